Background: an optimization exercise with open tools, aiming at small area. Do not read the settings as production practice. Function was checked by simulation only, so behaviour that the tests miss may differ from the original. The runs stand in the order in which they began. Some may have run side by side, so a run need not build on the results above it, and the first need not be the original design. Not every run is shown, and edits may drop behaviour that the tests do not exercise.

<file path="design.v">
module clock_divider_1s #(parameter integer CLK_HZ = 50000000)(
    input wire clk, 
    input wire rst_n,
    output reg clk_1s 
);
reg [25:0] cnt;   
always @(posedge clk or negedge rst_n) begin
    if(!rst_n) begin
        cnt <= 26'd0;
        clk_1s <= 1'b0;
    end
    else begin
        clk_1s <= 1'b0;          
        if(cnt != CLK_HZ - 1)   
            cnt <= cnt + 1'b1;
        else begin
            cnt <= 26'd0;
            clk_1s <= 1'b1;   
        end
    end
end
endmodule
module btn_onepulse #(
    parameter integer CLK_HZ = 50_000_000,
    parameter integer DEBOUNCE_MS = 20
)(
    input  wire clk,
    input  wire rst_n,
    input  wire btn_n,   
    output reg  pulse    
);
    localparam integer N = (CLK_HZ/1000)*DEBOUNCE_MS;
    reg [1:0] sync;
    always @(posedge clk or negedge rst_n) begin
        if (!rst_n) begin
            sync <= 2'b00;
        end else begin
            sync <= {sync[0], ~btn_n};
        end
    end
    reg [31:0] cnt;
    reg db, db_d;
    always @(posedge clk or negedge rst_n) begin
        if (!rst_n) begin
            cnt   <= 32'd0;
            db    <= 1'b0;
            db_d  <= 1'b0;
            pulse <= 1'b0;
        end else begin
            if (sync[1] == db) begin
                cnt <= 32'd0;
            end else begin
                if (cnt >= N[31:0]) begin
                    db  <= sync[1];
                    cnt <= 32'd0;
                end else begin
                    cnt <= cnt + 32'd1;
                end
            end
            db_d <= db;
            if (db == 1'b1) begin
                if (db_d == 1'b0) pulse <= 1'b1;
                else              pulse <= 1'b0;
            end else begin
                pulse <= 1'b0;
            end
        end
    end
endmodule
module adjust_select(
    input  wire clk,
    input  wire rst_n,
    input  wire sw_mode,      
    input  wire sel_pulse,    
    input  wire up_pulse,     
    input  wire down_pulse,   
    output reg [1:0] idx,      
    output reg en_sec,  
    output reg en_min,
    output reg en_hour,
    output reg en_day,
    output reg en_mon,
    output reg en_year,
    output reg adj_sec_up,  output reg adj_sec_down,
    output reg adj_min_up,  output reg adj_min_down,
    output reg adj_hour_up, output reg adj_hour_down,
    output reg adj_day_up,  output reg adj_day_down,
    output reg adj_mon_up,  output reg adj_mon_down,
    output reg adj_year_up, output reg adj_year_down
);
    reg sw_mode_d;
    always @(posedge clk or negedge rst_n) begin
        if (!rst_n) begin
            sw_mode_d <= 1'b0;
            idx       <= 2'd0;     
        end else begin
            if (sw_mode != sw_mode_d) begin
                sw_mode_d <= sw_mode;
                idx       <= 2'd0;   
            end else begin
                sw_mode_d <= sw_mode_d;
                if (sel_pulse == 1'b1) begin
                    if (idx == 2'd2) begin
                        idx <= 2'd0;
                    end else begin
                        idx <= idx + 2'd1;
                    end
                end else begin
                    idx <= idx;  
                end
            end
        end
    end
    always @(posedge clk or negedge rst_n) begin
        if (!rst_n) begin
            en_sec  <= 1'b0; en_min  <= 1'b0; en_hour <= 1'b0;
            en_day  <= 1'b0; en_mon  <= 1'b0; en_year <= 1'b0;
        end else begin
            en_sec  <= 1'b0; en_min  <= 1'b0; en_hour <= 1'b0;
            en_day  <= 1'b0; en_mon  <= 1'b0; en_year <= 1'b0;
            if (!(up_pulse || down_pulse)) begin
            end else if (sw_mode == 1'b0) begin
                if (idx == 2'd0) begin
                    en_hour <= 1'b1;
                end else if (idx == 2'd1) begin
                    en_min  <= 1'b1;
                end else begin
                    en_sec  <= 1'b1;
                end
            end else begin
                if (idx == 2'd0) begin
                    en_day  <= 1'b1;
                end else if (idx == 2'd1) begin
                    en_mon  <= 1'b1;
                end else begin
                    en_year <= 1'b1;
                end
            end
        end
    end
    always @(posedge clk or negedge rst_n) begin
        if (!rst_n) begin
            adj_sec_up  <= 1'b0; adj_sec_down  <= 1'b0;
            adj_min_up  <= 1'b0; adj_min_down  <= 1'b0;
            adj_hour_up <= 1'b0; adj_hour_down <= 1'b0;
            adj_day_up  <= 1'b0; adj_day_down  <= 1'b0;
            adj_mon_up  <= 1'b0; adj_mon_down  <= 1'b0;
            adj_year_up <= 1'b0; adj_year_down <= 1'b0;
        end else begin
            adj_sec_up  <= 1'b0; adj_sec_down  <= 1'b0;
            adj_min_up  <= 1'b0; adj_min_down  <= 1'b0;
            adj_hour_up <= 1'b0; adj_hour_down <= 1'b0;
            adj_day_up  <= 1'b0; adj_day_down  <= 1'b0;
            adj_mon_up  <= 1'b0; adj_mon_down  <= 1'b0;
            adj_year_up <= 1'b0; adj_year_down <= 1'b0;
            if (sw_mode == 1'b0) begin
                if (idx == 2'd0) begin
                    if (up_pulse == 1'b1) begin
                        adj_hour_up <= 1'b1;
                    end else begin
                        if (down_pulse == 1'b1) begin
                            adj_hour_down <= 1'b1;
                        end else begin
                            adj_hour_up   <= 1'b0;
                            adj_hour_down <= 1'b0;
                        end
                    end
                end else if (idx == 2'd1) begin
                    if (up_pulse == 1'b1) begin
                        adj_min_up <= 1'b1;
                    end else begin
                        if (down_pulse == 1'b1) begin
                            adj_min_down <= 1'b1;
                        end else begin
                            adj_min_up   <= 1'b0;
                            adj_min_down <= 1'b0;
                        end
                    end
                end else begin
                    if (up_pulse == 1'b1) begin
                        adj_sec_up <= 1'b1;
                    end else begin
                        if (down_pulse == 1'b1) begin
                            adj_sec_down <= 1'b1;
                        end else begin
                            adj_sec_up   <= 1'b0;
                            adj_sec_down <= 1'b0;
                        end
                    end
                end
            end else begin
                if (idx == 2'd0) begin
                    if (up_pulse == 1'b1) begin
                        adj_day_up <= 1'b1;
                    end else begin
                        if (down_pulse == 1'b1) begin
                            adj_day_down <= 1'b1;
                        end else begin
                            adj_day_up   <= 1'b0;
                            adj_day_down <= 1'b0;
                        end
                    end
                end else if (idx == 2'd1) begin
                    if (up_pulse == 1'b1) begin
                        adj_mon_up <= 1'b1;
                    end else begin
                        if (down_pulse == 1'b1) begin
                            adj_mon_down <= 1'b1;
                        end else begin
                            adj_mon_up   <= 1'b0;
                            adj_mon_down <= 1'b0;
                        end
                    end
                end else begin
                    if (up_pulse == 1'b1) begin
                        adj_year_up <= 1'b1;
                    end else begin
                        if (down_pulse == 1'b1) begin
                            adj_year_down <= 1'b1;
                        end else begin
                            adj_year_up   <= 1'b0;
                            adj_year_down <= 1'b0;
                        end
                    end
                end
            end
        end
    end
endmodule
module count_adjust_sec(
    input wire clk, 
    input wire rst_n,
    input wire t_1s,  
    input wire adj_en,
    input wire adj_up,
    input wire adj_down,
    output reg [5:0] sec,  
    output reg carry_sec  
);
always @(posedge clk or negedge rst_n) begin
    if(!rst_n) begin
        sec <= 6'd0;
        carry_sec <= 1'b0;
    end else begin
        carry_sec <= 1'b0;
        if(adj_en) begin
            if(adj_up && !adj_down) begin
                if(sec == 6'd59)
                    sec <= 6'd0;
                else 
                    sec <= sec + 6'd1;
            end else if(adj_down && !adj_up) begin
                if(sec == 6'd0)
                    sec <= 6'd59;
                else
                    sec <= sec - 6'd1;
            end else 
                sec <= sec;
        end else begin
            if(t_1s) begin
                if(sec == 6'd59) begin
                    sec <= 6'd0;  
                    carry_sec <= 1'b1;
                end else 
                    sec <= sec + 6'd1;
            end else
                sec <= sec;
        end
    end
end
endmodule 
module count_adjust_min(
    input wire clk, 
    input wire rst_n,
    input wire carry_sec,
    input wire adj_en,
    input wire adj_up,
    input wire adj_down,
    output reg [5:0] min,  
    output reg carry_min  
);
always @(posedge clk or negedge rst_n) begin
    if(!rst_n) begin
        carry_min <= 1'b0;
        min <= 6'd0;
    end else begin
        carry_min <= 1'b0;
        if(adj_en) begin
            if(adj_up && !adj_down) begin
                if(min == 6'd59)
                    min <= 6'd0;
                else 
                    min <= min + 6'd1;
            end else if(adj_down && !adj_up) begin
                if(min == 6'd0)
                    min <= 6'd59;
                else 
                    min <= min - 6'd1;
            end else
                min <= min;
        end else begin
            if(carry_sec) begin
                if(min == 6'd59) begin
                    min <= 6'd0;  
                    carry_min <= 1'b1;
                end else
                    min <= min + 6'd1;
            end else
                min <= min;
        end
    end
end
endmodule
module count_adjust_hour(
    input wire clk, 
    input wire rst_n,
    input wire carry_min,
    input wire adj_en,
    input wire adj_up,
    input wire adj_down,
    output reg [4:0] hour,  
    output reg carry_hour  
);
always @(posedge clk or negedge rst_n) begin
    if(!rst_n) begin
        carry_hour <= 1'b0;
        hour <= 5'd0;
    end else begin
        carry_hour <= 1'b0;
        if(adj_en) begin
            if(adj_up && !adj_down) begin
                if(hour == 5'd23)
                    hour <= 5'd0;
                else 
                    hour <= hour + 5'd1;
            end else if(adj_down && !adj_up) begin
                if(hour == 5'd0)
                    hour <= 5'd23;
                else
                    hour <= hour - 5'd1;
            end else
                hour <= hour;
        end else begin
            if(carry_min) begin
                if(hour == 5'd23) begin
                    hour <= 5'd0;  
                    carry_hour <= 1'b1;
                end else
                    hour <= hour + 5'd1;
            end else
                hour <= hour;
        end
    end
end
endmodule
module count_adjust_day(
    input wire clk,
    input wire rst_n,
    input wire carry_hour,
    input wire adj_en,
    input wire adj_up,
    input wire adj_down,
    input wire [3:0] mon,  
    input wire [13:0] year, 
    output reg [4:0] day,  
    output reg carry_day  
);
reg [4:0] max_day;
reg is_leap_year; 
always @(year) begin 
    if((year % 14'd400) == 14'd0) is_leap_year = 1'b1;
    else if ((year % 14'd100) == 14'd0) is_leap_year = 1'b0;
    else if ((year % 14'd4) == 14'd0) is_leap_year = 1'b1;
    else is_leap_year = 1'b0;
end
always @(mon or is_leap_year) begin
    case(mon)
        4'd1, 4'd3, 4'd5, 4'd7, 4'd8, 4'd10, 4'd12: max_day = 5'd31;
        4'd4, 4'd6, 4'd9, 4'd11                   : max_day = 5'd30;
        4'd2                                      : max_day = (is_leap_year ? 5'd29 : 5'd28);
        default                                   : max_day = 5'd31;
    endcase
end
always @(posedge clk or negedge rst_n) begin
    if(!rst_n) begin
        carry_day <= 1'b0;
        day <= 5'd1;
    end else begin
        carry_day <= 1'b0;
        if (day < 5'd1 || day > max_day) begin
            day <= 5'd1;
        end else begin
            if(adj_en) begin
                if(adj_up && !adj_down) begin
                    if(day == max_day) 
                        day <= 5'd1;
                    else 
                        day <= day + 5'd1;
                end else if(adj_down && !adj_up) begin
                    if(day == 5'd1)
                        day <= max_day;
                    else
                        day <= day - 5'd1;
                end else 
                    day <= day;
            end else begin
                if(carry_hour) begin
                    if(day == max_day) begin
                        day <= 5'd1;
                        carry_day <= 1'b1;
                    end else
                        day <= day + 5'd1;
                end else 
                    day <= day;
            end
        end
    end
end
endmodule
module count_adjust_month(
    input  wire clk,
    input  wire rst_n,
    input  wire carry_day,
    input  wire adj_en,    
    input  wire adj_up,    
    input  wire adj_down,    
    output reg        carry_mon,
    output reg [3:0]  mon
);
always @(posedge clk or negedge rst_n) begin
    if (!rst_n) begin
        carry_mon <= 1'b0;
        mon       <= 4'd1;
    end else begin
        carry_mon <= 1'b0;
        if (mon < 4'd1 || mon > 4'd12) begin
            mon <= 4'd1;
        end else begin
            if (adj_en) begin
                if (adj_up && !adj_down) begin
                    if (mon == 4'd12) begin
                        mon <= 4'd1;
                    end else begin
                        mon <= mon + 4'd1;
                    end
                end else begin
                    if (adj_down && !adj_up) begin
                        if (mon == 4'd1) begin
                            mon <= 4'd12;
                        end else begin
                            mon <= mon - 4'd1;
                        end
                    end else begin
                        mon <= mon;
                    end
                end
            end else begin
                if (carry_day) begin
                    if (mon == 4'd12) begin
                        mon <= 4'd1;
                        carry_mon <= 1'b1;
                    end else begin
                        mon <= mon + 4'd1;
                    end
                end else begin
                    mon <= mon;
                end
            end
        end
    end
end
endmodule
module count_adjust_year(
    input wire clk,
    input wire rst_n,
    input wire carry_mon,
    input wire adj_en,    
    input wire adj_up,   
    input wire adj_down,
    output reg [13:0] year
);
always @(posedge clk or negedge rst_n) begin
    if(!rst_n)
        year <= 14'd2000;
    else begin
        if(adj_en) begin
            if(adj_up && !adj_down)
                year <= year + 14'd1;
            else if(adj_down && !adj_up)
                year <= year - 14'd1;
            else
                year <= year;
        end else begin
            if(carry_mon)
                year <= year + 14'd1;
            else
                year <= year;
        end
    end
end
endmodule
module clock_blink #(parameter integer CLK_HZ = 50000000)(
    input wire clk, rst_n,
    input wire en,
    input wire event_clk1s,  
    output reg blink 
);
always @(posedge clk or negedge rst_n) begin
    if(!rst_n) 
        blink <= 1'b0;
    else if(en && event_clk1s) 
        blink <= ~blink;  
    else 
        blink <= blink;
end
endmodule
module bcd_0_99(
    input wire [6:0] digit,
    output reg [3:0] digit0,  
    output reg [3:0] digit1  
);
    always @(digit) begin
        if (digit > 7'd99) begin       
           digit1 = 4'd9; 
           digit0 = 4'd9;
        end
        else if(digit >= 7'd90) begin
            digit1 = 4'd9;
            digit0 = digit - 7'd90;
        end
        else if(digit >= 7'd80) begin
            digit1 = 4'd8;
            digit0 = digit - 7'd80;
        end
        else if(digit >= 7'd70) begin
            digit1 = 4'd7;
            digit0 = digit - 7'd70;
        end
        else if(digit >= 7'd60) begin
            digit1 = 4'd6;
            digit0 = digit - 7'd60;
        end
        else if(digit >= 7'd50) begin
            digit1 = 4'd5;
            digit0 = digit - 7'd50;
        end
        else if(digit >= 7'd40) begin
            digit1 = 4'd4;
            digit0 = digit - 7'd40;
        end
        else if(digit >= 7'd30) begin
            digit1 = 4'd3;
            digit0 = digit - 7'd30;
        end
        else if(digit >= 7'd20) begin
            digit1 = 4'd2;
            digit0 = digit - 7'd20;
        end
        else if(digit >= 7'd10) begin
            digit1 = 4'd1;
            digit0 = digit - 7'd10;
        end
        else begin
            digit1 = 4'd0;
            digit0 = digit;
        end
    end
endmodule
module bcd_to_7seg(
    input wire [3:0] hex_digit,
    output reg [6:0] seg_data
);
    always @(hex_digit) begin
        case (hex_digit)
            4'b0000: seg_data = 7'b1000000;  
            4'b0001: seg_data = 7'b1111001;  
            4'b0010: seg_data = 7'b0100100;  
            4'b0011: seg_data = 7'b0110000;  
            4'b0100: seg_data = 7'b0011001;  
            4'b0101: seg_data = 7'b0010010;  
            4'b0110: seg_data = 7'b0000010;  
            4'b0111: seg_data = 7'b1111000;  
            4'b1000: seg_data = 7'b0000000;  
            4'b1001: seg_data = 7'b0010000;  
            default: seg_data = 7'b1111111;  
        endcase
    end
endmodule
module top_level(
    input  wire clk,
    input  wire [3:0]  button,       
    input  wire [17:0] SW,        
    output wire [6:0]  HEX0, HEX1, HEX2, HEX3, HEX4, HEX5, HEX6, HEX7
);
    wire rst_n = button[3];           
    wire clk_1s;
    clock_divider_1s #(.CLK_HZ(32768)) u_div (
        .clk(clk), .rst_n(rst_n), .clk_1s(clk_1s)
    );
    wire sel_pulse, up_pulse, down_pulse;
    btn_onepulse #(.CLK_HZ(32768)) u_sel  (.clk(clk), .rst_n(rst_n), .btn_n(button[2]), .pulse(sel_pulse));
    btn_onepulse #(.CLK_HZ(32768)) u_up   (.clk(clk), .rst_n(rst_n), .btn_n(button[1]), .pulse(up_pulse));
    btn_onepulse #(.CLK_HZ(32768)) u_down (.clk(clk), .rst_n(rst_n), .btn_n(button[0]), .pulse(down_pulse));
    wire sw_mode = SW[0];   
    wire [1:0] idx;
    wire adjust_active;
    wire en_sec,en_min,en_hour,en_day,en_mon,en_year;
    wire adj_sec_up,adj_sec_down,adj_min_up,adj_min_down,adj_hour_up,adj_hour_down;
    wire adj_day_up,adj_day_down,adj_mon_up,adj_mon_down,adj_year_up,adj_year_down;
    adjust_select u_adj (
        .clk(clk), .rst_n(rst_n),
        .sw_mode(sw_mode),
        .sel_pulse(sel_pulse), .up_pulse(up_pulse), .down_pulse(down_pulse),
        .idx(idx),
        .en_sec(en_sec), .en_min(en_min), .en_hour(en_hour),
        .en_day(en_day), .en_mon(en_mon), .en_year(en_year),
        .adj_sec_up(adj_sec_up),   .adj_sec_down(adj_sec_down),
        .adj_min_up(adj_min_up),   .adj_min_down(adj_min_down),
        .adj_hour_up(adj_hour_up), .adj_hour_down(adj_hour_down),
        .adj_day_up(adj_day_up),   .adj_day_down(adj_day_down),
        .adj_mon_up(adj_mon_up),   .adj_mon_down(adj_mon_down),
        .adj_year_up(adj_year_up), .adj_year_down(adj_year_down)
    );
    wire [5:0] sec, min;
    wire [4:0] hour, day;
    wire [3:0] mon;
    wire [13:0] year;
    wire carry_sec, carry_min, carry_hour, carry_day, carry_mon;
    count_adjust_sec u_sec (
        .clk(clk), .rst_n(rst_n),
        .t_1s(clk_1s),
        .adj_en(en_sec), .adj_up(adj_sec_up), .adj_down(adj_sec_down),
        .sec(sec), .carry_sec(carry_sec)
    );
    count_adjust_min u_min (
        .clk(clk), .rst_n(rst_n),
        .carry_sec(carry_sec),
        .adj_en(en_min), .adj_up(adj_min_up), .adj_down(adj_min_down),
        .min(min), .carry_min(carry_min)
    );
    count_adjust_hour u_hour (
        .clk(clk), .rst_n(rst_n),
        .carry_min(carry_min),
        .adj_en(en_hour), .adj_up(adj_hour_up), .adj_down(adj_hour_down),
        .hour(hour), .carry_hour(carry_hour)
    );
    count_adjust_day u_day (
        .clk(clk), .rst_n(rst_n),
        .carry_hour(carry_hour),
        .adj_en(en_day), .adj_up(adj_day_up), .adj_down(adj_day_down),
        .mon(mon), .year(year),
        .day(day), .carry_day(carry_day)
    );
    count_adjust_month u_mon (
        .clk(clk), .rst_n(rst_n),
        .carry_day(carry_day),
        .adj_en(en_mon), .adj_up(adj_mon_up), .adj_down(adj_mon_down),
        .carry_mon(carry_mon), .mon(mon)
    );
    count_adjust_year u_year (
        .clk(clk), .rst_n(rst_n),
        .carry_mon(carry_mon),
        .adj_en(en_year), .adj_up(adj_year_up), .adj_down(adj_year_down),
        .year(year)
    );
    wire blink;
    clock_blink u_blink (.clk(clk), .rst_n(rst_n), .en(1'b1), .event_clk1s(clk_1s), .blink(blink));
    wire [3:0] s0,s1,m0,m1,h0,h1;
    wire [3:0] d0,d1,mo0,mo1;
    bcd_0_99 u_bcd_sec  (.digit(sec),              .digit0(s0),  .digit1(s1));         
    bcd_0_99 u_bcd_min  (.digit(min),              .digit0(m0),  .digit1(m1));         
    bcd_0_99 u_bcd_hour (.digit({2'b00,hour}),     .digit0(h0),  .digit1(h1));         
    bcd_0_99 u_bcd_day  (.digit({2'b00,day}),      .digit0(d0),  .digit1(d1));         
    bcd_0_99 u_bcd_mon  (.digit({3'b000,mon}),     .digit0(mo0), .digit1(mo1));        
    reg [6:0] y_lo, y_hi;
    always @(year) begin
        y_lo = year % 14'd100;
        y_hi = year / 14'd100;
    end
    wire [3:0] y0,y1,y2,y3;
    bcd_0_99 u_bcd_ylo (.digit(y_lo), .digit0(y0), .digit1(y1));  
    bcd_0_99 u_bcd_yhi (.digit(y_hi), .digit0(y2), .digit1(y3));  
    wire [3:0] dHEX7 = (sw_mode) ? y3  : 4'd15;  
    wire [3:0] dHEX6 = (sw_mode) ? y2  : 4'd15;
    wire [3:0] dHEX5 = (sw_mode) ? y1  : h1;
    wire [3:0] dHEX4 = (sw_mode) ? y0  : h0;
    wire [3:0] dHEX3 = (sw_mode) ? mo1 : m1;
    wire [3:0] dHEX2 = (sw_mode) ? mo0 : m0;
    wire [3:0] dHEX1 = (sw_mode) ? d1  : s1;
    wire [3:0] dHEX0 = (sw_mode) ? d0  : s0;
    reg [7:0] en_mask;
    always @(posedge clk or negedge rst_n) begin
        if (!rst_n) begin
            en_mask <= 8'hFF;
        end else begin
            en_mask <= 8'hFF;
            if (blink == 1'b0) begin
                if (sw_mode == 1'b0) begin
                    if (idx == 2'd0)      en_mask[5:4] <= 2'b00;   
                    else if (idx == 2'd1) en_mask[3:2] <= 2'b00;   
                    else                  en_mask[1:0] <= 2'b00;   
                    en_mask[7:6] <= 2'b00;  
                end else begin
                    if (idx == 2'd0)      en_mask[1:0] <= 2'b00;    
                    else if (idx == 2'd1) en_mask[3:2] <= 2'b00;    
                    else                  en_mask[7:4] <= 4'b0000;  
                end
            end
        end
    end
    wire [6:0] seg7,seg6,seg5,seg4,seg3,seg2,seg1,seg0;
    wire [6:0] seg7r,seg6r,seg5r,seg4r,seg3r,seg2r,seg1r,seg0r;
    bcd_to_7seg u7 (.hex_digit(dHEX7), .seg_data(seg7r));
    bcd_to_7seg u6 (.hex_digit(dHEX6), .seg_data(seg6r));
    bcd_to_7seg u5 (.hex_digit(dHEX5), .seg_data(seg5r));
    bcd_to_7seg u4 (.hex_digit(dHEX4), .seg_data(seg4r));
    bcd_to_7seg u3 (.hex_digit(dHEX3), .seg_data(seg3r));
    bcd_to_7seg u2 (.hex_digit(dHEX2), .seg_data(seg2r));
    bcd_to_7seg u1 (.hex_digit(dHEX1), .seg_data(seg1r));
    bcd_to_7seg u0 (.hex_digit(dHEX0), .seg_data(seg0r));
    wire [6:0] blank = 7'b1111111;
    assign HEX7 = en_mask[7] ? seg7r : blank;
    assign HEX6 = en_mask[6] ? seg6r : blank;
    assign HEX5 = en_mask[5] ? seg5r : blank;
    assign HEX4 = en_mask[4] ? seg4r : blank;
    assign HEX3 = en_mask[3] ? seg3r : blank;
    assign HEX2 = en_mask[2] ? seg2r : blank;
    assign HEX1 = en_mask[1] ? seg1r : blank;
    assign HEX0 = en_mask[0] ? seg0r : blank;
endmodule
</file>
<file path="run.sh">
#!/bin/bash
# synth_recipe.tcl (not shown) runs the flow's synth.tcl, then flattens the netlist and writes it again
# the make line also repeats each setting of config.mk as NAME=value (left out here)
make -C /OpenROAD-flow-scripts/flow DESIGN_CONFIG=/design/flow/config.mk WORK_HOME=/design/flow/orfs CLKGATE_MAP_FILE= SYNTH_SCRIPT=/design/flow/synth_recipe.tcl finish
</file>
<file path="config.mk">
export PLATFORM = sky130hd
export DESIGN_NAME = top_level
export DESIGN_NICKNAME = top_level
export VERILOG_FILES = /design/flow/design.v
export SDC_FILE = /design/flow/constraint.sdc
export NUM_CORES = 8
export LEC_CHECK = 0
export CAP_MARGIN = 20
export CORE_MARGIN = 2
export CORE_UTILIZATION = 40
export SLEW_MARGIN = 20
</file>
<file path="constraint.sdc">
create_clock -name core_clock -period 15.0 [get_ports {clk}]
set_input_delay 3.0000 -clock core_clock [delete_from_list [all_inputs] [get_ports {clk}]]
set_output_delay 3.0000 -clock core_clock [all_outputs]
set_load 0.01 [all_outputs]
</file>
==> impl_metrics.tcl, run 1 <==
set metrics [dict create \
    drive_above_1_share 0.07018 \
    synthXorXnorAreaFrac 0.05452 \
    synth_top_cell_area_share 0.3240 \
    cts_tree "built" \
    clk_pin_slew_ps 60 \
    drv_cap 0 \
    cpMostUsedCell "a21oi_1" \
    syn_inst 1787 \
    max_freq_mhz 72.04 \
    drt_iter0_markers 951 \
    synthSimpleGateAreaFrac 0.2187 \
    setup_ws_ps 1118 \
    critPathKind "flip-flop to primary output" \
    rr_startpoint "u_year.year[13]" \
    synth_area_leaders "dfrtp_1 32%, ha_1 8.9%, nand2_1 4.6%" \
    design.core.area_sq_um 37580 \
    grt_pass1_vias 12380 \
    dpl_worst_slack_ps 1852 \
    fin_cells 2392 \
    arrival_ps 10880 \
    setup_viol 0 \
    cts_resized 0 \
    cts_hold_buffers 0 \
    synth_compound_area_frac 0.2248 \
    tns_ps 0 \
    startpoint_type "flip-flop" \
    start_util 0.4049 \
    worst_slew_pin_slew_ps 954.2 \
    syn_area_sq_um 15220 \
    place_inst 2350 \
    status "no timing/DRC/antenna violations" \
    cts.sinks 209 \
    synth.avg_cell_area_sq_um 8.515 \
    grt_first_pass_wirelength_mm 60.59 \
    hold_depth 0 \
    synth.area.mux_share 0.02154 \
    ys_ff_latch 209 \
    synth_warnings 15 \
    synth_top_family_by_area "compound AO/OA/AOI/OAI gates" \
    firstDrtPassIters 6 \
    cts_setup_buffers 0 \
    io_buffers 61 \
    cts-root-buf "clkbuf_16" \
    syn2layout_area_growth_pct 12.79 \
    clk_latency_ps 510 \
    final_hold_viol_count 0 \
    drc 0 \
    die_area_sq_um 39610 \
    via_count 13070 \
    h-tree-depth 1 \
    fp.dieW_um 199.0 \
    slowest_stage "dfrtp_1" \
    worstRegToRegCells 27 \
    ys_types 113 \
    io_pins 79 \
    antenna_found_initial 0 \
    avgRoutedWirePerCell_um 14.84 \
    cts_buffer_depth 3 \
    track_usage 0.1818 \
    synth_edf_count 0 \
    critPathMaxFanout 27 \
    critPathLaunch "u_year.year[13]" \
    antenna_cells 0 \
    cts_inserted_buffers 23 \
    rsz0062_at_grt "false" \
    placementRows 71 \
    async_flop_share 1.000 \
    grt_max_degree 79 \
    final_max_slew_viol_count 0 \
    hold_start "u_up.sync[0]" \
    post-route-min-period_ps 13880 \
    fin_crit_sh 0.9255 \
    critPathRequiredTime_ps 12000 \
    synth-main-ff-cell "dfrtp_1" \
    endpoint_kind "primary output" \
    holdWs_ps 349.1 \
    synth_fa_ha_area_frac 0.08955 \
    detail_route.vias_per_cell 5.463 \
    synth_largest_area_cell "dfrtp_1" \
    final_nets 1995 \
    drtAntennaViolNets 0 \
    critical-path-max-stage-delay_ps 860 \
    dp_hpwl_mm 25.63 \
    dieHeight_um 199.0 \
    place_congestion 0.8629 \
    grt_overflow 0 \
    routed_wl_mm 35.49 \
    fin_skew_ps 15.18 \
    slew_headroom 0.3584 \
    ys_seq_area_frac 0.3447 \
    hold_class "flip-flop to flip-flop" \
]
-- metrics by stage --
stage          utilization  instance area (sq um)
6_report            0.4567                  17160
3_3_place_gp        0.4357                  16370
5_1_grt             0.4567                  17160
4_1_cts             0.4567                  17160
3_5_place_dp        0.4357                  16370
2_1_floorplan            -                  15460
-- cells by family (layout without fill, tap and decap cells) --
family | after synthesis | count (layout)
other cells | 1 | 66
mux | 31 | 31
compound gates | 487 | 487
fa+ha+maj | 109 | 109
xor+xnor | 93 | 93
buf+inv | 167 | 196
flops | 209 | 209
simple gates | 690 | 690
-- sequential cells by signal, indices dropped and copies added (netlist names), 2 cells and up --
signal	cells
u_sec.sec	6
u_up.sync	2
u_day.day	5
u_div.cnt	26
u_adj.idx	2
en_mask	4
u_min.min	6
u_down.sync	2
u_year.year	14
u_mon.mon	4
u_hour.hour	5
u_sel.cnt	32
u_sel.sync	2
u_up.cnt	32
u_down.cnt	32
-- cell usage in the layout (no fill, tap or decap), types with 9 or more instances in the layout --
cell	instances
nand4_1	28
ha_1	108
inv_1	83
nor2_1	177
clkbuf_16	23
clkdlybuf4s50_1	59
a31oi_1	34
and3_1	26
nand2b_1	25
mux2_2	9
a211oi_1	9
xor2_1	26
conb_1	66
nor3_1	49
nand3_1	84
o22ai_1	11
o211ai_1	18
nor2b_1	12
dfrtp_1	197
dfstp_2	12
o21ai_0	111
and2_1	21
mux2i_1	20
nand2_1	187
a21oi_1	99
xnor2_1	65
nor4_1	27
o21a_1	10
a21o_1	20
or3_1	11
o31ai_1	20
o21ai_1	16
-- routing by layer --
metal  up-vias  wire, um  GRT usage  part of all wire
met1      6189     16870     0.2561              0.48
met4         0       671    0.04422             0.019
met5         -         0          0                 0
met3        42      1512    0.02492             0.043
met2       309     16440     0.2944              0.46
li1       6527         -          -                 -
-- area by class of cell --
type	instances	area, sq um
clock inverters	8	113.9
clock buffers	34	676.9
inverters	90	337.8
repair buffers	64	631.9
flip-flops and latches	209	5245
multi-input cells	1476	9517
well taps	511	639.4
fillers	3637	20420
-- critical path, delay by kind of cell, from the launching register on --
kind	cells	cell delay (ps)
xor+xnor	2	400
buf+inv	4	1260
simple gates	5	1090
compound gates	18	6150
flops	1	860
fa+ha+maj	2	590
-- worst paths after layout --
check / endpoint / slack [ps]
worst max-delay path: HEX5[3] / 1120
worst min-delay path: u_up.sync[1] / 350
worst max register to register: u_day.day[0] / 5800
worst min register to register: u_up.sync[1] / 350
max in group asynchronous: u_up.cnt[16] / 11150
min in group asynchronous: u_down.cnt[31] / 2470
-- cell usage after synthesis (all sizes together) (28+ instances only) --
cell / instances
nand4: 28
nor2: 178
dfrtp: 197
inv: 89
buf: 32
ha: 108
o21ai: 131
nand2: 190
nand3: 86
nor3: 55
clkbuf: 45
a21oi: 104
xnor2: 66
a31oi: 38
Power of run 1 is not shown: the default activity estimate is doubtful for this run.
==> run 2, diff against run 1 <==
==> design.v (replaced) <==
module clock_divider_1s(
    input  wire clk,
    input  wire rst_n,
    output wire tick,       
    output wire first,      
    output wire tick_d1,    
    output wire [4:0] ph    
);
    reg [14:0] s;
    reg f;
    wire z13 = ~|s[13:1];
    wire fb = s[14] ^ s[13] ^ (z13 & ~s[0]);
    always @(posedge clk or negedge rst_n) begin
        if (!rst_n) begin
            s <= 15'd0;
            f <= 1'b0;
        end else begin
            s <= {s[13:0], fb};
            if (s[14] & z13 & ~s[0]) f <= 1'b1;
        end
    end
    wire zhi = ~s[14] & z13;
    assign tick    = f & zhi & ~s[0];
    assign first   = ~f & zhi & ~s[0];
    assign tick_d1 = f & zhi & s[0];
    assign ph = s[4:0];
endmodule
module btn_onepulse(
    input  wire clk,
    input  wire rst_n,
    input  wire btn_n,   
    output reg  pulse    
);
    reg [1:0] sync;
    reg [9:0] cnt;
    reg db, db_d;
    wire full = cnt[9] & cnt[6] & cnt[5] & cnt[4] & cnt[3] & cnt[2] & cnt[0];
    wire fb = ~(cnt[9] ^ cnt[2]);
    always @(posedge clk or negedge rst_n) begin
        if (!rst_n) begin
            sync  <= 2'b00;
            cnt   <= 10'd0;
            db    <= 1'b0;
            db_d  <= 1'b0;
            pulse <= 1'b0;
        end else begin
            sync <= {sync[0], ~btn_n};
            if (sync[1] == db || full)
                cnt <= 10'd0;
            else
                cnt <= {cnt[8:0], fb};
            if (sync[1] != db && full)
                db <= sync[1];
            db_d  <= db;
            pulse <= db & ~db_d;
        end
    end
endmodule
module top_level(
    input  wire clk,
    input  wire [3:0]  button,
    input  wire [17:0] SW,
    output wire [6:0]  HEX0, HEX1, HEX2, HEX3, HEX4, HEX5, HEX6, HEX7
);
    wire rst_n = button[3];
    wire sw_mode = SW[0];
    wire tick, first, tick_d1;
    wire [4:0] ph;
    clock_divider_1s u_div (.clk(clk), .rst_n(rst_n), .tick(tick), .first(first),
                            .tick_d1(tick_d1), .ph(ph));
    wire sel_pulse, up_pulse, down_pulse;
    btn_onepulse u_sel  (.clk(clk), .rst_n(rst_n), .btn_n(button[2]), .pulse(sel_pulse));
    btn_onepulse u_up   (.clk(clk), .rst_n(rst_n), .btn_n(button[1]), .pulse(up_pulse));
    btn_onepulse u_down (.clk(clk), .rst_n(rst_n), .btn_n(button[0]), .pulse(down_pulse));
    reg sw_mode_d;
    reg [1:0] idx, i_r;
    reg up_r, dn_r;
    always @(posedge clk or negedge rst_n) begin
        if (!rst_n) begin
            sw_mode_d <= 1'b0;
            idx <= 2'd0;
            i_r <= 2'd0;
            up_r <= 1'b0;
            dn_r <= 1'b0;
        end else begin
            sw_mode_d <= sw_mode;
            i_r <= idx;
            up_r <= up_pulse;
            dn_r <= down_pulse & ~up_pulse;
            if (sw_mode != sw_mode_d)
                idx <= 2'd0;
            else if (sel_pulse)
                idx <= idx[1] ? 2'd0 : idx + 2'd1;
        end
    end
    wire adj = up_r | dn_r;
    wire f0 = ~i_r[1] & ~i_r[0];
    wire f1 = ~i_r[1] &  i_r[0];
    wire f2 =  i_r[1];
    wire en_hour = adj & ~sw_mode_d & f0;
    wire en_min  = adj & ~sw_mode_d & f1;
    wire en_sec  = adj & ~sw_mode_d & f2;
    wire en_day  = adj &  sw_mode_d & f0;
    wire en_mon  = adj &  sw_mode_d & f1;
    wire en_year = adj &  sw_mode_d & f2;
    reg [2:0] s1; reg [3:0] s0;      
    reg [2:0] m1; reg [3:0] m0;      
    reg [1:0] h1; reg [3:0] h0;      
    reg [1:0] d1; reg [3:0] d0;      
    reg       o1; reg [3:0] o0;      
    reg [3:0] l1, l0;                
    reg [7:0] yh;                    
    reg c;                           
    wire carry_sec  = c & ph[0];
    wire carry_min  = c & ph[1];
    wire carry_hour = c & ph[2];
    wire carry_day  = c & ph[3];
    wire carry_mon  = c & ph[4];
    wire s59 = (s1 == 3'd5) & (s0 == 4'd9);
    wire s00 = (s1 == 3'd0) & (s0 == 4'd0);
    wire mi59 = (m1 == 3'd5) & (m0 == 4'd9);
    wire mi00 = (m1 == 3'd0) & (m0 == 4'd0);
    wire h23 = (h1 == 2'd2) & (h0 == 4'd3);
    wire h00 = (h1 == 2'd0) & (h0 == 4'd0);
    wire o12 = o1 & (o0 == 4'd2);
    wire o01 = ~o1 & (o0 == 4'd1);
    wire l_div4 = l1[0] ? (l0 == 4'd2 || l0 == 4'd6) : (l0 == 4'd0 || l0 == 4'd4 || l0 == 4'd8);
    wire yl0 = (l1 == 4'd0) & (l0 == 4'd0);
    wire leap = yl0 ? (yh[1:0] == 2'd0) : l_div4;
    wire [3:0] mon = o1 ? (o0 + 4'd10) : o0;
    wire m30 = (mon == 4'd4) | (mon == 4'd6) | (mon == 4'd9) | (mon == 4'd11);
    wire feb = (mon == 4'd2);
    wire [1:0] maxd1 = feb ? 2'd2 : 2'd3;
    wire [3:0] maxd0 = feb ? (leap ? 4'd9 : 4'd8) : (m30 ? 4'd0 : 4'd1);
    wire dmax = (d1 == maxd1) & (d0 == maxd0);
    wire d01 = (d1 == 2'd0) & (d0 == 4'd1);
    wire dbig = ({d1, d0} > {maxd1, maxd0});
    always @(posedge clk or negedge rst_n) begin
        if (!rst_n) begin
            s1 <= 3'd0; s0 <= 4'd0;
            m1 <= 3'd0; m0 <= 4'd0;
            h1 <= 2'd0; h0 <= 4'd0;
            d1 <= 2'd0; d0 <= 4'd1;
            o1 <= 1'b0; o0 <= 4'd1;
            l1 <= 4'd0; l0 <= 4'd0;
            yh <= 8'd20;
            c <= 1'b0;
        end else begin
            c <= (tick & ~en_sec & s59)
               | (carry_sec & ~en_min & mi59)
               | (carry_min & ~en_hour & h23)
               | (carry_hour & ~en_day & dmax)
               | (carry_day & ~en_mon & o12);
            if ((en_sec & up_r) | (~en_sec & tick)) begin
                if (s0 == 4'd9) begin
                    s0 <= 4'd0;
                    s1 <= (s1 == 3'd5) ? 3'd0 : s1 + 3'd1;
                end else s0 <= s0 + 4'd1;
            end else if (en_sec & dn_r) begin
                if (s0 == 4'd0) begin
                    s0 <= 4'd9;
                    s1 <= (s1 == 3'd0) ? 3'd5 : s1 - 3'd1;
                end else s0 <= s0 - 4'd1;
            end
            if ((en_min & up_r) | (~en_min & carry_sec)) begin
                if (m0 == 4'd9) begin
                    m0 <= 4'd0;
                    m1 <= (m1 == 3'd5) ? 3'd0 : m1 + 3'd1;
                end else m0 <= m0 + 4'd1;
            end else if (en_min & dn_r) begin
                if (m0 == 4'd0) begin
                    m0 <= 4'd9;
                    m1 <= (m1 == 3'd0) ? 3'd5 : m1 - 3'd1;
                end else m0 <= m0 - 4'd1;
            end
            if ((en_hour & up_r) | (~en_hour & carry_min)) begin
                if (h23) begin
                    h1 <= 2'd0; h0 <= 4'd0;
                end else if (h0 == 4'd9) begin
                    h0 <= 4'd0; h1 <= h1 + 2'd1;
                end else h0 <= h0 + 4'd1;
            end else if (en_hour & dn_r) begin
                if (h00) begin
                    h1 <= 2'd2; h0 <= 4'd3;
                end else if (h0 == 4'd0) begin
                    h0 <= 4'd9; h1 <= h1 - 2'd1;
                end else h0 <= h0 - 4'd1;
            end
            if (dbig) begin
                d1 <= 2'd0; d0 <= 4'd1;
            end else if ((en_day & up_r) | (~en_day & carry_hour)) begin
                if (dmax) begin
                    d1 <= 2'd0; d0 <= 4'd1;
                end else if (d0 == 4'd9) begin
                    d0 <= 4'd0; d1 <= d1 + 2'd1;
                end else d0 <= d0 + 4'd1;
            end else if (en_day & dn_r) begin
                if (d01) begin
                    d1 <= maxd1; d0 <= maxd0;
                end else if (d0 == 4'd0) begin
                    d0 <= 4'd9; d1 <= d1 - 2'd1;
                end else d0 <= d0 - 4'd1;
            end
            if ((en_mon & up_r) | (~en_mon & carry_day)) begin
                if (o12) begin
                    o1 <= 1'b0; o0 <= 4'd1;
                end else if (o0 == 4'd9) begin
                    o1 <= 1'b1; o0 <= 4'd0;
                end else o0 <= o0 + 4'd1;
            end else if (en_mon & dn_r) begin
                if (o01) begin
                    o1 <= 1'b1; o0 <= 4'd2;
                end else if (o0 == 4'd0) begin
                    o1 <= 1'b0; o0 <= 4'd9;
                end else o0 <= o0 - 4'd1;
            end
            if ((en_year & up_r) | (~en_year & carry_mon)) begin
                if (yh == 8'd163 && l1 == 4'd8 && l0 == 4'd3) begin
                    yh <= 8'd0; l1 <= 4'd0; l0 <= 4'd0;
                end else if (l0 == 4'd9) begin
                    l0 <= 4'd0;
                    if (l1 == 4'd9) begin
                        l1 <= 4'd0; yh <= yh + 8'd1;
                    end else l1 <= l1 + 4'd1;
                end else l0 <= l0 + 4'd1;
            end else if (en_year & dn_r) begin
                if (yh == 8'd0 && yl0) begin
                    yh <= 8'd163; l1 <= 4'd8; l0 <= 4'd3;
                end else if (l0 == 4'd0) begin
                    l0 <= 4'd9;
                    if (l1 == 4'd0) begin
                        l1 <= 4'd9; yh <= yh - 8'd1;
                    end else l1 <= l1 - 4'd1;
                end else l0 <= l0 - 4'd1;
            end
        end
    end
    reg nb;    
    always @(posedge clk or negedge rst_n) begin
        if (!rst_n) nb <= 1'b0;
        else nb <= first | (nb ^ tick_d1);
    end
    wire b = ~nb;
    wire e76 = b | (sw_mode_d & ~f2 ? 1'b1 : 1'b0);
    wire e54 = b | ~((~sw_mode_d & f0) | (sw_mode_d & f2));
    wire e32 = b | ~f1;
    wire e10 = b | ~((~sw_mode_d & f2) | (sw_mode_d & f0));
    wire [6:0] yv = yh[6:0];
    reg [3:0] y3, y2;
    always @(*) begin
        if (yv > 7'd99) begin
            y3 = 4'd9; y2 = 4'd9;
        end else begin
            y3 = yv / 7'd10;
            y2 = yv % 7'd10;
        end
    end
    wire [3:0] dg7 = y3;
    wire [3:0] dg6 = y2;
    wire [3:0] dg5 = sw_mode ? l1 : {2'b00, h1};
    wire [3:0] dg4 = sw_mode ? l0 : h0;
    wire [2:0] dg3 = sw_mode ? {2'b00, o1} : m1;
    wire [3:0] dg2 = sw_mode ? o0 : m0;
    wire [2:0] dg1 = sw_mode ? {1'b0, d1} : s1;
    wire [3:0] dg0 = sw_mode ? d0 : s0;
    function [6:0] seg;
        input [3:0] v;
        case (v)
            4'd0: seg = 7'b1000000;
            4'd1: seg = 7'b1111001;
            4'd2: seg = 7'b0100100;
            4'd3: seg = 7'b0110000;
            4'd4: seg = 7'b0011001;
            4'd5: seg = 7'b0010010;
            4'd6: seg = 7'b0000010;
            4'd7: seg = 7'b1111000;
            4'd8: seg = 7'b0000000;
            4'd9: seg = 7'b0010000;
            default: seg = 7'b1111111;
        endcase
    endfunction
    wire [6:0] blank = 7'b1111111;
    assign HEX7 = (sw_mode & e76) ? seg(dg7) : blank;
    assign HEX6 = (sw_mode & e76) ? seg(dg6) : blank;
    assign HEX5 = e54 ? seg(dg5) : blank;
    assign HEX4 = e54 ? seg(dg4) : blank;
    assign HEX3 = e32 ? seg({1'b0, dg3}) : blank;
    assign HEX2 = e32 ? seg(dg2) : blank;
    assign HEX1 = e10 ? seg({1'b0, dg1}) : blank;
    assign HEX0 = e10 ? seg(dg0) : blank;
endmodule
--- a/config.mk
+++ b/config.mk
@@ -6,4 +6,5 @@
 export NUM_CORES = 8
 export LEC_CHECK = 0
+export ABC_AREA = 1
 export CAP_MARGIN = 20
 export CORE_MARGIN = 2
==> run 2 against run 1 <==
Compared with the run above: still clean; cell area is 43% lower; utilization is 2.6 points higher; sequential share of layout area is 0.65 points lower; cell count is 37% lower; via count is 44% lower.
==> impl_metrics.tcl, run 2 <==
set metrics [dict create \
    status "no timing/DRC/antenna violations" \
    cts_tree "built" \
    cts_buffer_depth 2 \
    io_pins 79 \
    gr-usage-met2 0.2634 \
    io_buffers 61 \
    final_common_cell "nand2_1" \
    via_count 7330 \
    cts_setup_buffers 0 \
    ys_ff_latch 117 \
    antenna_found_initial 0 \
    grt_pass1_vias 6718 \
    layout_common_cells "224 x nand2_1, 192 x inv_1, 149 x nor2_1, 113 x dfrtp_1, 102 x o21ai_0" \
    fin_skew_ps 12.12 \
    critPathMaxFanout 42 \
    fin_cells 1500 \
    largest_register_ffs 15 \
    final_nets 1305 \
    critPathKind "input pin to primary output" \
    avgRoutedWirePerCell_um 11.74 \
    grt_first_pass_wirelength_mm 30.64 \
    fp.dieW_um 148.0 \
    dieHeight_um 148.0 \
    async_flop_share 1.000 \
    synth_area_leaders "dfrtp_1 34%, nand2_1 10%, ha_1 9.8%" \
    drtAntennaViolNets 0 \
    synth_warnings 3 \
    final_max_slew_viol_count 0 \
    routed_wl_mm 17.61 \
    ys_seq_area_frac 0.3535 \
    dp_hpwl_mm 13.19 \
    cts_inserted_buffers 17 \
    final_hold_viol_count 0 \
    syn2layout_area_growth_pct 18.21 \
    synth_largest_area_cell "dfrtp_1" \
    grt_overflow 0 \
    drive_above_1_share 0.08049 \
    syn_inst 1143 \
    critical-path-max-stage-delay_ps 650 \
    top_register "u_div.s" \
    cts.sinks 117 \
    worst_slew_pin_slew_ps 816.6 \
    synth-main-ff-cell "dfrtp_1" \
    grt_max_degree 61 \
    post-route-min-period_ps 8672 \
    start_util 0.4087 \
    synth.avg_cell_area_sq_um 7.258 \
    placementRows 52 \
    synth_edf_count 0 \
    cts-root-buf "clkbuf_16" \
    slowest_stage "o21ai_0" \
    setup_viol 0 \
    track_usage 0.1677 \
    arrival_ps 5670 \
    drc 0 \
    antenna_cells 0 \
    max_freq_mhz 115.3 \
    cts_resized 0 \
    detail_route.vias_per_cell 4.887 \
    drv_cap 0 \
    hold_class "flip-flop to flip-flop" \
    holdWs_ps 346.9 \
    place_inst 1468 \
    post-route-util 0.4831 \
    critPathRequiredTime_ps 12000 \
    design.core.area_sq_um 20300 \
    synth_top_cell_area_share 0.3409 \
    startpoint_type "input pin" \
    h-tree-depth 4 \
    met1_usage 0.2367 \
    cpMostUsedCell "clkdlybuf4s50_1" \
    endpoint_kind "primary output" \
    worstPathCellList "clkdlybuf4s50_1 > buf_4 > o21ai_0 > inv_1 > ha_1 > or2_2 > o211ai_1 > nand2_1 > clkdlybuf4s50_1" \
    ys_types 55 \
    clk_latency_ps 410 \
    top_usage_layer "met2" \
    fin_crit_sh 0.5781 \
    place_congestion 0.8850 \
    tns_ps 0 \
    synthTopCellsByCount "224 x nand2_1, 192 x inv_1, 149 x nor2_1" \
    gr-usage-met3 0.03333 \
    rsz0062_at_grt "false" \
    synth.most_common_cell "nand2_1" \
    slew_headroom 0.4556 \
    syn_area_sq_um 8295 \
    die_area_sq_um 21910 \
    drt_iter0_markers 377 \
    firstDrtPassIters 5 \
    clk_pin_slew_ps 60 \
    cts_hold_buffers 0 \
]
==> run 2: logic make-up (layout without fill, tap and decap cells) <==
| kind of cell | count (synthesis) | count (layout) | synth area share |
|---|---|---|---|
| AO/OA/AOI/OAI | 220 | 220 | 0.1554 |
| XOR/XNOR | 22 | 22 | 0.02323 |
| adder cells (fa/ha/maj) | 65 | 65 | 0.09804 |
| buffers and inverters | 215 | 302 | 0.1002 |
| flip-flops | 117 | 117 | 0.3535 |
| multiplexers | 1 | 1 | 0.001357 |
| AND/OR/NAND/NOR | 503 | 503 | 0.2683 |
==> run 2: area by class of cell <==
cell class	instances	area (sq um)
Clock buffer	18	439.2
Clock inverter	14	148.9
Fill cell	2067	10490
Inverter	207	792.0
Multi-Input combinational cell	811	4532
Sequential cell	117	2933
Tap cell	270	337.8
Timing Repair Buffer	63	623.1
==> run 2: worst max-delay path: cells and delay by family <==
| family | cells | cell delay [ps] |
|---|---|---|
| AOI/OAI and AO/OA | 2 | 740 |
| buffers and inverters | 4 | 1310 |
| adders and majority gates | 1 | 230 |
| and+or+nand+nor | 2 | 380 |
==> run 2: routing by layer <==
layer / vias to the layer above / part of all wire
met5: - / 0
met4: 0 / 0.011
met3: 11 / 0.031
met2: 116 / 0.44
met1: 3350 / 0.51
li1: 3853 / -
==> run 2: final timing paths <==
kind,start,to,slack [ps],cells past startpoint
max,SW[0],HEX4[6],6330,9
min,u_down.sync[0],u_down.sync[1],350,0
max reg2reg,o0[1],d1[1],11460,15
min reg2reg,u_down.sync[0],u_down.sync[1],350,0
max in group asynchronous,button[3],yh[3],11080,2
min in group asynchronous,button[3],s1[1],2650,1
==> run 2: stage by stage <==
stage / cell area (sq um) / setup WS, ps
floorplan: 8295 / 7427
global placement: 9218 / 6373
detailed placement: 9218 / 6322
CTS: 9806 / 6322
global route: 9806 / 6125
finish: 9806 / 6328
Power of run 2 is not shown: the default activity estimate is doubtful for this run.
==> run 3, diff against run 2 <==
==> design.v (replaced) <==
module clock_divider_1s(
    input  wire clk,
    input  wire rst_n,
    output wire tick,       
    output wire first,      
    output wire tick_d1,    
    output wire [4:0] ph    
);
    reg [14:0] s;
    reg f;
    wire z13 = ~|s[13:1];
    wire fb = s[14] ^ s[13] ^ (z13 & ~s[0]);
    always @(posedge clk or negedge rst_n) begin
        if (!rst_n) begin
            s <= 15'd0;
            f <= 1'b0;
        end else begin
            s <= {s[13:0], fb};
            if (s[14] & z13 & ~s[0]) f <= 1'b1;
        end
    end
    wire zhi = ~s[14] & z13;
    assign tick    = f & zhi & ~s[0];
    assign first   = ~f & zhi & ~s[0];
    assign tick_d1 = f & zhi & s[0];
    assign ph = s[4:0];
endmodule
module btn_onepulse(
    input  wire clk,
    input  wire rst_n,
    input  wire btn_n,   
    output reg  pulse    
);
    reg [1:0] sync;
    reg [9:0] cnt;
    reg db, db_d;
    wire full = cnt[9] & cnt[6] & cnt[5] & cnt[4] & cnt[3] & cnt[2] & cnt[0];
    wire fb = ~(cnt[9] ^ cnt[2]);
    always @(posedge clk or negedge rst_n) begin
        if (!rst_n) begin
            sync  <= 2'b00;
            cnt   <= 10'd0;
            db    <= 1'b0;
            db_d  <= 1'b0;
            pulse <= 1'b0;
        end else begin
            sync <= {sync[0], ~btn_n};
            if (sync[1] == db || full)
                cnt <= 10'd0;
            else
                cnt <= {cnt[8:0], fb};
            if (sync[1] != db && full)
                db <= sync[1];
            db_d  <= db;
            pulse <= db & ~db_d;
        end
    end
endmodule
module adjust_select(
    input  wire clk, rst_n,
    input  wire sw_mode,
    input  wire sel_pulse, up_pulse, down_pulse,
    input  wire first, tick_d1,
    output wire inc_sec, dec_sec, inc_min, dec_min, inc_hour, dec_hour,
    output wire inc_day, dec_day, inc_mon, dec_mon, inc_year, dec_year,
    output wire en_sec, en_min, en_hour, en_day, en_mon, en_year,
    output wire e76, e54, e32, e10         
);
    reg sw_mode_d, up_r, dn_r, nb;
    reg [1:0] idx, i_r;
    always @(posedge clk or negedge rst_n) begin
        if (!rst_n) begin
            sw_mode_d <= 1'b0;
            idx <= 2'd0;
            i_r <= 2'd0;
            up_r <= 1'b0;
            dn_r <= 1'b0;
            nb <= 1'b0;
        end else begin
            sw_mode_d <= sw_mode;
            i_r <= idx;
            up_r <= up_pulse;
            dn_r <= down_pulse & ~up_pulse;
            nb <= first | (nb ^ tick_d1);
            if (sw_mode != sw_mode_d)
                idx <= 2'd0;
            else if (sel_pulse)
                idx <= idx[1] ? 2'd0 : idx + 2'd1;
        end
    end
    wire f0 = ~i_r[1] & ~i_r[0];
    wire f1 = ~i_r[1] &  i_r[0];
    wire f2 =  i_r[1];
    wire t = ~sw_mode_d, d = sw_mode_d;
    assign inc_hour = up_r & t & f0;  assign dec_hour = dn_r & t & f0;
    assign inc_min  = up_r & t & f1;  assign dec_min  = dn_r & t & f1;
    assign inc_sec  = up_r & t & f2;  assign dec_sec  = dn_r & t & f2;
    assign inc_day  = up_r & d & f0;  assign dec_day  = dn_r & d & f0;
    assign inc_mon  = up_r & d & f1;  assign dec_mon  = dn_r & d & f1;
    assign inc_year = up_r & d & f2;  assign dec_year = dn_r & d & f2;
    wire adj = up_r | dn_r;
    assign en_hour = adj & t & f0;
    assign en_min  = adj & t & f1;
    assign en_sec  = adj & t & f2;
    assign en_day  = adj & d & f0;
    assign en_mon  = adj & d & f1;
    assign en_year = adj & d & f2;
    wire b = ~nb;
    assign e76 = b | (d & ~f2);
    assign e54 = b | ~((t & f0) | (d & f2));
    assign e32 = b | ~f1;
    assign e10 = b | ~((t & f2) | (d & f0));
endmodule
module bcd60(
    input  wire clk, rst_n,
    input  wire inc, dec,           
    output reg [2:0] q1,            
    output reg [3:0] q0,            
    output wire top                 
);
    assign top = (q1 == 3'd5) & (q0 == 4'd9);
    always @(posedge clk or negedge rst_n) begin
        if (!rst_n) begin
            q1 <= 3'd0; q0 <= 4'd0;
        end else if (inc) begin
            if (q0 == 4'd9) begin
                q0 <= 4'd0;
                q1 <= (q1 == 3'd5) ? 3'd0 : q1 + 3'd1;
            end else q0 <= q0 + 4'd1;
        end else if (dec) begin
            if (q0 == 4'd0) begin
                q0 <= 4'd9;
                q1 <= (q1 == 3'd0) ? 3'd5 : q1 - 3'd1;
            end else q0 <= q0 - 4'd1;
        end
    end
endmodule
module hour24(
    input  wire clk, rst_n,
    input  wire inc, dec,
    output reg [1:0] q1,
    output reg [3:0] q0,
    output wire top                 
);
    assign top = (q1 == 2'd2) & (q0 == 4'd3);
    wire bot = (q1 == 2'd0) & (q0 == 4'd0);
    always @(posedge clk or negedge rst_n) begin
        if (!rst_n) begin
            q1 <= 2'd0; q0 <= 4'd0;
        end else if (inc) begin
            if (top) begin
                q1 <= 2'd0; q0 <= 4'd0;
            end else if (q0 == 4'd9) begin
                q0 <= 4'd0; q1 <= q1 + 2'd1;
            end else q0 <= q0 + 4'd1;
        end else if (dec) begin
            if (bot) begin
                q1 <= 2'd2; q0 <= 4'd3;
            end else if (q0 == 4'd0) begin
                q0 <= 4'd9; q1 <= q1 - 2'd1;
            end else q0 <= q0 - 4'd1;
        end
    end
endmodule
module day31(
    input  wire clk, rst_n,
    input  wire inc, dec,
    input  wire m30, feb, leap,     
    output reg [1:0] q1,
    output reg [3:0] q0,
    output wire top                 
);
    wire [1:0] max1 = feb ? 2'd2 : 2'd3;
    wire [3:0] max0 = feb ? {3'b100, leap} : {3'b000, ~m30};
    assign top = (q1 == max1) & (q0 == max0);
    wire bot = (q1 == 2'd0) & (q0 == 4'd1);
    wire big = ({q1, q0} > {max1, max0});
    always @(posedge clk or negedge rst_n) begin
        if (!rst_n) begin
            q1 <= 2'd0; q0 <= 4'd1;
        end else if (big) begin
            q1 <= 2'd0; q0 <= 4'd1;
        end else if (inc) begin
            if (top) begin
                q1 <= 2'd0; q0 <= 4'd1;
            end else if (q0 == 4'd9) begin
                q0 <= 4'd0; q1 <= q1 + 2'd1;
            end else q0 <= q0 + 4'd1;
        end else if (dec) begin
            if (bot) begin
                q1 <= max1; q0 <= max0;
            end else if (q0 == 4'd0) begin
                q0 <= 4'd9; q1 <= q1 - 2'd1;
            end else q0 <= q0 - 4'd1;
        end
    end
endmodule
module month12(
    input  wire clk, rst_n,
    input  wire inc, dec,
    output reg       q1,
    output reg [3:0] q0,
    output wire top                 
);
    assign top = q1 & (q0 == 4'd2);
    wire bot = ~q1 & (q0 == 4'd1);
    always @(posedge clk or negedge rst_n) begin
        if (!rst_n) begin
            q1 <= 1'b0; q0 <= 4'd1;
        end else if (inc) begin
            if (top) begin
                q1 <= 1'b0; q0 <= 4'd1;
            end else if (q0 == 4'd9) begin
                q1 <= 1'b1; q0 <= 4'd0;
            end else q0 <= q0 + 4'd1;
        end else if (dec) begin
            if (bot) begin
                q1 <= 1'b1; q0 <= 4'd2;
            end else if (q0 == 4'd0) begin
                q1 <= 1'b0; q0 <= 4'd9;
            end else q0 <= q0 - 4'd1;
        end
    end
endmodule
module year16k(
    input  wire clk, rst_n,
    input  wire inc, dec,
    output reg [3:0] l1, l0,
    output reg [7:0] yh,
    output wire leap
);
    wire l00 = (l1 == 4'd0) & (l0 == 4'd0);
    wire l99 = (l1 == 4'd9) & (l0 == 4'd9);
    wire l_div4 = l1[0] ? (l0 == 4'd2 || l0 == 4'd6) : (l0 == 4'd0 || l0 == 4'd4 || l0 == 4'd8);
    assign leap = l00 ? (yh[1:0] == 2'd0) : l_div4;
    wire ymax = (yh == 8'd163) & (l1 == 4'd8) & (l0 == 4'd3);
    wire ymin = (yh == 8'd0) & l00;
    always @(posedge clk or negedge rst_n) begin
        if (!rst_n) begin
            l1 <= 4'd0; l0 <= 4'd0; yh <= 8'd20;
        end else if (inc) begin
            if (ymax) begin
                yh <= 8'd0; l1 <= 4'd0; l0 <= 4'd0;
            end else if (l0 == 4'd9) begin
                l0 <= 4'd0;
                if (l1 == 4'd9) begin
                    l1 <= 4'd0; yh <= yh + 8'd1;
                end else l1 <= l1 + 4'd1;
            end else l0 <= l0 + 4'd1;
        end else if (dec) begin
            if (ymin) begin
                yh <= 8'd163; l1 <= 4'd8; l0 <= 4'd3;
            end else if (l0 == 4'd0) begin
                l0 <= 4'd9;
                if (l1 == 4'd0) begin
                    l1 <= 4'd9; yh <= yh - 8'd1;
                end else l1 <= l1 - 4'd1;
            end else l0 <= l0 - 4'd1;
        end
    end
endmodule
module yh_digits(
    input  wire [6:0] v,
    output reg  [3:0] t, o
);
    always @(*) begin
        if (v > 7'd99) begin
            t = 4'd9; o = 4'd9;
        end else begin
            t = v / 7'd10;
            o = v % 7'd10;
        end
    end
endmodule
module seg7(
    input  wire [3:0] v,
    output wire [6:0] s
);
    assign s[0] = (~v[3] & ~v[2] & ~v[1] & v[0]) | (v[2] & ~v[1] & ~v[0]);
    assign s[1] = v[2] & (v[1] ^ v[0]);
    assign s[2] = ~v[2] & v[1] & ~v[0];
    assign s[3] = (v[2] & ~(v[1] ^ v[0])) | (~v[3] & ~v[2] & ~v[1] & v[0]);
    assign s[4] = v[0] | (v[2] & ~v[1]);
    assign s[5] = (v[1] & v[0]) | (~v[2] & v[1]) | (~v[3] & ~v[2] & v[0]);
    assign s[6] = (~v[3] & ~v[2] & ~v[1]) | (v[2] & v[1] & v[0]);
endmodule
module top_level(
    input  wire clk,
    input  wire [3:0]  button,
    input  wire [17:0] SW,
    output wire [6:0]  HEX0, HEX1, HEX2, HEX3, HEX4, HEX5, HEX6, HEX7
);
    wire rst_n = button[3];
    wire sw_mode = SW[0];
    wire tick, first, tick_d1;
    wire [4:0] ph;
    clock_divider_1s u_div (.clk(clk), .rst_n(rst_n), .tick(tick), .first(first),
                            .tick_d1(tick_d1), .ph(ph));
    wire sel_pulse, up_pulse, down_pulse;
    btn_onepulse u_sel  (.clk(clk), .rst_n(rst_n), .btn_n(button[2]), .pulse(sel_pulse));
    btn_onepulse u_up   (.clk(clk), .rst_n(rst_n), .btn_n(button[1]), .pulse(up_pulse));
    btn_onepulse u_down (.clk(clk), .rst_n(rst_n), .btn_n(button[0]), .pulse(down_pulse));
    wire inc_sec, dec_sec, inc_min, dec_min, inc_hour, dec_hour;
    wire inc_day, dec_day, inc_mon, dec_mon, inc_year, dec_year;
    wire en_sec, en_min, en_hour, en_day, en_mon, en_year;
    wire e76, e54, e32, e10;
    adjust_select u_adj (
        .clk(clk), .rst_n(rst_n), .sw_mode(sw_mode),
        .sel_pulse(sel_pulse), .up_pulse(up_pulse), .down_pulse(down_pulse),
        .first(first), .tick_d1(tick_d1),
        .inc_sec(inc_sec), .dec_sec(dec_sec), .inc_min(inc_min), .dec_min(dec_min),
        .inc_hour(inc_hour), .dec_hour(dec_hour), .inc_day(inc_day), .dec_day(dec_day),
        .inc_mon(inc_mon), .dec_mon(dec_mon), .inc_year(inc_year), .dec_year(dec_year),
        .en_sec(en_sec), .en_min(en_min), .en_hour(en_hour),
        .en_day(en_day), .en_mon(en_mon), .en_year(en_year),
        .e76(e76), .e54(e54), .e32(e32), .e10(e10));
    reg c;
    wire carry_sec  = c & ph[0];
    wire carry_min  = c & ph[1];
    wire carry_hour = c & ph[2];
    wire carry_day  = c & ph[3];
    wire carry_mon  = c & ph[4];
    wire [2:0] s1, m1; wire [3:0] s0, m0, h0, d0, o0, l1, l0;
    wire [1:0] h1, d1; wire o1; wire [7:0] yh;
    wire s_top, m_top, h_top, d_top, o_top, leap;
    bcd60 u_sec (.clk(clk), .rst_n(rst_n), .inc(inc_sec | (~en_sec & tick)), .dec(dec_sec),
                 .q1(s1), .q0(s0), .top(s_top));
    bcd60 u_min (.clk(clk), .rst_n(rst_n), .inc(inc_min | (~en_min & carry_sec)), .dec(dec_min),
                 .q1(m1), .q0(m0), .top(m_top));
    hour24 u_hour (.clk(clk), .rst_n(rst_n), .inc(inc_hour | (~en_hour & carry_min)), .dec(dec_hour),
                   .q1(h1), .q0(h0), .top(h_top));
    wire m30 = ~o1 ? (o0 == 4'd4 || o0 == 4'd6 || o0 == 4'd9) : (o0 == 4'd1);
    wire feb = ~o1 & (o0 == 4'd2);
    day31 u_day (.clk(clk), .rst_n(rst_n), .inc(inc_day | (~en_day & carry_hour)), .dec(dec_day),
                 .m30(m30), .feb(feb), .leap(leap), .q1(d1), .q0(d0), .top(d_top));
    month12 u_mon (.clk(clk), .rst_n(rst_n), .inc(inc_mon | (~en_mon & carry_day)), .dec(dec_mon),
                   .q1(o1), .q0(o0), .top(o_top));
    year16k u_year (.clk(clk), .rst_n(rst_n), .inc(inc_year | (~en_year & carry_mon)), .dec(dec_year),
                    .l1(l1), .l0(l0), .yh(yh), .leap(leap));
    always @(posedge clk or negedge rst_n) begin
        if (!rst_n) c <= 1'b0;
        else c <= (tick & ~en_sec & s_top)
                | (carry_sec & ~en_min & m_top)
                | (carry_min & ~en_hour & h_top)
                | (carry_hour & ~en_day & d_top)
                | (carry_day & ~en_mon & o_top);
    end
    wire [3:0] y3, y2;
    yh_digits u_yh (.v(yh[6:0]), .t(y3), .o(y2));
    wire [3:0] dg7 = y3;
    wire [3:0] dg6 = y2;
    wire [3:0] dg5 = sw_mode ? l1 : {2'b00, h1};
    wire [3:0] dg4 = sw_mode ? l0 : h0;
    wire [3:0] dg3 = sw_mode ? {3'b000, o1} : {1'b0, m1};
    wire [3:0] dg2 = sw_mode ? o0 : m0;
    wire [3:0] dg1 = sw_mode ? {2'b00, d1} : {1'b0, s1};
    wire [3:0] dg0 = sw_mode ? d0 : s0;
    wire [6:0] g7, g6, g5, g4, g3, g2, g1, g0;
    seg7 u7 (.v(dg7), .s(g7));
    seg7 u6 (.v(dg6), .s(g6));
    seg7 u5 (.v(dg5), .s(g5));
    seg7 u4 (.v(dg4), .s(g4));
    seg7 u3 (.v(dg3), .s(g3));
    seg7 u2 (.v(dg2), .s(g2));
    seg7 u1 (.v(dg1), .s(g1));
    seg7 u0 (.v(dg0), .s(g0));
    assign HEX7 = g7 | {7{~(sw_mode & e76)}};
    assign HEX6 = g6 | {7{~(sw_mode & e76)}};
    assign HEX5 = g5 | {7{~e54}};
    assign HEX4 = g4 | {7{~e54}};
    assign HEX3 = g3 | {7{~e32}};
    assign HEX2 = g2 | {7{~e32}};
    assign HEX1 = g1 | {7{~e10}};
    assign HEX0 = g0 | {7{~e10}};
endmodule
==> flow/run.sh (new file) <==
#!/bin/bash
# Layout flow: the standard flow (standard.sh) with these changes
#  - synthesis maps the logic with an area-oriented ABC script (flow/area.abc)
#    and without extracting half/full adder cells;
#  - ports are buffered with buf_1 cells;
#  - clock tree built with small clock buffers.
set -euo pipefail
export FLOW_WORK=$PWD
export FLOW_ABC_SCRIPT=$PWD/flow/area.abc
bash standard.sh \
  SYNTH_SCRIPT=$PWD/flow/synth.tcl \
  ADDER_MAP_FILE= \
  "BUFFER_PORTS_ARGS=-buffer_cell sky130_fd_sc_hd__buf_1" \
  finish > flow.log 2>&1
==> flow/area.abc (new file) <==
strash
&get -n
&fraig -x
&put
scorr
dc2
strash
&get -n
&deepsyn -T 60
&dch -f
&nf -R 1000 -p
&put
==> flow/synth.tcl (new file) <==
# The standard flow's synthesis (synth_recipe.tcl, which runs ORFS's synth.tcl) with one
# change: ABC maps the logic with flow/area.abc, an area-oriented script, in
# place of ORFS's abc_area.script.  Registers are mapped before ABC runs and
# are not touched by it.
proc abc {args} {
  set i [lsearch -exact $args -script]
  if {$i >= 0} {
    lset args [expr {$i + 1}] $::env(FLOW_ABC_SCRIPT)
  }
  yosys abc {*}$args
}
source $::env(FLOW_WORK)/synth_recipe.tcl
==> standard.sh (new file) <==
#!/bin/bash
# synth_recipe.tcl (not shown) runs the flow's synth.tcl, then flattens the netlist and writes it again
# the make line also repeats each setting of config.mk as NAME=value (left out here)
make -C /OpenROAD-flow-scripts/flow DESIGN_CONFIG=/design/flow/config.mk WORK_HOME=/design/flow/orfs CLKGATE_MAP_FILE= SYNTH_SCRIPT=/design/flow/synth_recipe.tcl "${@:-finish}"
--- a/config.mk
+++ b/config.mk
@@ -10,3 +10,4 @@
 export CORE_MARGIN = 2
 export CORE_UTILIZATION = 40
+export CTS_BUF_LIST = sky130_fd_sc_hd__clkbuf_4
 export SLEW_MARGIN = 20
removed: run.sh
==> run 3 against run 2 <==
Compared with the run above: clock skew barely moved; critical path depth stayed put; highest routed layer unchanged; first-iteration DRC count is 8.0% higher; maximum frequency rose by 6.2%; synthesized area fell by 27%; cell area fell by 31%; non-clock buffer count did not move.
==> impl_metrics.tcl, run 3 <==
set metrics [dict create \
    status "no timing/DRC/antenna violations" \
    synth.most_common_cell "dfrtp_1" \
    final_max_slew_viol_count 0 \
    synth_largest_area_cell "dfrtp_1" \
    drive_above_1_share 0.04980 \
    dieHeight_um 126.8 \
    syn_area_sq_um 6027 \
    top_layer "met4" \
    arrival_ps 5170 \
    cts_buffer_depth 2 \
    start_util 0.4116 \
    design.core.area_sq_um 14640 \
    hold_class "flip-flop to flip-flop" \
    fin_skew_ps 12.35 \
    critPathMaxFanout 29 \
    grt_overflow 0 \
    placementRows 44 \
    io_pins 79 \
    ys_types 49 \
    cts_inserted_buffers 17 \
    drc 0 \
    worst_slew_pin_slew_ps 989.1 \
    post-route-util 0.4648 \
    place_inst 915 \
    synth_top_cell_area_share 0.4692 \
    tns_ps 0 \
    holdWs_ps 359.0 \
    fin_cells 948 \
    grt_pass1_vias 5014 \
    worstRegToRegCells 16 \
    synth_area_leaders "dfrtp_1 47%, nand2_1 5.7%, nor2_1 4.5%" \
    top_register "u_div.s" \
    ys_seq_area_frac 0.4866 \
    fin_crit_sh 0.5444 \
    synth_edf_count 0 \
    final_nets 773 \
    cts_tree "built" \
    endpoint_kind "primary output" \
    clk_pin_slew_ps 100 \
    cts-root-buf "clkbuf_4" \
    slew_headroom 0.3336 \
    synth.avg_cell_area_sq_um 9.022 \
    avgRoutedWirePerCell_um 13.83 \
    io_buffers 61 \
    cts_hold_buffers 0 \
    firstDrtPassIters 5 \
    setup_viol 0 \
    wl_met1_mm 6.011 \
    syn2layout_area_growth_pct 12.93 \
    synthTopCellsByCount "113 x dfrtp_1, 91 x nand2_1, 72 x nor2_1" \
    async_flop_share 1.000 \
    met2_wirelength_mm 6.315 \
    synth-main-ff-cell "dfrtp_1" \
    drt_iter0_markers 407 \
    via_count 5196 \
    synth_warnings 10 \
    clk_latency_ps 510 \
    antenna_found_initial 1 \
    h-tree-depth 4 \
    syn_inst 668 \
    fp.dieW_um 126.8 \
    cts.sinks 117 \
    final_common_cell "dfrtp_1" \
    max_freq_mhz 122.5 \
    track_usage 0.1758 \
    post-route-min-period_ps 8166 \
    dp_hpwl_mm 9.412 \
    die_area_sq_um 16070 \
    ys_ff_latch 117 \
    critical_path.endpoint "HEX6[2]" \
    critPathLaunch "SW[0]" \
    critPathKind "input pin to primary output" \
    grt_first_pass_wirelength_mm 23.23 \
    layout_common_cells "113 x dfrtp_1, 91 x nand2_1, 72 x nor2_1, 60 x buf_1, 51 x o21ai_0" \
    drtAntennaViolNets 0 \
    hold_start "u_up.sync[0]" \
    rr_startpoint "u_adj.up_r" \
    final_hold_viol_count 0 \
    grt_max_degree 85 \
    critPathRequiredTime_ps 12000 \
    reg2reg_slack_ps 10260 \
    routed_wl_mm 13.11 \
    detail_route.vias_per_cell 5.481 \
    cts_resized 0 \
    wl_met3_um 602 \
    place_congestion 0.9018 \
    largest_register_ffs 15 \
    r2r-end "u_year.yh[4]" \
    drv_cap 0 \
    cts_setup_buffers 0 \
    startpoint_type "input pin" \
    rsz0062_at_grt "false" \
]
-- run 3: changes by cell type after synthesis, moves of 12 or more --
cell / change
ha_1: -65
nand2b_1: +26
nor2_1: -77
nand2_2: -12
o21ai_0: -50
nor2b_1: +40
inv_2: -13
inv_1: -192
xnor2_1: +18
nand3_1: -32
nand2_1: -133
clkinv_1: +23
o211ai_1: -14
-- run 3: critical path, cell delays in order --
cell      delay (ps)
buf_1             70
buf_4            330
clkinv_1         470
a21oi_1          580
nand3_1          180
o21ai_0          110
nand3_1          120
a21boi_0         140
buf_1            160
-- run 3: layout make-up --
| type | count | area [sq um] |
|---|---|---|
| clock inverter | 14 | 160.2 |
| sequential | 117 | 2933 |
| multi-input combinational | 528 | 3008 |
| clock buffer | 18 | 135.1 |
| antenna | 1 | 2.502 |
| timing repair buffer | 63 | 251.5 |
| inverter | 23 | 86.33 |
| tap | 184 | 230.2 |
| fill | 1439 | 7838 |
-- run 3: cell families (layout without fill, tap and decap cells) --
| logic type | count (synthesis) | count (layout) | share of synthesized area |
|---|---|---|---|
| DFF | 117 | 117 | 0.4866 |
| other | 0 | 1 | 0 |
| muxes | 12 | 12 | 0.02138 |
| buffers and inverters | 23 | 118 | 0.01432 |
| AOI/OAI and AO/OA | 171 | 171 | 0.1781 |
| xor gates and xnor gates | 38 | 38 | 0.05522 |
| and+or+nand+nor | 307 | 307 | 0.2443 |
-- run 3: metrics by stage --
stage                     worst slack (ps)  area [sq um]
after floorplan                       7735          6027
after global placement                6900          6505
after detailed placement              6801          6505
after CTS                             6801          6800
after global routing                  6451          6807
final                                 6834          6807
-- run 3: worst min path at each step --
stage,end,slack [ps],cells after the start
5_1_grt,u_up.sync[1],370,0
6_report,u_up.sync[1],360,0
3_5_place_dp,u_up.sync[1],340,0
4_1_cts,u_up.sync[1],360,0
2_1_floorplan,u_down.sync[1],330,0
3_3_place_gp,u_up.sync[1],330,0
-- run 3: routing by layer --
metal / track usage / up-vias
met5: 0 / -
met4: 0.06141 / 0
met3: 0.04386 / 16
met2: 0.2855 / 125
met1: 0.2306 / 2508
li1: - / 2547
Power of run 3 is not shown: the default activity estimate is doubtful for this run.
==> run 4, diff against run 3 <==
--- a/design.v
+++ b/design.v
@@ -32,24 +32,28 @@
     output reg  pulse    
 );
-    reg [1:0] sync;
-    reg [9:0] cnt;
+    localparam [9:0] MASK = 10'b1010101010;
+    reg s0, s1;                  
+    reg [9:0] q;
     reg db, db_d;
+    wire [9:0] cnt = q ^ MASK;
+    wire lvl = ~s1;              
+    wire diff = lvl ^ db;
     wire full = cnt[9] & cnt[6] & cnt[5] & cnt[4] & cnt[3] & cnt[2] & cnt[0];
     wire fb = ~(cnt[9] ^ cnt[2]);
+    wire run = diff & ~full;
     always @(posedge clk or negedge rst_n) begin
         if (!rst_n) begin
-            sync  <= 2'b00;
-            cnt   <= 10'd0;
+            s0    <= 1'b1;
+            s1    <= 1'b1;
+            q     <= MASK;
             db    <= 1'b0;
             db_d  <= 1'b0;
             pulse <= 1'b0;
         end else begin
-            sync <= {sync[0], ~btn_n};
-            if (sync[1] == db || full)
-                cnt <= 10'd0;
-            else
-                cnt <= {cnt[8:0], fb};
-            if (sync[1] != db && full)
-                db <= sync[1];
+            s0 <= btn_n;
+            s1 <= s0;
+            q  <= ({10{run}} & {cnt[8:0], fb}) ^ MASK;
+            if (diff & full)
+                db <= ~db;
             db_d  <= db;
             pulse <= db & ~db_d;
@@ -119,18 +123,18 @@
     output wire top                 
 );
-    assign top = (q1 == 3'd5) & (q0 == 4'd9);
+    wire o9 = q0[3] & q0[0];
+    wire o0 = ~q0[3] & ~q0[2] & ~q0[1] & ~q0[0];
+    assign top = q1[2] & q1[0] & o9;
+    wire [3:0] ti0 = {q0[0] & (q0[3] | q0[2] & q0[1]), q0[0] & q0[1], q0[0] & ~q0[3], 1'b1};
+    wire [3:0] td0 = {~q0[0] & ~q0[1] & ~q0[2], ~q0[0] & ~q0[1] & (q0[2] | q0[3]),
+                      ~q0[0] & (q0[1] | q0[2] | q0[3]), 1'b1};
+    wire [2:0] ti1 = {q1[0] & (q1[1] | q1[2]), q1[0] & ~q1[2], 1'b1};
+    wire [2:0] td1 = {~q1[0] & ~q1[1], ~q1[0] & (q1[1] | q1[2]), 1'b1};
     always @(posedge clk or negedge rst_n) begin
         if (!rst_n) begin
             q1 <= 3'd0; q0 <= 4'd0;
-        end else if (inc) begin
-            if (q0 == 4'd9) begin
-                q0 <= 4'd0;
-                q1 <= (q1 == 3'd5) ? 3'd0 : q1 + 3'd1;
-            end else q0 <= q0 + 4'd1;
-        end else if (dec) begin
-            if (q0 == 4'd0) begin
-                q0 <= 4'd9;
-                q1 <= (q1 == 3'd0) ? 3'd5 : q1 - 3'd1;
-            end else q0 <= q0 - 4'd1;
+        end else begin
+            q0 <= q0 ^ ({4{inc}} & ti0 | {4{dec}} & td0);
+            q1 <= q1 ^ ({3{inc & o9}} & ti1 | {3{dec & o0}} & td1);
         end
     end
@@ -143,21 +147,22 @@
     output wire top                 
 );
-    assign top = (q1 == 2'd2) & (q0 == 4'd3);
-    wire bot = (q1 == 2'd0) & (q0 == 4'd0);
+    wire o9 = q0[3] & q0[0];
+    wire o0 = ~q0[3] & ~q0[2] & ~q0[1] & ~q0[0];
+    assign top = q1[1] & q0[1] & q0[0];           
+    wire bot = ~q1[1] & ~q1[0] & o0;
+    wire [3:0] ti0 = {q0[0] & (q0[3] | q0[2] & q0[1]), q0[0] & q0[1], q0[0] & ~q0[3], 1'b1};
+    wire [3:0] td0 = {~q0[0] & ~q0[1] & ~q0[2], ~q0[0] & ~q0[1] & (q0[2] | q0[3]),
+                      ~q0[0] & (q0[1] | q0[2] | q0[3]), 1'b1};
     always @(posedge clk or negedge rst_n) begin
         if (!rst_n) begin
             q1 <= 2'd0; q0 <= 4'd0;
-        end else if (inc) begin
-            if (top) begin
-                q1 <= 2'd0; q0 <= 4'd0;
-            end else if (q0 == 4'd9) begin
-                q0 <= 4'd0; q1 <= q1 + 2'd1;
-            end else q0 <= q0 + 4'd1;
-        end else if (dec) begin
-            if (bot) begin
-                q1 <= 2'd2; q0 <= 4'd3;
-            end else if (q0 == 4'd0) begin
-                q0 <= 4'd9; q1 <= q1 - 2'd1;
-            end else q0 <= q0 - 4'd1;
+        end else if (inc & top) begin
+            q1 <= 2'd0; q0 <= 4'd0;
+        end else if (dec & bot) begin
+            q1 <= 2'd2; q0 <= 4'd3;
+        end else begin
+            q0 <= q0 ^ ({4{inc}} & ti0 | {4{dec}} & td0);
+            if (inc & o9) q1 <= {q1[0], ~q1[0]};
+            else if (dec & o0) q1 <= {1'b0, q1[1]};
         end
     end
@@ -171,26 +176,29 @@
     output wire top                 
 );
-    wire [1:0] max1 = feb ? 2'd2 : 2'd3;
-    wire [3:0] max0 = feb ? {3'b100, leap} : {3'b000, ~m30};
-    assign top = (q1 == max1) & (q0 == max0);
-    wire bot = (q1 == 2'd0) & (q0 == 4'd1);
-    wire big = ({q1, q0} > {max1, max0});
+    wire d31 = q1[1] & q1[0] & q0[0];
+    wire d30 = q1[1] & q1[0] & ~q0[0];
+    wire d29 = q1[1] & ~q1[0] & q0[3] & q0[0];
+    wire d28 = q1[1] & ~q1[0] & q0[3] & ~q0[0];
+    assign top = feb ? (leap ? d29 : d28) : (m30 ? d30 : d31);
+    wire big = (d31 & (m30 | feb)) | (feb & (d30 | (d29 & ~leap)));
+    wire bot = ~q1[1] & ~q1[0] & ~q0[3] & ~q0[2] & ~q0[1];
+    wire o9 = q0[3] & q0[0];
+    wire o0 = ~q0[3] & ~q0[2] & ~q0[1] & ~q0[0];
+    wire [3:0] ti0 = {q0[0] & (q0[3] | q0[2] & q0[1]), q0[0] & q0[1], q0[0] & ~q0[3], 1'b1};
+    wire [3:0] td0 = {~q0[0] & ~q0[1] & ~q0[2], ~q0[0] & ~q0[1] & (q0[2] | q0[3]),
+                      ~q0[0] & (q0[1] | q0[2] | q0[3]), 1'b1};
+    wire [1:0] ti1 = {q1[0], 1'b1};
+    wire [1:0] td1 = {~q1[0], 1'b1};
     always @(posedge clk or negedge rst_n) begin
         if (!rst_n) begin
             q1 <= 2'd0; q0 <= 4'd1;
-        end else if (big) begin
+        end else if (big | (inc & top)) begin
             q1 <= 2'd0; q0 <= 4'd1;
-        end else if (inc) begin
-            if (top) begin
-                q1 <= 2'd0; q0 <= 4'd1;
-            end else if (q0 == 4'd9) begin
-                q0 <= 4'd0; q1 <= q1 + 2'd1;
-            end else q0 <= q0 + 4'd1;
-        end else if (dec) begin
-            if (bot) begin
-                q1 <= max1; q0 <= max0;
-            end else if (q0 == 4'd0) begin
-                q0 <= 4'd9; q1 <= q1 - 2'd1;
-            end else q0 <= q0 - 4'd1;
+        end else if (dec & bot) begin
+            q1 <= feb ? 2'd2 : 2'd3;
+            q0 <= feb ? {3'b100, leap} : {3'b000, ~m30};
+        end else begin
+            q0 <= q0 ^ ({4{inc}} & ti0 | {4{dec}} & td0);
+            q1 <= q1 ^ ({2{inc & o9}} & ti1 | {2{dec & o0}} & td1);
         end
     end
@@ -203,21 +211,21 @@
     output wire top                 
 );
-    assign top = q1 & (q0 == 4'd2);
-    wire bot = ~q1 & (q0 == 4'd1);
+    assign top = q1 & q0[1];                      
+    wire bot = ~q1 & ~q0[3] & ~q0[2] & ~q0[1];    
+    wire o9 = q0[3] & q0[0];
+    wire o0 = ~q0[3] & ~q0[2] & ~q0[1] & ~q0[0];
+    wire [3:0] ti0 = {q0[0] & (q0[3] | q0[2] & q0[1]), q0[0] & q0[1], q0[0] & ~q0[3], 1'b1};
+    wire [3:0] td0 = {~q0[0] & ~q0[1] & ~q0[2], ~q0[0] & ~q0[1] & (q0[2] | q0[3]),
+                      ~q0[0] & (q0[1] | q0[2] | q0[3]), 1'b1};
     always @(posedge clk or negedge rst_n) begin
         if (!rst_n) begin
             q1 <= 1'b0; q0 <= 4'd1;
-        end else if (inc) begin
-            if (top) begin
-                q1 <= 1'b0; q0 <= 4'd1;
-            end else if (q0 == 4'd9) begin
-                q1 <= 1'b1; q0 <= 4'd0;
-            end else q0 <= q0 + 4'd1;
-        end else if (dec) begin
-            if (bot) begin
-                q1 <= 1'b1; q0 <= 4'd2;
-            end else if (q0 == 4'd0) begin
-                q1 <= 1'b0; q0 <= 4'd9;
-            end else q0 <= q0 - 4'd1;
+        end else if (inc & top) begin
+            q1 <= 1'b0; q0 <= 4'd1;
+        end else if (dec & bot) begin
+            q1 <= 1'b1; q0 <= 4'd2;
+        end else begin
+            q0 <= q0 ^ ({4{inc}} & ti0 | {4{dec}} & td0);
+            if ((inc & o9) | (dec & o0)) q1 <= ~q1;
         end
     end
@@ -227,49 +235,51 @@
     input  wire inc, dec,
     output reg [3:0] l1, l0,
-    output reg [7:0] yh,
-    output wire leap
+    output reg [3:0] e1, e0,
+    output reg [1:0] r,
+    output wire leap,
+    output wire [3:0] y3, y2
 );
-    wire l00 = (l1 == 4'd0) & (l0 == 4'd0);
-    wire l99 = (l1 == 4'd9) & (l0 == 4'd9);
-    wire l_div4 = l1[0] ? (l0 == 4'd2 || l0 == 4'd6) : (l0 == 4'd0 || l0 == 4'd4 || l0 == 4'd8);
-    assign leap = l00 ? (yh[1:0] == 2'd0) : l_div4;
-    wire ymax = (yh == 8'd163) & (l1 == 4'd8) & (l0 == 4'd3);
-    wire ymin = (yh == 8'd0) & l00;
+    wire a9 = l0[3] & l0[0];
+    wire a0 = ~l0[3] & ~l0[2] & ~l0[1] & ~l0[0];
+    wire b9 = l1[3] & l1[0];
+    wire b0 = ~l1[3] & ~l1[2] & ~l1[1] & ~l1[0];
+    wire l00 = a0 & b0, l99 = a9 & b9;
+    wire c9 = e0[3] & e0[0];
+    wire c0 = ~e0[3] & ~e0[2] & ~e0[1] & ~e0[0];
+    wire d0 = ~e1[3] & ~e1[2] & ~e1[1] & ~e1[0];
+    wire e00 = c0 & d0;
+    wire l_div4 = ~l0[0] & (l1[0] ^ ~l0[1]);
+    wire e_div4 = ~e0[0] & (e1[0] ^ ~e0[1]);
+    assign leap = l00 ? e_div4 : l_div4;
+    wire etop = r[1] ? (~e1[3] & e1[1] & e1[0] & ~e0[3] & e0[2] & ~e0[1] & e0[0])
+              : r[0] ? (~e1[3] & e1[1] & ~e1[0] & ~e0[3] & e0[2] & e0[1] & e0[0])
+              : (e1[3] & e1[0] & c9);
+    wire ymax = r[1] & etop & l1[3] & ~l1[0] & ~l0[2] & l0[1] & l0[0];
+    wire ymin = ~r[1] & ~r[0] & e00 & l00;
+    function [3:0] ti(input [3:0] q); ti = {q[0] & (q[3] | q[2] & q[1]), q[0] & q[1], q[0] & ~q[3], 1'b1}; endfunction
+    function [3:0] td(input [3:0] q); td = {~q[0] & ~q[1] & ~q[2], ~q[0] & ~q[1] & (q[2] | q[3]), ~q[0] & (q[1] | q[2] | q[3]), 1'b1}; endfunction
+    wire ei = inc & l99, ed = dec & l00;
     always @(posedge clk or negedge rst_n) begin
         if (!rst_n) begin
-            l1 <= 4'd0; l0 <= 4'd0; yh <= 8'd20;
-        end else if (inc) begin
-            if (ymax) begin
-                yh <= 8'd0; l1 <= 4'd0; l0 <= 4'd0;
-            end else if (l0 == 4'd9) begin
-                l0 <= 4'd0;
-                if (l1 == 4'd9) begin
-                    l1 <= 4'd0; yh <= yh + 8'd1;
-                end else l1 <= l1 + 4'd1;
-            end else l0 <= l0 + 4'd1;
-        end else if (dec) begin
-            if (ymin) begin
-                yh <= 8'd163; l1 <= 4'd8; l0 <= 4'd3;
-            end else if (l0 == 4'd0) begin
-                l0 <= 4'd9;
-                if (l1 == 4'd0) begin
-                    l1 <= 4'd9; yh <= yh - 8'd1;
-                end else l1 <= l1 - 4'd1;
-            end else l0 <= l0 - 4'd1;
-        end
-    end
-endmodule
-module yh_digits(
-    input  wire [6:0] v,
-    output reg  [3:0] t, o
-);
-    always @(*) begin
-        if (v > 7'd99) begin
-            t = 4'd9; o = 4'd9;
+            l1 <= 4'd0; l0 <= 4'd0; e1 <= 4'd2; e0 <= 4'd0; r <= 2'd0;
+        end else if (inc & ymax) begin
+            l1 <= 4'd0; l0 <= 4'd0; e1 <= 4'd0; e0 <= 4'd0; r <= 2'd0;
+        end else if (dec & ymin) begin
+            l1 <= 4'd8; l0 <= 4'd3; e1 <= 4'd3; e0 <= 4'd5; r <= 2'd2;
         end else begin
-            t = v / 7'd10;
-            o = v % 7'd10;
+            l0 <= l0 ^ ({4{inc}} & ti(l0) | {4{dec}} & td(l0));
+            l1 <= l1 ^ ({4{inc & a9}} & ti(l1) | {4{dec & a0}} & td(l1));
+            if (ei & etop) begin
+                e1 <= 4'd0; e0 <= 4'd0; r <= {r[0], ~r[0] & ~r[1]};
+            end else if (ed & e00) begin
+                e1 <= r[1] ? 4'd2 : 4'd9; e0 <= r[1] ? 4'd7 : 4'd9; r <= {1'b0, r[1]};
+            end else begin
+                e0 <= e0 ^ ({4{ei}} & ti(e0) | {4{ed}} & td(e0));
+                e1 <= e1 ^ ({4{ei & c9}} & ti(e1) | {4{ed & c0}} & td(e1));
+            end
         end
     end
+    assign y3 = r[0] ? 4'd9 : e1;
+    assign y2 = r[0] ? 4'd9 : e0;
 endmodule
 module seg7(
@@ -285,4 +295,16 @@
     assign s[6] = (~v[3] & ~v[2] & ~v[1]) | (v[2] & v[1] & v[0]);
 endmodule
+module seg7t(
+    input  wire [2:0] v,
+    output wire [6:0] s
+);
+    assign s[0] = (v[0] & ~v[1] & ~v[2]) | (~v[0] & v[2]);
+    assign s[1] = (v[0] & v[2]);
+    assign s[2] = (~v[0] & v[1]);
+    assign s[3] = (v[0] & ~v[1] & ~v[2]) | (~v[0] & v[2]);
+    assign s[4] = ~((~v[0] & ~v[2]));
+    assign s[5] = (v[0] & ~v[2]) | (v[1]);
+    assign s[6] = (~v[1] & ~v[2]);
+endmodule
 module top_level(
     input  wire clk,
@@ -322,5 +344,6 @@
     wire carry_mon  = c & ph[4];
     wire [2:0] s1, m1; wire [3:0] s0, m0, h0, d0, o0, l1, l0;
-    wire [1:0] h1, d1; wire o1; wire [7:0] yh;
+    wire [1:0] h1, d1; wire o1;
+    wire [3:0] y3, y2;
     wire s_top, m_top, h_top, d_top, o_top, leap;
     bcd60 u_sec (.clk(clk), .rst_n(rst_n), .inc(inc_sec | (~en_sec & tick)), .dec(dec_sec),
@@ -337,5 +360,5 @@
                    .q1(o1), .q0(o0), .top(o_top));
     year16k u_year (.clk(clk), .rst_n(rst_n), .inc(inc_year | (~en_year & carry_mon)), .dec(dec_year),
-                    .l1(l1), .l0(l0), .yh(yh), .leap(leap));
+                    .l1(l1), .l0(l0), .e1(), .e0(), .r(), .leap(leap), .y3(y3), .y2(y2));
     always @(posedge clk or negedge rst_n) begin
         if (!rst_n) c <= 1'b0;
@@ -346,13 +369,11 @@
                 | (carry_day & ~en_mon & o_top);
     end
-    wire [3:0] y3, y2;
-    yh_digits u_yh (.v(yh[6:0]), .t(y3), .o(y2));
     wire [3:0] dg7 = y3;
     wire [3:0] dg6 = y2;
     wire [3:0] dg5 = sw_mode ? l1 : {2'b00, h1};
     wire [3:0] dg4 = sw_mode ? l0 : h0;
-    wire [3:0] dg3 = sw_mode ? {3'b000, o1} : {1'b0, m1};
+    wire [2:0] dg3 = sw_mode ? {2'b00, o1} : m1;
     wire [3:0] dg2 = sw_mode ? o0 : m0;
-    wire [3:0] dg1 = sw_mode ? {2'b00, d1} : {1'b0, s1};
+    wire [2:0] dg1 = sw_mode ? {1'b0, d1} : s1;
     wire [3:0] dg0 = sw_mode ? d0 : s0;
     wire [6:0] g7, g6, g5, g4, g3, g2, g1, g0;
@@ -361,7 +382,7 @@
     seg7 u5 (.v(dg5), .s(g5));
     seg7 u4 (.v(dg4), .s(g4));
-    seg7 u3 (.v(dg3), .s(g3));
+    seg7t u3 (.v(dg3), .s(g3));
     seg7 u2 (.v(dg2), .s(g2));
-    seg7 u1 (.v(dg1), .s(g1));
+    seg7t u1 (.v(dg1), .s(g1));
     seg7 u0 (.v(dg0), .s(g0));
     assign HEX7 = g7 | {7{~(sw_mode & e76)}};
==> flow/run.sh (replaced) <==
#!/bin/bash
# Layout flow: the standard flow (standard.sh) with these changes
#  - synthesis maps the logic with an area-oriented ABC script (flow/area.abc)
#    and without extracting half/full adder cells (ADDER_MAP_FILE empty);
#  - ports are buffered with buf_1 cells;
#  - the clock tree is built from clkbuf_4 cells, without dummy loads.
# Each tool's output goes to the ORFS logs under orfs/logs; the make output
# to flow.log.
set -euo pipefail
export FLOW_WORK=$PWD
export FLOW_ABC_SCRIPT=$PWD/flow/area.abc
bash standard.sh \
  SYNTH_SCRIPT=$PWD/flow/synth.tcl \
  ADDER_MAP_FILE= \
  "BUFFER_PORTS_ARGS=-buffer_cell sky130_fd_sc_hd__buf_1" \
  "CTS_ARGS=-sink_clustering_enable -repair_clock_nets -buf_list sky130_fd_sc_hd__clkbuf_4 -dont_use_dummy_load" \
  finish > flow.log 2>&1
==> flow/area.abc (replaced) <==
strash
&get -n
&fraig -x
&put
scorr
dc2
strash
&get -n
&deepsyn -T 120
&dch -f
&nf -R 1000 -p -F 10 -A 10
&put
--- a/config.mk
+++ b/config.mk
@@ -10,4 +10,3 @@
 export CORE_MARGIN = 2
 export CORE_UTILIZATION = 40
-export CTS_BUF_LIST = sky130_fd_sc_hd__clkbuf_4
 export SLEW_MARGIN = 20
==> run 4 against run 3 <==
Compared with the run above: still clean on timing, DRC and antenna; global-route usage down 0.67 points; first-iteration DRC count down 1.2%; die area down 1.5%; largest cell class is now flip-flops and latches; sequential share of layout area up 3.0 points; cell area down 4.1%; register-to-register slack better by 490 ps; cell count down 3.2%; synthesized cell count down 1.9%; via count down 2.6%; critical path depth down 2.
==> impl_metrics.tcl, run 4 <==
set metrics [dict create \
    ys_seq_area_frac 0.5072 \
    r2r-end "u_year.e0[2]" \
    critPathLaunch "SW[0]" \
    critPathRequiredTime_ps 12000 \
    ys_ff_latch 119 \
    firstDrtPassIters 5 \
    place_congestion 0.8665 \
    drive_above_1_share 0.06267 \
    max_freq_mhz 127.3 \
    drc 0 \
    io_buffers 61 \
    synth.avg_cell_area_sq_um 9.054 \
    syn_inst 655 \
    slew_headroom 0.2870 \
    cts_inserted_buffers 17 \
    fin_crit_sh 0.5237 \
    hold_class "flip-flop to flip-flop" \
    cts_tree "built" \
    final_common_cell "nand2_1" \
    grt_overflow 0 \
    clk_pin_slew_ps 70 \
    die_area_sq_um 15820 \
    clk_latency_ps 520 \
    antenna_found_initial 0 \
    synth.most_common_cell "nand2_1" \
    path_buf_inv 3 \
    startpoint_type "input pin" \
    cts-root-buf "clkbuf_4" \
    cts_resized 0 \
    dieHeight_um 125.8 \
    synth_area_leaders "dfrtp_1 40%, dfstp_2 11%, nand2_1 7.5%" \
    placementRows 44 \
    io_pins 79 \
    dp_hpwl_mm 9.256 \
    post-route-min-period_ps 7856 \
    path_depth 7 \
    synth-main-ff-cell "dfrtp_1" \
    critPathKind "input pin to primary output" \
    routed_wl_mm 12.72 \
    via_count 5062 \
    async_flop_share 1.000 \
    place_inst 901 \
    largest_register_ffs 15 \
    cts_hold_buffers 0 \
    avgRoutedWirePerCell_um 13.86 \
    arrival_ps 4860 \
    worstRegToRegCells 14 \
    cts.sinks 119 \
    worst_slew_pin_slew_ps 1058 \
    ys_types 53 \
    cpMostUsedCell "a21boi_0" \
    syn2layout_area_growth_pct 10.11 \
    design.core.area_sq_um 14530 \
    antenna_cells 0 \
    crit_family "buffers and inverters" \
    layout_common_cells "119 x nand2_1, 95 x dfrtp_1, 80 x nor2_1, 59 x buf_1, 40 x a21oi_1" \
    setup_viol 0 \
    hold_start "u_sel.s0" \
    grt_pass1_vias 4739 \
    tns_ps 0 \
    synth_top_cell_area_share 0.4008 \
    slowest_stage "clkbuf_2" \
    post-route-util 0.4493 \
    detail_route.vias_per_cell 5.514 \
    synth_warnings 9 \
    critical_path.endpoint "HEX7[0]" \
    fp.dieW_um 125.8 \
    syn_area_sq_um 5931 \
    rsz0062_at_grt "false" \
    worstPathCellList "clkbuf_2 > a21boi_0 > buf_4 > o311ai_0 > o21a_1 > a21boi_0 > buf_1" \
    fin_skew_ps 48.65 \
    top_register "u_div.s" \
    drv_cap 0 \
    synth_edf_count 0 \
    grt_max_degree 63 \
    drt_iter0_markers 402 \
    cts_buffer_depth 2 \
    final_hold_viol_count 0 \
    synth_largest_area_cell "dfrtp_1" \
    h-tree-depth 4 \
    status "no timing/DRC/antenna violations" \
    final_nets 759 \
    start_util 0.4081 \
    grt_first_pass_wirelength_mm 22.12 \
    endpoint_kind "primary output" \
    final_max_slew_viol_count 0 \
    track_usage 0.1692 \
    rr_startpoint "u_adj.sw_mode_d" \
    critical-path-max-stage-delay_ps 640 \
    reg2reg_slack_ps 10750 \
    critPathMaxFanout 39 \
    drtAntennaViolNets 0 \
    cts_setup_buffers 0 \
    fin_cells 918 \
    synthTopCellsByCount "119 x nand2_1, 95 x dfrtp_1, 80 x nor2_1" \
]
## run 4: changes by cell type after synthesis, moves of 10 or more
cell      before  now
xor2_1        18    8
o21ai_0       52   38
dfstp_2        4   24
nand2_1       91  119
nand2b_1      26   15
nor2b_1       40   14
dfrtp_1      113   95
## run 4: worst min-delay path by stage
stage                 to  slack, ps  depth (start not counted)
2_1_floorplan  u_down.s1        350                          0
3_3_place_gp   u_down.s1        350                          0
3_5_place_dp    u_sel.s1        350                          0
4_1_cts         u_sel.s1        360                          0
5_1_grt         u_sel.s1        360                          0
6_report        u_sel.s1        360                          0
## run 4: cell families after synthesis
family,Yosys count,share of synthesized area
AND/OR/NAND/NOR,335,0.2675
AO/OA/AOI/OAI,146,0.1544
flip-flops,119,0.5072
XOR/XNOR,25,0.03692
buffers and inverters,18,0.01266
multiplexers,12,0.02131
## run 4: per-layer routing
metal | wire length (um) | vias up | part of all wire | track usage
met1 | 5915 | 2434 | 0.46 | 0.2287
met5 | 0 | - | 0 | 0
li1 | - | 2496 | - | -
met4 | 159 | 0 | 0.012 | 0.05818
met3 | 633 | 12 | 0.050 | 0.04163
met2 | 6013 | 120 | 0.47 | 0.2680
## run 4: final cells by class
class                           instances  area (sq um)
Sequential cell                       119          3008
Fill cell                            1442          8004
Clock buffer                           17         127.6
Multi-Input combinational cell        518          2848
Timing Repair Buffer                   64         256.5
Tap cell                              184         230.2
Inverter                               16         60.06
## run 4: stage by stage
step / area, sq um / hold slack, ps / setup WS (ps)
2_1_floorplan: 5931 / 345.2 / 7526
3_5_place_dp: 6402 / 347.2 / 7149
4_1_cts: 6530 / 358.2 / 7140
5_1_grt: 6530 / 363.5 / 6958
3_3_place_gp: 6402 / 345.7 / 7199
6_report: 6530 / 356.6 / 7144
## run 4: worst reg2reg max path, delay by kind of cell (launching register included)
kind | cells | cell delay [ps]
AND/OR/NAND/NOR | 11 | 2850
flip-flops | 1 | 500
multiplexers | 1 | 450
AO/OA/AOI/OAI | 2 | 370
Power of run 4 is not shown: the default activity estimate is doubtful for this run.
==> run 5, diff against run 4 <==
--- a/design.v
+++ b/design.v
@@ -42,19 +42,19 @@
     wire fb = ~(cnt[9] ^ cnt[2]);
     wire run = diff & ~full;
+    always @(posedge clk) begin
+        db_d <= db;
+        q    <= ({10{run}} & {cnt[8:0], fb}) ^ MASK;
+    end
     always @(posedge clk or negedge rst_n) begin
         if (!rst_n) begin
             s0    <= 1'b1;
             s1    <= 1'b1;
-            q     <= MASK;
             db    <= 1'b0;
-            db_d  <= 1'b0;
             pulse <= 1'b0;
         end else begin
             s0 <= btn_n;
             s1 <= s0;
-            q  <= ({10{run}} & {cnt[8:0], fb}) ^ MASK;
             if (diff & full)
                 db <= ~db;
-            db_d  <= db;
             pulse <= db & ~db_d;
         end
@@ -73,15 +73,15 @@
     reg sw_mode_d, up_r, dn_r, nb;
     reg [1:0] idx, i_r;
+    always @(posedge clk) begin
+        sw_mode_d <= sw_mode;
+        i_r <= idx;
+    end
     always @(posedge clk or negedge rst_n) begin
         if (!rst_n) begin
-            sw_mode_d <= 1'b0;
             idx <= 2'd0;
-            i_r <= 2'd0;
             up_r <= 1'b0;
             dn_r <= 1'b0;
             nb <= 1'b0;
         end else begin
-            sw_mode_d <= sw_mode;
-            i_r <= idx;
             up_r <= up_pulse;
             dn_r <= down_pulse & ~up_pulse;
@@ -236,50 +236,38 @@
     output reg [3:0] l1, l0,
     output reg [3:0] e1, e0,
-    output reg [1:0] r,
+    output reg r,
     output wire leap,
     output wire [3:0] y3, y2
 );
-    wire a9 = l0[3] & l0[0];
-    wire a0 = ~l0[3] & ~l0[2] & ~l0[1] & ~l0[0];
-    wire b9 = l1[3] & l1[0];
-    wire b0 = ~l1[3] & ~l1[2] & ~l1[1] & ~l1[0];
+    function [3:0] ti(input [3:0] q); ti = {q[0] & (q[3] | q[2] & q[1]), q[0] & q[1], q[0] & ~q[3], 1'b1}; endfunction
+    function [3:0] td(input [3:0] q); td = {~q[0] & ~q[1] & ~q[2], ~q[0] & ~q[1] & (q[2] | q[3]), ~q[0] & (q[1] | q[2] | q[3]), 1'b1}; endfunction
+    wire a9 = l0[3] & l0[0], a0 = ~l0[3] & ~l0[2] & ~l0[1] & ~l0[0];
+    wire b9 = l1[3] & l1[0], b0 = ~l1[3] & ~l1[2] & ~l1[1] & ~l1[0];
+    wire c9 = e0[3] & e0[0], c0 = ~e0[3] & ~e0[2] & ~e0[1] & ~e0[0];
+    wire f9 = e1[3] & e1[0], f0 = ~e1[3] & ~e1[2] & ~e1[1] & ~e1[0];
     wire l00 = a0 & b0, l99 = a9 & b9;
-    wire c9 = e0[3] & e0[0];
-    wire c0 = ~e0[3] & ~e0[2] & ~e0[1] & ~e0[0];
-    wire d0 = ~e1[3] & ~e1[2] & ~e1[1] & ~e1[0];
-    wire e00 = c0 & d0;
     wire l_div4 = ~l0[0] & (l1[0] ^ ~l0[1]);
     wire e_div4 = ~e0[0] & (e1[0] ^ ~e0[1]);
     assign leap = l00 ? e_div4 : l_div4;
-    wire etop = r[1] ? (~e1[3] & e1[1] & e1[0] & ~e0[3] & e0[2] & ~e0[1] & e0[0])
-              : r[0] ? (~e1[3] & e1[1] & ~e1[0] & ~e0[3] & e0[2] & e0[1] & e0[0])
-              : (e1[3] & e1[0] & c9);
-    wire ymax = r[1] & etop & l1[3] & ~l1[0] & ~l0[2] & l0[1] & l0[0];
-    wire ymin = ~r[1] & ~r[0] & e00 & l00;
-    function [3:0] ti(input [3:0] q); ti = {q[0] & (q[3] | q[2] & q[1]), q[0] & q[1], q[0] & ~q[3], 1'b1}; endfunction
-    function [3:0] td(input [3:0] q); td = {~q[0] & ~q[1] & ~q[2], ~q[0] & ~q[1] & (q[2] | q[3]), ~q[0] & (q[1] | q[2] | q[3]), 1'b1}; endfunction
     wire ei = inc & l99, ed = dec & l00;
+    wire wmax = inc & r & e1[2] & e1[1] & e0[1] & e0[0] & l1[3] & ~l1[0] & ~l0[2] & l0[1] & l0[0];
+    wire wmin = dec & ~r & c0 & f0 & l00;
     always @(posedge clk or negedge rst_n) begin
         if (!rst_n) begin
-            l1 <= 4'd0; l0 <= 4'd0; e1 <= 4'd2; e0 <= 4'd0; r <= 2'd0;
-        end else if (inc & ymax) begin
-            l1 <= 4'd0; l0 <= 4'd0; e1 <= 4'd0; e0 <= 4'd0; r <= 2'd0;
-        end else if (dec & ymin) begin
-            l1 <= 4'd8; l0 <= 4'd3; e1 <= 4'd3; e0 <= 4'd5; r <= 2'd2;
+            l1 <= 4'd0; l0 <= 4'd0; e1 <= 4'd2; e0 <= 4'd0; r <= 1'b0;
         end else begin
-            l0 <= l0 ^ ({4{inc}} & ti(l0) | {4{dec}} & td(l0));
-            l1 <= l1 ^ ({4{inc & a9}} & ti(l1) | {4{dec & a0}} & td(l1));
-            if (ei & etop) begin
-                e1 <= 4'd0; e0 <= 4'd0; r <= {r[0], ~r[0] & ~r[1]};
-            end else if (ed & e00) begin
-                e1 <= r[1] ? 4'd2 : 4'd9; e0 <= r[1] ? 4'd7 : 4'd9; r <= {1'b0, r[1]};
-            end else begin
-                e0 <= e0 ^ ({4{ei}} & ti(e0) | {4{ed}} & td(e0));
-                e1 <= e1 ^ ({4{ei & c9}} & ti(e1) | {4{ed & c0}} & td(e1));
-            end
+            l0 <= l0 ^ ({4{inc}} & ti(l0) | {4{dec}} & td(l0)) ^ {wmin, wmax, wmin, 1'b0};
+            l1 <= l1 ^ ({4{inc & a9}} & ti(l1) | {4{dec & a0}} & td(l1)) ^ {wmax, 2'b00, wmin};
+            e0 <= e0 ^ ({4{ei}} & ti(e0) | {4{ed}} & td(e0)) ^ {wmin, 1'b0, wmax | wmin, wmax};
+            e1 <= e1 ^ ({4{ei & c9}} & ti(e1) | {4{ed & c0}} & td(e1)) ^ {wmin, wmax | wmin, wmax | wmin, wmin};
+            r  <= r ^ (ei & c9 & f9) ^ (ed & c0 & f0) ^ wmax;
         end
     end
-    assign y3 = r[0] ? 4'd9 : e1;
-    assign y2 = r[0] ? 4'd9 : e0;
+    wire lt28 = ~e1[2] & (~e1[1] | (~e1[0] & ~e0[3]));
+    wire bor = ~e0[3];
+    wire [3:0] o28 = bor ? e0 + 4'd2 : {3'b000, e0[0]};
+    wire [3:0] t28 = e1 - 4'd2 - {3'b000, bor};
+    assign y3 = ~r ? e1 : lt28 ? 4'd9 : t28;
+    assign y2 = ~r ? e0 : lt28 ? 4'd9 : o28;
 endmodule
 module seg7(
@@ -353,6 +341,6 @@
     hour24 u_hour (.clk(clk), .rst_n(rst_n), .inc(inc_hour | (~en_hour & carry_min)), .dec(dec_hour),
                    .q1(h1), .q0(h0), .top(h_top));
-    wire m30 = ~o1 ? (o0 == 4'd4 || o0 == 4'd6 || o0 == 4'd9) : (o0 == 4'd1);
-    wire feb = ~o1 & (o0 == 4'd2);
+    wire m30 = o1 ? o0[0] : (o0[2] & ~o0[0]) | (o0[3] & o0[0]);
+    wire feb = ~o1 & ~o0[2] & o0[1] & ~o0[0];
     day31 u_day (.clk(clk), .rst_n(rst_n), .inc(inc_day | (~en_day & carry_hour)), .dec(dec_day),
                  .m30(m30), .feb(feb), .leap(leap), .q1(d1), .q0(d0), .top(d_top));
@@ -361,7 +349,6 @@
     year16k u_year (.clk(clk), .rst_n(rst_n), .inc(inc_year | (~en_year & carry_mon)), .dec(dec_year),
                     .l1(l1), .l0(l0), .e1(), .e0(), .r(), .leap(leap), .y3(y3), .y2(y2));
-    always @(posedge clk or negedge rst_n) begin
-        if (!rst_n) c <= 1'b0;
-        else c <= (tick & ~en_sec & s_top)
+    always @(posedge clk) begin
+        c <= (tick & ~en_sec & s_top)
                 | (carry_sec & ~en_min & m_top)
                 | (carry_min & ~en_hour & h_top)
==> run 5 against run 4 <==
Compared with the run above: still clean on timing, DRC and antenna; worst setup slack worse by 970 ps; maximum frequency is 11% lower; cell count is 1.4% lower; flip-flop and latch count is 1 lower; hold slack worse by 6.8 ps; first-iteration DRC count is 17% lower.
==> impl_metrics.tcl, run 5 <==
set metrics [dict create \
    fin_crit_sh 0.5886 \
    largest_register_ffs 15 \
    slew_headroom 0.4311 \
    synth.most_common_cell "nand2_1" \
    dp_hpwl_mm 9.116 \
    final_max_slew_viol_count 0 \
    endpoint_kind "primary output" \
    io_buffers 61 \
    gr-usage-met2 0.2795 \
    place_congestion 0.8335 \
    start_util 0.4111 \
    fillCellCount 1368 \
    synth.avg_cell_area_sq_um 8.853 \
    antenna_found_initial 0 \
    rsz0062_at_grt "false" \
    grt_overflow 0 \
    via_count 4872 \
    top_register "u_div.s" \
    placementRows 43 \
    synth_top_cell_area_share 0.3145 \
    avgRoutedWirePerCell_um 13.59 \
    synthTopCellsByCount "101 x nand2_1, 72 x dfrtp_1, 65 x nor2_1" \
    async_flop_share 0.6864 \
    drt_iter0_markers 332 \
    drtAntennaViolNets 0 \
    fin_skew_ps 25.24 \
    cts_resized 0 \
    cts-root-buf "clkbuf_4" \
    fin_cells 905 \
    synth_largest_area_cell "dfrtp_1" \
    cts_setup_buffers 0 \
    synth_warnings 9 \
    clk_latency_ps 490 \
    final_nets 750 \
    antenna_cells 0 \
    track_usage 0.1721 \
    synth-main-ff-cell "dfrtp_1" \
    arrival_ps 5830 \
    grt_pass1_vias 4489 \
    gr-usage-met3 0.04396 \
    synth_edf_count 0 \
    io_pins 79 \
    final_common_cell "nand2_1" \
    critPathKind "input pin to primary output" \
    critPathMaxFanout 38 \
    ys_seq_area_frac 0.4851 \
    layout_common_cells "101 x nand2_1, 72 x dfrtp_1, 65 x nor2_1, 60 x buf_1, 56 x o21ai_0" \
    clk_pin_slew_ps 90 \
    routed_wl_mm 12.30 \
    cts_inserted_buffers 17 \
    top_usage_layer "met2" \
    syn_inst 647 \
    cts_buffer_depth 2 \
    cts_tree "built" \
    drive_above_1_share 0.04000 \
    setup_ws_ps 6171 \
    syn_area_sq_um 5728 \
    worst_slew_pin_slew_ps 845.8 \
    max_freq_mhz 113.3 \
    tns_ps 0 \
    cts_hold_buffers 0 \
    detail_route.vias_per_cell 5.383 \
    dpl_worst_slack_ps 6178 \
    h-tree-depth 4 \
    grt_max_degree 59 \
    firstDrtPassIters 4 \
    met1_usage 0.2255 \
    drc 0 \
    ys_types 51 \
    fp.dieW_um 123.7 \
    grt_first_pass_wirelength_mm 20.71 \
    final_hold_viol_count 0 \
    die_area_sq_um 15290 \
    ys_ff_latch 118 \
    dieHeight_um 123.7 \
    status "no timing/DRC/antenna violations" \
    holdWs_ps 349.8 \
    syn2layout_area_growth_pct 10.22 \
    post-route-min-period_ps 8829 \
    synth_area_leaders "dfrtp_1 31%, dfxtp_1 13%, nand2_1 6.6%" \
    critPathRequiredTime_ps 12000 \
    place_inst 888 \
    cts.sinks 118 \
    startpoint_type "input pin" \
    design.core.area_sq_um 13930 \
    drv_cap 0 \
    setup_viol 0 \
    hold_class "flip-flop to flip-flop" \
]
[run 5: cell count changes in the layout (fill, tap and decap cells not counted), sizes merged, moves of 15 or more]
cell   previous run  this run
dfrtp            95        72
o21ai            38        56
nor2             80        65
nand2           119       101
dfstp            24         9
dfxtp             0        37
[run 5: cells by family after synthesis]
group / Yosys count / synth area share
buffers and inverters: 15 / 0.01114
xor gates and xnor gates: 31 / 0.04740
and+or+nand+nor: 307 / 0.2595
DFF: 118 / 0.4851
muxes: 13 / 0.02425
AOI/OAI and AO/OA: 163 / 0.1726
[run 5: worst paths after layout]
kind	slack [ps]	cells after the start	endpoint	from
worst min-delay path	350	0	u_sel.s1	u_sel.s0
max in group asynchronous	11500	2	u_min.q0[2]	button[3]
worst max-delay path	6170	11	HEX6[2]	SW[0]
worst max register to register	11300	12	u_year.e0[1]	u_adj.sw_mode_d
min in group asynchronous	2430	1	u_adj.idx[0]	button[3]
worst min register to register	350	0	u_sel.s1	u_sel.s0
[run 5: layout make-up]
cell class | count | area, sq um | share of cell area
timing repair buffer | 63 | 247.7 | 0.03924
sequential | 118 | 2779 | 0.4402
multi-input combinational | 514 | 2885 | 0.4570
inverter | 13 | 48.80 | 0.007729
tap | 180 | 225.2 | 0.03567
clock buffer | 17 | 127.6 | 0.02021
[run 5: stage by stage]
| step | area (sq um) | util |
|---|---|---|
| floorplan | 5728 | - |
| global placement | 6186 | 0.4439 |
| detailed placement | 6186 | 0.4439 |
| CTS | 6314 | 0.4531 |
| global route | 6314 | 0.4531 |
| finish | 6314 | 0.4531 |
[run 5: routing by layer]
| metal | share of wire | wire length [um] |
|---|---|---|
| met5 | 0 | 0 |
| met4 | 0.0052 | 64 |
| met3 | 0.028 | 342 |
| met2 | 0.49 | 6015 |
| met1 | 0.48 | 5874 |
[run 5: critical path, stage by stage]
cell,delay [ps]
buf_1,70
buf_4,370
a21boi_0,740
o21ai_0,210
a311o_1,390
a21boi_0,170
o31ai_1,300
nor2b_1,120
a21o_1,180
a21boi_0,120
buf_1,150
Power of run 5 is not shown: the default activity estimate is doubtful for this run.
==> run 6, diff against run 5 <==
--- a/flow/run.sh
+++ b/flow/run.sh
@@ -1,5 +1,6 @@
 #!/bin/bash
 # Layout flow: the standard flow (standard.sh) with these changes
-#  - synthesis maps the logic with an area-oriented ABC script (flow/area.abc)
+#  - synthesis maps the logic with an area-oriented ABC script (flow/area.abc),
+#    the best of several seeds (see flow/synth.tcl),
 #    and without extracting half/full adder cells (ADDER_MAP_FILE empty);
 #  - ports are buffered with buf_1 cells;
@@ -10,4 +11,5 @@
 export FLOW_WORK=$PWD
 export FLOW_ABC_SCRIPT=$PWD/flow/area.abc
+export FLOW_ABC_SEEDS="1 2 3 4 5 6"
 bash standard.sh \
   SYNTH_SCRIPT=$PWD/flow/synth.tcl \
==> flow/area.abc (replaced) <==
strash
&get -n
&fraig -x
&put
scorr
dc2
strash
&get -n
&deepsyn -T 60 -S @SEED@
&dch -f
&nf -R 1000 -p -F 10 -A 10
&put
==> flow/synth.tcl (replaced) <==
# The standard flow's synthesis (synth_recipe.tcl, which runs ORFS's synth.tcl) with one
# change: ABC maps the logic with an area-oriented script (flow/area.abc,
# which ends with &deepsyn and &nf), tried with several random seeds of
# &deepsyn; the smallest result is kept.  Registers are mapped before ABC
# runs and are not touched by it.
proc abc {args} {
  set i [lsearch -exact $args -script]
  set lib_args {}
  foreach {k v} $args { if {$k eq "-liberty"} { lappend lib_args -liberty $v } }
  set tmpl [read [open $::env(FLOW_ABC_SCRIPT)]]
  set best_area 1e99
  yosys design -save abc_in
  foreach seed $::env(FLOW_ABC_SEEDS) {
    set script $::env(FLOW_WORK)/abc_seed$seed.script
    set f [open $script w]
    puts $f [string map [list @SEED@ $seed] $tmpl]
    close $f
    yosys design -load abc_in
    lset args [expr {$i + 1}] $script
    yosys abc {*}$args
    yosys tee -q -o $::env(FLOW_WORK)/abc_seed$seed.stat stat {*}$lib_args
    set area 1e99
    regexp {Chip area for module [^:]*: ([0-9.]+)} [read [open $::env(FLOW_WORK)/abc_seed$seed.stat]] -> area
    puts "ABC seed $seed: area $area"
    if {$area < $best_area} {
      set best_area $area
      yosys design -save abc_best
    }
  }
  yosys design -load abc_best
  puts "ABC: kept area $best_area"
}
source $::env(FLOW_WORK)/synth_recipe.tcl
==> run 6 against run 5 <==
Compared with the run above: synthesized area decreased by 1.3%; critical path depth down 2; count of clock-buffer cells in the layout unchanged; non-clock buffer count did not move; utilization down 0.15 points; register-to-register slack got worse by 20 ps; critical endpoint is now HEX4[3].
==> impl_metrics.tcl, run 6 <==
set metrics [dict create \
    final_common_cell "nand2_1" \
    place_congestion 0.8153 \
    dieHeight_um 122.9 \
    synth.area.mux_share 0.01350 \
    ys_ff_latch 118 \
    ys_seq_area_frac 0.4915 \
    place_area_sq_um 6112 \
    synth_top_family_by_area "simple AND/OR/NAND/NOR gates" \
    drt_iter0_markers 337 \
    syn_area_sq_um 5654 \
    top_register "u_div.s" \
    cts-root-buf "clkbuf_4" \
    grt_pass1_vias 4678 \
    slew_headroom 0.4677 \
    synth_top_cell_area_share 0.3187 \
    avgRoutedWirePerCell_um 14.12 \
    start_util 0.4089 \
    final_hold_viol_count 0 \
    synth_compound_area_frac 0.1890 \
    hold_start "u_down.s0" \
    startpoint_type "input pin" \
    die_area_sq_um 15100 \
    fin_skew_ps 29.52 \
    max_freq_mhz 123.1 \
    final_max_slew_viol_count 0 \
    largest_register_ffs 15 \
    syn2layout_area_growth_pct 10.42 \
    cts_hold_buffers 0 \
    reg2reg_slack_ps 11280 \
    cts.sinks 118 \
    syn_inst 647 \
    clk_latency_ps 510 \
    io_buffers 61 \
    final_nets 750 \
    synth-main-ff-cell "dfrtp_1" \
    post-route-min-period_ps 8124 \
    cts_setup_buffers 0 \
    routed_wl_mm 12.78 \
    h-tree-depth 4 \
    fp.dieW_um 122.9 \
    detail_route.vias_per_cell 5.463 \
    synthTopCellsByCount "102 x nand2_1, 72 x dfrtp_1, 72 x nor2_1" \
    drv_cap 0 \
    status "no timing/DRC/antenna violations" \
    critPathMaxFanout 34 \
    grt_max_degree 82 \
    fin_crit_sh 0.5416 \
    synth.most_common_cell "nand2_1" \
    synthSimpleGateAreaFrac 0.2478 \
    grt_overflow 0 \
    placementRows 43 \
    antenna_found_initial 0 \
    hold_depth 0 \
    r2r-end "u_year.e0[1]" \
    endpoint_kind "primary output" \
    cts_tree "built" \
    rr_startpoint "u_adj.sw_mode_d" \
    final_area_sq_um 6243 \
    antenna_cells 0 \
    layout_common_cells "102 x nand2_1, 72 x nor2_1, 72 x dfrtp_1, 60 x buf_1, 56 x o21ai_0" \
    synth_warnings 9 \
    synth_edf_count 0 \
    drive_above_1_share 0.04000 \
    track_usage 0.1825 \
    cts_buffer_depth 2 \
    hold_class "flip-flop to flip-flop" \
    async_flop_share 0.6864 \
    io_pins 79 \
    synthXorXnorAreaFrac 0.04492 \
    via_count 4944 \
    synth_largest_area_cell "dfrtp_1" \
    setup_viol 0 \
    clk_pin_slew_ps 90 \
    firstDrtPassIters 5 \
    tns_ps 0 \
    dp_hpwl_mm 9.274 \
    critPathRequiredTime_ps 12000 \
    synth_fa_ha_area_frac 0 \
    drc 0 \
    drtAntennaViolNets 0 \
    fillCellCount 1399 \
    grt_first_pass_wirelength_mm 21.72 \
    worst_slew_pin_slew_ps 791.4 \
    cts_resized 0 \
    synth_area_leaders "dfrtp_1 32%, dfxtp_1 13%, nand2_1 6.8%" \
    ys_types 52 \
    arrival_ps 5120 \
    design.core.area_sq_um 13830 \
    cts_inserted_buffers 17 \
    synth.avg_cell_area_sq_um 8.739 \
    worstRegToRegCells 14 \
    critPathKind "input pin to primary output" \
    rsz0062_at_grt "false" \
    hold_end "u_down.s1" \
]
run 6: metrics by stage:
step / util / setup slack (ps) / instances / hold slack, ps
2_1_floorplan: - / 7710 / 647 / 343.4
3_3_place_gp: 0.4420 / 6901 / 888 / 345.3
3_5_place_dp: 0.4420 / 6854 / 888 / 348.9
4_1_cts: 0.4513 / 6847 / 905 / 338.8
5_1_grt: 0.4515 / 6718 / 905 / 343.4
6_report: 0.4515 / 6876 / 905 / 338.1
run 6: worst max-delay path, stage by stage:
cell	delay, ps
buf_1	70
buf_4	360
clkinv_1	480
nand2_1	220
o22ai_1	120
or3_1	410
a21boi_0	150
nand2b_1	160
buf_1	120
run 6: logic make-up after synthesis:
kind of cell,count (synthesis)
flops,118
xor+xnor,29
buf+inv,18
simple gates,302
compound gates,173
mux,7
run 6: area by class of cell:
class	instances	area, sq um	share of cell area
timing repair buffer	63	251.5	0.04028
clock buffer	17	127.6	0.02044
inverter	16	60.06	0.009619
tap	180	225.2	0.03607
multi-input combinational	511	2800	0.4485
sequential	118	2779	0.4451
run 6: how the worst max path moves through the flow:
stage / from / endpoint / slack (ps) / depth (start not counted)
after global routing: SW[0] / HEX4[3] / 6720 / 9
after CTS: SW[0] / HEX4[3] / 6850 / 9
after global placement: SW[0] / HEX4[3] / 6900 / 9
after floorplan: SW[0] / HEX0[3] / 7710 / 5
after detailed placement: SW[0] / HEX4[3] / 6850 / 9
final: SW[0] / HEX4[3] / 6880 / 9
run 6: routing by layer:
layer,part of all wire,wire [um],track usage
met1,0.48,6073,0.2384
met4,0.0073,93,0.06897
met3,0.042,540,0.04474
met5,0,0,0
met2,0.48,6074,0.2932
Power of run 6 is not shown: the default activity estimate is doubtful for this run.
==> run 7, diff against run 6 <==
--- a/design.v
+++ b/design.v
@@ -143,91 +143,61 @@
     input  wire clk, rst_n,
     input  wire inc, dec,
-    output reg [1:0] q1,
-    output reg [3:0] q0,
+    output wire [1:0] q1,
+    output wire [3:0] q0,
     output wire top                 
 );
-    wire o9 = q0[3] & q0[0];
-    wire o0 = ~q0[3] & ~q0[2] & ~q0[1] & ~q0[0];
-    assign top = q1[1] & q0[1] & q0[0];           
-    wire bot = ~q1[1] & ~q1[0] & o0;
-    wire [3:0] ti0 = {q0[0] & (q0[3] | q0[2] & q0[1]), q0[0] & q0[1], q0[0] & ~q0[3], 1'b1};
-    wire [3:0] td0 = {~q0[0] & ~q0[1] & ~q0[2], ~q0[0] & ~q0[1] & (q0[2] | q0[3]),
-                      ~q0[0] & (q0[1] | q0[2] | q0[3]), 1'b1};
+    reg [4:0] h;
+    assign top = h[4] & h[2] & h[1] & h[0];       
+    wire bot = ~|h;
     always @(posedge clk or negedge rst_n) begin
-        if (!rst_n) begin
-            q1 <= 2'd0; q0 <= 4'd0;
-        end else if (inc & top) begin
-            q1 <= 2'd0; q0 <= 4'd0;
-        end else if (dec & bot) begin
-            q1 <= 2'd2; q0 <= 4'd3;
-        end else begin
-            q0 <= q0 ^ ({4{inc}} & ti0 | {4{dec}} & td0);
-            if (inc & o9) q1 <= {q1[0], ~q1[0]};
-            else if (dec & o0) q1 <= {1'b0, q1[1]};
-        end
+        if (!rst_n) h <= 5'd0;
+        else if (inc) h <= top ? 5'd0 : h + 5'd1;
+        else if (dec) h <= bot ? 5'd23 : h - 5'd1;
     end
+    assign q1 = (h >= 5'd20) ? 2'd2 : (h >= 5'd10) ? 2'd1 : 2'd0;
+    assign q0 = (h >= 5'd20) ? h[3:0] - 4'd4 : (h >= 5'd10) ? h[3:0] - 4'd10 : h[3:0];
 endmodule
 module day31(
     input  wire clk, rst_n,
     input  wire inc, dec,
-    input  wire m30, feb, leap,     
-    output reg [1:0] q1,
-    output reg [3:0] q0,
-    output wire top                 
-);
-    wire d31 = q1[1] & q1[0] & q0[0];
-    wire d30 = q1[1] & q1[0] & ~q0[0];
-    wire d29 = q1[1] & ~q1[0] & q0[3] & q0[0];
-    wire d28 = q1[1] & ~q1[0] & q0[3] & ~q0[0];
-    assign top = feb ? (leap ? d29 : d28) : (m30 ? d30 : d31);
-    wire big = (d31 & (m30 | feb)) | (feb & (d30 | (d29 & ~leap)));
-    wire bot = ~q1[1] & ~q1[0] & ~q0[3] & ~q0[2] & ~q0[1];
-    wire o9 = q0[3] & q0[0];
-    wire o0 = ~q0[3] & ~q0[2] & ~q0[1] & ~q0[0];
-    wire [3:0] ti0 = {q0[0] & (q0[3] | q0[2] & q0[1]), q0[0] & q0[1], q0[0] & ~q0[3], 1'b1};
-    wire [3:0] td0 = {~q0[0] & ~q0[1] & ~q0[2], ~q0[0] & ~q0[1] & (q0[2] | q0[3]),
-                      ~q0[0] & (q0[1] | q0[2] | q0[3]), 1'b1};
-    wire [1:0] ti1 = {q1[0], 1'b1};
-    wire [1:0] td1 = {~q1[0], 1'b1};
+    input  wire m30, feb, leap,
+    output wire [1:0] q1,
+    output wire [3:0] q0,
+    output wire top
+);
+    reg [4:0] d;
+    wire [4:0] mx = feb ? {4'b1110, leap} : {4'b1111, ~m30};
+    assign top = d == mx;
+    wire big = d > mx;
+    wire bot = d == 5'd1;
     always @(posedge clk or negedge rst_n) begin
-        if (!rst_n) begin
-            q1 <= 2'd0; q0 <= 4'd1;
-        end else if (big | (inc & top)) begin
-            q1 <= 2'd0; q0 <= 4'd1;
-        end else if (dec & bot) begin
-            q1 <= feb ? 2'd2 : 2'd3;
-            q0 <= feb ? {3'b100, leap} : {3'b000, ~m30};
-        end else begin
-            q0 <= q0 ^ ({4{inc}} & ti0 | {4{dec}} & td0);
-            q1 <= q1 ^ ({2{inc & o9}} & ti1 | {2{dec & o0}} & td1);
-        end
+        if (!rst_n) d <= 5'd1;
+        else if (big | (inc & top)) d <= 5'd1;
+        else if (inc) d <= d + 5'd1;
+        else if (dec) d <= bot ? mx : d - 5'd1;
     end
+    assign q1 = (d >= 5'd30) ? 2'd3 : (d >= 5'd20) ? 2'd2 : (d >= 5'd10) ? 2'd1 : 2'd0;
+    assign q0 = (d >= 5'd30) ? d[3:0] - 4'd14 : (d >= 5'd20) ? d[3:0] - 4'd4 : (d >= 5'd10) ? d[3:0] - 4'd10 : d[3:0];
 endmodule
 module month12(
     input  wire clk, rst_n,
     input  wire inc, dec,
-    output reg       q1,
-    output reg [3:0] q0,
-    output wire top                 
-);
-    assign top = q1 & q0[1];                      
-    wire bot = ~q1 & ~q0[3] & ~q0[2] & ~q0[1];    
-    wire o9 = q0[3] & q0[0];
-    wire o0 = ~q0[3] & ~q0[2] & ~q0[1] & ~q0[0];
-    wire [3:0] ti0 = {q0[0] & (q0[3] | q0[2] & q0[1]), q0[0] & q0[1], q0[0] & ~q0[3], 1'b1};
-    wire [3:0] td0 = {~q0[0] & ~q0[1] & ~q0[2], ~q0[0] & ~q0[1] & (q0[2] | q0[3]),
-                      ~q0[0] & (q0[1] | q0[2] | q0[3]), 1'b1};
+    output wire       q1,
+    output wire [3:0] q0,
+    output wire top,                
+    output wire m30, feb            
+);
+    reg [3:0] m;
+    assign top = m[3] & m[2];                     
+    wire bot = ~m[3] & ~m[2] & ~m[1];             
     always @(posedge clk or negedge rst_n) begin
-        if (!rst_n) begin
-            q1 <= 1'b0; q0 <= 4'd1;
-        end else if (inc & top) begin
-            q1 <= 1'b0; q0 <= 4'd1;
-        end else if (dec & bot) begin
-            q1 <= 1'b1; q0 <= 4'd2;
-        end else begin
-            q0 <= q0 ^ ({4{inc}} & ti0 | {4{dec}} & td0);
-            if ((inc & o9) | (dec & o0)) q1 <= ~q1;
-        end
+        if (!rst_n) m <= 4'd1;
+        else if (inc) m <= top ? 4'd1 : m + 4'd1;
+        else if (dec) m <= bot ? 4'd12 : m - 4'd1;
     end
+    assign q1 = m[3] & (m[2] | m[1]);             
+    assign q0 = q1 ? m - 4'd10 : m;
+    assign m30 = (m == 4'd4) | (m == 4'd6) | (m == 4'd9) | (m == 4'd11);
+    assign feb = (m == 4'd2);
 endmodule
 module year16k(
@@ -341,10 +311,9 @@
     hour24 u_hour (.clk(clk), .rst_n(rst_n), .inc(inc_hour | (~en_hour & carry_min)), .dec(dec_hour),
                    .q1(h1), .q0(h0), .top(h_top));
-    wire m30 = o1 ? o0[0] : (o0[2] & ~o0[0]) | (o0[3] & o0[0]);
-    wire feb = ~o1 & ~o0[2] & o0[1] & ~o0[0];
+    wire m30, feb;
     day31 u_day (.clk(clk), .rst_n(rst_n), .inc(inc_day | (~en_day & carry_hour)), .dec(dec_day),
                  .m30(m30), .feb(feb), .leap(leap), .q1(d1), .q0(d0), .top(d_top));
     month12 u_mon (.clk(clk), .rst_n(rst_n), .inc(inc_mon | (~en_mon & carry_day)), .dec(dec_mon),
-                   .q1(o1), .q0(o0), .top(o_top));
+                   .q1(o1), .q0(o0), .top(o_top), .m30(m30), .feb(feb));
     year16k u_year (.clk(clk), .rst_n(rst_n), .inc(inc_year | (~en_year & carry_mon)), .dec(dec_year),
                     .l1(l1), .l0(l0), .e1(), .e0(), .r(), .leap(leap), .y3(y3), .y2(y2));
--- a/flow/run.sh
+++ b/flow/run.sh
@@ -11,5 +11,5 @@
 export FLOW_WORK=$PWD
 export FLOW_ABC_SCRIPT=$PWD/flow/area.abc
-export FLOW_ABC_SEEDS="1 2 3 4 5 6"
+export FLOW_ABC_SEEDS="1 2 3 4 5 6 7 8"
 bash standard.sh \
   SYNTH_SCRIPT=$PWD/flow/synth.tcl \
==> run 7 against run 6 <==
Compared with the run above: still clean; synthesized cell count is 0.31% lower; flip-flop and latch count is 3 lower; clock skew is 9.4 ps higher; sequential share of layout area is 0.98 points lower; maximum frequency is 1.9% lower; critical endpoint is now HEX4[5].
==> impl_metrics.tcl, run 7 <==
set metrics [dict create \
    status "no timing/DRC/antenna violations" \
    clk_pin_slew_ps 80 \
    max_freq_mhz 120.7 \
    final_nets 748 \
    synth_warnings 9 \
    final_max_slew_viol_count 0 \
    synth.most_common_cell "nand2_1" \
    grt_pass1_vias 4457 \
    ys_ff_latch 115 \
    synth.avg_cell_area_sq_um 8.714 \
    firstDrtPassIters 4 \
    drive_above_1_share 0.04011 \
    hold_end "u_sel.s1" \
    drv_cap 0 \
    syn2layout_area_growth_pct 10.53 \
    die_area_sq_um 15010 \
    design.core.area_sq_um 13830 \
    via_count 4875 \
    holdWs_ps 358.8 \
    synthTopCellsByCount "94 x nand2_1, 82 x nor2_1, 69 x dfrtp_1" \
    cts_resized 0 \
    drt_iter0_markers 359 \
    synth_fa_ha_area_frac 0 \
    placementRows 43 \
    tns_ps 0 \
    io_pins 79 \
    grt_overflow 0 \
    clk_latency_ps 510 \
    ys_types 51 \
    detail_route.vias_per_cell 5.393 \
    synth_top_cell_area_share 0.3072 \
    synth_largest_area_cell "dfrtp_1" \
    routed_wl_mm 12.08 \
    ys_seq_area_frac 0.4811 \
    synthSimpleGateAreaFrac 0.2680 \
    start_util 0.4065 \
    rr_startpoint "u_adj.i_r[1]" \
    largest_register_ffs 15 \
    avgRoutedWirePerCell_um 13.37 \
    final_hold_viol_count 0 \
    setup_viol 0 \
    synth.area.mux_share 0.01536 \
    h-tree-depth 4 \
    dp_hpwl_mm 8.698 \
    async_flop_share 0.6783 \
    grt_first_pass_wirelength_mm 20.47 \
    critPathRequiredTime_ps 12000 \
    hold_class "flip-flop to flip-flop" \
    dieHeight_um 122.5 \
    synth_top_family_by_area "simple AND/OR/NAND/NOR gates" \
    startpoint_type "input pin" \
    reg2reg_slack_ps 11200 \
    cts.sinks 115 \
    fp.dieW_um 122.5 \
    synth-main-ff-cell "dfrtp_1" \
    fin_skew_ps 38.96 \
    synthXorXnorAreaFrac 0.05454 \
    hold_depth 0 \
    cts_hold_buffers 0 \
    cts_buffer_depth 2 \
    hold_start "u_sel.s0" \
    cts_inserted_buffers 17 \
    drtAntennaViolNets 0 \
    worstRegToRegCells 12 \
    io_buffers 61 \
    cts_tree "built" \
    post-route-min-period_ps 8284 \
    synth_edf_count 0 \
    ff_latch_area_sq_um 2704 \
    grt_max_degree 79 \
    place_congestion 0.8501 \
    synth_area_leaders "dfrtp_1 31%, dfxtp_1 13%, nand2_1 6.3%" \
    syn_area_sq_um 5620 \
    antenna_found_initial 1 \
    critPathKind "input pin to primary output" \
    top_register "u_div.s" \
    multiInputGateArea_sq_um 2830 \
    worst_slew_pin_slew_ps 857.7 \
    rsz0062_at_grt "false" \
    layout_common_cells "94 x nand2_1, 82 x nor2_1, 69 x dfrtp_1, 60 x buf_1, 47 x o21ai_0" \
    synth_compound_area_frac 0.1656 \
    fin_crit_sh 0.5523 \
    critPathMaxFanout 35 \
    slew_headroom 0.4255 \
    syn_inst 645 \
    fillCellCount 1378 \
    final_common_cell "nand2_1" \
    endpoint_kind "primary output" \
    cts_setup_buffers 0 \
    arrival_ps 5280 \
    track_usage 0.1709 \
    cts-root-buf "clkbuf_4" \
    drc 0 \
    r2r-end "u_year.e1[0]" \
]
## run 7: layout make-up
cell class              count  share of cell area
multi-input cells         509              0.4556
diodes                      1           0.0004028
inverters                  19             0.01148
repair buffers             63             0.04048
well taps                 180             0.03625
clock buffers              17             0.02054
flip-flops and latches    115              0.4352
## run 7: logic make-up (layout without fill, tap and decap cells)
group	Yosys count	in the layout
AND/OR/NAND/NOR	316	316
XOR/XNOR	35	35
flip-flops	115	115
AO/OA/AOI/OAI	150	150
buffers and inverters	21	99
multiplexers	8	8
other	0	1
## run 7: worst max-delay path, stage by stage
cell,delay [ps]
buf_1,60
buf_4,350
clkinv_1,490
o21ai_0,500
nor2_1,120
nor3b_1,260
clkinv_1,140
a22o_1,220
buf_1,120
## run 7: metrics by stage
step	instance area [sq um]	utilization	setup slack, ps	cells
after floorplan	5620	-	7727	645
after global placement	6078	0.4396	6816	886
after detailed placement	6078	0.4396	6767	886
after CTS	6206	0.4488	6754	903
after global routing	6212	0.4493	6464	904
final	6212	0.4493	6716	904
## run 7: worst max-delay path by stage
stage | end | from | slack [ps]
floorplan | HEX0[3] | SW[0] | 7730
global placement | HEX4[5] | SW[0] | 6820
detailed placement | HEX4[5] | SW[0] | 6770
CTS | HEX4[5] | SW[0] | 6750
global route | HEX4[5] | SW[0] | 6460
finish | HEX4[5] | SW[0] | 6720
## run 7: routing by layer
| metal | track usage | vias up | wire (um) |
|---|---|---|---|
| met1 | 0.2224 | 2331 | 5800 |
| met5 | 0 | - | 0 |
| met3 | 0.05204 | 8 | 444 |
| met2 | 0.2694 | 88 | 5693 |
| met4 | 0.06106 | 0 | 144 |
| li1 | - | 2448 | - |
Power of run 7 is not shown: the default activity estimate is doubtful for this run.
==> run 8, diff against run 7 <==
--- a/flow/run.sh
+++ b/flow/run.sh
@@ -2,5 +2,6 @@
 # Layout flow: the standard flow (standard.sh) with these changes
 #  - synthesis maps the logic with an area-oriented ABC script (flow/area.abc),
-#    the best of several seeds (see flow/synth.tcl),
+#    run as 16 parallel trials (seeds, with or without &synch2), keeping
+#    the smallest (see flow/synth.tcl),
 #    and without extracting half/full adder cells (ADDER_MAP_FILE empty);
 #  - ports are buffered with buf_1 cells;
--- a/flow/area.abc
+++ b/flow/area.abc
@@ -7,4 +7,5 @@
 strash
 &get -n
+@PRE@
 &deepsyn -T 60 -S @SEED@
 &dch -f
==> flow/synth.tcl (replaced) <==
# The standard flow's synthesis (synth_recipe.tcl, which runs ORFS's synth.tcl) with one
# change: ABC maps the logic with an area-oriented script (flow/area.abc,
# &deepsyn then &nf), tried in parallel with several random seeds and with
# and without an &synch2 pass first; the smallest result is kept.
# Registers are mapped before ABC runs and are not touched by it.
proc abc {args} {
  set w $::env(FLOW_WORK)/abc_trials
  file mkdir $w
  set i [lsearch -exact $args -script]
  set lib_args {}
  foreach {k v} $args { if {$k eq "-liberty"} { lappend lib_args -liberty $v } }
  set f [open $::env(FLOW_ABC_SCRIPT)]; set tmpl [read $f]; close $f
  yosys write_rtlil $w/abc_in.il
  set trials {}
  foreach pre {"" "&synch2"} {
    foreach seed $::env(FLOW_ABC_SEEDS) {
      set t [llength $trials]
      set script $w/t$t.abc
      set f [open $script w]; puts $f [string map [list @SEED@ $seed @PRE@ $pre] $tmpl]; close $f
      set targs $args
      lset targs [expr {$i + 1}] $script
      set f [open $w/t$t.ys w]
      puts $f "read_rtlil $w/abc_in.il"
      puts $f "abc $targs"
      puts $f "tee -q -o $w/t$t.stat stat $lib_args"
      puts $f "write_rtlil $w/t$t.il"
      puts $f "tee -q -o $w/t$t.done log done"
      close $f
      lappend trials $t
    }
  }
  # run the trials, at most NUM_CORES at a time
  if {[info exists ::env(YOSYS_EXE)] && $::env(YOSYS_EXE) ne ""} {
    set yosys_exe $::env(YOSYS_EXE)
  } else {
    set yosys_exe [auto_execok yosys]
  }
  set pending $trials
  set running {}
  while {[llength $pending] > 0 || [llength $running] > 0} {
    while {[llength $pending] > 0 && [llength $running] < $::env(NUM_CORES)} {
      set t [lindex $pending 0]; set pending [lrange $pending 1 end]
      exec $yosys_exe -q -l $w/t$t.log -s $w/t$t.ys >& /dev/null &
      lappend running $t
    }
    after 2000
    set still {}
    foreach t $running {
      if {![file exists $w/t$t.done]} {
        if {[file exists $w/t$t.log] && [catch {exec grep -q "ERROR" $w/t$t.log}] == 0} { continue }
        lappend still $t
      }
    }
    set running $still
  }
  after 2000
  set best ""; set best_area 1e99
  foreach t $trials {
    set area 1e99
    if {[file exists $w/t$t.done] && [file exists $w/t$t.stat]} {
      set f [open $w/t$t.stat]; regexp {Chip area for module [^:]*: ([0-9.]+)} [read $f] -> area; close $f
    }
    puts "ABC trial $t: area $area"
    if {$area < $best_area} { set best_area $area; set best $t }
  }
  if {$best eq ""} { error "no ABC trial finished" }
  puts "ABC: kept trial $best, area $best_area"
  yosys design -reset
  yosys read_rtlil $w/t$best.il
}
source $::env(FLOW_WORK)/synth_recipe.tcl
==> run 8 against run 7 <==
Compared with the run above: still clean on timing, DRC and antenna; cell count decreased by 0.11%; maximum frequency increased by 0.32%; clock skew decreased by 6.5 ps; worst setup slack improved by 27 ps; critical path type unchanged; highest routed layer unchanged.
==> impl_metrics.tcl, run 8 <==
set metrics [dict create \
    status "no timing/DRC/antenna violations" \
    antenna_cells 0 \
    placementRows 43 \
    syn_area_sq_um 5620 \
    post-route-min-period_ps 8258 \
    drt_iter0_markers 234 \
    final_nets 748 \
    h-tree-depth 4 \
    final_hold_viol_count 0 \
    rr_startpoint "u_adj.sw_mode_d" \
    cts_setup_buffers 0 \
    cts.sinks 115 \
    hold_depth 0 \
    synth_area_leaders "dfrtp_1 31%, dfxtp_1 13%, nand2_1 6.3%" \
    max_freq_mhz 121.1 \
    slowest_stage "o21ai_0" \
    io_pins 79 \
    syn_inst 645 \
    dieHeight_um 122.5 \
    synth.most_common_cell "nand2_1" \
    synth_warnings 9 \
    grt_max_degree 62 \
    endpoint_kind "primary output" \
    syn2layout_area_growth_pct 10.42 \
    drtAntennaViolNets 0 \
    fin_skew_ps 32.49 \
    fp.dieW_um 122.5 \
    drv_cap 0 \
    critical-path-max-stage-delay_ps 490 \
    antenna_found_initial 0 \
    cts-root-buf "clkbuf_4" \
    rsz0062_at_grt "false" \
    dp_hpwl_mm 8.789 \
    grt_pass1_vias 4298 \
    synthTopCellsByCount "94 x nand2_1, 82 x nor2_1, 69 x dfrtp_1" \
    final_max_slew_viol_count 0 \
    detail_route.vias_per_cell 5.352 \
    cts_hold_buffers 0 \
    ys_types 51 \
    top_register "u_div.s" \
    start_util 0.4065 \
    drc 0 \
    place_congestion 0.8637 \
    path_buf_inv 5 \
    ys_ff_latch 115 \
    hold_start "u_up.s0" \
    synth_largest_area_cell "dfrtp_1" \
    critPathRequiredTime_ps 12000 \
    synth.avg_cell_area_sq_um 8.714 \
    tns_ps 0 \
    synth-main-ff-cell "dfrtp_1" \
    critPathLaunch "SW[0]" \
    avgRoutedWirePerCell_um 13.22 \
    path_depth 9 \
    crit_family "buffers and inverters" \
    routed_wl_mm 11.94 \
    worst_slew_pin_slew_ps 849.4 \
    drive_above_1_share 0.04011 \
    cts_tree "built" \
    worstPathCellList "buf_1 > buf_4 > clkinv_1 > o21ai_0 > nor2_1 > nor3b_1 > clkinv_1 > a22o_1 > buf_1" \
    grt_first_pass_wirelength_mm 20.12 \
    layout_common_cells "94 x nand2_1, 82 x nor2_1, 69 x dfrtp_1, 60 x buf_1, 47 x o21ai_0" \
    track_usage 0.1665 \
    fin_crit_sh 0.5505 \
    via_count 4833 \
    worstRegToRegCells 12 \
    cts_resized 0 \
    startpoint_type "input pin" \
    arrival_ps 5260 \
    hold_class "flip-flop to flip-flop" \
    synth_edf_count 0 \
    grt_overflow 0 \
    critPathKind "input pin to primary output" \
    io_buffers 61 \
    async_flop_share 0.6783 \
    clk_latency_ps 490 \
    cts_buffer_depth 2 \
    die_area_sq_um 15010 \
    slew_headroom 0.4311 \
    cts_inserted_buffers 17 \
    firstDrtPassIters 4 \
    clk_pin_slew_ps 110 \
    setup_viol 0 \
    critPathMaxFanout 35 \
    ys_seq_area_frac 0.4811 \
    final_common_cell "nand2_1" \
    design.core.area_sq_um 13830 \
    synth_top_cell_area_share 0.3072 \
    largest_register_ffs 15 \
]
==> run 8: cell counts after synthesis <==
No cell type changed its count.
==> run 8: cells by family after synthesis <==
family	Yosys count	share of synthesized area
simple gates	316	0.2680
compound gates	150	0.1656
flops	115	0.4811
xor+xnor	35	0.05454
buf+inv	21	0.01536
mux	8	0.01536
==> run 8: final timing paths <==
| check | end | slack, ps |
|---|---|---|
| hold reg to reg | u_up.s1 | 360 |
| setup / recovery | HEX4[5] | 6740 |
| setup reg to reg | u_year.e1[0] | 11190 |
| min in group asynchronous | u_year.l1[3] | 2390 |
| hold / removal | u_up.s1 | 360 |
| max in group asynchronous | u_sel.db | 11540 |
==> run 8: per-layer routing <==
metal / track usage / wire length [um] / vias to the layer above
met5: 0 / 0 / -
met1: 0.2211 / 5686 / 2251
li1: - / - / 2451
met2: 0.2635 / 5525 / 109
met3: 0.03903 / 475 / 22
met4: 0.06394 / 249 / 0
==> run 8: final cells by class <==
class / instances / area [sq um]
Tap cell: 180 / 225.2
Clock buffer: 17 / 127.6
Timing Repair Buffer: 63 / 247.7
Inverter: 19 / 71.32
Multi-Input combinational cell: 509 / 2830
Sequential cell: 115 / 2704
Fill cell: 1340 / 7621
==> run 8: per-stage QoR <==
stage                     worst slack (ps)  hold slack, ps  utilization  instances  instance area, sq um
after floorplan                       7727           343.4            -        645                  5620
after global placement                6850           345.8       0.4396        886                  6078
after detailed placement              6782           347.6       0.4396        886                  6078
after CTS                             6774           362.5       0.4488        903                  6206
after global routing                  6534           368.6       0.4488        903                  6206
final                                 6742           362.2       0.4488        903                  6206
Power of run 8 is not shown: the default activity estimate is doubtful for this run.
==> run 9, diff against run 8 <==
--- a/design.v
+++ b/design.v
@@ -125,10 +125,8 @@
     wire o9 = q0[3] & q0[0];
     wire o0 = ~q0[3] & ~q0[2] & ~q0[1] & ~q0[0];
-    assign top = q1[2] & q1[0] & o9;
+    assign top = q1[2] & ~q1[1] & o9;            
     wire [3:0] ti0 = {q0[0] & (q0[3] | q0[2] & q0[1]), q0[0] & q0[1], q0[0] & ~q0[3], 1'b1};
     wire [3:0] td0 = {~q0[0] & ~q0[1] & ~q0[2], ~q0[0] & ~q0[1] & (q0[2] | q0[3]),
                       ~q0[0] & (q0[1] | q0[2] | q0[3]), 1'b1};
-    wire [2:0] ti1 = {q1[0] & (q1[1] | q1[2]), q1[0] & ~q1[2], 1'b1};
-    wire [2:0] td1 = {~q1[0] & ~q1[1], ~q1[0] & (q1[1] | q1[2]), 1'b1};
     always @(posedge clk or negedge rst_n) begin
         if (!rst_n) begin
@@ -136,5 +134,6 @@
         end else begin
             q0 <= q0 ^ ({4{inc}} & ti0 | {4{dec}} & td0);
-            q1 <= q1 ^ ({3{inc & o9}} & ti1 | {3{dec & o0}} & td1);
+            if (inc & o9) q1 <= {q1[1:0], ~q1[2]};
+            else if (dec & o0) q1 <= {~q1[0], q1[2:1]};
         end
     end
@@ -162,5 +161,5 @@
     input  wire inc, dec,
     input  wire m30, feb, leap,
-    output wire [1:0] q1,
+    output wire [2:0] q1,           
     output wire [3:0] q0,
     output wire top
@@ -177,5 +176,5 @@
         else if (dec) d <= bot ? mx : d - 5'd1;
     end
-    assign q1 = (d >= 5'd30) ? 2'd3 : (d >= 5'd20) ? 2'd2 : (d >= 5'd10) ? 2'd1 : 2'd0;
+    assign q1 = (d >= 5'd30) ? 3'b111 : (d >= 5'd20) ? 3'b011 : (d >= 5'd10) ? 3'b001 : 3'b000;
     assign q0 = (d >= 5'd30) ? d[3:0] - 4'd14 : (d >= 5'd20) ? d[3:0] - 4'd4 : (d >= 5'd10) ? d[3:0] - 4'd10 : d[3:0];
 endmodule
@@ -257,10 +256,10 @@
     output wire [6:0] s
 );
-    assign s[0] = (v[0] & ~v[1] & ~v[2]) | (~v[0] & v[2]);
-    assign s[1] = (v[0] & v[2]);
-    assign s[2] = (~v[0] & v[1]);
-    assign s[3] = (v[0] & ~v[1] & ~v[2]) | (~v[0] & v[2]);
-    assign s[4] = ~((~v[0] & ~v[2]));
-    assign s[5] = (v[0] & ~v[2]) | (v[1]);
+    assign s[0] = (v[0] & ~v[1]) | (~v[0] & v[1]);
+    assign s[1] = (~v[1] & v[2]);
+    assign s[2] = (v[1] & ~v[2]);
+    assign s[3] = (v[0] & ~v[1]) | (~v[0] & v[1]);
+    assign s[4] = (v[0] & ~v[1]) | (v[2]);
+    assign s[5] = (v[0]);
     assign s[6] = (~v[1] & ~v[2]);
 endmodule
@@ -302,5 +301,5 @@
     wire carry_mon  = c & ph[4];
     wire [2:0] s1, m1; wire [3:0] s0, m0, h0, d0, o0, l1, l0;
-    wire [1:0] h1, d1; wire o1;
+    wire [1:0] h1; wire [2:0] d1; wire o1;
     wire [3:0] y3, y2;
     wire s_top, m_top, h_top, d_top, o_top, leap;
@@ -331,5 +330,5 @@
     wire [2:0] dg3 = sw_mode ? {2'b00, o1} : m1;
     wire [3:0] dg2 = sw_mode ? o0 : m0;
-    wire [2:0] dg1 = sw_mode ? {1'b0, d1} : s1;
+    wire [2:0] dg1 = sw_mode ? d1 : s1;
     wire [3:0] dg0 = sw_mode ? d0 : s0;
     wire [6:0] g7, g6, g5, g4, g3, g2, g1, g0;
==> run 9 against run 8 <==
Compared with the run above: hold slack lost 2.8 ps; count of clock-buffer cells in the layout is the same; flip-flop and latch count is the same; worst setup slack lost 83 ps; die area shrank 0.34%; cell count grew 0.78%; non-clock buffer count is the same.
==> impl_metrics.tcl, run 9 <==
set metrics [dict create \
    hold_class "flip-flop to flip-flop" \
    synth_fa_ha_area_frac 0 \
    grt_pass1_vias 4584 \
    drc 0 \
    dp_hpwl_mm 8.718 \
    cts.sinks 115 \
    synthSimpleGateAreaFrac 0.2627 \
    synth_compound_area_frac 0.1743 \
    synthTopCellsByCount "131 x nand2_1, 86 x nor2_1, 69 x dfrtp_1" \
    critPathRequiredTime_ps 12000 \
    crit_family "compound AO/OA/AOI/OAI gates" \
    cpMostUsedCell "buf_1" \
    max_freq_mhz 119.9 \
    critPathMaxFanout 32 \
    h-tree-depth 4 \
    clk_latency_ps 500 \
    cts_setup_buffers 0 \
    status "no timing/DRC/antenna violations" \
    grt_first_pass_wirelength_mm 20.40 \
    start_util 0.4066 \
    fin_skew_ps 33.57 \
    avgRoutedWirePerCell_um 13.28 \
    drive_above_1_share 0.03973 \
    cts_buffer_depth 2 \
    rsz0062_at_grt "false" \
    final_nets 755 \
    synth.area.mux_share 0.01720 \
    setup_viol 0 \
    synth_top_family_by_area "simple AND/OR/NAND/NOR gates" \
    synth_area_leaders "dfrtp_1 31%, dfxtp_1 13%, nand2_1 8.8%" \
    antenna_found_initial 0 \
    syn_area_sq_um 5600 \
    antenna_cells 0 \
    synth_largest_area_cell "dfrtp_1" \
    via_count 4935 \
    async_flop_share 0.6783 \
    arrival_ps 5340 \
    track_usage 0.1696 \
    firstDrtPassIters 5 \
    fp.dieW_um 122.3 \
    syn2layout_area_growth_pct 10.52 \
    post-route-min-period_ps 8341 \
    detail_route.vias_per_cell 5.423 \
    io_buffers 61 \
    synth-main-ff-cell "dfrtp_1" \
    tns_ps 0 \
    syn_inst 652 \
    layout_common_cells "131 x nand2_1, 86 x nor2_1, 69 x dfrtp_1, 60 x buf_1, 44 x o21ai_0" \
    drt_iter0_markers 426 \
    synth_top_cell_area_share 0.3083 \
    synth.avg_cell_area_sq_um 8.590 \
    place_congestion 0.8461 \
    synth_warnings 9 \
    endpoint_kind "primary output" \
    ys_ff_latch 115 \
    fin_crit_sh 0.5561 \
    cts_tree "built" \
    grt_max_degree 79 \
    dieHeight_um 122.3 \
    drtAntennaViolNets 0 \
    design.core.area_sq_um 13770 \
    final_max_slew_viol_count 0 \
    final_common_cell "nand2_1" \
    cts_resized 0 \
    critical-path-max-stage-delay_ps 710 \
    cts_hold_buffers 0 \
    slowest_stage "a21oi_1" \
    slew_headroom 0.3705 \
    final_hold_viol_count 0 \
    io_pins 79 \
    path_buf_inv 4 \
    top_register "u_div.s" \
    worst_slew_pin_slew_ps 934.4 \
    largest_register_ffs 15 \
    synthXorXnorAreaFrac 0.05161 \
    critPathKind "input pin to primary output" \
    worstPathCellList "buf_1 > buf_4 > clkinv_1 > a21oi_1 > nand3_1 > nor2_1 > o22ai_1 > o21ai_0 > buf_1" \
    grt_overflow 0 \
    drv_cap 0 \
    synth.most_common_cell "nand2_1" \
    die_area_sq_um 14960 \
    startpoint_type "input pin" \
    cts_inserted_buffers 17 \
    placementRows 43 \
    ys_seq_area_frac 0.4828 \
    routed_wl_mm 12.09 \
    ys_types 51 \
    synth_edf_count 0 \
    clk_pin_slew_ps 90 \
    cts-root-buf "clkbuf_4" \
]
## run 9: cells by family after synthesis
| logic type | count (synthesis) |
|---|---|
| AOI/OAI and AO/OA | 156 |
| xor gates and xnor gates | 33 |
| buffers and inverters | 15 |
| DFF | 115 |
| muxes | 9 |
| and+or+nand+nor | 324 |
## run 9: path summary, 6_finish.rpt
check / from / to / slack (ps) / cells after the start
worst min register to register: u_down.s0 / u_down.s1 / 360 / 0
worst max-delay path: SW[0] / HEX6[2] / 6660 / 9
worst min-delay path: u_down.s0 / u_down.s1 / 360 / 0
worst max register to register: u_adj.sw_mode_d / u_year.e0[1] / 11110 / 14
min in group asynchronous: button[3] / u_sec.q0[1] / 2650 / 2
max in group asynchronous: button[3] / u_year.l1[0] / 11830 / 2
## run 9: through the flow
step | instance area, sq um | utilization | setup slack [ps] | hold slack [ps] | std cells
floorplan | 5600 | - | 7648 | 343.4 | 652
global placement | 6058 | 0.4399 | 6766 | 346.1 | 893
detailed placement | 6058 | 0.4399 | 6659 | 347.8 | 893
CTS | 6186 | 0.4491 | 6694 | 360.9 | 910
global route | 6190 | 0.4494 | 6442 | 368.3 | 910
finish | 6190 | 0.4494 | 6659 | 359.4 | 910
## run 9: worst register-to-register path: stages, from the launching register on
cell     delay (ps)
dfxtp_1         560
nand3_1         210
or3_1           370
or3_1           430
or4_1           470
or2_0           240
nor2_1          280
nand3_1         210
nor3_1          240
nor2_1          120
a21oi_1         200
a21oi_1         100
a21oi_1         210
a21oi_1          60
a21oi_1         110
## run 9: layout make-up
type,count,area (sq um)
Clock buffer,17,127.6
Timing Repair Buffer,63,251.5
Tap cell,180,225.2
Sequential cell,115,2704
Multi-Input combinational cell,522,2833
Fill cell,1395,7584
Inverter,13,48.80
## run 9: layer usage
metal	part of all wire	up-vias	global-route usage	wire [um]
met1	0.47	2341	0.2179	5707
met2	0.47	110	0.2736	5721
met4	0.013	0	0.05963	157
met5	0	-	0	0
li1	-	2471	-	-
met3	0.041	13	0.04879	501
Power of run 9 is not shown: the default activity estimate is doubtful for this run.
==> run 10, diff against run 9 <==
--- a/flow/run.sh
+++ b/flow/run.sh
@@ -2,6 +2,6 @@
 # Layout flow: the standard flow (standard.sh) with these changes
 #  - synthesis maps the logic with an area-oriented ABC script (flow/area.abc),
-#    run as 16 parallel trials (seeds, with or without &synch2), keeping
-#    the smallest (see flow/synth.tcl),
+#    run as 24 parallel trials (8 seeds; nothing, &synch2 or &syn3 first),
+#    keeping the smallest (see flow/synth.tcl),
 #    and without extracting half/full adder cells (ADDER_MAP_FILE empty);
 #  - ports are buffered with buf_1 cells;
@@ -13,4 +13,5 @@
 export FLOW_ABC_SCRIPT=$PWD/flow/area.abc
 export FLOW_ABC_SEEDS="1 2 3 4 5 6 7 8"
+export FLOW_ABC_PRE="{} &synch2 &syn3"
 bash standard.sh \
   SYNTH_SCRIPT=$PWD/flow/synth.tcl \
--- a/flow/synth.tcl
+++ b/flow/synth.tcl
@@ -1,6 +1,7 @@
 # The standard flow's synthesis (synth_recipe.tcl, which runs ORFS's synth.tcl) with one
 # change: ABC maps the logic with an area-oriented script (flow/area.abc,
-# &deepsyn then &nf), tried in parallel with several random seeds and with
-# and without an &synch2 pass first; the smallest result is kept.
+# &deepsyn then &nf), tried in parallel with several random seeds
+# (FLOW_ABC_SEEDS) and passes run first (FLOW_ABC_PRE); the smallest
+# result is kept.
 # Registers are mapped before ABC runs and are not touched by it.
 proc abc {args} {
@@ -13,5 +14,5 @@
   yosys write_rtlil $w/abc_in.il
   set trials {}
-  foreach pre {"" "&synch2"} {
+  foreach pre $::env(FLOW_ABC_PRE) {
     foreach seed $::env(FLOW_ABC_SEEDS) {
       set t [llength $trials]
==> run 10 against run 9 <==
Compared with the run above: utilization hardly changed; worst setup slack worse by 300 ps; hold slack worse by 19 ps; cell area about the same; maximum frequency decreased by 3.5%; flip-flop and latch count did not move; die area is 0.33% lower; first-iteration DRC count is 11% lower; non-clock buffer count increased by 2; highest routed layer unchanged; still clean on timing, DRC and antenna; critical path depth did not move; via count decreased by 1.6%; synthesized area fell by 0.34%.
==> impl_metrics.tcl, run 10 <==
set metrics [dict create \
    status "no timing/DRC/antenna violations" \
    final_max_slew_viol_count 0 \
    crit_family "compound AO/OA/AOI/OAI gates" \
    h-tree-depth 4 \
    placementRows 43 \
    critPathKind "input pin to primary output" \
    async_flop_share 0.6783 \
    endpoint_kind "primary output" \
    drv_cap 0 \
    drt_iter0_markers 380 \
    hold_class "flip-flop to flip-flop" \
    place_congestion 0.8543 \
    start_util 0.4053 \
    setup_viol 0 \
    final_nets 753 \
    final_common_cell "nand2_1" \
    grt_overflow 0 \
    cts_resized 0 \
    slowest_stage "a21oi_1" \
    critical-path-max-stage-delay_ps 740 \
    synth.most_common_cell "nand2_1" \
    top_register "u_div.s" \
    critPathMaxFanout 27 \
    cts-root-buf "clkbuf_4" \
    ys_seq_area_frac 0.4844 \
    clk_pin_slew_ps 90 \
    post-route-min-period_ps 8640 \
    grt_first_pass_wirelength_mm 20.26 \
    holdWs_ps 340.3 \
    drive_above_1_share 0.04258 \
    largest_register_ffs 15 \
    ys_ff_latch 115 \
    grt_pass1_vias 4483 \
    critPathRequiredTime_ps 12000 \
    track_usage 0.1700 \
    dieHeight_um 122.1 \
    syn_inst 648 \
    layout_common_cells "115 x nand2_1, 80 x nor2_1, 69 x dfrtp_1, 60 x buf_1, 53 x o21ai_0" \
    final_hold_viol_count 0 \
    design.core.area_sq_um 13770 \
    synth-main-ff-cell "dfrtp_1" \
    die_area_sq_um 14910 \
    fp.dieW_um 122.1 \
    synth_edf_count 0 \
    cts_setup_buffers 0 \
    synthTopCellsByCount "115 x nand2_1, 80 x nor2_1, 69 x dfrtp_1" \
    path_buf_inv 4 \
    cts.sinks 115 \
    detail_route.vias_per_cell 5.348 \
    antenna_found_initial 0 \
    tns_ps 0 \
    slew_headroom 0.4986 \
    cts_buffer_depth 2 \
    antenna_cells 0 \
    clk_latency_ps 510 \
    dp_hpwl_mm 8.713 \
    synth_top_cell_area_share 0.3093 \
    synth_largest_area_cell "dfrtp_1" \
    cts_tree "built" \
    synth_area_leaders "dfrtp_1 31%, dfxtp_1 13%, nand2_1 7.7%" \
    io_pins 79 \
    routed_wl_mm 12.10 \
    syn2layout_area_growth_pct 10.98 \
    cpMostUsedCell "buf_1" \
    fin_skew_ps 32.37 \
    synth_warnings 9 \
    fin_crit_sh 0.5760 \
    rsz0062_at_grt "false" \
    worst_slew_pin_slew_ps 752.1 \
    max_freq_mhz 115.7 \
    cts_inserted_buffers 17 \
    worstPathCellList "buf_1 > buf_4 > clkinv_1 > a21oi_1 > nand3_1 > o21a_1 > nand2b_1 > o31ai_1 > buf_1" \
    ys_types 55 \
    firstDrtPassIters 5 \
    startpoint_type "input pin" \
    io_buffers 61 \
    drc 0 \
    drtAntennaViolNets 0 \
    synth.avg_cell_area_sq_um 8.614 \
    cts_hold_buffers 0 \
    via_count 4856 \
    grt_max_degree 79 \
    syn_area_sq_um 5582 \
    avgRoutedWirePerCell_um 13.33 \
    arrival_ps 5640 \
]
## run 10: routing by layer
metal	up-vias	GRT usage	part of all wire
met1	2294	0.2231	0.48
met4	0	0.06609	0.011
met2	102	0.2723	0.47
met5	-	0	0
met3	14	0.04026	0.041
li1	2446	-	-
## run 10: cells by family (layout without fill, tap and decap cells)
group / count (synthesis) / in the layout / synth area share
compound gates: 160 / 160 / 0.1762
xor+xnor: 38 / 38 / 0.05963
buf+inv: 24 / 104 / 0.01748
flops: 115 / 115 / 0.4844
mux: 6 / 6 / 0.01166
simple gates: 305 / 305 / 0.2506
## run 10: final timing paths
check	start	to	slack (ps)	cells past startpoint
setup / recovery	SW[0]	HEX6[1]	6360	9
hold / removal	u_down.s0	u_down.s1	340	0
setup reg to reg	u_adj.sw_mode_d	u_year.l0[3]	11580	12
hold reg to reg	u_down.s0	u_down.s1	340	0
max in group asynchronous	button[3]	u_mon.m[0]	11750	3
min in group asynchronous	button[3]	u_adj.up_r	2580	2
## run 10: through the flow
stage	std cells	area (sq um)	setup WS (ps)	utilization
after floorplan	648	5582	7369	-
after global placement	890	6047	6471	0.4390
after detailed placement	890	6047	6337	0.4390
after CTS	907	6175	6318	0.4483
after global routing	908	6195	6159	0.4498
final	908	6195	6360	0.4498
## run 10: worst register-to-register path: stages, from the launching register on
cell and delay (ps):
dfxtp_1 520, nand3_1 200, nor2_1 190, nand2_1 90
nor2_1 200, nand3_1 160, or4_1 480, nor4_1 200
buf_4 200, nand2_1 100, or3_1 350, o21a_1 250
a311o_1 340
## run 10: final cells by class
type | instances | area [sq um]
Timing Repair Buffer | 65 | 275.3
Clock buffer | 17 | 127.6
Tap cell | 180 | 225.2
Fill cell | 1326 | 7579
Inverter | 22 | 82.58
Multi-Input combinational cell | 509 | 2780
Sequential cell | 115 | 2704
Power of run 10 is not shown: the default activity estimate is doubtful for this run.
==> run 11, diff against run 10 <==
--- a/design.v
+++ b/design.v
@@ -26,14 +26,15 @@
     assign ph = s[4:0];
 endmodule
-module btn_onepulse(
+module btn_onepulse #(parameter ACT = 0) (
     input  wire clk,
     input  wire rst_n,
     input  wire btn_n,   
-    output reg  pulse    
+    output wire pulse    
 );
     localparam [9:0] MASK = 10'b1010101010;
     reg s0, s1;                  
     reg [9:0] q;
-    reg db, db_d;
+    reg db, db_d, p;
+    reg [1:0] ph;
     wire [9:0] cnt = q ^ MASK;
     wire lvl = ~s1;              
@@ -51,5 +52,6 @@
             s1    <= 1'b1;
             db    <= 1'b0;
-            pulse <= 1'b0;
+            p     <= 1'b0;
+            ph    <= 2'b00;
         end else begin
             s0 <= btn_n;
@@ -57,7 +59,9 @@
             if (diff & full)
                 db <= ~db;
-            pulse <= db & ~db_d;
+            p     <= db & ~db_d;
+            ph    <= {ph[0], (diff & full & lvl) | (ph[0] & ~ph[1])};
         end
     end
+    assign pulse = ACT ? (ph[1] & ~ph[0]) : p;
 endmodule
 module adjust_select(
@@ -71,5 +75,7 @@
     output wire e76, e54, e32, e10         
 );
-    reg sw_mode_d, up_r, dn_r, nb;
+    reg sw_mode_d, nb;
+    wire up_r = up_pulse;
+    wire dn_r = down_pulse & ~up_pulse;
     reg [1:0] idx, i_r;
     always @(posedge clk) begin
@@ -80,10 +86,6 @@
         if (!rst_n) begin
             idx <= 2'd0;
-            up_r <= 1'b0;
-            dn_r <= 1'b0;
             nb <= 1'b0;
         end else begin
-            up_r <= up_pulse;
-            dn_r <= down_pulse & ~up_pulse;
             nb <= first | (nb ^ tick_d1);
             if (sw_mode != sw_mode_d)
@@ -278,6 +280,6 @@
     wire sel_pulse, up_pulse, down_pulse;
     btn_onepulse u_sel  (.clk(clk), .rst_n(rst_n), .btn_n(button[2]), .pulse(sel_pulse));
-    btn_onepulse u_up   (.clk(clk), .rst_n(rst_n), .btn_n(button[1]), .pulse(up_pulse));
-    btn_onepulse u_down (.clk(clk), .rst_n(rst_n), .btn_n(button[0]), .pulse(down_pulse));
+    btn_onepulse #(.ACT(1)) u_up   (.clk(clk), .rst_n(rst_n), .btn_n(button[1]), .pulse(up_pulse));
+    btn_onepulse #(.ACT(1)) u_down (.clk(clk), .rst_n(rst_n), .btn_n(button[0]), .pulse(down_pulse));
     wire inc_sec, dec_sec, inc_min, dec_min, inc_hour, dec_hour;
     wire inc_day, dec_day, inc_mon, dec_mon, inc_year, dec_year;
==> run 11 against run 10 <==
Compared with the run above: still clean on timing, DRC and antenna; cell count shrank 0.77%; register-to-register slack is essentially flat; cell area shrank 1.5%; first-iteration DRC count shrank 6.3%; maximum frequency grew 2.6%; sequential share of layout area is essentially flat; critical path depth is the same; clock skew grew 4.9 ps; synthesized cell count shrank 0.15%; die area shrank 1.1%; flip-flop and latch count shrank 2; count of clock-buffer cells in the layout is the same; largest cell class unchanged; highest routed layer unchanged.
==> impl_metrics.tcl, run 11 <==
set metrics [dict create \
    synth_warnings 10 \
    ys_seq_area_frac 0.4829 \
    clk_latency_ps 500 \
    drive_above_1_share 0.04000 \
    rr_startpoint "u_up.ph[0]" \
    status "no timing/DRC/antenna violations" \
    critical-path-max-stage-delay_ps 700 \
    clk_pin_slew_ps 90 \
    r2r-end "u_year.e1[0]" \
    cts_inserted_buffers 17 \
    slew_headroom 0.3540 \
    grt_max_degree 79 \
    synth_top_cell_area_share 0.3130 \
    hold_depth 0 \
    synthTopCellsByCount "118 x nand2_1, 79 x nor2_1, 69 x dfrtp_1" \
    syn2layout_area_growth_pct 10.59 \
    grt_pass1_vias 4391 \
    worst_slew_pin_slew_ps 958.9 \
    fp.dieW_um 121.4 \
    arrival_ps 5420 \
    grt_overflow 0 \
    critical_path.endpoint "HEX6[4]" \
    synth_largest_area_cell "dfrtp_1" \
    synth_fa_ha_area_frac 0 \
    critPathRequiredTime_ps 12000 \
    synth.avg_cell_area_sq_um 8.526 \
    synth-main-ff-cell "dfrtp_1" \
    fin_skew_ps 37.26 \
    drtAntennaViolNets 0 \
    async_flop_share 0.6903 \
    cts_hold_buffers 0 \
    setup_ws_ps 6576 \
    reg2reg_slack_ps 11580 \
    cpMostUsedCell "buf_1" \
    io_pins 79 \
    synth_top_family_by_area "simple AND/OR/NAND/NOR gates" \
    cts_tree "built" \
    avgRoutedWirePerCell_um 13.26 \
    synthXorXnorAreaFrac 0.04763 \
    design.core.area_sq_um 13350 \
    drc 0 \
    drv_cap 0 \
    slowest_stage "a21oi_1" \
    synth_compound_area_frac 0.1626 \
    fin_crit_sh 0.5616 \
    worstRegToRegCells 15 \
    endpoint_kind "primary output" \
    place_congestion 0.8480 \
    cts_setup_buffers 0 \
    track_usage 0.1717 \
    final_max_slew_viol_count 0 \
    synth.area.mux_share 0.01338 \
    dpl_worst_slack_ps 6555 \
    cts.sinks 113 \
    firstDrtPassIters 5 \
    start_util 0.4133 \
    cts_buffer_depth 2 \
    drt_iter0_markers 356 \
    startpoint_type "input pin" \
    top_register "u_div.s" \
    cts_resized 0 \
    largest_register_ffs 15 \
    rsz0062_at_grt "false" \
    antenna_cells 0 \
    layout_common_cells "118 x nand2_1, 79 x nor2_1, 69 x dfrtp_1, 60 x buf_1, 44 x o21ai_0" \
    synth_area_leaders "dfrtp_1 31%, dfxtp_1 13%, nand2_1 8.0%" \
    via_count 4830 \
    cts-root-buf "clkbuf_4" \
    final_nets 750 \
    final_common_cell "nand2_1" \
    critPathMaxFanout 26 \
    syn_inst 647 \
    holdWs_ps 360.6 \
    io_buffers 61 \
    h-tree-depth 4 \
    worstPathCellList "buf_1 > buf_4 > clkinv_1 > a21oi_1 > nand3_1 > nand2_1 > o21ai_0 > or3_1 > buf_1" \
    final_hold_viol_count 0 \
    synth_edf_count 0 \
    critPathKind "input pin to primary output" \
    syn_area_sq_um 5517 \
    hold_class "flip-flop to flip-flop" \
    setup_viol 0 \
    detail_route.vias_per_cell 5.361 \
    synthSimpleGateAreaFrac 0.2772 \
    ys_ff_latch 113 \
    tns_ps 0 \
    die_area_sq_um 14750 \
    max_freq_mhz 118.7 \
    ys_types 52 \
    grt_first_pass_wirelength_mm 20.27 \
    synth.most_common_cell "nand2_1" \
    dp_hpwl_mm 8.624 \
    dieHeight_um 121.4 \
    critPathLaunch "SW[0]" \
    placementRows 42 \
    routed_wl_mm 11.95 \
    post-route-util 0.4571 \
    antenna_found_initial 0 \
    post-route-min-period_ps 8424 \
]
run 11: critical path, delay by kind of cell:
family / cells / cell delay (ps)
AO/OA/AOI/OAI: 2 / 810
buffers and inverters: 4 / 970
AND/OR/NAND/NOR: 3 / 630
run 11: cell families after synthesis:
logic type	count (synthesis)
AO/OA/AOI/OAI	146
XOR/XNOR	30
buffers and inverters	22
flip-flops	113
multiplexers	7
AND/OR/NAND/NOR	329
run 11: worst min-delay path by stage:
stage	startpoint	end	slack [ps]
global placement	u_sel.q[8]	u_sel.q[9]	350
floorplan	u_down.q[8]	u_down.q[9]	340
detailed placement	u_up.s0	u_up.s1	350
finish	u_up.s0	u_up.s1	360
CTS	u_up.s0	u_up.s1	360
global route	u_up.s0	u_up.s1	370
run 11: metal layers:
metal	wire, um	up-vias	GRT usage
li1	-	2454	-
met5	0	-	0
met4	121	0	0.05388
met2	5360	86	0.2679
met3	454	10	0.04558
met1	6012	2280	0.2333
run 11: per-stage QoR:
stage / cells / cell area (sq um)
detailed placement: 884 / 5969
global placement: 884 / 5969
floorplan: 647 / 5517
finish: 901 / 6101
CTS: 901 / 6097
global route: 901 / 6101
run 11: final cells by class:
| cell class | instances | area, sq um |
|---|---|---|
| Tap cell | 176 | 220.2 |
| Multi-Input combinational cell | 512 | 2763 |
| Fill cell | 1350 | 7247 |
| Timing Repair Buffer | 63 | 251.5 |
| Inverter | 20 | 75.07 |
| Clock buffer | 17 | 127.6 |
| Sequential cell | 113 | 2664 |
Power of run 11 is not shown: the default activity estimate is doubtful for this run.
==> run 12, diff against run 11 <==
==> flow/run.sh (replaced) <==
#!/bin/bash
# Layout flow: the standard flow (standard.sh) with these changes
#  - synthesis maps the logic with an area-oriented ABC script (flow/area.abc),
#    run as 48 parallel trials (16 seeds; nothing, &synch2 or &syn3 first),
#    keeping the smallest (see flow/synth.tcl),
#    and without extracting half/full adder cells (ADDER_MAP_FILE empty);
#  - ports are buffered with buf_1 cells, and so are the outputs that
#    synthesis finds equal to another output (MIN_BUF_CELL_AND_PORTS);
#  - the clock tree is built from clkbuf_4 cells, without dummy loads.
# Each tool's output goes to the ORFS logs under orfs/logs; the make output
# to flow.log.
set -euo pipefail
export FLOW_WORK=$PWD
export FLOW_ABC_SCRIPT=$PWD/flow/area.abc
export FLOW_ABC_SEEDS="1 2 3 4 5 6 7 8 9 10 11 12 13 14 15 16"
export FLOW_ABC_PRE="{} &synch2 &syn3"
bash standard.sh \
  SYNTH_SCRIPT=$PWD/flow/synth.tcl \
  ADDER_MAP_FILE= \
  "MIN_BUF_CELL_AND_PORTS=sky130_fd_sc_hd__buf_1 A X" \
  "BUFFER_PORTS_ARGS=-buffer_cell sky130_fd_sc_hd__buf_1" \
  "CTS_ARGS=-sink_clustering_enable -repair_clock_nets -buf_list sky130_fd_sc_hd__clkbuf_4 -dont_use_dummy_load" \
  finish > flow.log 2>&1
==> run 12 against run 11 <==
Compared with the run above: still clean; non-clock buffer count down 1; synthesized cell count unchanged; sequential share of layout area up 0.054 points; critical endpoint unchanged.
==> impl_metrics.tcl, run 12 <==
set metrics [dict create \
    fin_cells 900 \
    dp_hpwl_mm 8.684 \
    ys_types 52 \
    design.core.area_sq_um 13350 \
    worstPathCellList "buf_1 > buf_4 > clkinv_1 > a21oi_1 > nand3_1 > nand2_1 > o21ai_0 > or3_1 > buf_1" \
    h-tree-depth 4 \
    endpoint_kind "primary output" \
    worstRegToRegCells 15 \
    io_buffers 61 \
    clk_latency_ps 490 \
    critical-path-max-stage-delay_ps 710 \
    firstDrtPassIters 5 \
    cts_resized 0 \
    reg2reg_slack_ps 11570 \
    synth_area_leaders "dfrtp_1 31%, dfxtp_1 13%, nand2_1 8.0%" \
    fp.dieW_um 121.4 \
    track_usage 0.1724 \
    ys_seq_area_frac 0.4835 \
    setup_viol 0 \
    rr_startpoint "u_up.ph[0]" \
    start_util 0.4127 \
    critPathRequiredTime_ps 12000 \
    worst_slew_pin_slew_ps 913.2 \
    cts_tree "built" \
    synth_top_cell_area_share 0.3134 \
    slowest_stage "a21oi_1" \
    drc 0 \
    detail_route.vias_per_cell 5.404 \
    hold_class "flip-flop to flip-flop" \
    synth.most_common_cell "nand2_1" \
    synth.avg_cell_area_sq_um 8.515 \
    avgRoutedWirePerCell_um 13.42 \
    ys_ff_latch 113 \
    grt_first_pass_wirelength_mm 20.44 \
    drt_iter0_markers 251 \
    syn_inst 647 \
    cts_buffer_depth 2 \
    synth-main-ff-cell "dfrtp_1" \
    async_flop_share 0.6903 \
    post-route-min-period_ps 8473 \
    die_area_sq_um 14730 \
    startpoint_type "input pin" \
    antenna_found_initial 0 \
    io_pins 79 \
    arrival_ps 5470 \
    place_congestion 0.8223 \
    critPathLaunch "SW[0]" \
    synth_warnings 10 \
    max_freq_mhz 118.0 \
    drtAntennaViolNets 0 \
    tns_ps 0 \
    place_inst 883 \
    routed_wl_mm 12.08 \
    cts_hold_buffers 0 \
    critPathKind "input pin to primary output" \
    grt_overflow 0 \
    dieHeight_um 121.4 \
    fillCellCount 1344 \
    status "no timing/DRC/antenna violations" \
    final_common_cell "nand2_1" \
    synthTopCellsByCount "118 x nand2_1, 79 x nor2_1, 69 x dfrtp_1" \
    critPathMaxFanout 26 \
    rsz0062_at_grt "false" \
    top_register "u_div.s" \
    syn_area_sq_um 5509 \
    placementRows 42 \
    cts.sinks 113 \
    via_count 4864 \
    antenna_cells 0 \
    final_nets 749 \
    fin_crit_sh 0.5649 \
    synth_largest_area_cell "dfrtp_1" \
    post-route-util 0.4565 \
    layout_common_cells "118 x nand2_1, 79 x nor2_1, 69 x dfrtp_1, 60 x buf_1, 44 x o21ai_0" \
    grt_pass1_vias 4450 \
    synth_edf_count 0 \
    clk_pin_slew_ps 90 \
    final_max_slew_viol_count 0 \
    slew_headroom 0.3848 \
    drive_above_1_share 0.03867 \
    drv_cap 0 \
    fin_skew_ps 31.83 \
    grt_max_degree 79 \
    cpMostUsedCell "buf_1" \
    cts_inserted_buffers 17 \
    cts-root-buf "clkbuf_4" \
    final_hold_viol_count 0 \
    syn2layout_area_growth_pct 10.61 \
    r2r-end "u_year.e1[0]" \
    critical_path.endpoint "HEX6[4]" \
    cts_setup_buffers 0 \
    largest_register_ffs 15 \
]
[run 12: kinds of logic after synthesis]
logic type                share of synthesized area
muxes                                       0.01340
and+or+nand+nor                              0.2775
buffers and inverters                       0.01499
DFF                                          0.4835
xor gates and xnor gates                    0.04769
AOI/OAI and AO/OA                            0.1628
[run 12: per-stage QoR]
stage | area, sq um | setup WS [ps] | hold WS [ps]
final | 6093 | 6527 | 352.9
after global routing | 6093 | 6321 | 353.0
after detailed placement | 5962 | 6515 | 347.6
after CTS | 6090 | 6519 | 359.9
after floorplan | 5509 | 7520 | 343.4
after global placement | 5962 | 6584 | 346.7
[run 12: final cells by class]
type / instances / area [sq um] / share of cell area
multi-input cells: 512 / 2763 / 0.4534
flip-flops and latches: 113 / 2664 / 0.4372
clock buffers: 17 / 127.6 / 0.02094
inverters: 20 / 75.07 / 0.01232
well taps: 176 / 220.2 / 0.03614
repair buffers: 62 / 244.0 / 0.04004
[run 12: per-layer routing]
layer,track usage,part of all wire,up-vias
met1,0.2364,0.50,2294
met4,0.05819,0.0093,0
li1,-,-,2455
met2,0.2690,0.45,104
met3,0.03994,0.042,11
met5,0,0,-
[run 12: worst max-delay path, delay by kind of cell]
kind                   cells  cell delay, ps
buffers and inverters      4             960
AO/OA/AOI/OAI              2             840
AND/OR/NAND/NOR            3             650
[run 12: worst min path at each step]
stage | slack (ps) | endpoint | cells past startpoint | start
after floorplan | 340 | u_down.q[9] | 1 | u_down.q[8]
after detailed placement | 350 | u_up.s1 | 0 | u_up.s0
after global routing | 350 | u_down.s1 | 0 | u_down.s0
after global placement | 350 | u_sel.q[9] | 1 | u_sel.q[8]
final | 350 | u_down.s1 | 0 | u_down.s0
after CTS | 360 | u_down.s1 | 0 | u_down.s0
Power of run 12 is not shown: the default activity estimate is doubtful for this run.
==> run 13, diff against run 12 <==
--- a/design.v
+++ b/design.v
@@ -222,5 +222,8 @@
     assign leap = l00 ? e_div4 : l_div4;
     wire ei = inc & l99, ed = dec & l00;
-    wire wmax = inc & r & e1[2] & e1[1] & e0[1] & e0[0] & l1[3] & ~l1[0] & ~l0[2] & l0[1] & l0[0];
+    wire hi = e1[3] | e1[2];                  
+    wire up01 = ei & ~r & c9 & f9;
+    wire dn10 = ed & r & e1[2] & ~e0[2] & e0[1] & ~e0[0];
+    wire wmax = inc & r & ~e1[2] & e1[1] & e1[0] & e0[2] & ~e0[1] & e0[0] & l1[3] & ~l1[0] & ~l0[2] & l0[1] & l0[0];
     wire wmin = dec & ~r & c0 & f0 & l00;
     always @(posedge clk or negedge rst_n) begin
@@ -230,15 +233,13 @@
             l0 <= l0 ^ ({4{inc}} & ti(l0) | {4{dec}} & td(l0)) ^ {wmin, wmax, wmin, 1'b0};
             l1 <= l1 ^ ({4{inc & a9}} & ti(l1) | {4{dec & a0}} & td(l1)) ^ {wmax, 2'b00, wmin};
-            e0 <= e0 ^ ({4{ei}} & ti(e0) | {4{ed}} & td(e0)) ^ {wmin, 1'b0, wmax | wmin, wmax};
-            e1 <= e1 ^ ({4{ei & c9}} & ti(e1) | {4{ed & c0}} & td(e1)) ^ {wmin, wmax | wmin, wmax | wmin, wmin};
-            r  <= r ^ (ei & c9 & f9) ^ (ed & c0 & f0) ^ wmax;
+            e0 <= e0 ^ ({4{ei}} & ti(e0) | {4{ed}} & td(e0))
+                     ^ {wmin | dn10, wmax | wmin, up01, wmax};
+            e1 <= e1 ^ ({4{ei & c9}} & ti(e1) | {4{ed & c0}} & td(e1))
+                     ^ {wmin | dn10, up01 | dn10, wmax | wmin | up01 | dn10, wmax | up01};
+            r  <= r ^ up01 ^ dn10 ^ wmax ^ wmin;
         end
     end
-    wire lt28 = ~e1[2] & (~e1[1] | (~e1[0] & ~e0[3]));
-    wire bor = ~e0[3];
-    wire [3:0] o28 = bor ? e0 + 4'd2 : {3'b000, e0[0]};
-    wire [3:0] t28 = e1 - 4'd2 - {3'b000, bor};
-    assign y3 = ~r ? e1 : lt28 ? 4'd9 : t28;
-    assign y2 = ~r ? e0 : lt28 ? 4'd9 : o28;
+    assign y3 = (r & hi) ? 4'd9 : e1;
+    assign y2 = (r & hi) ? 4'd9 : e0;
 endmodule
 module seg7(
==> run 13 against run 12 <==
Compared with the run above: worst setup slack worse by 120 ps; register-to-register slack worse by 500 ps; first-iteration DRC count rose by 17%; non-clock buffer count increased by 2; flip-flop and latch count unchanged.
==> impl_metrics.tcl, run 13 <==
set metrics [dict create \
    critPathKind "input pin to primary output" \
    final_common_cell "nand2_1" \
    die_area_sq_um 14700 \
    hold_class "flip-flop to flip-flop" \
    drc 0 \
    setup_viol 0 \
    synth_top_family_by_area "simple AND/OR/NAND/NOR gates" \
    final_max_slew_viol_count 0 \
    critPathRequiredTime_ps 12000 \
    drv_cap 0 \
    synth_area_leaders "dfrtp_1 31%, dfxtp_1 13%, nand2_1 8.0%" \
    worstPathCellList "buf_1 > buf_4 > clkinv_1 > a21oi_1 > o311ai_0 > or3_1 > nand2_1 > o21ai_0 > buf_1" \
    rr_startpoint "u_up.ph[1]" \
    fillCellCount 1332 \
    fin_crit_sh 0.5732 \
    cts_setup_buffers 0 \
    synth.most_common_cell "nand2_1" \
    design.core.area_sq_um 13350 \
    antenna_cells 0 \
    cts-root-buf "clkbuf_4" \
    arrival_ps 5600 \
    hold_end "u_sel.s1" \
    final_hold_viol_count 0 \
    cpMostUsedCell "buf_1" \
    synth_top_cell_area_share 0.3141 \
    synthTopCellsByCount "117 x nand2_1, 88 x nor2_1, 69 x dfrtp_1" \
    synth.avg_cell_area_sq_um 8.564 \
    drive_above_1_share 0.04161 \
    grt_overflow 0 \
    critPathMaxFanout 23 \
    synth.area.mux_share 0.01365 \
    cts.sinks 113 \
    reg2reg_slack_ps 11070 \
    syn_inst 642 \
    critical-path-max-stage-delay_ps 710 \
    top_register "u_div.s" \
    drt_iter0_markers 294 \
    cts_buffer_depth 2 \
    dieHeight_um 121.2 \
    slowest_stage "a21oi_1" \
    io_buffers 61 \
    h-tree-depth 4 \
    synthXorXnorAreaFrac 0.05257 \
    routed_wl_mm 12.21 \
    synth_fa_ha_area_frac 0 \
    synth-main-ff-cell "dfrtp_1" \
    syn_area_sq_um 5498 \
    max_freq_mhz 116.3 \
    grt_first_pass_wirelength_mm 20.61 \
    layout_common_cells "117 x nand2_1, 88 x nor2_1, 69 x dfrtp_1, 60 x buf_1, 52 x o21ai_0" \
    worstRegToRegCells 15 \
    ys_ff_latch 113 \
    async_flop_share 0.6903 \
    synth_edf_count 0 \
    detail_route.vias_per_cell 5.443 \
    ys_seq_area_frac 0.4845 \
    syn2layout_area_growth_pct 10.90 \
    synth_warnings 10 \
    largest_register_ffs 15 \
    hold_depth 0 \
    dp_hpwl_mm 8.911 \
    final_area_sq_um 6097 \
    drtAntennaViolNets 0 \
    fin_skew_ps 34.99 \
    worst_slew_pin_slew_ps 722.2 \
    rsz0062_at_grt "false" \
    io_pins 79 \
    avgRoutedWirePerCell_um 13.61 \
    tns_ps 0 \
    place_area_sq_um 5966 \
    synthSimpleGateAreaFrac 0.2551 \
    final_nets 746 \
    via_count 4882 \
    cts_inserted_buffers 17 \
    r2r-end "u_year.e1[3]" \
    startpoint_type "input pin" \
    place_congestion 0.8563 \
    firstDrtPassIters 5 \
    slew_headroom 0.5175 \
    antenna_found_initial 0 \
    clk_latency_ps 480 \
    track_usage 0.1742 \
    grt_pass1_vias 4510 \
    ys_types 50 \
    endpoint_kind "primary output" \
    synth_largest_area_cell "dfrtp_1" \
    cts_hold_buffers 0 \
    synth_compound_area_frac 0.1771 \
    fp.dieW_um 121.2 \
    post-route-min-period_ps 8598 \
    placementRows 42 \
    cts_tree "built" \
    status "no timing/DRC/antenna violations" \
    cts_resized 0 \
    grt_max_degree 79 \
    clk_pin_slew_ps 100 \
    hold_start "u_sel.s0" \
    start_util 0.4119 \
]
-- run 13: cell count changes after synthesis, sizes merged, moves of 4 or more --
cell	change
nor2	+9
a21oi	-6
nand4	-4
a22oi	+5
o22ai	-5
o31ai	+6
o21ai	+8
nand3	-15
xnor2	+6
nor3	-5
nand3b	-4
-- run 13: metrics by stage --
step / cells / setup WS [ps] / utilization / hold slack (ps)
floorplan: 642 / 7306 / - / 343.4
global placement: 880 / 6493 / 0.4469 / 344.8
detailed placement: 880 / 6405 / 0.4469 / 346.9
CTS: 897 / 6407 / 0.4565 / 363.8
global route: 897 / 6132 / 0.4568 / 367.3
finish: 897 / 6402 / 0.4568 / 362.4
-- run 13: cells by family (layout without fill, tap and decap cells) --
group                  count (synthesis)  in the layout
AO/OA/AOI/OAI                        155            155
XOR/XNOR                              33             33
buffers and inverters                 25            104
flip-flops                           113            113
multiplexers                           7              7
AND/OR/NAND/NOR                      309            309
-- run 13: cell type report --
cell class,count,area (sq um),area share
Inverter,23,86.33,0.01416
Clock buffer,17,127.6,0.02093
Tap cell,176,220.2,0.03612
Timing Repair Buffer,64,259.0,0.04248
Multi-Input combinational cell,504,2740,0.4494
Sequential cell,113,2664,0.4369
-- run 13: metal layers --
layer / GRT usage / share of wire / vias up
li1: - / - / 2427
met5: 0 / 0 / -
met3: 0.03853 / 0.043 / 20
met1: 0.2232 / 0.46 / 2315
met2: 0.2872 / 0.48 / 120
met4: 0.06753 / 0.018 / 0
-- run 13: how the worst max path moves through the flow --
stage | from | slack [ps] | cells after the start | to
floorplan | SW[0] | 7310 | 6 | HEX7[5]
global placement | SW[0] | 6490 | 9 | HEX7[5]
detailed placement | SW[0] | 6400 | 9 | HEX7[5]
CTS | SW[0] | 6410 | 9 | HEX7[5]
global route | SW[0] | 6130 | 9 | HEX7[5]
finish | SW[0] | 6400 | 9 | HEX7[5]
-- run 13: worst max-delay path, delay by kind of cell --
family / cells / cell delay (ps)
compound gates: 3 / 1140
buf+inv: 4 / 990
simple gates: 2 / 460
Power of run 13 is not shown: the default activity estimate is doubtful for this run.
==> run 14, diff against run 13 <==
--- a/design.v
+++ b/design.v
@@ -32,5 +32,6 @@
     output wire pulse    
 );
-    localparam [9:0] MASK = 10'b1010101010;
+    localparam [9:0] SEED = 10'd60;
+    localparam [9:0] MASK = SEED ^ 10'b1010101010;
     reg s0, s1;                  
     reg [9:0] q;
@@ -40,10 +41,10 @@
     wire lvl = ~s1;              
     wire diff = lvl ^ db;
-    wire full = cnt[9] & cnt[6] & cnt[5] & cnt[4] & cnt[3] & cnt[2] & cnt[0];
+    wire full = cnt[8] & cnt[5] & cnt[4] & cnt[2] & cnt[1] & ~cnt[0];
     wire fb = ~(cnt[9] ^ cnt[2]);
     wire run = diff & ~full;
     always @(posedge clk) begin
         db_d <= db;
-        q    <= ({10{run}} & {cnt[8:0], fb}) ^ MASK;
+        q    <= (run ? {cnt[8:0], fb} : SEED) ^ MASK;
     end
     always @(posedge clk or negedge rst_n) begin
==> run 14 against run 13 <==
Compared with the run above: flip-flop and latch count did not move; still clean; via count fell by 1.8%; highest routed layer unchanged; first-iteration DRC count rose by 4.8%; critical path type unchanged; synthesized cell count decreased by 2.5%; register-to-register slack lost 90 ps.
==> impl_metrics.tcl, run 14 <==
set metrics [dict create \
    status "no timing/DRC/antenna violations" \
    synth_warnings 10 \
    io_buffers 61 \
    slew_headroom 0.3445 \
    setup_ws_ps 6633 \
    avgRoutedWirePerCell_um 14.00 \
    reg2reg_slack_ps 10980 \
    design.core.area_sq_um 13350 \
    fin_crit_sh 0.5578 \
    worstRegToRegCells 17 \
    endpoint_kind "primary output" \
    drtAntennaViolNets 0 \
    synth_area_leaders "dfrtp_1 31%, dfxtp_1 13%, nand2_1 6.8%" \
    via_count 4793 \
    fillCellCount 1341 \
    cts_buffer_depth 2 \
    final_nets 730 \
    synth.avg_cell_area_sq_um 8.770 \
    drc 0 \
    h-tree-depth 4 \
    fp.dieW_um 121.2 \
    dp_hpwl_mm 8.929 \
    cts.sinks 113 \
    firstDrtPassIters 5 \
    track_usage 0.1778 \
    rsz0062_at_grt "false" \
    critPathMaxFanout 32 \
    grt_overflow 0 \
    syn_inst 626 \
    tns_ps 0 \
    async_flop_share 0.6903 \
    syn2layout_area_growth_pct 10.92 \
    rr_startpoint "u_down.ph[0]" \
    grt_max_degree 79 \
    place_inst 864 \
    cts_tree "built" \
    drive_above_1_share 0.04255 \
    synth_edf_count 0 \
    drt_iter0_markers 308 \
    detail_route.vias_per_cell 5.440 \
    start_util 0.4113 \
    placementRows 42 \
    routed_wl_mm 12.33 \
    antenna_found_initial 0 \
    max_freq_mhz 119.5 \
    clk_latency_ps 490 \
    path_depth 8 \
    critical_path.endpoint "HEX6[5]" \
    post-route-util 0.4562 \
    fin_skew_ps 35.74 \
    grt_pass1_vias 4481 \
    ys_seq_area_frac 0.4852 \
    cts_setup_buffers 0 \
    synth.most_common_cell "nand2_1" \
    final_hold_viol_count 0 \
    dieHeight_um 121.2 \
    cts_resized 0 \
    dpl_worst_slack_ps 6643 \
    fin_cells 881 \
    cts_hold_buffers 0 \
    synth_largest_area_cell "dfrtp_1" \
    ys_types 55 \
    ys_ff_latch 113 \
    top_register "u_div.s" \
    clk_pin_slew_ps 100 \
    critical-path-max-stage-delay_ps 790 \
    path_buf_inv 4 \
    io_pins 79 \
    grt_first_pass_wirelength_mm 20.92 \
    critPathKind "input pin to primary output" \
    synth-main-ff-cell "dfrtp_1" \
    startpoint_type "input pin" \
    worst_slew_pin_slew_ps 969.6 \
    final_max_slew_viol_count 0 \
    place_congestion 0.8107 \
    syn_area_sq_um 5490 \
    cts-root-buf "clkbuf_4" \
    post-route-min-period_ps 8367 \
    hold_class "flip-flop to flip-flop" \
    r2r-end "u_year.e0[2]" \
    antenna_cells 0 \
    layout_common_cells "99 x nand2_1, 69 x dfrtp_1, 67 x nor2_1, 60 x buf_1, 55 x o21ai_0" \
    largest_register_ffs 15 \
    synth_top_cell_area_share 0.3145 \
    drv_cap 0 \
    slowest_stage "a21oi_1" \
    crit_family "compound AO/OA/AOI/OAI gates" \
    worstPathCellList "buf_1 > buf_4 > clkinv_1 > a21oi_1 > o21ai_0 > nand2_1 > o21ai_0 > buf_1" \
    cts_inserted_buffers 17 \
    critPathRequiredTime_ps 12000 \
    die_area_sq_um 14680 \
    arrival_ps 5370 \
    setup_viol 0 \
    final_common_cell "nand2_1" \
    synthTopCellsByCount "99 x nand2_1, 69 x dfrtp_1, 67 x nor2_1" \
    critPathLaunch "SW[0]" \
]
## run 14: changes by cell type after synthesis, sizes merged, moves of 4 or more
| cell | delta |
|---|---|
| nand2 | -18 |
| xor2 | +7 |
| nand4 | +4 |
| xnor2 | -7 |
| nor2 | -21 |
| a21o | +7 |
| o22ai | -5 |
| a21oi | -9 |
| and4b | -4 |
| nand3 | +11 |
| a22oi | -5 |
| nor3 | +12 |
## run 14: worst register-to-register path: cells and delay by family (launching register included)
| family | cells | cell delay, ps |
|---|---|---|
| AOI/OAI and AO/OA | 5 | 1300 |
| buffers and inverters | 1 | 60 |
| DFF | 1 | 400 |
| and+or+nand+nor | 11 | 2160 |
## run 14: kinds of logic (layout without fill, tap and decap cells)
logic type	count (synthesis)	count (layout)	synth area share
XOR/XNOR	33	33	0.05264
multiplexers	6	6	0.01139
AO/OA/AOI/OAI	155	155	0.1830
buffers and inverters	23	102	0.01573
AND/OR/NAND/NOR	296	296	0.2520
flip-flops	113	113	0.4852
## run 14: layer usage
layer  vias to the layer above  GRT usage  share of wire
met3                        10    0.05028          0.045
met2                       104     0.2848           0.46
met5                         -          0              0
met1                      2277     0.2360           0.48
met4                         0    0.04957          0.010
li1                       2402          -              -
## run 14: metrics by stage
stage          instance area, sq um  hold slack, ps
2_1_floorplan                  5490           345.2
3_3_place_gp                   5958           345.7
3_5_place_dp                   5958           347.0
4_1_cts                        6086           334.5
5_1_grt                        6090           348.4
6_report                       6090           331.1
## run 14: worst min-delay path by stage
stage / to / startpoint / slack (ps) / cells after the start
4_1_cts: u_down.s1 / u_down.s0 / 330 / 0
2_1_floorplan: u_down.s1 / u_down.s0 / 350 / 0
3_3_place_gp: u_down.s1 / u_down.s0 / 350 / 0
6_report: u_down.s1 / u_down.s0 / 330 / 0
5_1_grt: u_down.s1 / u_down.s0 / 350 / 0
3_5_place_dp: u_sel.s1 / u_sel.s0 / 350 / 0
## run 14: area by class of cell
class	instances	area, sq um	share of cell area
clock buffer	17	127.6	0.02096
sequential	113	2664	0.4374
tap	176	220.2	0.03616
timing repair buffer	64	259.0	0.04253
inverter	21	78.83	0.01294
multi-input combinational	490	2740	0.4500
Power of run 14 is not shown: the default activity estimate is doubtful for this run.
==> run 15, diff against run 14 <==
--- a/design.v
+++ b/design.v
@@ -79,19 +79,20 @@
     wire up_r = up_pulse;
     wire dn_r = down_pulse & ~up_pulse;
-    reg [1:0] idx, i_r;
+    reg sw_mode_dd;
+    reg [1:0] i_r;
     always @(posedge clk) begin
         sw_mode_d <= sw_mode;
-        i_r <= idx;
+        sw_mode_dd <= sw_mode_d;
     end
     always @(posedge clk or negedge rst_n) begin
         if (!rst_n) begin
-            idx <= 2'd0;
+            i_r <= 2'd0;
             nb <= 1'b0;
         end else begin
             nb <= first | (nb ^ tick_d1);
-            if (sw_mode != sw_mode_d)
-                idx <= 2'd0;
+            if (sw_mode_d != sw_mode_dd)
+                i_r <= 2'd0;
             else if (sel_pulse)
-                idx <= idx[1] ? 2'd0 : idx + 2'd1;
+                i_r <= i_r[1] ? 2'd0 : i_r + 2'd1;
         end
     end
@@ -281,5 +282,5 @@
                             .tick_d1(tick_d1), .ph(ph));
     wire sel_pulse, up_pulse, down_pulse;
-    btn_onepulse u_sel  (.clk(clk), .rst_n(rst_n), .btn_n(button[2]), .pulse(sel_pulse));
+    btn_onepulse #(.ACT(1)) u_sel  (.clk(clk), .rst_n(rst_n), .btn_n(button[2]), .pulse(sel_pulse));
     btn_onepulse #(.ACT(1)) u_up   (.clk(clk), .rst_n(rst_n), .btn_n(button[1]), .pulse(up_pulse));
     btn_onepulse #(.ACT(1)) u_down (.clk(clk), .rst_n(rst_n), .btn_n(button[0]), .pulse(down_pulse));
--- a/flow/run.sh
+++ b/flow/run.sh
@@ -7,5 +7,5 @@
 #  - ports are buffered with buf_1 cells, and so are the outputs that
 #    synthesis finds equal to another output (MIN_BUF_CELL_AND_PORTS);
-#  - the clock tree is built from clkbuf_4 cells, without dummy loads.
+#  - the clock tree is built from clkbuf_8 cells, without dummy loads.
 # Each tool's output goes to the ORFS logs under orfs/logs; the make output
 # to flow.log.
@@ -20,4 +20,4 @@
   "MIN_BUF_CELL_AND_PORTS=sky130_fd_sc_hd__buf_1 A X" \
   "BUFFER_PORTS_ARGS=-buffer_cell sky130_fd_sc_hd__buf_1" \
-  "CTS_ARGS=-sink_clustering_enable -repair_clock_nets -buf_list sky130_fd_sc_hd__clkbuf_4 -dont_use_dummy_load" \
+  "CTS_ARGS=-sink_clustering_enable -repair_clock_nets -buf_list sky130_fd_sc_hd__clkbuf_8 -dont_use_dummy_load" \
   finish > flow.log 2>&1
==> run 15 against run 14 <==
Compared with the run above: sequential share of layout area about the same; clock skew decreased by 15 ps; hold slack improved by 19 ps; synthesized cell count decreased by 0.16%; first-iteration DRC count increased by 9.1%; non-clock buffer count decreased by 1; critical path type unchanged; highest routed layer unchanged.
==> impl_metrics.tcl, run 15 <==
set metrics [dict create \
    layout_common_cells "94 x nand2_1, 71 x nor2_1, 70 x dfrtp_1, 60 x buf_1, 48 x o21ai_0" \
    final_hold_viol_count 0 \
    critPathMaxFanout 28 \
    cts-root-buf "clkbuf_8" \
    async_flop_share 0.7054 \
    drive_above_1_share 0.03022 \
    ys_seq_area_frac 0.4839 \
    cts_setup_buffers 0 \
    clk_pin_slew_ps 90 \
    arrival_ps 5260 \
    fin_skew_ps 20.46 \
    drc 0 \
    hold_depth 0 \
    holdWs_ps 349.7 \
    synth_warnings 9 \
    clk_latency_ps 380 \
    rsz0062_at_grt "false" \
    setup_ws_ps 6743 \
    ys_types 54 \
    hold_start "u_down.s0" \
    syn_area_sq_um 5474 \
    rr_startpoint "u_up.ph[0]" \
    setup_viol 0 \
    synth-main-ff-cell "dfrtp_1" \
    placementRows 42 \
    grt_max_degree 80 \
    place_congestion 0.8275 \
    grt_first_pass_wirelength_mm 20.55 \
    slew_headroom 0.5236 \
    via_count 4779 \
    cts.sinks 112 \
    reg2reg_slack_ps 10880 \
    worst_slew_pin_slew_ps 707.2 \
    firstDrtPassIters 5 \
    fp.dieW_um 121.0 \
    design.core.area_sq_um 13300 \
    die_area_sq_um 14640 \
    final_nets 720 \
    grt_overflow 0 \
    synthTopCellsByCount "94 x nand2_1, 71 x nor2_1, 70 x dfrtp_1" \
    dieHeight_um 121.0 \
    final_common_cell "nand2_1" \
    drtAntennaViolNets 0 \
    h-tree-depth 3 \
    critPathRequiredTime_ps 12000 \
    synth_area_leaders "dfrtp_1 32%, dfxtp_1 12%, nand2_1 6.4%" \
    cts_inserted_buffers 9 \
    avgRoutedWirePerCell_um 14.08 \
    io_buffers 61 \
    final_max_slew_viol_count 0 \
    top_register "u_div.s" \
    synth.avg_cell_area_sq_um 8.758 \
    status "no timing/DRC/antenna violations" \
    ys_ff_latch 112 \
    largest_register_ffs 15 \
    dpl_worst_slack_ps 6767 \
    hold_class "flip-flop to flip-flop" \
    synth.most_common_cell "nand2_1" \
    cts_tree "built" \
    antenna_found_initial 0 \
    synth_largest_area_cell "dfrtp_1" \
    cts_hold_buffers 0 \
    drv_cap 0 \
    io_pins 79 \
    syn_inst 625 \
    hold_end "u_down.s1" \
    tns_ps 0 \
    routed_wl_mm 12.26 \
    dp_hpwl_mm 8.890 \
    antenna_cells 0 \
    post-route-min-period_ps 8257 \
    detail_route.vias_per_cell 5.487 \
    grt_pass1_vias 4401 \
    syn2layout_area_growth_pct 10.74 \
    synth_top_cell_area_share 0.3200 \
    worstRegToRegCells 20 \
    cts_buffer_depth 2 \
    fin_crit_sh 0.5505 \
    endpoint_kind "primary output" \
    r2r-end "u_year.e0[2]" \
    start_util 0.4117 \
    track_usage 0.1739 \
    startpoint_type "input pin" \
    max_freq_mhz 121.1 \
    cts_resized 0 \
    drt_iter0_markers 336 \
    synth_edf_count 0 \
    critPathKind "input pin to primary output" \
]
-- run 15: cell count changes in the layout (fill, tap and decap cells not counted), moves of 4 or more --
| cell | before | now |
|---|---|---|
| a21oi_1 | 22 | 39 |
| clkbuf_4 | 18 | 1 |
| nand3_1 | 31 | 21 |
| clkbuf_8 | 0 | 9 |
| nor3_1 | 23 | 16 |
| nor4_1 | 4 | 11 |
| o21ai_0 | 55 | 48 |
| a21o_1 | 10 | 5 |
| nand2_1 | 99 | 94 |
| nor2_1 | 67 | 71 |
| o211ai_1 | 3 | 7 |
-- run 15: kinds of logic after synthesis --
kind of cell           count (synthesis)  synth area share
AO/OA/AOI/OAI                        162            0.1861
XOR/XNOR                              32           0.05120
buffers and inverters                 22           0.01509
flip-flops                           112            0.4839
multiplexers                           5           0.01006
AND/OR/NAND/NOR                      292            0.2537
-- run 15: per-stage QoR --
| step | cell area, sq um | cells | utilization |
|---|---|---|---|
| finish | 6062 | 871 | 0.4560 |
| global route | 6062 | 871 | 0.4560 |
| CTS | 6058 | 871 | 0.4557 |
| detailed placement | 5934 | 862 | 0.4464 |
| global placement | 5934 | 862 | 0.4464 |
| floorplan | 5474 | 625 | - |
-- run 15: routing by layer --
metal | global-route usage | routed length, um
met5 | 0 | 0
met4 | 0.05087 | 221
met3 | 0.04135 | 527
met2 | 0.2830 | 5691
met1 | 0.2306 | 5822
-- run 15: final cells by class --
cell class | instances | area (sq um)
fill | 1296 | 7233
multi-input combinational | 491 | 2743
sequential | 112 | 2649
timing repair buffer | 63 | 251.5
tap | 176 | 220.2
clock buffer | 9 | 123.9
inverter | 20 | 75.07
-- run 15: worst max-delay path by stage --
stage,startpoint,to,slack (ps),cells after the start
6_report,SW[0],HEX0[2],6740,11
5_1_grt,SW[0],HEX0[2],6480,11
3_5_place_dp,SW[0],HEX0[2],6770,11
4_1_cts,SW[0],HEX0[2],6760,11
2_1_floorplan,SW[0],HEX0[2],7640,8
3_3_place_gp,SW[0],HEX0[2],6800,11
-- run 15: worst max-delay path, stage by stage --
cell and delay, ps:
buf_1 70, buf_4 300, clkinv_1 420, a31oi_1 300, nand3b_1 130, o211ai_1 140
nor2_1 80, nor3_1 330, clkinv_1 140, o21ai_0 160, buf_1 170
Power of run 15 is not shown: the default activity estimate is doubtful for this run.
==> run 16, diff against run 15 <==
--- a/flow/run.sh
+++ b/flow/run.sh
@@ -7,4 +7,6 @@
 #  - ports are buffered with buf_1 cells, and so are the outputs that
 #    synthesis finds equal to another output (MIN_BUF_CELL_AND_PORTS);
+#    the buffers of button[3] and SW[0], which drive many cells, are sized
+#    up before repair_design (flow/resize.tcl);
 #  - the clock tree is built from clkbuf_8 cells, without dummy loads.
 # Each tool's output goes to the ORFS logs under orfs/logs; the make output
@@ -20,4 +22,5 @@
   "MIN_BUF_CELL_AND_PORTS=sky130_fd_sc_hd__buf_1 A X" \
   "BUFFER_PORTS_ARGS=-buffer_cell sky130_fd_sc_hd__buf_1" \
+  PRE_RESIZE_TCL=$PWD/flow/resize.tcl \
   "CTS_ARGS=-sink_clustering_enable -repair_clock_nets -buf_list sky130_fd_sc_hd__clkbuf_8 -dont_use_dummy_load" \
   finish > flow.log 2>&1
==> flow/resize.tcl (new file) <==
# Before repair_design: size the input buffers of the two high-fanout
# inputs for their loads (the reset, button[3], drives every flip-flop
# with a reset; SW[0] selects the displayed digits), so that repair_design
# needs no extra buffer stage behind them.
proc size_input_buffer {port cell} {
  set block [ord::get_db_block]
  set bterm [$block findBTerm $port]
  if {$bterm eq "NULL"} { return }
  set net [$bterm getNet]
  foreach it [$net getITerms] {
    set inst [$it getInst]
    if {[string match "*buf*" [[$inst getMaster] getName]] && [$it isInputSignal]} {
      puts "resize.tcl: [$inst getName] ($port) -> $cell"
      replace_cell [$inst getName] $cell
    }
  }
}
size_input_buffer {button[3]} sky130_fd_sc_hd__buf_6
size_input_buffer {SW[0]} sky130_fd_sc_hd__buf_4
==> run 16 against run 15 <==
Compared with the run above: cell area is 0.12% higher; flip-flop and latch count stayed put; clock skew is 2.6 ps higher; register-to-register slack worse by 60 ps; utilization is 0.056 points higher.
==> impl_metrics.tcl, run 16 <==
set metrics [dict create \
    fin_cells 871 \
    syn_inst 625 \
    h-tree-depth 3 \
    critical-path-max-stage-delay_ps 420 \
    track_usage 0.1740 \
    synth_warnings 9 \
    slowest_stage "clkinv_1" \
    critPathKind "input pin to primary output" \
    synthTopCellsByCount "94 x nand2_1, 71 x nor2_1, 70 x dfrtp_1" \
    drtAntennaViolNets 0 \
    ys_types 54 \
    critPathMaxFanout 28 \
    worstPathCellList "buf_4 > buf_4 > clkinv_1 > a31oi_1 > nand3b_1 > o211ai_1 > nor2_1 > nor3_1 > clkinv_1 > o21ai_0 > buf_1" \
    place_inst 862 \
    syn_area_sq_um 5474 \
    via_count 4810 \
    async_flop_share 0.7054 \
    synth-main-ff-cell "dfrtp_1" \
    cts_buffer_depth 2 \
    status "no timing/DRC/antenna violations" \
    synth_top_cell_area_share 0.3200 \
    final_common_cell "nand2_1" \
    syn2layout_area_growth_pct 10.88 \
    antenna_cells 0 \
    cts_tree "built" \
    largest_register_ffs 15 \
    fillCellCount 1340 \
    grt_first_pass_wirelength_mm 20.48 \
    io_buffers 61 \
    arrival_ps 5270 \
    rsz0062_at_grt "false" \
    cts_inserted_buffers 9 \
    crit_family "buffers and inverters" \
    post-route-min-period_ps 8274 \
    ys_ff_latch 112 \
    ys_seq_area_frac 0.4839 \
    critPathRequiredTime_ps 12000 \
    grt_pass1_vias 4396 \
    hold_class "flip-flop to flip-flop" \
    detail_route.vias_per_cell 5.522 \
    placementRows 42 \
    start_util 0.4117 \
    final_hold_viol_count 0 \
    clk_pin_slew_ps 90 \
    fin_crit_sh 0.5516 \
    worst_slew_pin_slew_ps 723.1 \
    tns_ps 0 \
    startpoint_type "input pin" \
    synth_largest_area_cell "dfrtp_1" \
    path_buf_inv 5 \
    antenna_found_initial 0 \
    firstDrtPassIters 4 \
    grt_overflow 0 \
    synth_area_leaders "dfrtp_1 32%, dfxtp_1 12%, nand2_1 6.4%" \
    final_nets 720 \
    synth.most_common_cell "nand2_1" \
    fin_skew_ps 23.08 \
    routed_wl_mm 12.35 \
    cts.sinks 112 \
    io_pins 79 \
    drv_cap 0 \
    top_register "u_div.s" \
    max_freq_mhz 120.9 \
    dieHeight_um 121.0 \
    drc 0 \
    final_max_slew_viol_count 0 \
    drt_iter0_markers 335 \
    place_congestion 0.8275 \
    drive_above_1_share 0.03165 \
    grt_max_degree 80 \
    endpoint_kind "primary output" \
    synth_edf_count 0 \
    holdWs_ps 358.3 \
    design.core.area_sq_um 13300 \
    synth.avg_cell_area_sq_um 8.758 \
    die_area_sq_um 14640 \
    clk_latency_ps 380 \
    dp_hpwl_mm 8.970 \
    setup_viol 0 \
    cts_setup_buffers 0 \
    layout_common_cells "94 x nand2_1, 71 x nor2_1, 70 x dfrtp_1, 59 x buf_1, 48 x o21ai_0" \
    slew_headroom 0.5135 \
    cts-root-buf "clkbuf_8" \
    fp.dieW_um 121.0 \
    avgRoutedWirePerCell_um 14.18 \
    cts_resized 0 \
    cts_hold_buffers 0 \
]
==> run 16: cell counts after synthesis <==
Identical to the previous run, type by type.
==> run 16: cell type report <==
cell class	instances	area, sq um	area share
Timing Repair Buffer	63	259.0	0.04267
Inverter	20	75.07	0.01237
Sequential cell	112	2649	0.4364
Multi-Input combinational cell	491	2743	0.4519
Clock buffer	9	123.9	0.02041
Tap cell	176	220.2	0.03628
==> run 16: path summary, 6_finish.rpt <==
path	slack [ps]	end	startpoint	cells past startpoint
max in group asynchronous	11760	u_hour.h[4]	button[3]	2
setup / recovery	6730	HEX0[2]	SW[0]	11
setup reg to reg	10820	u_year.e0[2]	u_up.ph[0]	20
min in group asynchronous	2730	u_div.s[0]	button[3]	2
hold / removal	360	u_down.s1	u_down.s0	0
hold reg to reg	360	u_down.s1	u_down.s0	0
==> run 16: routing by layer <==
metal	up-vias	track usage	part of all wire
li1	2379	-	-
met3	11	0.04229	0.039
met1	2322	0.2278	0.47
met2	98	0.2883	0.48
met4	0	0.04578	0.012
met5	-	0	0
==> run 16: stage by stage <==
stage	instance area (sq um)	setup slack [ps]	util
5_1_grt	6070	6457	0.4565
4_1_cts	6066	6736	0.4562
2_1_floorplan	5474	7641	-
3_3_place_gp	5934	6805	0.4464
6_report	6070	6726	0.4565
3_5_place_dp	5942	6738	0.4469
==> run 16: cell families after synthesis <==
| logic type | Yosys count | share of synthesized area |
|---|---|---|
| buffers and inverters | 22 | 0.01509 |
| xor gates and xnor gates | 32 | 0.05120 |
| muxes | 5 | 0.01006 |
| and+or+nand+nor | 292 | 0.2537 |
| AOI/OAI and AO/OA | 162 | 0.1861 |
| DFF | 112 | 0.4839 |
==> run 16: worst register-to-register path: stages (launching register included) <==
cell	delay (ps)
dfrtp_1	380
clkinv_1	80
nand2_1	80
nand3_1	270
or4_1	570
nor4_1	420
nand2b_1	190
nor2_1	270
nand2_1	100
nor2_1	120
and2_0	260
clkinv_1	110
o21ai_0	290
nor2b_1	210
xnor2_1	150
a21oi_1	60
nor3_1	160
a21o_1	130
nor3_1	50
a21oi_1	130
nor2_1	50
Power of run 16 is not shown: the default activity estimate is doubtful for this run.

## afterwards: timing with drivers on the ports
The flow's constraints put no driver on any port. The routed layouts listed below were extracted and timed again, unchanged, in two steps.
Step 1, drivers: a clkbuf_16 drives clk and a buf_2 each remaining input, both assumed.
Step 2 adds t to the input delays and takes it off the output delays; t is the mean of the earliest and latest rising clock arrival at the registers after step 1. Input paths then give back, and output paths get back, about the clock's delay inside the block.
Slacks: ideal ports / drivers / drivers and shift; pairs: ideal ports / drivers.
run | shift t [ns] | setup slack, ns | hold slack, ns | worst setup path at the end
run 1 | 0.552 | 1.118 / 1.073 / 1.625 | 0.349 / 0.349 / 0.349 | register to output
run 2 | 0.453 | 6.328 / 6.305 / 6.305 | 0.347 / 0.347 / 0.347 | input to output
run 3 | 0.545 | 6.834 / 6.812 / 6.812 | 0.359 / 0.359 / 0.359 | input to output
run 4 | 0.535 | 7.144 / 7.122 / 7.122 | 0.357 / 0.357 / 0.357 | input to output
run 5 | 0.518 | 6.171 / 6.147 / 6.147 | 0.350 / 0.350 / 0.350 | input to output
run 6 | 0.536 | 6.876 / 6.854 / 6.854 | 0.338 / 0.338 / 0.338 | input to output
run 7 | 0.530 | 6.716 / 6.692 / 6.692 | 0.359 / 0.359 / 0.359 | input to output
run 8 | 0.509 | 6.742 / 6.719 / 6.719 | 0.362 / 0.362 / 0.362 | input to output
run 9 | 0.520 | 6.659 / 6.633 / 6.633 | 0.359 / 0.359 / 0.359 | input to output
run 10 | 0.519 | 6.360 / 6.339 / 6.339 | 0.340 / 0.340 / 0.340 | input to output
run 11 | 0.516 | 6.576 / 6.554 / 6.554 | 0.361 / 0.361 / 0.361 | input to output
run 12 | 0.512 | 6.527 / 6.505 / 6.505 | 0.353 / 0.353 / 0.353 | input to output
run 13 | 0.504 | 6.402 / 6.376 / 6.376 | 0.362 / 0.362 / 0.362 | input to output
run 14 | 0.510 | 6.633 / 6.611 / 6.611 | 0.331 / 0.331 / 0.331 | input to output
run 15 | 0.400 | 6.743 / 6.715 / 6.715 | 0.350 / 0.350 / 0.350 | input to output
run 16 | 0.405 | 6.726 / 6.692 / 6.692 | 0.358 / 0.358 / 0.358 | input to output
After both steps every run listed still meets setup and hold. The setup slack of run 16, which loses most, moves by -0.034 ns with the drivers and by -0.034 ns with both steps.
